This is an optimization exercise on Yosys and OpenROAD, whose aim is small area and a short achievable clock period, not a production implementation.
Where RTL was checked, it was by simulation tests only, not by an equivalence proof against the original.
The runs stand in the order in which they began. Some may have run side by side, so a run need not build on the results above it, and the first need not be the original design.
Some runs may be left out. An edit can pass the tests and still lose a function that they never use.
Only the layout flow was run in runs 2 to 8 and 20; the RTL was not checked for function there.
Power is estimated from default activity; no workload was simulated. The clock port is modelled as an ideal driver; clocking choices that lean on that would not hold on a real chip.

`flow/config.mk`:
```
export PLATFORM = sky130hd
export DESIGN_NAME = top_level
export DESIGN_NICKNAME = top_level
export VERILOG_FILES = /design/flow/design.v
export SDC_FILE = /design/flow/constraint.sdc
export NUM_CORES = 4
export LEC_CHECK = 0
export CAP_MARGIN = 40
export CORE_MARGIN = 2
export CORE_UTILIZATION = 22
export GPL_ROUTABILITY_DRIVEN = 1
export PLACE_DENSITY = 0.32
export SLEW_MARGIN = 40
```
`flow/design.v`:
```
module RankerCore (
    input  wire        clk,
    input  wire        rst,
    input  wire        valid,
    input  wire        pos_hi_zero,
    input  wire [9:0]  pos_lo,
    input  wire [31:0] base_score,
    output reg  [31:0] result,
    output reg  [15:0] rank,
    output reg         seen
);
    wire [9:0] bias_lut;
    bias_table lut (.p(pos_lo), .bias_lut(bias_lut));
    wire [9:0] bias = {10{pos_hi_zero}} & bias_lut;
    always @(posedge clk) begin
        if (valid)
            result <= base_score + {22'd0, bias};
    end
    always @(posedge clk or posedge rst) begin
        if (rst) begin
            rank <= 16'd0;
            seen <= 1'b0;
        end else if (valid) begin
            rank <= rank + {15'd0, seen};
            seen <= 1'b1;
        end
    end
endmodule
module bias_table(p, bias_lut);
  input [9:0] p;
  wire [9:0] p;
  output [9:0] bias_lut;
  wire [9:0] bias_lut;
  wire _000_;
  wire _001_;
  wire _002_;
  wire _003_;
  wire _004_;
  wire _005_;
  wire _006_;
  wire _007_;
  wire _008_;
  wire _009_;
  wire _010_;
  wire _011_;
  wire _012_;
  wire _013_;
  wire _014_;
  wire _015_;
  wire _016_;
  wire _017_;
  wire _018_;
  wire _019_;
  wire _020_;
  wire _021_;
  wire _022_;
  wire _023_;
  wire _024_;
  wire _025_;
  wire _026_;
  wire _027_;
  wire _028_;
  wire _029_;
  wire _030_;
  wire _031_;
  wire _032_;
  wire _033_;
  wire _034_;
  wire _035_;
  wire _036_;
  wire _037_;
  wire _038_;
  wire _039_;
  wire _040_;
  wire _041_;
  wire _042_;
  wire _043_;
  wire _044_;
  wire _045_;
  wire _046_;
  wire _047_;
  wire _048_;
  wire _049_;
  wire _050_;
  wire _051_;
  wire _052_;
  wire _053_;
  wire _054_;
  wire _055_;
  wire _056_;
  wire _057_;
  wire _058_;
  wire _059_;
  wire _060_;
  wire _061_;
  wire _062_;
  wire _063_;
  wire _064_;
  wire _065_;
  wire _066_;
  wire _067_;
  wire _068_;
  wire _069_;
  wire _070_;
  wire _071_;
  wire _072_;
  wire _073_;
  wire _074_;
  wire _075_;
  wire _076_;
  wire _077_;
  wire _078_;
  wire _079_;
  wire _080_;
  wire _081_;
  wire _082_;
  wire _083_;
  wire _084_;
  wire _085_;
  wire _086_;
  wire _087_;
  wire _088_;
  wire _089_;
  wire _090_;
  wire _091_;
  wire _092_;
  wire _093_;
  wire _094_;
  wire _095_;
  wire _096_;
  wire _097_;
  wire _098_;
  wire _099_;
  wire _100_;
  wire _101_;
  wire _102_;
  wire _103_;
  wire _104_;
  wire _105_;
  wire _106_;
  wire _107_;
  wire _108_;
  wire _109_;
  wire _110_;
  wire _111_;
  wire _112_;
  wire _113_;
  wire _114_;
  wire _115_;
  wire _116_;
  wire _117_;
  wire _118_;
  wire _119_;
  wire _120_;
  wire _121_;
  wire _122_;
  wire _123_;
  wire _124_;
  wire _125_;
  wire _126_;
  wire _127_;
  wire _128_;
  wire _129_;
  wire _130_;
  wire _131_;
  wire _132_;
  wire _133_;
  wire _134_;
  wire _135_;
  wire _136_;
  wire _137_;
  wire _138_;
  wire _139_;
  wire _140_;
  wire _141_;
  wire _142_;
  wire _143_;
  wire _144_;
  wire _145_;
  wire _146_;
  wire _147_;
  wire _148_;
  wire _149_;
  wire _150_;
  wire _151_;
  wire _152_;
  wire _153_;
  wire _154_;
  wire _155_;
  wire _156_;
  wire _157_;
  wire _158_;
  wire _159_;
  wire _160_;
  wire _161_;
  wire _162_;
  wire _163_;
  wire _164_;
  wire _165_;
  wire _166_;
  wire _167_;
  wire _168_;
  wire _169_;
  wire _170_;
  wire _171_;
  wire _172_;
  wire _173_;
  wire _174_;
  wire _175_;
  wire _176_;
  wire _177_;
  wire _178_;
  wire _179_;
  wire _180_;
  wire _181_;
  wire _182_;
  wire _183_;
  wire _184_;
  wire _185_;
  wire _186_;
  wire _187_;
  wire _188_;
  wire _189_;
  wire _190_;
  wire _191_;
  wire _192_;
  wire _193_;
  wire _194_;
  wire _195_;
  wire _196_;
  wire _197_;
  wire _198_;
  wire _199_;
  wire _200_;
  wire _201_;
  wire _202_;
  wire _203_;
  wire _204_;
  wire _205_;
  wire _206_;
  wire _207_;
  wire _208_;
  wire _209_;
  wire _210_;
  wire _211_;
  wire _212_;
  wire _213_;
  wire _214_;
  wire _215_;
  wire _216_;
  wire _217_;
  wire _218_;
  wire _219_;
  wire _220_;
  wire _221_;
  wire _222_;
  wire _223_;
  wire _224_;
  wire _225_;
  wire _226_;
  wire _227_;
  wire _228_;
  wire _229_;
  wire _230_;
  wire _231_;
  wire _232_;
  wire _233_;
  wire _234_;
  wire _235_;
  wire _236_;
  wire _237_;
  wire _238_;
  wire _239_;
  wire _240_;
  wire _241_;
  wire _242_;
  wire _243_;
  wire _244_;
  wire _245_;
  wire _246_;
  wire _247_;
  wire _248_;
  wire _249_;
  wire _250_;
  wire _251_;
  wire _252_;
  wire _253_;
  wire _254_;
  wire _255_;
  wire _256_;
  wire _257_;
  wire _258_;
  wire _259_;
  wire _260_;
  wire _261_;
  wire _262_;
  wire _263_;
  wire _264_;
  wire _265_;
  wire _266_;
  wire _267_;
  wire _268_;
  wire _269_;
  wire _270_;
  wire _271_;
  wire _272_;
  wire _273_;
  wire _274_;
  wire _275_;
  wire _276_;
  wire _277_;
  wire _278_;
  wire _279_;
  wire _280_;
  wire _281_;
  wire _282_;
  wire _283_;
  wire _284_;
  wire _285_;
  wire _286_;
  wire _287_;
  wire _288_;
  wire _289_;
  wire _290_;
  wire _291_;
  wire _292_;
  wire _293_;
  wire _294_;
  wire _295_;
  wire _296_;
  wire _297_;
  wire _298_;
  wire _299_;
  wire _300_;
  wire _301_;
  wire _302_;
  wire _303_;
  wire _304_;
  wire _305_;
  wire _306_;
  wire _307_;
  wire _308_;
  wire _309_;
  wire _310_;
  wire _311_;
  wire _312_;
  wire _313_;
  wire _314_;
  wire _315_;
  assign _109_ = 4'h1 >> p[9:8];
  assign _120_ = 4'h1 >> p[7:6];
  assign _130_ = 4'h8 >> { _120_, _109_ };
  assign _141_ = 4'h4 >> { _109_, p[7] };
  assign _152_ = 4'h4 >> { _141_, p[6] };
  assign _163_ = 4'h1 >> p[5:4];
  assign _174_ = 4'h4 >> { _163_, p[3] };
  assign _185_ = 4'h1 >> { p[5], p[3] };
  assign _196_ = 4'h4 >> { _185_, p[4] };
  assign _207_ = 4'h8 >> { _217_, _216_ };
  assign _215_ = 4'h2 >> { _185_, p[6] };
  assign _226_ = 4'h8 >> { p[0], p[1] };
  assign _235_ = 4'h1 >> { _226_, p[2] };
  assign _245_ = 4'h4 >> { _235_, _215_ };
  assign bias_lut[8] = 4'h8 >> { _245_, _207_ };
  assign _252_ = 4'h4 >> { p[5], p[3] };
  assign _253_ = 4'h8 >> p[2:1];
  assign _254_ = 4'h1 >> { _253_, p[4] };
  assign _255_ = 4'h8 >> { _254_, _252_ };
  assign _256_ = 4'h2 >> { _255_, p[7] };
  assign _257_ = 4'h8 >> p[5:4];
  assign _258_ = 4'h1 >> p[2:1];
  assign _259_ = 4'h2 >> { _258_, p[3] };
  assign _260_ = 4'h8 >> { p[3], p[1] };
  assign _261_ = 4'h8 >> p[3:2];
  assign _262_ = 4'h1 >> { _261_, _260_ };
  assign _263_ = 4'h2 >> { _218_, _257_ };
  assign _264_ = 4'h1 >> { _254_, p[5] };
  assign _265_ = 4'h1 >> { _264_, p[6] };
  assign _266_ = 4'h1 >> { _265_, _217_ };
  assign _267_ = 4'h4 >> { _266_, _263_ };
  assign _268_ = 4'h1 >> { _263_, _217_ };
  assign _269_ = 4'h4 >> { _268_, _265_ };
  assign _270_ = 4'h2 >> { _219_, _256_ };
  assign _271_ = 4'h2 >> p[7:6];
  assign _272_ = 4'h1 >> { p[0], p[1] };
  assign _273_ = 4'h2 >> { _272_, _261_ };
  assign _274_ = 4'h2 >> { _273_, _257_ };
  assign _275_ = 4'h4 >> p[4:3];
  assign _276_ = 4'h8 >> { _275_, _235_ };
  assign _277_ = 4'h1 >> { _276_, _274_ };
  assign _278_ = 4'h8 >> { _277_, _271_ };
  assign _279_ = 4'h2 >> { _276_, _271_ };
  assign _280_ = 4'h4 >> { _279_, _274_ };
  assign _281_ = 4'h2 >> { p[4], p[1] };
  assign _282_ = 4'h1 >> p[3:2];
  assign _283_ = 4'h1 >> { _282_, _281_ };
  assign _284_ = 4'h8 >> { _261_, _226_ };
  assign _285_ = 4'h1 >> { p[5], p[2] };
  assign _286_ = 4'h2 >> p[3:2];
  assign _287_ = 4'h1 >> { _286_, _260_ };
  assign _288_ = 4'h4 >> { _287_, _285_ };
  assign _289_ = 4'h1 >> { _285_, _260_ };
  assign _290_ = 4'h4 >> { _289_, _286_ };
  assign _291_ = 4'h1 >> { _221_, _284_ };
  assign _292_ = 4'h1 >> { _291_, _283_ };
  assign _293_ = 4'h4 >> p[3:2];
  assign _294_ = 4'h8 >> { _293_, _281_ };
  assign _295_ = 4'h1 >> { _294_, p[5] };
  assign _296_ = 4'h4 >> { _295_, _258_ };
  assign _297_ = 4'h4 >> { _296_, _275_ };
  assign _298_ = 4'h1 >> { _275_, _258_ };
  assign _299_ = 4'h8 >> { _298_, _295_ };
  assign _300_ = 4'h1 >> { _222_, _292_ };
  assign _301_ = 4'h8 >> { _300_, _220_ };
  assign _302_ = 4'h2 >> { _292_, _220_ };
  assign _303_ = 4'h4 >> { _302_, _222_ };
  assign _304_ = 4'h2 >> { _222_, _220_ };
  assign _305_ = 4'h4 >> { _304_, _292_ };
  assign _306_ = 4'h1 >> { _223_, _270_ };
  assign _307_ = 4'h1 >> { _306_, p[8] };
  assign _308_ = 4'h1 >> { p[4], p[0] };
  assign _309_ = 4'h4 >> { _308_, p[5] };
  assign _310_ = 4'h4 >> { _163_, p[0] };
  assign _311_ = 4'h1 >> { _224_, _257_ };
  assign _312_ = 4'h4 >> { p[3], p[1] };
  assign _313_ = 4'h2 >> { p[3], p[1] };
  assign _314_ = 4'h1 >> { _313_, _312_ };
  assign _315_ = 4'h1 >> { _314_, p[6] };
  assign _000_ = 4'h1 >> { p[3], p[1] };
  assign _001_ = 4'h1 >> { _260_, p[6] };
  assign _002_ = 4'h4 >> { _001_, _000_ };
  assign _003_ = 4'h4 >> { _225_, _311_ };
  assign _004_ = 4'h1 >> { _003_, p[2] };
  assign _005_ = 4'h8 >> { _308_, _252_ };
  assign _006_ = 4'h2 >> { _005_, p[2] };
  assign _007_ = 4'h1 >> { _006_, _004_ };
  assign _008_ = 4'h1 >> { _221_, _276_ };
  assign _009_ = 4'h2 >> { _257_, p[0] };
  assign _010_ = 4'h4 >> { _009_, _008_ };
  assign _011_ = 4'h8 >> { _286_, _226_ };
  assign _012_ = 4'h2 >> { p[5], p[2] };
  assign _013_ = 4'h8 >> { _012_, _275_ };
  assign _014_ = 4'h1 >> { _013_, p[8] };
  assign _015_ = 4'h4 >> { _014_, _011_ };
  assign _016_ = 4'h1 >> { _011_, p[8] };
  assign _017_ = 4'h4 >> { _016_, _013_ };
  assign _018_ = 4'h8 >> { _284_, p[4] };
  assign _019_ = 4'h2 >> { _018_, _227_ };
  assign _020_ = 4'h8 >> { _263_, _253_ };
  assign _021_ = 4'h1 >> { _308_, _285_ };
  assign _022_ = 4'h2 >> { _021_, _260_ };
  assign _023_ = 4'h4 >> { _022_, _224_ };
  assign _024_ = 4'h2 >> { _224_, _260_ };
  assign _025_ = 4'h4 >> { _024_, _021_ };
  assign _026_ = 4'h1 >> { _228_, _020_ };
  assign _027_ = 4'h8 >> { _026_, _019_ };
  assign _028_ = 4'h1 >> { _020_, p[8] };
  assign _029_ = 4'h1 >> { _013_, _011_ };
  assign _030_ = 4'h4 >> { _029_, _018_ };
  assign _031_ = 4'h4 >> { _030_, _228_ };
  assign _032_ = 4'h8 >> { _031_, _028_ };
  assign _033_ = 4'h4 >> { _229_, _010_ };
  assign _034_ = 4'h4 >> { _033_, _007_ };
  assign _035_ = 4'h4 >> { _229_, _007_ };
  assign _036_ = 4'h4 >> { _035_, _010_ };
  assign _037_ = 4'h1 >> { p[6], p[2] };
  assign _038_ = 4'h4 >> { _037_, _260_ };
  assign _039_ = 4'h4 >> { _038_, _000_ };
  assign _040_ = 4'h4 >> { _039_, _311_ };
  assign _041_ = 4'h1 >> { _040_, _228_ };
  assign _042_ = 4'h4 >> { _041_, _020_ };
  assign _043_ = 4'h8 >> { _005_, p[2] };
  assign _044_ = 4'h1 >> { _043_, _018_ };
  assign _045_ = 4'h8 >> { _044_, _227_ };
  assign _046_ = 4'h4 >> { _045_, _010_ };
  assign _047_ = 4'h8 >> { _046_, _042_ };
  assign _048_ = 4'h1 >> { _273_, p[4] };
  assign _049_ = 4'h1 >> { p[7], p[5] };
  assign _050_ = 4'h8 >> { _049_, _048_ };
  assign _051_ = 4'h1 >> { _050_, _120_ };
  assign _052_ = 4'h4 >> { _048_, p[5] };
  assign _053_ = 4'h2 >> { _273_, _163_ };
  assign _054_ = 4'h2 >> { _231_, p[6] };
  assign _055_ = 4'h1 >> { _054_, p[7] };
  assign _056_ = 4'h4 >> { _232_, _230_ };
  assign _057_ = 4'h8 >> { p[7], p[5] };
  assign _058_ = 4'h8 >> { _057_, p[6] };
  assign _059_ = 4'h8 >> p[6:5];
  assign _060_ = 4'h8 >> { _059_, p[7] };
  assign _061_ = 4'h8 >> { _233_, p[8] };
  assign _062_ = 4'h2 >> { _282_, p[4] };
  assign _063_ = 4'h8 >> { _062_, _061_ };
  assign _064_ = 4'h1 >> { _063_, p[9] };
  assign _065_ = 4'h4 >> { _064_, _056_ };
  assign _066_ = 4'h4 >> { _065_, _307_ };
  assign bias_lut[7] = 4'h8 >> { _066_, _207_ };
  assign _067_ = 4'h1 >> { _272_, _226_ };
  assign _068_ = 4'h8 >> { _067_, _286_ };
  assign _069_ = 4'h2 >> { _284_, _163_ };
  assign _070_ = 4'h8 >> { _069_, _216_ };
  assign _071_ = 4'h2 >> { _284_, _216_ };
  assign _072_ = 4'h8 >> { _071_, _163_ };
  assign _073_ = 4'h4 >> { _234_, _068_ };
  assign _074_ = 4'h1 >> { _284_, p[6] };
  assign _075_ = 4'h8 >> { _163_, _141_ };
  assign _076_ = 4'h4 >> { _075_, _068_ };
  assign _077_ = 4'h8 >> { _076_, _074_ };
  assign _078_ = 4'h8 >> { _261_, _254_ };
  assign _079_ = 4'h2 >> { _078_, _216_ };
  assign _080_ = 4'h2 >> { _018_, _295_ };
  assign _081_ = 4'h4 >> { _308_, _258_ };
  assign _082_ = 4'h2 >> { _081_, _080_ };
  assign _083_ = 4'h8 >> { _082_, _079_ };
  assign _084_ = 4'h2 >> { _081_, _216_ };
  assign _085_ = 4'h4 >> { _084_, _078_ };
  assign _086_ = 4'h8 >> { _085_, _080_ };
  assign _087_ = 4'h1 >> { _308_, _283_ };
  assign _088_ = 4'h2 >> { _087_, _080_ };
  assign _089_ = 4'h1 >> { _020_, p[6] };
  assign _090_ = 4'h4 >> { _089_, _088_ };
  assign _091_ = 4'h8 >> { _090_, _141_ };
  assign _092_ = 4'h2 >> { _020_, _216_ };
  assign _093_ = 4'h4 >> { _092_, _088_ };
  assign _094_ = 4'h4 >> { _224_, _253_ };
  assign _095_ = 4'h4 >> { _258_, p[0] };
  assign _096_ = 4'h4 >> { _272_, p[2] };
  assign _097_ = 4'h4 >> { _236_, _257_ };
  assign _098_ = 4'h1 >> { _097_, _094_ };
  assign _099_ = 4'h1 >> { _275_, _226_ };
  assign _100_ = 4'h2 >> { _099_, _012_ };
  assign _101_ = 4'h8 >> { _012_, _226_ };
  assign _102_ = 4'h1 >> { _101_, _013_ };
  assign _103_ = 4'h4 >> { _185_, p[1] };
  assign _104_ = 4'h4 >> { _000_, p[5] };
  assign _105_ = 4'h1 >> p[4:3];
  assign _106_ = 4'h4 >> { _105_, _238_ };
  assign _107_ = 4'h2 >> { _106_, _237_ };
  assign _108_ = 4'h8 >> { _107_, _098_ };
  assign _110_ = 4'h8 >> { _237_, _098_ };
  assign _111_ = 4'h4 >> { _110_, _106_ };
  assign _112_ = 4'h4 >> { _237_, _094_ };
  assign _113_ = 4'h1 >> { _106_, _097_ };
  assign _114_ = 4'h8 >> { _113_, _112_ };
  assign _115_ = 4'h8 >> { _257_, p[6] };
  assign _116_ = 4'h8 >> { _115_, _273_ };
  assign _117_ = 4'h8 >> { _273_, _257_ };
  assign _118_ = 4'h8 >> { _117_, p[6] };
  assign _119_ = 4'h1 >> { _240_, _089_ };
  assign _121_ = 4'h2 >> { _119_, _239_ };
  assign _122_ = 4'h4 >> { _020_, p[6] };
  assign _123_ = 4'h2 >> { _117_, p[6] };
  assign _124_ = 4'h2 >> { _123_, _239_ };
  assign _125_ = 4'h4 >> { _124_, _122_ };
  assign bias_lut[3] = 4'h2 >> { _241_, _141_ };
  assign _126_ = 4'h1 >> { _119_, _252_ };
  assign _127_ = 4'h1 >> { _020_, p[7] };
  assign _128_ = 4'h1 >> { _245_, _163_ };
  assign _129_ = 4'h8 >> { _128_, _127_ };
  assign _131_ = 4'h4 >> { _129_, _126_ };
  assign _132_ = 4'h1 >> { _123_, _252_ };
  assign _133_ = 4'h2 >> { _132_, _128_ };
  assign _134_ = 4'h8 >> { _133_, _127_ };
  assign _135_ = 4'h4 >> { _233_, _218_ };
  assign _136_ = 4'h2 >> p[2:1];
  assign _137_ = 4'h2 >> { _312_, p[5] };
  assign _138_ = 4'h4 >> { _137_, _136_ };
  assign _139_ = 4'h1 >> { _000_, _253_ };
  assign _140_ = 4'h2 >> { _139_, p[5] };
  assign _142_ = 4'h2 >> { _243_, _120_ };
  assign _143_ = 4'h4 >> { _142_, _284_ };
  assign _144_ = 4'h2 >> { _284_, _120_ };
  assign _145_ = 4'h4 >> { _074_, p[7] };
  assign _146_ = 4'h4 >> { _244_, _243_ };
  assign _147_ = 4'h1 >> { _246_, _135_ };
  assign _148_ = 4'h1 >> { _282_, p[4] };
  assign _149_ = 4'h2 >> { _148_, _226_ };
  assign _150_ = 4'h2 >> { _285_, p[4] };
  assign _151_ = 4'h4 >> { _150_, _238_ };
  assign _153_ = 4'h8 >> { _105_, _272_ };
  assign _154_ = 4'h8 >> { _000_, _308_ };
  assign _155_ = 4'h8 >> { _260_, _163_ };
  assign _156_ = 4'h1 >> { _155_, _247_ };
  assign _157_ = 4'h4 >> { _236_, _163_ };
  assign _158_ = 4'h2 >> { _157_, _156_ };
  assign _159_ = 4'h4 >> { _158_, _151_ };
  assign _160_ = 4'h4 >> { _159_, _149_ };
  assign _161_ = 4'h4 >> { _156_, _151_ };
  assign _162_ = 4'h1 >> { _157_, _149_ };
  assign _164_ = 4'h8 >> { _162_, _161_ };
  assign _165_ = 4'h1 >> { _248_, _147_ };
  assign _166_ = 4'h2 >> { _165_, _109_ };
  assign _167_ = 4'h4 >> { _166_, _242_ };
  assign _168_ = 4'h2 >> { _242_, _109_ };
  assign _169_ = 4'h4 >> { _168_, _165_ };
  assign _170_ = 4'h1 >> { _252_, _163_ };
  assign _171_ = 4'h2 >> { _170_, _258_ };
  assign _172_ = 4'h4 >> { _067_, _253_ };
  assign _173_ = 4'h4 >> { _264_, _258_ };
  assign _175_ = 4'h8 >> { _173_, _172_ };
  assign _176_ = 4'h1 >> { _258_, _253_ };
  assign _177_ = 4'h8 >> { _176_, _067_ };
  assign _178_ = 4'h8 >> { _177_, _264_ };
  assign _179_ = 4'h1 >> { _249_, _171_ };
  assign _180_ = 4'h1 >> { _179_, _308_ };
  assign _181_ = 4'h8 >> { p[5], p[3] };
  assign _182_ = 4'h4 >> { _181_, _048_ };
  assign _183_ = 4'h1 >> { _182_, _011_ };
  assign _184_ = 4'h4 >> { p[4], p[0] };
  assign _186_ = 4'h1 >> { _184_, _157_ };
  assign _187_ = 4'h1 >> { _293_, _260_ };
  assign _188_ = 4'h1 >> { _187_, _186_ };
  assign _189_ = 4'h4 >> { _094_, _293_ };
  assign _190_ = 4'h8 >> { _005_, p[1] };
  assign _191_ = 4'h1 >> { _190_, _189_ };
  assign _192_ = 4'h4 >> { _191_, _188_ };
  assign _193_ = 4'h8 >> { _192_, _183_ };
  assign _194_ = 4'h1 >> { _190_, _011_ };
  assign _195_ = 4'h4 >> { _194_, _189_ };
  assign _197_ = 4'h4 >> { _195_, _182_ };
  assign _198_ = 4'h4 >> { _197_, _188_ };
  assign _199_ = 4'h4 >> { _250_, _180_ };
  assign _200_ = 4'h2 >> { _199_, _127_ };
  assign _201_ = 4'h8 >> { _256_, p[5] };
  assign _202_ = 4'h1 >> { _201_, p[6] };
  assign _203_ = 4'h4 >> { _202_, _200_ };
  assign _204_ = 4'h2 >> { _087_, _185_ };
  assign _205_ = 4'h2 >> { _204_, _148_ };
  assign _206_ = 4'h1 >> { _135_, _220_ };
  assign _208_ = 4'h1 >> { _206_, _205_ };
  assign _209_ = 4'h1 >> { _208_, p[8] };
  assign _210_ = 4'h4 >> { _209_, _203_ };
  assign bias_lut[1] = 4'h2 >> { _210_, _064_ };
  assign _211_ = 4'h2 >> { _105_, _061_ };
  assign _212_ = 4'h8 >> { _211_, p[9] };
  assign _213_ = 4'h2 >> { _105_, p[9] };
  assign _214_ = 4'h8 >> { _213_, _061_ };
  assign bias_lut[0] = 4'h1 >> { _251_, _066_ };
  assign bias_lut[9] = 4'h8 >> { _272_, bias_lut[8] };
  assign _216_ = 4'he >> { _130_, _152_ };
  assign _217_ = 4'he >> { _174_, _196_ };
  assign _218_ = 4'hb >> { _259_, _262_ };
  assign _219_ = 4'he >> { _267_, _269_ };
  assign _220_ = 4'he >> { _278_, _280_ };
  assign _221_ = 4'he >> { _288_, _290_ };
  assign _222_ = 4'he >> { _297_, _299_ };
  assign _223_ = 8'hfe >> { _301_, _303_, _305_ };
  assign _224_ = 4'he >> { _309_, _310_ };
  assign _225_ = 4'he >> { _315_, _002_ };
  assign _227_ = 4'he >> { _015_, _017_ };
  assign _228_ = 4'he >> { _023_, _025_ };
  assign _229_ = 4'he >> { _027_, _032_ };
  assign _230_ = 8'hfe >> { _034_, _036_, _047_ };
  assign _231_ = 4'he >> { _052_, _053_ };
  assign _232_ = 4'hb >> { _051_, _055_ };
  assign _233_ = 4'he >> { _058_, _060_ };
  assign _234_ = 4'he >> { _070_, _072_ };
  assign bias_lut[6] = 4'he >> { _073_, _077_ };
  assign bias_lut[5] = 4'he >> { _083_, _086_ };
  assign bias_lut[4] = 4'he >> { _091_, _093_ };
  assign _236_ = 4'he >> { _095_, _096_ };
  assign _237_ = 4'hb >> { _100_, _102_ };
  assign _238_ = 4'he >> { _103_, _104_ };
  assign _239_ = 8'hfe >> { _108_, _111_, _114_ };
  assign _240_ = 4'he >> { _116_, _118_ };
  assign _241_ = 4'he >> { _121_, _125_ };
  assign _242_ = 4'he >> { _131_, _134_ };
  assign _243_ = 4'he >> { _138_, _140_ };
  assign _244_ = 4'he >> { _144_, _145_ };
  assign _246_ = 4'he >> { _143_, _146_ };
  assign _247_ = 4'he >> { _153_, _154_ };
  assign _248_ = 4'he >> { _160_, _164_ };
  assign bias_lut[2] = 4'he >> { _167_, _169_ };
  assign _249_ = 4'he >> { _175_, _178_ };
  assign _250_ = 4'he >> { _193_, _198_ };
  assign _251_ = 4'he >> { _212_, _214_ };
endmodule
module top_level (
    input wire clk,
    input wire rst_n,
    input  wire [15:0] axi_awaddr,
    input  wire        axi_awvalid,
    output wire        axi_awready,
    input  wire [2:0]  axi_awprot,
    input  wire [31:0] axi_wdata,
    input  wire [3:0]  axi_wstrb,
    input  wire        axi_wvalid,
    output wire        axi_wready,
    output wire [1:0]  axi_bresp,
    output wire        axi_bvalid,
    input  wire        axi_bready,
    input  wire [15:0] axi_araddr,
    input  wire        axi_arvalid,
    output wire        axi_arready,
    input  wire [2:0]  axi_arprot,
    output wire [31:0] axi_rdata,
    output wire [1:0]  axi_rresp,
    output wire        axi_rvalid,
    input  wire        axi_rready,
    output wire [31:0] mem_addr,
    output wire [15:0] mem_wdata,
    input  wire [15:0] mem_rdata,
    output wire        mem_we,
    output wire        mem_oe,
    output wire        mem_ce,
    input  wire        mem_ready,
    output wire [7:0]  led_status,
    output wire        led_error,
    output wire        irq_out
);
    wire reset = !rst_n;
    reg wr_dat, wr_rsp;
    wire wr_idle = !wr_dat & !wr_rsp;
    always @(posedge clk or posedge reset) begin
        if (reset) begin
            wr_dat <= 1'b0;
            wr_rsp <= 1'b0;
        end else begin
            wr_dat <= wr_idle & axi_awvalid & axi_wvalid;
            wr_rsp <= wr_dat | (wr_rsp & !axi_bready);
        end
    end
    reg rd_dat, rd_rsp;
    wire rd_idle = !rd_dat & !rd_rsp;
    always @(posedge clk or posedge reset) begin
        if (reset) begin
            rd_dat <= 1'b0;
            rd_rsp <= 1'b0;
        end else begin
            rd_dat <= rd_idle & axi_arvalid;
            rd_rsp <= rd_dat | (rd_rsp & !axi_rready);
        end
    end
    assign axi_awready = wr_dat;
    assign axi_wready  = wr_dat;
    assign axi_bvalid  = wr_rsp;
    assign axi_bresp   = 2'b00;
    assign axi_arready = rd_dat;
    assign axi_rvalid  = rd_rsp;
    assign axi_rresp   = 2'b00;
    reg       wa_hit, ra_hit;
    reg [3:0] wa_idx, ra_idx;
    always @(posedge clk) begin
        wa_hit <= (axi_awaddr[15:6] == 10'd0) & (axi_awaddr[1:0] == 2'b00);
        wa_idx <= axi_awaddr[5:2];
        ra_hit <= (axi_araddr[15:6] == 10'd0) & (axi_araddr[1:0] == 2'b00);
        ra_idx <= axi_araddr[5:2];
    end
    wire [15:0] wsel = {16{wr_dat & wa_hit}} & (16'd1 << wa_idx);
    wire [15:0] rsel = {16{ra_hit}} & (16'd1 << ra_idx);
    reg [31:0] ctrl_q, cfg_q, keyl_q, keyh_q, root_q, hashl_q, hashh_q, segl_q, segh_q, posl_q, posh_q;
    reg        ctrl_v, cfg_v, keyl_v, keyh_v, root_v, hashl_v, hashh_v, segl_v, segh_v, posl_v, posh_v;
    reg [31:0] score_q;
    always @(posedge clk) begin
        if (wsel[0])  ctrl_q  <= axi_wdata;
        if (wsel[2])  cfg_q   <= axi_wdata;
        if (wsel[4])  keyl_q  <= axi_wdata;
        if (wsel[5])  keyh_q  <= axi_wdata;
        if (wsel[6])  root_q  <= axi_wdata;
        if (wsel[8])  hashl_q <= axi_wdata;
        if (wsel[9])  hashh_q <= axi_wdata;
        if (wsel[10]) segl_q  <= axi_wdata;
        if (wsel[11]) segh_q  <= axi_wdata;
        if (wsel[12]) posl_q  <= axi_wdata;
        if (wsel[13]) posh_q  <= axi_wdata;
    end
    always @(posedge clk or posedge reset) begin
        if (reset) begin
            ctrl_v <= 1'b0; cfg_v <= 1'b0; keyl_v <= 1'b0; keyh_v <= 1'b0;
            root_v <= 1'b0; hashl_v <= 1'b0; hashh_v <= 1'b0; segl_v <= 1'b0;
            segh_v <= 1'b0; posl_v <= 1'b0; posh_v <= 1'b0;
            score_q <= 32'd0;
        end else begin
            if (wsel[0])  ctrl_v  <= 1'b1;
            if (wsel[2])  cfg_v   <= 1'b1;
            if (wsel[4])  keyl_v  <= 1'b1;
            if (wsel[5])  keyh_v  <= 1'b1;
            if (wsel[6])  root_v  <= 1'b1;
            if (wsel[8])  hashl_v <= 1'b1;
            if (wsel[9])  hashh_v <= 1'b1;
            if (wsel[10]) segl_v  <= 1'b1;
            if (wsel[11]) segh_v  <= 1'b1;
            if (wsel[12]) posl_v  <= 1'b1;
            if (wsel[13]) posh_v  <= 1'b1;
            if (wsel[14]) score_q <= axi_wdata;
        end
    end
    wire ranker_valid = ctrl_v & ctrl_q[1];
    wire [31:0] rnk_res;
    wire [15:0] rnk_rank;
    wire        rnk_seen;
    wire        pos_hi_zero = (!posh_v | (posh_q == 32'd0)) & (!posl_v | (posl_q[31:10] == 22'd0));
    wire [9:0]  pos_lo = {10{posl_v}} & posl_q[9:0];
    RankerCore ranker (
        .clk(clk),
        .rst(reset),
        .valid(ranker_valid),
        .pos_hi_zero(pos_hi_zero),
        .pos_lo(pos_lo),
        .base_score(score_q),
        .result(rnk_res),
        .rank(rnk_rank),
        .seen(rnk_seen)
    );
    wire [31:0] rmux =
          ({32{rsel[0]  & ctrl_v}}  & ctrl_q)
        | ({32{rsel[1]}}            & {rnk_rank, 14'd0, rnk_seen, 1'b0})
        | ({32{rsel[2]  & cfg_v}}   & cfg_q)
        | ({32{rsel[4]  & keyl_v}}  & keyl_q)
        | ({32{rsel[5]  & keyh_v}}  & keyh_q)
        | ({32{rsel[6]  & root_v}}  & root_q)
        | ({32{rsel[8]  & hashl_v}} & hashl_q)
        | ({32{rsel[9]  & hashh_v}} & hashh_q)
        | ({32{rsel[10] & segl_v}}  & segl_q)
        | ({32{rsel[11] & segh_v}}  & segh_q)
        | ({32{rsel[12] & posl_v}}  & posl_q)
        | ({32{rsel[13] & posh_v}}  & posh_q)
        | ({32{rsel[14]}}           & score_q)
        | ({32{rsel[15] & rnk_seen}} & rnk_res)
        | ({32{!ra_hit}}            & 32'hDEADBEEF);
    reg [31:0] rd_data_q;
    always @(posedge clk or posedge reset) begin
        if (reset)
            rd_data_q <= 32'd0;
        else if (rd_dat)
            rd_data_q <= rmux;
    end
    assign axi_rdata = rd_data_q;
    assign mem_addr   = 32'd0;
    assign mem_wdata  = 16'd0;
    assign mem_we     = 1'b0;
    assign mem_oe     = 1'b0;
    assign mem_ce     = 1'b0;
    assign led_status = {1'b0, ranker_valid, 1'b0, mem_ready, 4'b0000};
    assign led_error  = 1'b0;
    assign irq_out    = ranker_valid;
endmodule
```
`flow/constraint.sdc`:
```
create_clock -name core_clock -period 300.0 [get_ports {clk}]
set_input_delay 60.0000 -clock core_clock [delete_from_list [all_inputs] [get_ports {clk}]]
set_output_delay 60.0000 -clock core_clock [all_outputs]
set_load 0.01 [all_outputs]
```
`flow/run.sh`:
```
#!/bin/bash
# synth_recipe.tcl (not shown) runs the flow's synth.tcl, then flattens the netlist and writes it again
# the make line also repeats each setting of config.mk as NAME=value (left out here)
make -C /OpenROAD-flow-scripts/flow DESIGN_CONFIG=/design/flow/config.mk WORK_HOME=/design/flow/orfs CLKGATE_MAP_FILE= SYNTH_SCRIPT=/design/flow/synth_recipe.tcl finish
```
==> results of run 1 <==
[cell type report]
class,instances,share of cell area
timing repair buffer,148,0.0570
clock inverter,21,0.00923
tap,1254,0.0629
multi-input combinational,844,0.237
inverter,21,0.00316
sequential,490,0.567
clock buffer,79,0.0636
[power by group through the flow]
| stage | Clock (mW) | Sequential [mW] | Combinational [mW] |
|---|---|---|---|
| after floorplan | 0 | 0.0757 | 0.00178 |
| after global placement | 0 | 0.0757 | 0.00505 |
| after detailed placement | 0 | 0.0757 | 0.00506 |
| after CTS | 0.0711 | 0.0743 | 0.00509 |
| after global routing | 0.0736 | 0.0743 | 0.00545 |
| final | 0.0689 | 0.0743 | 0.00494 |
[cells in the final DEF (no fill, tap or decap), types with 8 or more instances in the layout]
master             n
nor4_1            20
dfrtp_1           95
clkbuf_16         55
conb_1            62
and3_1            24
a221oi_1          26
xor2_1            25
ha_1              20
mux2_2            30
nor2_1            51
nor3_1            12
clkbuf_1          12
buf_4             35
o21ai_0           21
a31oi_1           17
nor2b_1            8
clkdlybuf4s50_1  108
nand3_1           38
inv_1             21
nand4_1           28
a222oi_1          21
and3_2             8
clkinv_1           8
a22o_1            25
a22oi_1          123
a21o_1             8
edfxtp_1         384
a21oi_1           45
clkbuf_8          12
xnor2_1           18
dfxtp_1           10
or2_2             15
nand2_1           57
o22a_1            13
[path summary, 6_finish.rpt]
path	from	endpoint	slack, ns	depth (start not counted)
max in group asynchronous	rst_n	rd_dat$_DFF_PN0_	239.51	2
min	rd_rsp$_DFF_PN0_	rd_dat$_DFF_PN0_	0.45	1
min in group asynchronous	rst_n	rd_data_q[29]$_DFFE_PN0P_	59.39	1
min reg2reg	rd_rsp$_DFF_PN0_	rd_dat$_DFF_PN0_	0.45	1
max	mem_ready	led_status[4]	180.00	0
max reg2reg	posl_q[2]$_DFFE_PP_	ranker.result[30]$_DFFE_PP_	294.32	15
[flip-flops by register name, summed over array words and instances, names as in the netlist, 4 cells and up]
name	cells
cfg_q	32
ctrl_q	32
hashh_q	32
hashl_q	32
keyh_q	32
keyl_q	32
posh_q	32
posl_q	32
ranker.result	32
rd_data_q	32
root_q	32
score_q	32
segh_q	32
segl_q	32
ranker.rank	16
ra_idx	4
wa_idx	4
[routing by layer]
metal / up-vias / part of all wire / global-route usage
met1: 6976 / 0.45 / 0.218
met3: 80 / 0.044 / 0.0252
met2: 390 / 0.49 / 0.269
li1: 5847 / - / -
met4: 2 / 0.016 / 0.0311
met5: - / 0.00017 / 0
[per-stage QoR]
stage | setup slack [ns] | area [um2] | util
after floorplan | 179.88 | 20800 | -
final | 180.00 | 24900 | 0.268
after global placement | 180.00 | 23000 | 0.247
after global routing | 180.00 | 24900 | 0.268
after detailed placement | 180.00 | 23100 | 0.248
after CTS | 180.00 | 24900 | 0.268
[cell families (layout without fill, tap and decap cells)]
group           Yosys count  in the layout  share of synthesized area
other cells               1             62                   0.000182
buf+inv                 176            269                     0.0447
flops                   490            490                      0.687
simple gates            315            315                     0.0830
fa+ha+maj                21             21                     0.0131
compound gates          369            369                      0.136
xor+xnor                 43             43                     0.0183
mux                      34             34                     0.0184
==> flow_summary.yaml, run 1 <==
cts:
  cts_setup_buffers: 0
  cts_made_buffers: 54
  clockBufferDepth: 3
  cts_resized: 0
  clock_latency_ns: 0.61
  clock-sinks: 490
  root_buffer: "clkbuf_16"
  htreeDepth: 2
  path_clk_slew_ns: 0.06
  cts_tree: "built"
  cts_hold_buf: 0
logic_synthesis:
  yosysWarnings: 2
  synthDistinctLibCells: 76
  async_flop_share: 0.196
  synth_commonest_cells: "384 x edfxtp_1, 123 x a22oi_1, 96 x dfrtp_1"
  ys.flop_type: "edfxtp_1"
  synthCells: 1449
  post-synth-top-count-cell: "edfxtp_1"
  avgSynthCellArea_um2: 14.2
  synth.ff_latch_count: 490
  synth_top_area_frac: 0.560
  netlist_top_cells_area: "edfxtp_1 56%, dfrtp_1 12%, a22oi_1 4.5%"
  seq_area_frac_synth: 0.687
  netlist_area_um2: 20600
  synth_largest_area_cell: "edfxtp_1"
  synth-edff-count: 384
setup_path:
  required_ns: 240.00
  worstPathMaxFanout: 1
  worst_ep_arrival_time_ns: 60.00
  path_class: "primary input to output pin"
  cp-end-kind: "output pin"
  start_kind: "primary input"
power_and_ir_drop:
  ir_worst_vdd_uv: 3.39
  seqPwrFrac: 0.501
  clockPowerShare: 0.465
  powerDensity_nw_per_um2: 5.94
  intPower_mw: 0.117
  p_leak_nw: 8.55
  p_sw_frac: 0.213
  comb_power_share: 0.033
  power_mw: 0.148
  p_sw_mw: 0.0316
detailed_routing:
  via_per_inst: 4.65
  vias: 13300
  ant_nets: 0
  drtPass1Iterations: 7
  wl_mm: 77.0
  wl_per_cell_um: 27.0
  drtIter0Drc: 1064
  drc: 0
die:
  die_w_um: 310
  rows: 112
  start_util: 0.221
  core_area_um2: 93000
  die_h_um: 310
  die_area_um2: 96000
  io_pins: 200
final_layout:
  final_nets: 1678
  drive_gt1_frac: 0.128
  diodes: 0
  instances_no_fill: 2857
  n_fill_cell: 9590
  syn_to_final_growth_pct: 21.1
  multi_input_area_um2: 5910
  regArea_um2: 14100
timing:
  whs_ns: 0.454
  timing.slew.headroom: 0.434
  setup_violations: 0
  rsz0062_at_grt: "no"
  drv_slew: 0
  fin_crit_ns: 120.00
  worstMarginPinSlew_ns: 0.841
  finalHoldViolCount: 0
  fin_setup_tns_ns: 0
  final.setup_skew_ns: 0.0212
  fmax_mhz: 8.33
  post-route-period-util: 0.400
global_route:
  grt-ovfl-total: 0
  global_route.usage.total: 0.160
  grt_max_degree: 65
  grt_pass1_wl_mm: 108
  grt_pass1_vias: 13600
  antenna_found_initial: 1
job:
  drv_cap: 0
run_status:
  outcome: "timing/DRC/antenna clean"
min_path:
  hp-class: "flop to flop"
placement:
  hpwl_mm: 44.6
  portBuffers: 109
  dpl.cell_count: 2756
  finalWeightedCongestion: 0.799
==> run 2, diff against run 1 <==
--- a/flow/design.v
+++ b/flow/design.v
@@ -22,5 +22,5 @@
             seen <= 1'b0;
-        end else if (valid) begin
-            rank <= rank + {15'd0, seen};
-            seen <= 1'b1;
+        end else begin
+            rank <= rank + {15'd0, valid & seen};
+            seen <= seen | valid;
         end
@@ -823,4 +823,4 @@
             rd_data_q <= 32'd0;
-        else if (rd_dat)
-            rd_data_q <= rmux;
+        else
+            rd_data_q <= ({32{rd_dat}} & rmux) | ({32{!rd_dat}} & rd_data_q);
     end
--- a/flow/config.mk
+++ b/flow/config.mk
@@ -7,7 +7,10 @@
 export LEC_CHECK = 0
-export CAP_MARGIN = 40
+export CAP_MARGIN = 10
 export CORE_MARGIN = 2
-export CORE_UTILIZATION = 22
+export CORE_UTILIZATION = 45
+export CTS_BUF_LIST = sky130_fd_sc_hd__clkbuf_8
+export CTS_CLUSTER_DIAMETER = 50
+export CTS_CLUSTER_SIZE = 16
 export GPL_ROUTABILITY_DRIVEN = 1
-export PLACE_DENSITY = 0.32
-export SLEW_MARGIN = 40
+export PLACE_DENSITY = 0.6
+export SLEW_MARGIN = 10
==> run 2 against run 1 <==
Against the previous run:
- still clean
- sequential share of layout area up 4.9 points
- via count barely moved
- clock skew grew 0.021 ns
- final cell count decreased by 25%
- hold slack improved by 0.014 ns
- power is 17% lower
- combinational power decreased by 5.9%
- worst setup slack unchanged
- final area shrank 8.0%
- critical path depth unchanged
- critical endpoint unchanged
- largest cell class unchanged
- largest power group unchanged
- highest routed layer is now met4
==> flow_summary.yaml, run 2 <==
run_status:
  outcome: "timing/DRC/antenna clean"
die:
  io_pins: 200
  start_util: 0.458
  die_h_um: 217
  die_w_um: 217
  rows: 77
  die_area_um2: 47000
  core_area_um2: 44400
detailed_routing:
  ant_nets: 0
  drc: 0
  via_per_inst: 6.21
  drtIter0Drc: 1436
  vias: 13300
  drtPass1Iterations: 6
  wl_per_cell_um: 28.1
  wl_mm: 60.1
logic_synthesis:
  synthCells: 1413
  yosysWarnings: 2
  synth_commonest_cells: "384 x edfxtp_1, 96 x dfrtp_1, 92 x a22oi_1"
  async_flop_share: 0.196
  netlist_top_cells_area: "edfxtp_1 57%, dfrtp_1 12%, a22oi_1 3.4%"
  synth_top_area_frac: 0.566
  netlist_area_um2: 20400
  synth_largest_area_cell: "edfxtp_1"
  synth-edff-count: 384
  post-synth-top-count-cell: "edfxtp_1"
  synthDistinctLibCells: 80
  seq_area_frac_synth: 0.694
  avgSynthCellArea_um2: 14.4
  synth.ff_latch_count: 490
  ys.flop_type: "edfxtp_1"
setup_path:
  path_class: "primary input to output pin"
  worst_ep_arrival_time_ns: 60.00
  startpoint: "mem_ready"
  worstPathMaxFanout: 1
  cp-end-kind: "output pin"
  start_kind: "primary input"
  rr_startpoint: "posl_q[3]$_DFFE_PP_"
  required_ns: 240.00
final_layout:
  multi_input_area_um2: 5650
  final_nets: 1634
  instances_no_fill: 2141
  final_area_um2: 22900
  n_fill_cell: 3729
  finish.utilization: 0.516
  final_common_cell: "edfxtp_1"
  drive_gt1_frac: 0.114
  syn_to_final_growth_pct: 12.6
  diodes: 0
  regArea_um2: 14100
  final_cell_mix: "384 x edfxtp_1, 108 x clkdlybuf4s50_1, 95 x dfrtp_1"
power_and_ir_drop:
  clockPowerShare: 0.355
  power_mw: 0.122
  comb_power_share: 0.038
  p_leak_nw: 8.01
  p_sw_mw: 0.0279
  intPower_mw: 0.0944
  ir_worst_vdd_uv: 2.80
  p_sw_frac: 0.228
  seqPwrFrac: 0.607
  powerDensity_nw_per_um2: 5.33
global_route:
  grt_max_degree: 60
  grt-ovfl-total: 0
  grt_pass1_vias: 12800
  antenna_found_initial: 0
  global_route.usage.total: 0.256
  grt_pass1_wl_mm: 87.7
min_path:
  hp-class: "flop to flop"
  min-delay-start: "rd_rsp$_DFF_PN0_"
timing:
  final.setup_skew_ns: 0.0425
  timing.slew.headroom: 0.360
  fin_crit_ns: 120.00
  fmax_mhz: 8.33
  fin_ws_ns: 180.00
  finalHoldViolCount: 0
  whs_ns: 0.467
  rsz0062_at_grt: "no"
  setup_violations: 0
  fin_setup_tns_ns: 0
  worstMarginPinSlew_ns: 0.957
  post-route-period-util: 0.400
  drv_slew: 0
placement:
  portBuffers: 109
  dpl.cell_count: 2060
  placed_cell_area_um2: 22000
  pre_cts_ws_ns: 180.00
  hpwl_mm: 33.4
  finalWeightedCongestion: 0.838
cts:
  clockBufferDepth: 3
  clock_latency_ns: 0.66
  path_clk_slew_ns: 0.09
  cts_setup_buffers: 0
  root_buffer: "clkbuf_8"
  cts_tree: "built"
  htreeDepth: 2
  cts_made_buffers: 45
  cts_resized: 0
  cts_hold_buf: 0
  clock-sinks: 490
job:
  drv_cap: 0
run 2: cell types whose count changed after synthesis, sizes merged, moves of 5 or more:
cell,change
a221oi,+28
a22o,+10
a22oi,-31
and3,-15
buf,+12
clkbuf,-17
nand2,+5
nor4,+8
o21ai,-6
run 2: cell type report:
cell class / instances / area share
Clock buffer: 49 / 0.0294
Inverter: 21 / 0.00344
Multi-Input combinational cell: 813 / 0.246
Sequential cell: 490 / 0.616
Timing Repair Buffer: 144 / 0.0589
Tap cell: 592 / 0.0323
Clock inverter: 32 / 0.0133
run 2: cell families (layout without fill, tap and decap cells):
| logic type | Yosys count | count (layout) | synth area share |
|---|---|---|---|
| compound gates | 346 | 346 | 0.131 |
| xor+xnor | 44 | 44 | 0.0189 |
| fa+ha+maj | 21 | 21 | 0.0133 |
| buf+inv | 171 | 246 | 0.0453 |
| flops | 490 | 490 | 0.694 |
| mux | 32 | 32 | 0.0176 |
| other cells | 1 | 62 | 0.000184 |
| simple gates | 308 | 308 | 0.0791 |
run 2: metal layers:
layer	vias up	GRT usage	wire [um]
li1	5663	-	-
met1	6863	0.370	25200
met2	677	0.413	28700
met3	94	0.0307	5060
met4	0	0.0694	1160
met5	-	0	0
run 2: final timing paths:
check                                         endpoint  slack (ns)  cells after the start
max in group asynchronous             rd_dat$_DFF_PN0_      239.28                      2
hold / removal                        rd_dat$_DFF_PN0_        0.47                      1
min in group asynchronous   asynchronous set/reset pin       59.34                      1
hold reg to reg                       rd_dat$_DFF_PN0_        0.47                      1
setup reg to reg           ranker.result[31]$_DFFE_PP_      294.45                     16
setup / recovery                         led_status[4]      180.00                      0
run 2: power by group through the flow:
stage          Sequential [mW]  Combinational [mW]  Clock [mW]
6_report                0.0742             0.00465      0.0434
5_1_grt                 0.0743             0.00503      0.0466
4_1_cts                 0.0742             0.00469      0.0440
3_5_place_dp            0.0757             0.00468           0
3_3_place_gp            0.0757             0.00461           0
2_1_floorplan           0.0757             0.00174           0
==> run 3, diff against run 2 <==
--- a/flow/config.mk
+++ b/flow/config.mk
@@ -10,5 +10,5 @@
 export CORE_UTILIZATION = 45
-export CTS_BUF_LIST = sky130_fd_sc_hd__clkbuf_8
-export CTS_CLUSTER_DIAMETER = 50
-export CTS_CLUSTER_SIZE = 16
+export CTS_BUF_LIST = sky130_fd_sc_hd__clkbuf_16
+export CTS_CLUSTER_DIAMETER = 70
+export CTS_CLUSTER_SIZE = 32
 export GPL_ROUTABILITY_DRIVEN = 1
==> run 3 against run 2 <==
Against the previous run:
- power increased by 1.9%
- synthesized cell count unchanged
- sequential power about the same
- highest routed layer unchanged
- fmax unchanged
- largest power group unchanged
- still clean
- hold slack got worse by 0.00059 ns
- via count decreased by 0.33%
- global-route usage decreased by 0.40 points
- first-iteration DRC count increased by 4.3%
==> flow_summary.yaml, run 3 <==
run_status:
  outcome: "timing/DRC/antenna clean"
detailed_routing:
  wl_per_cell_um: 28.2
  ant_nets: 0
  drtIter0Drc: 1498
  via_per_inst: 6.27
  drtPass1Iterations: 6
  wl_mm: 59.6
  drc: 0
  vias: 13300
timing:
  fmax_mhz: 8.33
  timing.slew.headroom: 0.362
  post-route-period-util: 0.400
  drv_slew: 0
  worstMarginPinSlew_ns: 0.957
  finalHoldViolCount: 0
  whs_ns: 0.467
  fin_crit_ns: 120.00
  setup_violations: 0
  rsz0062_at_grt: "no"
  fin_setup_tns_ns: 0
  final.setup_skew_ns: 0.0269
min_path:
  hp-class: "flop to flop"
logic_synthesis:
  netlist_top_cells_area: "edfxtp_1 57%, dfrtp_1 12%, a22oi_1 3.4%"
  synth-edff-count: 384
  post-synth-top-count-cell: "edfxtp_1"
  avgSynthCellArea_um2: 14.4
  synth.ff_latch_count: 490
  yosysWarnings: 2
  synth_largest_area_cell: "edfxtp_1"
  netlist_area_um2: 20400
  synthDistinctLibCells: 80
  seq_area_frac_synth: 0.694
  synth_commonest_cells: "384 x edfxtp_1, 96 x dfrtp_1, 92 x a22oi_1"
  synth_top_area_frac: 0.566
  synthCells: 1413
  ys.flop_type: "edfxtp_1"
  async_flop_share: 0.196
cts:
  clock_latency_ns: 0.61
  root_buffer: "clkbuf_16"
  cts_hold_buf: 0
  cts_tree: "built"
  cts_setup_buffers: 0
  clock-sinks: 490
  clockBufferDepth: 3
  path_clk_slew_ns: 0.08
  cts_resized: 0
  htreeDepth: 1
  cts_made_buffers: 29
power_and_ir_drop:
  p_leak_nw: 7.99
  powerDensity_nw_per_um2: 5.42
  power_mw: 0.125
  ir_worst_vdd_uv: 4.04
die:
  die_w_um: 217
  core_area_um2: 44400
  die_area_um2: 47000
  rows: 77
  die_h_um: 217
  io_pins: 200
  start_util: 0.458
final_layout:
  syn_to_final_growth_pct: 13.0
  final_cell_mix: "384 x edfxtp_1, 108 x clkdlybuf4s50_1, 95 x dfrtp_1"
  n_fill_cell: 3716
  instances_no_fill: 2113
  drive_gt1_frac: 0.105
  finish.utilization: 0.518
  multi_input_area_um2: 5650
  final_nets: 1618
  final_common_cell: "edfxtp_1"
  regArea_um2: 14100
  diodes: 0
setup_path:
  worst_ep_arrival_time_ns: 60.00
  start_kind: "primary input"
  worstPathMaxFanout: 1
  required_ns: 240.00
  path_class: "primary input to output pin"
  cp-end-kind: "output pin"
global_route:
  grt_pass1_wl_mm: 86.6
  grt_max_degree: 60
  grt_pass1_vias: 12600
  global_route.usage.total: 0.252
  grt-ovfl-total: 0
  antenna_found_initial: 0
placement:
  hpwl_mm: 33.4
  finalWeightedCongestion: 0.838
  portBuffers: 109
  dpl.cell_count: 2060
job:
  drv_cap: 0
[run 3: cells by family (layout without fill, tap and decap cells)]
| group | count (synthesis) | in the layout | synth area share |
|---|---|---|---|
| other cells | 1 | 62 | 0.000184 |
| buf+inv | 171 | 218 | 0.0453 |
| xor+xnor | 44 | 44 | 0.0189 |
| flops | 490 | 490 | 0.694 |
| compound gates | 346 | 346 | 0.131 |
| simple gates | 308 | 308 | 0.0791 |
| fa+ha+maj | 21 | 21 | 0.0133 |
| mux | 32 | 32 | 0.0176 |
[run 3: worst paths after layout]
path	start	to	slack, ns	cells after the start
max	mem_ready	led_status[4]	180.00	0
min	rd_rsp$_DFF_PN0_	rd_dat$_DFF_PN0_	0.47	1
max reg2reg	posl_q[3]$_DFFE_PP_	ranker.result[31]$_DFFE_PP_	294.47	16
min reg2reg	rd_rsp$_DFF_PN0_	rd_dat$_DFF_PN0_	0.47	1
max in group asynchronous	rst_n	rd_dat$_DFF_PN0_	239.20	2
min in group asynchronous	rst_n	score_q[28]$_DFFE_PN0P_	59.39	1
[run 3: where the power goes]
group          switching [mW]  leakage [nW]  internal (mW)  total [mW]
logic                 0.00264          2.79        0.00201     0.00465
registers            0.000570          4.69         0.0736      0.0742
clock network          0.0259         0.508         0.0199      0.0458
total                  0.0291          7.99         0.0955       0.125
[run 3: worst register-to-register path, stage by stage (launching register included)]
cell and delay [ns]:
edfxtp_1 0.81, nand2_1 0.33, inv_1 0.15, ha_1 0.30, nor2_1 0.09, nor3_1 0.26, nand3_1 0.32, nand2_1 0.14
a22oi_1 0.08, a211oi_1 0.54, ha_1 0.35, a211oi_1 0.23, o21bai_1 0.13, a211oi_1 0.45, o31a_1 0.69, nor4b_1 0.22
xor2_1 0.19
[run 3: final cells by class]
type	count	share of cell area
sequential	490	0.614
multi-input combinational	813	0.246
timing repair buffer	144	0.0587
tap	592	0.0322
clock buffer	29	0.0315
clock inverter	24	0.0144
inverter	21	0.00343
[run 3: per-layer routing]
metal	global-route usage	vias to the layer above	part of all wire
met5	0	-	0
met4	0.0571	0	0.019
met3	0.0269	81	0.082
met2	0.411	661	0.48
met1	0.367	6886	0.42
li1	-	5625	-
[run 3: metrics by stage]
| step | worst slack, ns | instance area, um2 |
|---|---|---|
| final | 180.00 | 23000 |
| after global routing | 180.00 | 23000 |
| after CTS | 180.00 | 23000 |
| after detailed placement | 180.00 | 22000 |
| after global placement | 180.00 | 22000 |
| after floorplan | 179.88 | 20600 |
==> run 4, diff against run 3 <==
==> flow/flow/run.sh (new file) <==
#!/bin/bash
# Own layout flow: the standard ORFS flow, with small port buffers
# (buf_1 instead of the default pick) and CTS without dummy loads.
set -euo pipefail
cd "$(dirname "$0")/.."
{
  echo 'export BUFFER_PORTS_ARGS = -buffer_cell sky130_fd_sc_hd__buf_1'
} >> config.mk
bash standard.sh > standard_flow.log 2>&1
==> flow/standard.sh (new file) <==
#!/bin/bash
# synth_recipe.tcl (not shown) runs the flow's synth.tcl, then flattens the netlist and writes it again
# the make line also repeats each setting of config.mk as NAME=value (left out here)
make -C /OpenROAD-flow-scripts/flow DESIGN_CONFIG=/design/flow/config.mk WORK_HOME=/design/flow/orfs CLKGATE_MAP_FILE= SYNTH_SCRIPT=/design/flow/synth_recipe.tcl "${@:-finish}"
--- a/flow/config.mk
+++ b/flow/config.mk
@@ -16 +16,2 @@
 export SLEW_MARGIN = 10
+export BUFFER_PORTS_ARGS = -buffer_cell sky130_fd_sc_hd__buf_1
removed: flow/run.sh
==> run 4 against run 3 <==
Against the previous run:
- still clean
- sequential power hardly changed
- flip-flop and latch count stayed put
- routed wire length is 0.90% lower
- critical path depth stayed put
- clock skew is 0.0028 ns lower
- clock-buffer cell count stayed put
==> flow_summary.yaml, run 4 <==
global_route:
  antenna_found_initial: 0
  grt_pass1_vias: 12500
  global_route.usage.total: 0.249
  grt_max_degree: 53
  grt_pass1_wl_mm: 85.3
  grt-ovfl-total: 0
cts:
  clock-sinks: 490
  clockBufferDepth: 3
  cts_made_buffers: 28
  root_buffer: "clkbuf_16"
  clock_latency_ns: 0.60
  cts_hold_buf: 0
  htreeDepth: 1
  cts_resized: 0
  cts_tree: "built"
  path_clk_slew_ns: 0.09
  cts_setup_buffers: 0
power_and_ir_drop:
  ir_worst_vdd_uv: 4.93
  p_leak_nw: 7.69
  power_mw: 0.123
  powerDensity_nw_per_um2: 5.52
timing:
  drv_slew: 0
  fin_setup_tns_ns: 0
  fin_ws_ns: 180.00
  timing.slew.headroom: 0.301
  final.setup_skew_ns: 0.0241
  setup_violations: 0
  fin_crit_ns: 120.00
  fmax_mhz: 8.33
  finalHoldViolCount: 0
  rsz0062_at_grt: "no"
  post-route-period-util: 0.400
  whs_ns: 0.467
  worstMarginPinSlew_ns: 1.05
detailed_routing:
  ant_nets: 0
  drtIter0Drc: 1715
  via_per_inst: 6.18
  drtPass1Iterations: 6
  drc: 0
  wl_per_cell_um: 28.0
  wl_mm: 59.1
  vias: 13100
logic_synthesis:
  synth.ff_latch_count: 490
  synthAdderAreaFrac: 0.0133
  synth_commonest_cells: "384 x edfxtp_1, 96 x dfrtp_1, 92 x a22oi_1"
  post-synth-top-count-cell: "edfxtp_1"
  synth_compound_area_frac: 0.131
  seq_area_frac_synth: 0.694
  synth-edff-count: 384
  ys.flop_type: "edfxtp_1"
  avgSynthCellArea_um2: 14.4
  synth-simple-area-share: 0.0791
  synth_largest_area_cell: "edfxtp_1"
  synth_top_area_frac: 0.566
  async_flop_share: 0.196
  synthDistinctLibCells: 80
  synth_xor_area_frac: 0.0189
  yosysWarnings: 2
  netlist_area_um2: 20400
  synthMuxAreaShare: 0.0176
  synthCells: 1413
  synth_top_family_by_area: "compound AO/OA/AOI/OAI gates"
  netlist_top_cells_area: "edfxtp_1 57%, dfrtp_1 12%, a22oi_1 3.4%"
final_layout:
  syn_to_final_growth_pct: 9.67
  final_nets: 1618
  drive_gt1_frac: 0.103
  n_fill_cell: 3755
  diodes: 0
  final_common_cell: "edfxtp_1"
  finish.utilization: 0.503
  final_cell_mix: "384 x edfxtp_1, 108 x buf_1, 95 x dfrtp_1"
run_status:
  outcome: "timing/DRC/antenna clean"
die:
  start_util: 0.458
  rows: 77
  die_w_um: 217
  die_area_um2: 47000
  die_h_um: 217
  io_pins: 200
  core_area_um2: 44400
setup_path:
  path_class: "primary input to output pin"
  start_kind: "primary input"
  required_ns: 240.00
  worstPathMaxFanout: 1
  worst_ep_arrival_time_ns: 60.00
  cp-end-kind: "output pin"
placement:
  hpwl_mm: 33.2
  pre_cts_ws_ns: 180.00
  finalWeightedCongestion: 0.884
  portBuffers: 109
job:
  drv_cap: 0
min_path:
  hp-class: "flop to flop"
run 4: cell count changes in the layout (fill, tap and decap cells not counted), sizes merged:
cell,delta
buf,+108
clkdlybuf4s50,-108
bufinv,+2
inv,-2
clkbuf,+1
clkinvlp,-1
run 4: power breakdown:
| part | internal [mW] | leakage (nW) | switching (mW) | total (mW) |
|---|---|---|---|---|
| clock network | 0.0210 | 0.513 | 0.0247 | 0.0457 |
| logic | 0.000800 | 2.49 | 0.00264 | 0.00344 |
| registers | 0.0736 | 4.69 | 0.000553 | 0.0742 |
run 4: kinds of logic (layout without fill, tap and decap cells):
group / after synthesis / in the layout
simple gates: 308 / 308
fa+ha+maj: 21 / 21
xor+xnor: 44 / 44
other cells: 1 / 62
mux: 32 / 32
flops: 490 / 490
compound gates: 346 / 346
buf+inv: 171 / 218
run 4: layout make-up:
cell class                      count  area, um2  share of cell area
Clock buffer                       29        726              0.0325
Clock inverter                     23        315              0.0141
Inverter                           21       78.8             0.00353
Multi-Input combinational cell    813       5650               0.253
Sequential cell                   490      14100               0.633
Tap cell                          592        741              0.0332
Timing Repair Buffer              145        683              0.0306
run 4: worst paths after layout:
path / from / endpoint / slack (ns) / depth (start not counted)
max in group asynchronous: rst_n / rd_dat$_DFF_PN0_ / 239.13 / 2
setup reg to reg: posl_v$_DFFE_PN0P_ / ranker.result[31]$_DFFE_PP_ / 294.36 / 17
min in group asynchronous: rst_n / asynchronous set/reset pin / 59.50 / 1
hold reg to reg: hashl_v$_DFFE_PN0P_ / hashl_v$_DFFE_PN0P_ / 0.47 / 1
hold / removal: hashl_v$_DFFE_PN0P_ / hashl_v$_DFFE_PN0P_ / 0.47 / 1
setup / recovery: mem_ready / led_status[4] / 180.00 / 0
run 4: per-stage QoR:
stage | instance area [um2] | std cells
after detailed placement | 21300 | 2061
after global placement | 21300 | 2061
after global routing | 22300 | 2113
final | 22300 | 2113
after floorplan | 20600 | 1474
after CTS | 22300 | 2113
run 4: layer usage:
metal / track usage / vias up / share of wire
met5: 0 / - / 0
met4: 0.0587 / 0 / 0.021
met3: 0.0330 / 87 / 0.089
met2: 0.398 / 701 / 0.47
met1: 0.364 / 6642 / 0.42
li1: - / 5629 / -
==> run 5, diff against run 4 <==
==> flow/run.sh (new file) <==
#!/bin/bash
# synth_recipe.tcl (not shown) runs the flow's synth.tcl, then flattens the netlist and writes it again
# the make line also repeats each setting of config.mk as NAME=value (left out here)
make -C /OpenROAD-flow-scripts/flow DESIGN_CONFIG=/design/flow/config.mk WORK_HOME=/design/flow/orfs CLKGATE_MAP_FILE= SYNTH_SCRIPT=/design/flow/synth_recipe.tcl finish
--- a/flow/config.mk
+++ b/flow/config.mk
@@ -11,4 +11,4 @@
 export CTS_BUF_LIST = sky130_fd_sc_hd__clkbuf_16
-export CTS_CLUSTER_DIAMETER = 70
-export CTS_CLUSTER_SIZE = 32
+export CTS_CLUSTER_DIAMETER = 55
+export CTS_CLUSTER_SIZE = 45
 export GPL_ROUTABILITY_DRIVEN = 1
@@ -16,2 +16 @@
 export SLEW_MARGIN = 10
-export BUFFER_PORTS_ARGS = -buffer_cell sky130_fd_sc_hd__buf_1
removed: flow/flow/run.sh
removed: flow/standard.sh
==> run 5 against run 4 <==
Against the previous run:
- utilization rose by 1.9 points
- first-iteration DRC count fell by 28%
- via count rose by 0.93%
- fmax did not move
- clock power rose by 11%
- die area did not move
- synthesized cell count did not move
- global-route usage rose by 0.66 points
- power rose by 5.0%
- routed wire length rose by 1.3%
==> flow_summary.yaml, run 5 <==
final_layout:
  final_cell_mix: "384 x edfxtp_1, 108 x clkdlybuf4s50_1, 95 x dfrtp_1"
  final_nets: 1624
  drive_gt1_frac: 0.108
  final_common_cell: "edfxtp_1"
  instances_no_fill: 2123
  finish.utilization: 0.521
  syn_to_final_growth_pct: 13.8
  diodes: 0
  n_fill_cell: 3691
cts:
  path_clk_slew_ns: 0.07
  root_buffer: "clkbuf_16"
  htreeDepth: 2
  clock_latency_ns: 0.57
  cts_made_buffers: 35
  clockBufferDepth: 3
  cts_setup_buffers: 0
  clock-sinks: 490
  cts_resized: 0
  cts_hold_buf: 0
  cts_tree: "built"
power_and_ir_drop:
  p_sw_mw: 0.0277
  clockPowerShare: 0.391
  p_leak_nw: 8.08
  intPower_mw: 0.102
  ir_worst_vdd_uv: 3.42
  comb_power_share: 0.036
  seqPwrFrac: 0.573
  powerDensity_nw_per_um2: 5.59
  p_sw_frac: 0.214
global_route:
  global_route.usage.total: 0.255
  grt_max_degree: 60
  grt_pass1_wl_mm: 87.1
  grt_pass1_vias: 12700
  antenna_found_initial: 0
  grt-ovfl-total: 0
min_path:
  min-delay-start: "rd_rsp$_DFF_PN0_"
  hp-class: "flop to flop"
  hold_path_depth: 1
  hold_path_end: "rd_dat$_DFF_PN0_"
die:
  die_h_um: 217
  rows: 77
  start_util: 0.458
  die_w_um: 217
  io_pins: 200
  die_area_um2: 47000
  core_area_um2: 44400
timing:
  finalHoldViolCount: 0
  fin_crit_ns: 120.00
  drv_slew: 0
  post-route-period-util: 0.400
  fmax_mhz: 8.33
  worstMarginPinSlew_ns: 0.967
  final.setup_skew_ns: 0.0279
  fin_setup_tns_ns: 0
  rsz0062_at_grt: "no"
  timing.slew.headroom: 0.353
  setup_violations: 0
detailed_routing:
  ant_nets: 0
  wl_mm: 59.9
  wl_per_cell_um: 28.2
  drtPass1Iterations: 8
  drc: 0
  drtIter0Drc: 1229
  via_per_inst: 6.21
  vias: 13200
logic_synthesis:
  seq_area_frac_synth: 0.694
  synth_top_area_frac: 0.566
  synth_commonest_cells: "384 x edfxtp_1, 96 x dfrtp_1, 92 x a22oi_1"
  synthCells: 1413
  synth-edff-count: 384
  async_flop_share: 0.196
  synth.ff_latch_count: 490
  post-synth-top-count-cell: "edfxtp_1"
  ys.flop_type: "edfxtp_1"
  yosysWarnings: 2
  netlist_area_um2: 20400
  netlist_top_cells_area: "edfxtp_1 57%, dfrtp_1 12%, a22oi_1 3.4%"
  synth_largest_area_cell: "edfxtp_1"
  avgSynthCellArea_um2: 14.4
  synthDistinctLibCells: 80
setup_path:
  startpoint: "mem_ready"
  reg2reg_slack_ns: 294.51
  start_kind: "primary input"
  cp-end-kind: "output pin"
  rr_startpoint: "posl_q[3]$_DFFE_PP_"
  path_class: "primary input to output pin"
  worst_ep_arrival_time_ns: 60.00
  required_ns: 240.00
  crit_cells: 0
  reg2reg_to: "ranker.result[31]$_DFFE_PP_"
  worstPathMaxFanout: 1
  r2r_cells: 16
job:
  drv_cap: 0
placement:
  finalWeightedCongestion: 0.838
  hpwl_mm: 33.4
  portBuffers: 109
  dpl.cell_count: 2060
run_status:
  outcome: "timing/DRC/antenna clean"
## run 5: cell types whose count changed in the layout (fill, tap and decap cells not counted), sizes merged
cell and change:
clkbuf +6, clkdlybuf4s50 +108, clkinv +3, inv -3, buf -108, bufinv +2, clkinvlp +2
## run 5: how the worst max path moves through the flow
stage | to | slack [ns]
detailed placement | led_status[4] | 180.00
global route | led_status[4] | 180.00
CTS | led_status[4] | 180.00
global placement | led_status[4] | 180.00
floorplan | led_status[4] | 179.88
finish | led_status[4] | 180.00
## run 5: cell families after synthesis
family,Yosys count,synth area share
other,1,0.000184
adders and majority gates,21,0.0133
xor gates and xnor gates,44,0.0189
AOI/OAI and AO/OA,346,0.131
DFF,490,0.694
buffers and inverters,171,0.0453
and+or+nand+nor,308,0.0791
muxes,32,0.0176
## run 5: final cells by class
cell class	count	area (um2)	area share
Clock buffer	36	901	0.0389
Sequential cell	490	14100	0.610
Multi-Input combinational cell	813	5650	0.244
Tap cell	592	741	0.0320
Timing Repair Buffer	144	1350	0.0583
Inverter	21	78.8	0.00340
Clock inverter	27	303	0.0131
## run 5: power groups by stage
stage | Clock, mW | Combinational [mW] | Sequential [mW]
finish | 0.0507 | 0.00463 | 0.0742
global route | 0.0539 | 0.00503 | 0.0743
CTS | 0.0515 | 0.00469 | 0.0742
detailed placement | 0 | 0.00468 | 0.0757
global placement | 0 | 0.00461 | 0.0757
floorplan | 0 | 0.00174 | 0.0757
## run 5: routing by layer
metal | global-route usage | routed length (um) | part of all wire | vias up
met4 | 0.0689 | 1210 | 0.020 | 0
li1 | - | - | - | 5640
met2 | 0.409 | 28300 | 0.47 | 670
met5 | 0 | 0 | 0 | -
met3 | 0.0359 | 5080 | 0.085 | 88
met1 | 0.367 | 25300 | 0.42 | 6783
## run 5: metrics by stage
stage	instance area (um2)	power, mW	hold slack, ns	setup slack, ns
floorplan	20600	0.0775	0.430	179.88
global placement	22000	0.0803	0.445	180.00
detailed placement	22000	0.0804	0.448	180.00
CTS	23200	0.130	0.465	180.00
global route	23200	0.133	0.479	180.00
finish	23200	0.130	0.465	180.00
==> run 6, diff against run 5 <==
==> flow/flow/run.sh (new file) <==
#!/bin/bash
# Own layout flow: the standard ORFS flow (standard.sh), with buf_1 as
# the port buffer cell and CTS without dummy loads.
set -euo pipefail
cd "$(dirname "$0")/.."
{
  echo 'export BUFFER_PORTS_ARGS = -buffer_cell sky130_fd_sc_hd__buf_1'
  echo 'export CTS_ARGS = -sink_clustering_enable -repair_clock_nets -dont_use_dummy_load -buf_list sky130_fd_sc_hd__clkbuf_16 -sink_clustering_size 32 -sink_clustering_max_diameter 70'
} >> config.mk
bash standard.sh > standard_flow.log 2>&1
==> flow/standard.sh (new file) <==
#!/bin/bash
# synth_recipe.tcl (not shown) runs the flow's synth.tcl, then flattens the netlist and writes it again
# the make line also repeats each setting of config.mk as NAME=value (left out here)
make -C /OpenROAD-flow-scripts/flow DESIGN_CONFIG=/design/flow/config.mk WORK_HOME=/design/flow/orfs CLKGATE_MAP_FILE= SYNTH_SCRIPT=/design/flow/synth_recipe.tcl "${@:-finish}"
--- a/flow/config.mk
+++ b/flow/config.mk
@@ -10,5 +10,2 @@
 export CORE_UTILIZATION = 45
-export CTS_BUF_LIST = sky130_fd_sc_hd__clkbuf_16
-export CTS_CLUSTER_DIAMETER = 55
-export CTS_CLUSTER_SIZE = 45
 export GPL_ROUTABILITY_DRIVEN = 1
@@ -16 +13,3 @@
 export SLEW_MARGIN = 10
+export BUFFER_PORTS_ARGS = -buffer_cell sky130_fd_sc_hd__buf_1
+export CTS_ARGS = -sink_clustering_enable -repair_clock_nets -dont_use_dummy_load -buf_list sky130_fd_sc_hd__clkbuf_16 -sink_clustering_size 32 -sink_clustering_max_diameter 70
removed: flow/run.sh
==> run 6 against run 5 <==
Against the previous run:
- still clean on timing, DRC and antenna
- clock skew increased by 0.049 ns
- final cell count shrank 1.6%
- synthesized cell count unchanged
- first-iteration DRC count increased by 41%
- clock power is 27% lower
- register-to-register slack worse by 0.16 ns
- critical path type unchanged
- largest cell class unchanged
==> flow_summary.yaml, run 6 <==
final_layout:
  regArea_um2: 14100
  instances_no_fill: 2089
  multi_input_area_um2: 5650
  final_area_um2: 22000
  drive_gt1_frac: 0.0908
  final_cell_mix: "384 x edfxtp_1, 108 x buf_1, 95 x dfrtp_1"
  finish.utilization: 0.495
  syn_to_final_growth_pct: 8.00
  n_fill_cell: 3795
  final_common_cell: "edfxtp_1"
  final_nets: 1618
  diodes: 0
placement:
  dpl.cell_count: 2061
  portBuffers: 109
  placed_cell_area_um2: 21300
  finalWeightedCongestion: 0.884
  hpwl_mm: 33.2
global_route:
  grt_pass1_vias: 12400
  antenna_found_initial: 0
  grt-ovfl-total: 0
  global_route.usage.total: 0.248
  grt_pass1_wl_mm: 85.0
  grt_max_degree: 53
detailed_routing:
  wl_mm: 59.0
  wl_per_cell_um: 28.2
  drc: 0
  ant_nets: 0
  drtIter0Drc: 1738
  via_per_inst: 6.21
  drtPass1Iterations: 8
  vias: 13000
logic_synthesis:
  synth_top_family_by_area: "compound AO/OA/AOI/OAI gates"
  synth_commonest_cells: "384 x edfxtp_1, 96 x dfrtp_1, 92 x a22oi_1"
  synthAdderAreaFrac: 0.0133
  netlist_area_um2: 20400
  synth_top_area_frac: 0.566
  async_flop_share: 0.196
  yosysWarnings: 2
  synth_compound_area_frac: 0.131
  synthMuxAreaShare: 0.0176
  synth.ff_latch_count: 490
  ys.flop_type: "edfxtp_1"
  seq_area_frac_synth: 0.694
  synth_xor_area_frac: 0.0189
  synth-simple-area-share: 0.0791
  synthDistinctLibCells: 80
  synth-edff-count: 384
  avgSynthCellArea_um2: 14.4
  netlist_top_cells_area: "edfxtp_1 57%, dfrtp_1 12%, a22oi_1 3.4%"
  post-synth-top-count-cell: "edfxtp_1"
  synth_largest_area_cell: "edfxtp_1"
  synthCells: 1413
die:
  rows: 77
  die_h_um: 217
  start_util: 0.458
  die_w_um: 217
  core_area_um2: 44400
  io_pins: 200
  die_area_um2: 47000
cts:
  path_clk_slew_ns: 0.07
  cts_made_buffers: 28
  cts_hold_buf: 0
  cts_setup_buffers: 0
  clock-sinks: 490
  cts_tree: "built"
  htreeDepth: 1
  cts_resized: 0
  root_buffer: "clkbuf_16"
  clockBufferDepth: 3
  clock_latency_ns: 0.60
timing:
  post-route-period-util: 0.400
  rsz0062_at_grt: "no"
  worstMarginPinSlew_ns: 1.04
  final.setup_skew_ns: 0.0768
  fmax_mhz: 8.33
  setup_violations: 0
  finalHoldViolCount: 0
  drv_slew: 0
  timing.slew.headroom: 0.300
  fin_crit_ns: 120.00
  fin_setup_tns_ns: 0
min_path:
  hp-class: "flop to flop"
power_and_ir_drop:
  seqPwrFrac: 0.649
  intPower_mw: 0.0910
  p_leak_nw: 7.52
  p_sw_mw: 0.0235
  comb_power_share: 0.030
  p_sw_frac: 0.205
  power_mw: 0.114
  clockPowerShare: 0.321
  powerDensity_nw_per_um2: 5.20
  ir_worst_vdd_uv: 3.86
job:
  drv_cap: 0
setup_path:
  worstPathMaxFanout: 1
  path_class: "primary input to output pin"
  start_kind: "primary input"
  cp-end-kind: "output pin"
  worst_ep_arrival_time_ns: 60.00
  required_ns: 240.00
run_status:
  outcome: "timing/DRC/antenna clean"
run 6: cell counts after synthesis:
No cell type changed its count.
run 6: final cells by class:
class / count / area share
flip-flops and latches: 490 / 0.643
clock buffers: 28 / 0.0319
inverters: 21 / 0.00358
well taps: 592 / 0.0337
multi-input cells: 813 / 0.257
repair buffers: 145 / 0.0311
run 6: power groups by stage:
stage          registers, mW  logic (mW)  clock network [mW]
2_1_floorplan         0.0757     0.00174                   0
3_3_place_gp          0.0757     0.00341                   0
3_5_place_dp          0.0757     0.00348                   0
4_1_cts               0.0742     0.00348              0.0375
5_1_grt               0.0743     0.00380              0.0396
6_report              0.0742     0.00344              0.0368
run 6: path summary, 6_finish.rpt:
| path | start | endpoint | slack [ns] | cells past startpoint |
|---|---|---|---|---|
| max reg2reg | posl_v$_DFFE_PN0P_ | ranker.result[31]$_DFFE_PP_ | 294.35 | 17 |
| max in group asynchronous | rst_n | rd_dat$_DFF_PN0_ | 239.08 | 2 |
| min | hashl_v$_DFFE_PN0P_ | hashl_v$_DFFE_PN0P_ | 0.46 | 1 |
| max | mem_ready | led_status[4] | 180.00 | 0 |
| min reg2reg | hashl_v$_DFFE_PN0P_ | hashl_v$_DFFE_PN0P_ | 0.46 | 1 |
| min in group asynchronous | rst_n | asynchronous set/reset pin | 59.51 | 1 |
run 6: kinds of logic after synthesis:
logic type	Yosys count
and+or+nand+nor	308
AOI/OAI and AO/OA	346
adders and majority gates	21
DFF	490
xor gates and xnor gates	44
other	1
buffers and inverters	171
muxes	32
run 6: worst register-to-register path, cell delays in order, from the launching register on:
cell and delay, ns:
dfrtp_1 0.48, buf_4 0.42, nand2_1 0.25, inv_1 0.17, ha_1 0.42, nor4_1 0.09
a21oi_1 0.19, o2111ai_1 0.13, nor4_1 0.32, nor2_1 0.12, a211oi_1 0.52, ha_1 0.36
a211oi_1 0.21, o21bai_1 0.15, a211oi_1 0.45, o31a_1 0.70, nor4b_1 0.21, xor2_1 0.19
run 6: stage by stage:
| step | worst slack (ns) | hold WS [ns] |
|---|---|---|
| 6_report | 180.00 | 0.462 |
| 5_1_grt | 180.00 | 0.470 |
| 3_5_place_dp | 180.00 | 0.444 |
| 3_3_place_gp | 180.00 | 0.443 |
| 2_1_floorplan | 179.88 | 0.430 |
| 4_1_cts | 180.00 | 0.463 |
run 6: metal layers:
layer | GRT usage | part of all wire | up-vias
met3 | 0.0324 | 0.080 | 76
met4 | 0.0557 | 0.020 | 0
met1 | 0.365 | 0.43 | 6624
li1 | - | - | 5599
met5 | 0 | 0 | -
met2 | 0.396 | 0.47 | 664
==> run 7, diff against run 6 <==
==> flow/flow/run.sh (replaced) <==
#!/bin/bash
# Own layout flow: the standard ORFS flow (standard.sh), with buf_1 as
# the port buffer cell and CTS without dummy loads.
set -euo pipefail
cd "$(dirname "$0")/.."
{
  echo 'export BUFFER_PORTS_ARGS = -buffer_cell sky130_fd_sc_hd__buf_1'
  echo 'export CTS_ARGS = -sink_clustering_enable -repair_clock_nets -dont_use_dummy_load -buf_list sky130_fd_sc_hd__clkbuf_16 -sink_clustering_size 40 -sink_clustering_max_diameter 50'
} >> config.mk
bash standard.sh > standard_flow.log 2>&1
==> flow/config.mk (replaced) <==
export PLATFORM = sky130hd
export DESIGN_NAME = top_level
export DESIGN_NICKNAME = top_level
export VERILOG_FILES = /design/flow/design.v
export SDC_FILE = /design/flow/constraint.sdc
export NUM_CORES = 4
export LEC_CHECK = 0
export CAP_MARGIN = 10
export CORE_MARGIN = 2
export CORE_UTILIZATION = 70
export GPL_ROUTABILITY_DRIVEN = 1
export PLACE_DENSITY = 0.8
export SLEW_MARGIN = 10
export BUFFER_PORTS_ARGS = -buffer_cell sky130_fd_sc_hd__buf_1
export CTS_ARGS = -sink_clustering_enable -repair_clock_nets -dont_use_dummy_load -buf_list sky130_fd_sc_hd__clkbuf_16 -sink_clustering_size 40 -sink_clustering_max_diameter 50
==> run 7 against run 6 <==
Against the previous run:
- clock-buffer cell count increased by 8
- still clean on timing, DRC and antenna
- global-route usage grew 12 points
- critical path depth stayed put
- flip-flop and latch count did not move
- first-iteration DRC count is 32% higher
- non-clock buffer count fell by 1
- register-to-register slack better by 0.26 ns
==> flow_summary.yaml, run 7 <==
cts:
  clock_latency_ns: 0.54
  clock-sinks: 490
  path_clk_slew_ns: 0.05
  root_buffer: "clkbuf_16"
  cts_made_buffers: 36
  cts_hold_buf: 0
  clockBufferDepth: 3
  cts_resized: 0
  cts_tree: "built"
  htreeDepth: 2
  cts_setup_buffers: 0
detailed_routing:
  via_per_inst: 7.21
  ant_nets: 0
  drc: 0
  drtPass1Iterations: 6
  wl_mm: 54.8
  wl_per_cell_um: 29.0
  drtIter0Drc: 2300
  vias: 13600
placement:
  hpwl_mm: 30.9
  portBuffers: 109
  finalWeightedCongestion: 0.898
  pre_cts_ws_ns: 180.00
final_layout:
  final_cell_mix: "384 x edfxtp_1, 108 x buf_1, 95 x dfrtp_1"
  regArea_um2: 14100
  n_fill_cell: 1722
  multi_input_area_um2: 5650
  final_common_cell: "edfxtp_1"
  syn_to_final_growth_pct: 7.68
  final_nets: 1625
  drive_gt1_frac: 0.0944
die:
  io_pins: 200
  die_h_um: 175
  rows: 62
  die_w_um: 175
  start_util: 0.709
  die_area_um2: 30500
  core_area_um2: 28700
setup_path:
  cp-end-kind: "output pin"
  worstPathMaxFanout: 1
  start_kind: "primary input"
  path_class: "primary input to output pin"
  worst_ep_arrival_time_ns: 60.00
  required_ns: 240.00
timing:
  rsz0062_at_grt: "no"
  drv_slew: 0
  fin_ws_ns: 180.00
  worstMarginPinSlew_ns: 1.23
  fin_crit_ns: 120.00
  final.setup_skew_ns: 0.0631
  fmax_mhz: 8.33
  timing.slew.headroom: 0.180
  setup_violations: 0
  fin_setup_tns_ns: 0
  post-route-period-util: 0.400
  finalHoldViolCount: 0
power_and_ir_drop:
  powerDensity_nw_per_um2: 5.45
  ir_worst_vdd_uv: 5.04
  p_sw_frac: 0.199
  comb_power_share: 0.029
  p_leak_nw: 7.61
  intPower_mw: 0.0957
  clockPowerShare: 0.350
  seqPwrFrac: 0.621
  p_sw_mw: 0.0237
logic_synthesis:
  synth_top_area_frac: 0.566
  synth.ff_latch_count: 490
  synth_largest_area_cell: "edfxtp_1"
  synth_commonest_cells: "384 x edfxtp_1, 96 x dfrtp_1, 92 x a22oi_1"
  synth-edff-count: 384
  synth_top_family_by_area: "compound AO/OA/AOI/OAI gates"
  async_flop_share: 0.196
  synthDistinctLibCells: 80
  post-synth-top-count-cell: "edfxtp_1"
  seq_area_frac_synth: 0.694
  netlist_area_um2: 20400
  ys.flop_type: "edfxtp_1"
  synthMuxAreaShare: 0.0176
  synth_xor_area_frac: 0.0189
  synthCells: 1413
  synth_compound_area_frac: 0.131
  yosysWarnings: 2
  netlist_top_cells_area: "edfxtp_1 57%, dfrtp_1 12%, a22oi_1 3.4%"
  synth-simple-area-share: 0.0791
  synthAdderAreaFrac: 0.0133
  avgSynthCellArea_um2: 14.4
global_route:
  grt-ovfl-total: 0
  grt_max_degree: 52
  grt_pass1_vias: 13300
  global_route.usage.total: 0.366
  grt_pass1_wl_mm: 81.9
  antenna_found_initial: 4
min_path:
  hp-class: "flop to flop"
job:
  drv_cap: 0
run_status:
  outcome: "timing/DRC/antenna clean"
[run 7: cell types whose count changed in the layout (fill, tap and decap cells not counted), sizes merged]
cell    change
diode       +2
clkbuf      +8
buf         -1
[run 7: layout make-up]
class | instances | area share
Antenna cell | 2 | 0.000228
Clock buffer | 36 | 0.0411
Inverter | 21 | 0.00360
Multi-Input combinational cell | 813 | 0.258
Sequential cell | 490 | 0.645
Tap cell | 384 | 0.0219
Timing Repair Buffer | 144 | 0.0308
[run 7: through the flow]
stage | util | cells | power [mW] | hold WS [ns] | instance area [um2]
after floorplan | - | 1474 | 0.0775 | 0.430 | 20600
after global placement | 0.732 | 1852 | 0.0789 | 0.439 | 21000
after detailed placement | 0.732 | 1852 | 0.0791 | 0.445 | 21000
after CTS | 0.764 | 1888 | 0.120 | 0.457 | 21900
after global routing | 0.764 | 1890 | 0.123 | 0.470 | 21900
final | 0.764 | 1890 | 0.119 | 0.455 | 21900
[run 7: path summary, 6_finish.rpt]
| check | start | end | slack [ns] | cells after the start |
|---|---|---|---|---|
| min in group asynchronous | rst_n | asynchronous set/reset pin | 59.61 | 1 |
| max in group asynchronous | rst_n | score_q[28]$_DFFE_PN0P_ | 239.13 | 2 |
| worst min-delay path | wr_rsp$_DFF_PN0_ | wr_dat$_DFF_PN0_ | 0.45 | 1 |
| worst max-delay path | mem_ready | led_status[4] | 180.00 | 0 |
| worst min register to register | wr_rsp$_DFF_PN0_ | wr_dat$_DFF_PN0_ | 0.45 | 1 |
| worst max register to register | posl_q[3]$_DFFE_PP_ | ranker.result[31]$_DFFE_PP_ | 294.61 | 16 |
[run 7: kinds of logic (layout without fill, tap and decap cells)]
family                     count (synthesis)  count (layout)
xor gates and xnor gates                  44              44
and+or+nand+nor                          308             308
AOI/OAI and AO/OA                        346             346
buffers and inverters                    171             201
DFF                                      490             490
other                                      1              64
muxes                                     32              32
adders and majority gates                 21              21
[run 7: routing by layer]
metal  vias up  global-route usage  routed length (um)
met5         -                   0                  13
met4         2               0.149                2240
met3       177              0.0724                7500
met2      1169               0.563               25300
met1      6661               0.526               19800
li1       5614                   -                   -
[run 7: power groups by stage]
stage	Clock, mW	Sequential, mW	Combinational, mW
final	0.0418	0.0743	0.00341
after global routing	0.0445	0.0743	0.00376
after CTS	0.0420	0.0742	0.00342
after detailed placement	0	0.0757	0.00338
after global placement	0	0.0757	0.00324
after floorplan	0	0.0757	0.00174
==> run 8, diff against run 7 <==
==> flow/flow/run.sh (replaced) <==
#!/bin/bash
# Own layout flow: the standard ORFS flow (standard.sh), with buf_1 as
# the port buffer cell and CTS without dummy loads.
set -euo pipefail
cd "$(dirname "$0")/.."
{
  echo 'export BUFFER_PORTS_ARGS = -buffer_cell sky130_fd_sc_hd__buf_1'
  echo 'export CTS_ARGS = -sink_clustering_enable -repair_clock_nets -dont_use_dummy_load -buf_list sky130_fd_sc_hd__clkbuf_16 -sink_clustering_size 30 -sink_clustering_max_diameter 100'
} >> config.mk
bash standard.sh > standard_flow.log 2>&1
==> flow/config.mk (replaced) <==
export PLATFORM = sky130hd
export DESIGN_NAME = top_level
export DESIGN_NICKNAME = top_level
export VERILOG_FILES = /design/flow/design.v
export SDC_FILE = /design/flow/constraint.sdc
export NUM_CORES = 4
export LEC_CHECK = 0
export CAP_MARGIN = 10
export CORE_MARGIN = 2
export CORE_UTILIZATION = 45
export GPL_ROUTABILITY_DRIVEN = 1
export PLACE_DENSITY = 0.6
export SLEW_MARGIN = 10
export BUFFER_PORTS_ARGS = -buffer_cell sky130_fd_sc_hd__buf_1
export CTS_ARGS = -sink_clustering_enable -repair_clock_nets -dont_use_dummy_load -buf_list sky130_fd_sc_hd__clkbuf_16 -sink_clustering_size 30 -sink_clustering_max_diameter 100
==> run 8 against run 7 <==
Against the previous run:
- flip-flop and latch count unchanged
- utilization decreased by 27 points
- global-route usage fell by 12 points
- largest power group unchanged
==> flow_summary.yaml, run 8 <==
final_layout:
  regArea_um2: 14100
  diodes: 0
  final_area_um2: 21800
  final_nets: 1610
  n_fill_cell: 3808
  drive_gt1_frac: 0.0860
  syn_to_final_growth_pct: 7.02
  final_cell_mix: "384 x edfxtp_1, 108 x buf_1, 95 x dfrtp_1"
  multi_input_area_um2: 5650
  final_common_cell: "edfxtp_1"
  instances_no_fill: 2081
power_and_ir_drop:
  seqPwrFrac: 0.680
  intPower_mw: 0.0865
  powerDensity_nw_per_um2: 5.01
  p_leak_nw: 7.42
  clockPowerShare: 0.288
  comb_power_share: 0.032
  ir_worst_vdd_uv: 4.48
  p_sw_mw: 0.0226
  p_sw_frac: 0.207
timing:
  rsz0062_at_grt: "no"
  post-route-period-util: 0.400
  fin_crit_ns: 120.00
  fin_setup_tns_ns: 0
  fmax_mhz: 8.33
  fin_ws_ns: 180.00
  worstMarginPinSlew_ns: 1.06
  drv_slew: 0
  timing.slew.headroom: 0.296
  setup_violations: 0
  finalHoldViolCount: 0
  final.setup_skew_ns: 0.0682
logic_synthesis:
  synthAdderAreaFrac: 0.0133
  synth_top_area_frac: 0.566
  seq_area_frac_synth: 0.694
  async_flop_share: 0.196
  avgSynthCellArea_um2: 14.4
  post-synth-top-count-cell: "edfxtp_1"
  synth.ff_latch_count: 490
  synthMuxAreaShare: 0.0176
  synthCells: 1413
  synth_largest_area_cell: "edfxtp_1"
  synth_xor_area_frac: 0.0189
  synthDistinctLibCells: 80
  synth_top_family_by_area: "compound AO/OA/AOI/OAI gates"
  ys.flop_type: "edfxtp_1"
  synth-edff-count: 384
  yosysWarnings: 2
  synth-simple-area-share: 0.0791
  netlist_area_um2: 20400
  synth_commonest_cells: "384 x edfxtp_1, 96 x dfrtp_1, 92 x a22oi_1"
  synth_compound_area_frac: 0.131
  netlist_top_cells_area: "edfxtp_1 57%, dfrtp_1 12%, a22oi_1 3.4%"
die:
  core_area_um2: 44400
  rows: 77
  die_h_um: 217
  start_util: 0.458
  io_pins: 200
  die_w_um: 217
  die_area_um2: 47000
setup_path:
  worstPathMaxFanout: 1
  worst_ep_arrival_time_ns: 60.00
  path_class: "primary input to output pin"
  required_ns: 240.00
  start_kind: "primary input"
  cp-end-kind: "output pin"
cts:
  cts_hold_buf: 0
  cts_setup_buffers: 0
  root_buffer: "clkbuf_16"
  htreeDepth: 1
  clock-sinks: 490
  path_clk_slew_ns: 0.10
  cts_resized: 0
  clock_latency_ns: 0.58
  cts_made_buffers: 20
  clockBufferDepth: 3
  cts_tree: "built"
placement:
  portBuffers: 109
  finalWeightedCongestion: 0.884
  placed_cell_area_um2: 21300
  hpwl_mm: 33.2
  pre_cts_ws_ns: 180.00
  dpl.cell_count: 2061
detailed_routing:
  drtIter0Drc: 1649
  drtPass1Iterations: 8
  drc: 0
  wl_per_cell_um: 28.3
  via_per_inst: 6.27
  ant_nets: 0
  vias: 13000
  wl_mm: 58.9
global_route:
  met2_usage: 0.395
  grt_max_degree: 53
  grt_pass1_wl_mm: 85.0
  antenna_found_initial: 0
  grt_pass1_vias: 12300
  grt_use_met3: 0.0289
  grt-ovfl-total: 0
  grt-busiest-layer: "met2"
  use_met1: 0.367
  global_route.usage.total: 0.248
job:
  drv_cap: 0
min_path:
  hp-class: "flop to flop"
run_status:
  outcome: "timing/DRC/antenna clean"
[run 8: cell counts after synthesis]
No cell type changed its count.
[run 8: power groups by stage]
| stage | clock network (mW) | logic (mW) | registers [mW] |
|---|---|---|---|
| 4_1_cts | 0.0319 | 0.00348 | 0.0742 |
| 3_5_place_dp | 0 | 0.00348 | 0.0757 |
| 3_3_place_gp | 0 | 0.00341 | 0.0757 |
| 2_1_floorplan | 0 | 0.00174 | 0.0757 |
| 5_1_grt | 0.0341 | 0.00381 | 0.0743 |
| 6_report | 0.0315 | 0.00345 | 0.0742 |
[run 8: cells by family (layout without fill, tap and decap cells)]
logic type | Yosys count | count (layout)
AOI/OAI and AO/OA | 346 | 346
xor gates and xnor gates | 44 | 44
adders and majority gates | 21 | 21
buffers and inverters | 171 | 186
DFF | 490 | 490
muxes | 32 | 32
other | 1 | 62
and+or+nand+nor | 308 | 308
[run 8: final cells by class]
cell class	instances	share of cell area
repair buffers	145	0.0314
inverters	21	0.00362
clock buffers	20	0.0230
multi-input cells	813	0.259
flip-flops and latches	490	0.649
well taps	592	0.0340
[run 8: path summary, 6_finish.rpt]
path                                      from                           to  slack, ns  depth (start not counted)
setup / recovery                     mem_ready                led_status[4]     180.00                          0
hold / removal             hashl_v$_DFFE_PN0P_          hashl_v$_DFFE_PN0P_       0.47                          1
setup reg to reg            posl_v$_DFFE_PN0P_  ranker.result[31]$_DFFE_PP_     294.37                         17
hold reg to reg            hashl_v$_DFFE_PN0P_          hashl_v$_DFFE_PN0P_       0.47                          1
max in group asynchronous                rst_n       score_q[3]$_DFFE_PN0P_     239.10                          2
min in group asynchronous                rst_n    ranker.rank[12]$_DFF_PN0_      59.53                          1
[run 8: per-stage QoR]
stage	utilization	hold WS (ns)	total power, mW
floorplan	-	0.430	0.0775
global placement	0.479	0.443	0.0791
detailed placement	0.479	0.444	0.0792
CTS	0.491	0.471	0.110
global route	0.491	0.480	0.112
finish	0.491	0.470	0.109
[run 8: layer usage]
layer  part of all wire  up-vias
met1               0.43     6711
met4              0.022        0
met3              0.084       82
met5                  0        -
li1                   -     5567
met2               0.47      686
==> run 9, diff against run 8 <==
--- a/flow/design.v
+++ b/flow/design.v
@@ -7,3 +7,4 @@
     input  wire [31:0] base_score,
-    output reg  [31:0] result,
+    input  wire        base_valid,
+    output wire [31:0] result,
     output reg  [15:0] rank,
@@ -14,6 +15,13 @@
     wire [9:0] bias = {10{pos_hi_zero}} & bias_lut;
+    wire [10:0] lo_sum = {1'b0, {10{base_valid}} & base_score[9:0]} + {1'b0, bias};
+    wire [21:0] hi_sum = base_score[31:10] + {21'd0, lo_sum[10]};
+    reg  [31:0] res_q;
+    reg         hi_valid;
     always @(posedge clk) begin
-        if (valid)
-            result <= base_score + {22'd0, bias};
+        if (valid) begin
+            res_q    <= {hi_sum, lo_sum[9:0]};
+            hi_valid <= base_valid;
+        end
     end
+    assign result = {{22{hi_valid}} & res_q[31:10], res_q[9:0]};
     always @(posedge clk or posedge rst) begin
@@ -749,5 +757,4 @@
     wire [15:0] rsel = {16{ra_hit}} & (16'd1 << ra_idx);
-    reg [31:0] ctrl_q, cfg_q, keyl_q, keyh_q, root_q, hashl_q, hashh_q, segl_q, segh_q, posl_q, posh_q;
-    reg        ctrl_v, cfg_v, keyl_v, keyh_v, root_v, hashl_v, hashh_v, segl_v, segh_v, posl_v, posh_v;
-    reg [31:0] score_q;
+    reg [31:0] score_q, ctrl_q, cfg_q, keyl_q, keyh_q, root_q, hashl_q, hashh_q, segl_q, segh_q, posl_q, posh_q;
+    reg        score_v, ctrl_v, cfg_v, keyl_v, keyh_v, root_v, hashl_v, hashh_v, segl_v, segh_v, posl_v, posh_v;
     always @(posedge clk) begin
@@ -764,2 +771,3 @@
         if (wsel[13]) posh_q  <= axi_wdata;
+        if (wsel[14]) score_q <= axi_wdata;
     end
@@ -770,3 +778,3 @@
             segh_v <= 1'b0; posl_v <= 1'b0; posh_v <= 1'b0;
-            score_q <= 32'd0;
+            score_v <= 1'b0;
         end else begin
@@ -783,3 +791,3 @@
             if (wsel[13]) posh_v  <= 1'b1;
-            if (wsel[14]) score_q <= axi_wdata;
+            if (wsel[14]) score_v <= 1'b1;
         end
@@ -799,2 +807,3 @@
         .base_score(score_q),
+        .base_valid(score_v),
         .result(rnk_res),
@@ -816,3 +825,3 @@
         | ({32{rsel[13] & posh_v}}  & posh_q)
-        | ({32{rsel[14]}}           & score_q)
+        | ({32{rsel[14] & score_v}} & score_q)
         | ({32{rsel[15] & rnk_seen}} & rnk_res)
--- a/flow/config.mk
+++ b/flow/config.mk
@@ -7,3 +7,3 @@
 export LEC_CHECK = 0
-export CAP_MARGIN = 10
+export CAP_MARGIN = 0
 export CORE_MARGIN = 2
@@ -12,3 +12,3 @@
 export PLACE_DENSITY = 0.6
-export SLEW_MARGIN = 10
+export SLEW_MARGIN = 0
 export BUFFER_PORTS_ARGS = -buffer_cell sky130_fd_sc_hd__buf_1
==> run 9 against run 8 <==
Against the previous run:
- first-iteration DRC count is 1.5% higher
- fmax is the same
- non-clock buffer count fell by 3
- clock-buffer cell count unchanged
- clock power barely moved
- power increased by 0.71%
- critical endpoint unchanged
- largest power group unchanged
- highest routed layer is now met5
==> flow_summary.yaml, run 9 <==
run_status:
  outcome: "timing/DRC/antenna clean"
placement:
  hpwl_mm: 33.2
  placed_cell_area_um2: 21200
  finalWeightedCongestion: 0.853
  portBuffers: 109
  pre_cts_ws_ns: 180.00
cts:
  clockBufferDepth: 3
  clock_latency_ns: 0.56
  path_clk_slew_ns: 0.11
  cts_hold_buf: 0
  clock-sinks: 492
  cts_made_buffers: 20
  cts_tree: "built"
  cts_resized: 0
  htreeDepth: 1
  cts_setup_buffers: 0
  root_buffer: "clkbuf_16"
die:
  die_area_um2: 46900
  start_util: 0.458
  die_h_um: 217
  io_pins: 200
  core_area_um2: 44400
  rows: 77
  die_w_um: 217
power_and_ir_drop:
  p_sw_mw: 0.0224
  p_leak_nw: 7.09
  seqPwrFrac: 0.684
  power_mw: 0.110
  powerDensity_nw_per_um2: 5.06
  p_sw_frac: 0.204
  ir_worst_vdd_uv: 4.69
  intPower_mw: 0.0875
  clockPowerShare: 0.286
  comb_power_share: 0.031
min_path:
  min-delay-start: "rd_rsp$_DFF_PN0_"
  hp-class: "flop to flop"
detailed_routing:
  via_per_inst: 6.21
  top_layer_used: "met5"
  vias: 12800
  wl_mm: 57.0
  drtPass1Iterations: 6
  wl_per_cell_um: 27.8
  wl_met1_mm: 24.5
  wl_met3_mm: 4.15
  drtIter0Drc: 1673
  wl_met2_mm: 27.2
  drc: 0
  ant_nets: 0
setup_path:
  cp-endpoint: "led_status[4]"
  worstPathMaxFanout: 1
  crit_cells: 0
  path_class: "primary input to output pin"
  worst_ep_arrival_time_ns: 60.00
  reg2reg_slack_ns: 293.67
  rr_startpoint: "posl_v$_DFFE_PN0P_"
  startpoint: "mem_ready"
  reg2reg_to: "ranker.res_q[26]$_DFFE_PP_"
  r2r_cells: 22
  start_kind: "primary input"
  required_ns: 240.00
  cp-end-kind: "output pin"
final_layout:
  final_cell_mix: "417 x edfxtp_1, 162 x a22oi_1, 108 x buf_1"
  drive_gt1_frac: 0.0684
  final_common_cell: "edfxtp_1"
  final_nets: 1586
  diodes: 0
  final_area_um2: 21700
  n_fill_cell: 3816
  syn_to_final_growth_pct: 6.76
timing:
  rsz0062_at_grt: "no"
  fin_setup_tns_ns: 0
  setup_violations: 0
  timing.slew.headroom: 0.271
  fmax_mhz: 8.33
  drv_slew: 0
  worstMarginPinSlew_ns: 1.09
  post-route-period-util: 0.400
  fin_crit_ns: 120.00
  final.setup_skew_ns: 0.0593
  finalHoldViolCount: 0
  fin_ws_ns: 180.00
logic_synthesis:
  synth_top_area_frac: 0.616
  synthCells: 1386
  netlist_area_um2: 20300
  synth_largest_area_cell: "edfxtp_1"
  netlist_top_cells_area: "edfxtp_1 62%, dfrtp_1 8.0%, a22oi_1 6.0%"
  ys.flop_type: "edfxtp_1"
  post-synth-top-count-cell: "edfxtp_1"
  synth_commonest_cells: "417 x edfxtp_1, 162 x a22oi_1, 66 x buf_4"
  avgSynthCellArea_um2: 14.7
  synthDistinctLibCells: 78
  seq_area_frac_synth: 0.706
  synth-edff-count: 417
  async_flop_share: 0.132
  synth.ff_latch_count: 492
  yosysWarnings: 2
job:
  drv_cap: 0
global_route:
  grt_pass1_vias: 12500
  grt-ovfl-total: 0
  grt_max_degree: 58
  global_route.usage.total: 0.240
  grt_pass1_wl_mm: 83.3
  antenna_found_initial: 2
## run 9: worst min-delay path by stage
stage / end / cells after the start
3_5_place_dp: rd_dat$_DFF_PN0_ / 1
5_1_grt: rd_dat$_DFF_PN0_ / 1
6_report: rd_dat$_DFF_PN0_ / 1
2_1_floorplan: hashh_v$_DFFE_PN0P_ / 1
4_1_cts: wr_dat$_DFF_PN0_ / 1
3_3_place_gp: rd_dat$_DFF_PN0_ / 1
## run 9: cell type report
class	instances	area (um2)	share of cell area
Inverter	19	72.6	0.00334
Timing Repair Buffer	142	661	0.0304
Multi-Input combinational cell	790	5380	0.248
Sequential cell	492	14400	0.661
Tap cell	592	741	0.0341
Clock buffer	20	500	0.0231
## run 9: per-layer routing
metal / track usage / up-vias
li1: - / 5493
met1: 0.349 / 6583
met2: 0.392 / 608
met3: 0.0241 / 78
met4: 0.0594 / 4
met5: 0 / -
## run 9: per-stage QoR
step / utilization / hold WS (ns) / std cells
6_report: 0.489 / 0.457 / 2055
3_5_place_dp: 0.477 / 0.444 / 2035
4_1_cts: 0.489 / 0.461 / 2055
5_1_grt: 0.489 / 0.468 / 2055
3_3_place_gp: 0.477 / 0.438 / 2035
2_1_floorplan: - / 0.430 / 1447
## run 9: kinds of logic after synthesis
| logic type | count (synthesis) | synth area share |
|---|---|---|
| compound gates | 332 | 0.126 |
| xor+xnor | 41 | 0.0177 |
| fa+ha+maj | 23 | 0.0145 |
| buf+inv | 165 | 0.0465 |
| flops | 492 | 0.706 |
| mux | 3 | 0.00148 |
| other cells | 1 | 0.000184 |
| simple gates | 329 | 0.0881 |
## run 9: power by group through the flow
stage | clock network [mW] | registers [mW] | logic (mW)
2_1_floorplan | 0 | 0.0766 | 0.00184
3_3_place_gp | 0 | 0.0766 | 0.00332
3_5_place_dp | 0 | 0.0767 | 0.00339
4_1_cts | 0.0319 | 0.0751 | 0.00341
5_1_grt | 0.0340 | 0.0752 | 0.00373
6_report | 0.0314 | 0.0752 | 0.00337
==> run 10, diff against run 9 <==
--- a/flow/config.mk
+++ b/flow/config.mk
@@ -9,5 +9,6 @@
 export CORE_MARGIN = 2
-export CORE_UTILIZATION = 45
+export CORE_UTILIZATION = 65
 export GPL_ROUTABILITY_DRIVEN = 1
-export PLACE_DENSITY = 0.6
+export GPL_TIMING_DRIVEN = 0
+export PLACE_DENSITY = 0.75
 export SLEW_MARGIN = 0
==> run 10 against run 9 <==
Against the previous run:
- still clean
- area after synthesis is the same
- utilization grew 24 points
- worst setup slack lost 0.22 ns
- first-iteration DRC count grew 44%
- largest power group unchanged
==> flow_summary.yaml, run 10 <==
global_route:
  grt_pass1_wl_mm: 88.3
  grt_pass1_vias: 13100
  global_route.usage.total: 0.374
  grt_max_degree: 31
  antenna_found_initial: 0
  grt-ovfl-total: 0
logic_synthesis:
  seq_area_frac_synth: 0.706
  synth.ff_latch_count: 492
  post-synth-top-count-cell: "edfxtp_1"
  avgSynthCellArea_um2: 14.7
  netlist_area_um2: 20300
  async_flop_share: 0.132
  synthDistinctLibCells: 78
  synthCells: 1386
  netlist_top_cells_area: "edfxtp_1 62%, dfrtp_1 8.0%, a22oi_1 6.0%"
  synth_commonest_cells: "417 x edfxtp_1, 162 x a22oi_1, 66 x buf_4"
  synth_top_area_frac: 0.616
  synth_largest_area_cell: "edfxtp_1"
  ys.flop_type: "edfxtp_1"
  yosysWarnings: 2
  synth-edff-count: 417
setup_path:
  slowest_stage: "buf_1"
  path_cells: "buf_4 > buf_1"
  crit_cells: 2
  worstPathMaxFanout: 1
  reg2reg_to: "ranker.res_q[26]$_DFFE_PP_"
  r2r_cells: 26
  worst_ep_arrival_time_ns: 60.22
  critPathBufInv: 2
  max_stage_delay_ns: 0.11
  path_class: "primary input to output pin"
  start_kind: "primary input"
  cp-end-kind: "output pin"
  required_ns: 240.00
  reg2reg_slack_ns: 292.93
  crit_family: "buffers and inverters"
  rr_startpoint: "posl_v$_DFFE_PN0P_"
cts:
  clock-sinks: 492
  cts_tree: "built"
  root_buffer: "clkbuf_16"
  htreeDepth: 1
  clock_latency_ns: 0.58
  cts_setup_buffers: 0
  cts_resized: 0
  cts_hold_buf: 0
  cts_made_buffers: 20
  path_clk_slew_ns: 0.08
  clockBufferDepth: 3
detailed_routing:
  drtIter0Drc: 2403
  drtPass1Iterations: 6
  via_per_inst: 7.02
  vias: 14100
  ant_nets: 0
  wl_per_cell_um: 30.7
  drc: 0
  wl_mm: 61.5
final_layout:
  diodes: 0
  instances_no_fill: 2006
  syn_to_final_growth_pct: 10.6
  drive_gt1_frac: 0.122
  finish.utilization: 0.733
  final_cell_mix: "417 x edfxtp_1, 162 x a22oi_1, 110 x buf_1"
  n_fill_cell: 1961
  final_nets: 1733
  final_common_cell: "edfxtp_1"
  regArea_um2: 14300
  multi_input_area_um2: 5350
placement:
  portBuffers: 110
  pre_cts_ws_ns: 179.78
  hpwl_mm: 42.4
  finalWeightedCongestion: 0.920
  dpl.cell_count: 1986
timing:
  worstMarginPinSlew_ns: 1.38
  fin_crit_ns: 120.22
  rsz0062_at_grt: "no"
  final.setup_skew_ns: 0.0731
  setup_violations: 0
  post-route-period-util: 0.401
  fin_setup_tns_ns: 0
  finalHoldViolCount: 0
  drv_slew: 0
  fin_ws_ns: 179.78
  fmax_mhz: 8.32
  timing.slew.headroom: 0.0695
job:
  drv_cap: 0
min_path:
  hp-class: "flop to flop"
  hold_path_end: "segl_v$_DFFE_PN0P_"
  min-delay-start: "segl_v$_DFFE_PN0P_"
  hold_path_depth: 1
run_status:
  outcome: "timing/DRC/antenna clean"
die:
  rows: 64
  die_area_um2: 32700
  start_util: 0.663
  die_w_um: 181
  io_pins: 200
  core_area_um2: 30700
  die_h_um: 181
power_and_ir_drop:
  power_mw: 0.111
  ir_worst_vdd_uv: 7.53
  powerDensity_nw_per_um2: 4.93
  p_leak_nw: 7.71
==> run 10: worst max-delay path by stage <==
stage                                to       from  slack [ns]
after floorplan           led_status[4]  mem_ready      179.88
after detailed placement  led_status[4]  mem_ready      179.78
after global routing      led_status[4]  mem_ready      179.78
after CTS                 led_status[4]  mem_ready      179.78
after global placement    led_status[4]  mem_ready      179.78
final                     led_status[4]  mem_ready      179.78
==> run 10: cell families after synthesis <==
family	share of synthesized area
fa+ha+maj	0.0145
simple gates	0.0881
compound gates	0.126
other cells	0.000184
flops	0.706
xor+xnor	0.0177
mux	0.00148
buf+inv	0.0465
==> run 10: layout make-up <==
| type | instances | area share |
|---|---|---|
| Clock buffer | 20 | 0.0223 |
| Multi-Input combinational cell | 790 | 0.238 |
| Tap cell | 396 | 0.0220 |
| Inverter | 19 | 0.00323 |
| Sequential cell | 492 | 0.638 |
| Timing Repair Buffer | 143 | 0.0374 |
| Buffer | 146 | 0.0389 |
==> run 10: per-layer routing <==
layer | wire length (um) | share of wire | global-route usage
met1 | 22200 | 0.36 | 0.543
met2 | 27500 | 0.45 | 0.562
met3 | 9750 | 0.16 | 0.0996
met4 | 2050 | 0.033 | 0.115
met5 | 0 | 0 | 0
==> run 10: report_power, final <==
| part | leakage, nW | total [mW] | switching (mW) | internal (mW) |
|---|---|---|---|---|
| Sequential | 4.60 | 0.0751 | 0.000565 | 0.0745 |
| Clock | 0.246 | 0.0314 | 0.0193 | 0.0121 |
| Combinational | 2.86 | 0.00431 | 0.00283 | 0.00148 |
| Total | 7.71 | 0.111 | 0.0227 | 0.0881 |
==> run 10: per-stage QoR <==
step / instance area, um2 / hold slack, ns
after global placement: 21500 / 0.439
after global routing: 22500 / 0.490
after floorplan: 20600 / 0.430
after detailed placement: 22000 / 0.448
after CTS: 22500 / 0.462
final: 22500 / 0.466
==> run 11, diff against run 10 <==
--- a/flow/config.mk
+++ b/flow/config.mk
@@ -9,6 +9,6 @@
 export CORE_MARGIN = 2
-export CORE_UTILIZATION = 65
+export CORE_UTILIZATION = 45
 export GPL_ROUTABILITY_DRIVEN = 1
 export GPL_TIMING_DRIVEN = 0
-export PLACE_DENSITY = 0.75
+export PLACE_DENSITY = 0.6
 export SLEW_MARGIN = 0
==> run 11 against run 10 <==
Against the previous run:
- first-iteration DRC count shrank 23%
- hold slack lost 0.0086 ns
- die area grew 43%
- final area grew 1.6%
- largest power group unchanged
- highest routed layer is now met5
==> flow_summary.yaml, run 11 <==
logic_synthesis:
  synthCells: 1386
  synth_top_area_frac: 0.616
  seq_area_frac_synth: 0.706
  ys.flop_type: "edfxtp_1"
  post-synth-top-count-cell: "edfxtp_1"
  synth-edff-count: 417
  avgSynthCellArea_um2: 14.7
  netlist_top_cells_area: "edfxtp_1 62%, dfrtp_1 8.0%, a22oi_1 6.0%"
  netlist_area_um2: 20300
  synth_commonest_cells: "417 x edfxtp_1, 162 x a22oi_1, 66 x buf_4"
  synth_largest_area_cell: "edfxtp_1"
  synthDistinctLibCells: 78
  async_flop_share: 0.132
  synth.ff_latch_count: 492
  yosysWarnings: 2
final_layout:
  n_fill_cell: 3791
  final_cell_mix: "417 x edfxtp_1, 162 x a22oi_1, 110 x buf_1"
  final_nets: 1738
  final_common_cell: "edfxtp_1"
  finish.utilization: 0.514
  syn_to_final_growth_pct: 12.3
  drive_gt1_frac: 0.124
  instances_no_fill: 2208
cts:
  cts_made_buffers: 20
  root_buffer: "clkbuf_16"
  clock_latency_ns: 0.56
  cts_hold_buf: 0
  cts_tree: "built"
  cts_resized: 0
  clockBufferDepth: 3
  cts_setup_buffers: 0
  clock-sinks: 492
  htreeDepth: 1
  path_clk_slew_ns: 0.10
detailed_routing:
  drtPass1Iterations: 6
  drc: 0
  wl_per_cell_um: 30.0
  ant_nets: 0
  vias: 13700
  wl_mm: 66.2
  via_per_inst: 6.18
  drtIter0Drc: 1859
setup_path:
  slowest_stage: "buf_1"
  worst_ep_arrival_time_ns: 60.22
  rr_startpoint: "posl_v$_DFFE_PN0P_"
  max_stage_delay_ns: 0.12
  cp-end-kind: "output pin"
  start_kind: "primary input"
  required_ns: 240.00
  critPathBufInv: 2
  path_class: "primary input to output pin"
  startpoint: "mem_ready"
  crit_family: "buffers and inverters"
  path_cells: "buf_4 > buf_1"
  worstPathMaxFanout: 1
power_and_ir_drop:
  power_mw: 0.111
  p_leak_nw: 7.76
  powerDensity_nw_per_um2: 4.86
  intPower_mw: 0.0881
  p_sw_frac: 0.205
  p_sw_mw: 0.0228
  seqPwrFrac: 0.677
  clockPowerShare: 0.284
  ir_worst_vdd_uv: 4.04
  comb_power_share: 0.039
timing:
  worstMarginPinSlew_ns: 1.43
  finalHoldViolCount: 0
  post-route-period-util: 0.401
  drv_slew: 0
  fin_setup_tns_ns: 0
  fin_crit_ns: 120.22
  rsz0062_at_grt: "no"
  whs_ns: 0.457
  fmax_mhz: 8.32
  final.setup_skew_ns: 0.0463
  timing.slew.headroom: 0.0391
  setup_violations: 0
global_route:
  grt-ovfl-total: 0
  antenna_found_initial: 2
  global_route.usage.total: 0.279
  grt_pass1_wl_mm: 93.9
  grt_pass1_vias: 13100
  grt_max_degree: 31
job:
  drv_cap: 0
die:
  die_w_um: 217
  core_area_um2: 44400
  rows: 77
  die_area_um2: 46900
  start_util: 0.458
  io_pins: 200
  die_h_um: 217
run_status:
  outcome: "timing/DRC/antenna clean"
placement:
  dpl.cell_count: 2187
  finalWeightedCongestion: 0.906
  hpwl_mm: 45.6
  portBuffers: 110
min_path:
  min-delay-start: "wr_rsp$_DFF_PN0_"
  hp-class: "flop to flop"
-- run 11: cell count changes in the layout (fill, tap and decap cells not counted), sizes merged --
cell / change
diode: +1
buf: +5
-- run 11: per-stage QoR --
stage	setup slack, ns	instance area (um2)
finish	179.78	22800
global route	179.77	22800
CTS	179.78	22800
detailed placement	179.78	22300
global placement	179.78	21700
floorplan	179.88	20600
-- run 11: area by class of cell --
type                            instances  area [um2]  area share
Tap cell                              592         741      0.0324
Clock buffer                           20         500      0.0219
Antenna cell                            1        2.50    0.000110
Inverter                               19        72.6     0.00318
Timing Repair Buffer                  148         955      0.0418
Sequential cell                       492       14300       0.628
Multi-Input combinational cell        790        5350       0.234
Buffer                                146         873      0.0382
-- run 11: routing by layer --
metal	wire length (um)	global-route usage
met5	13	0
met4	2460	0.0991
met3	5300	0.0296
met2	31800	0.460
met1	26600	0.387
-- run 11: path summary, 6_finish.rpt --
check | to | slack (ns) | cells after the start
setup / recovery | led_status[4] | 179.78 | 2
hold / removal | wr_dat$_DFF_PN0_ | 0.46 | 1
setup reg to reg | ranker.res_q[29]$_DFFE_PP_ | 293.02 | 26
hold reg to reg | wr_dat$_DFF_PN0_ | 0.46 | 1
max in group asynchronous | root_v$_DFFE_PN0P_ | 239.77 | 4
min in group asynchronous | asynchronous set/reset pin | 59.35 | 1
-- run 11: power groups by stage --
stage	combinational [mW]	sequential, mW	clock [mW]
finish	0.00436	0.0751	0.0315
CTS	0.00438	0.0751	0.0319
global placement	0.00416	0.0766	0
floorplan	0.00184	0.0766	0
detailed placement	0.00437	0.0766	0
global route	0.00482	0.0752	0.0340
-- run 11: kinds of logic after synthesis --
family / Yosys count / synth area share
XOR/XNOR: 41 / 0.0177
AO/OA/AOI/OAI: 332 / 0.126
AND/OR/NAND/NOR: 329 / 0.0881
adder cells (fa/ha/maj): 23 / 0.0145
other: 1 / 0.000184
flip-flops: 492 / 0.706
buffers and inverters: 165 / 0.0465
multiplexers: 3 / 0.00148
==> run 12, diff against run 11 <==
--- a/flow/config.mk
+++ b/flow/config.mk
@@ -7,3 +7,3 @@
 export LEC_CHECK = 0
-export CAP_MARGIN = 0
+export CAP_MARGIN = 10
 export CORE_MARGIN = 2
@@ -11,5 +11,4 @@
 export GPL_ROUTABILITY_DRIVEN = 1
-export GPL_TIMING_DRIVEN = 0
 export PLACE_DENSITY = 0.6
-export SLEW_MARGIN = 0
+export SLEW_MARGIN = 10
 export BUFFER_PORTS_ARGS = -buffer_cell sky130_fd_sc_hd__buf_1
==> run 12 against run 11 <==
Against the previous run:
- still clean
- fmax rose by 0.18%
- clock skew rose by 0.013 ns
- final cell count fell by 6.9%
- clock power barely moved
- register-to-register slack improved by 0.65 ns
- non-clock buffer count fell by 152
- area after synthesis did not move
==> flow_summary.yaml, run 12 <==
detailed_routing:
  via_per_inst: 6.21
  drc: 0
  vias: 12800
  drtIter0Drc: 1673
  ant_nets: 0
  wl_met2_mm: 27.2
  wl_met1_mm: 24.5
  wl_per_cell_um: 27.8
  wl_mm: 57.0
  drtPass1Iterations: 6
  top_layer_used: "met5"
  wl_met3_mm: 4.15
power_and_ir_drop:
  intPower_mw: 0.0875
  comb_power_share: 0.031
  p_sw_mw: 0.0224
  ir_worst_vdd_uv: 4.69
  p_sw_frac: 0.204
  clockPowerShare: 0.286
  p_leak_nw: 7.09
  powerDensity_nw_per_um2: 5.06
  seqPwrFrac: 0.684
timing:
  finalHoldViolCount: 0
  final.setup_skew_ns: 0.0593
  setup_violations: 0
  post-route-period-util: 0.400
  timing.slew.headroom: 0.271
  fin_ws_ns: 180.00
  drv_slew: 0
  fmax_mhz: 8.33
  rsz0062_at_grt: "no"
  fin_setup_tns_ns: 0
  fin_crit_ns: 120.00
  worstMarginPinSlew_ns: 1.09
setup_path:
  start_kind: "primary input"
  cp-end-kind: "output pin"
  rr_startpoint: "posl_v$_DFFE_PN0P_"
  worst_ep_arrival_time_ns: 60.00
  reg2reg_to: "ranker.res_q[26]$_DFFE_PP_"
  startpoint: "mem_ready"
  worstPathMaxFanout: 1
  required_ns: 240.00
  reg2reg_slack_ns: 293.67
  path_class: "primary input to output pin"
  crit_cells: 0
  cp-endpoint: "led_status[4]"
  r2r_cells: 22
cts:
  cts_made_buffers: 20
  cts_tree: "built"
  cts_setup_buffers: 0
  path_clk_slew_ns: 0.11
  clockBufferDepth: 3
  cts_hold_buf: 0
  clock_latency_ns: 0.56
  htreeDepth: 1
  clock-sinks: 492
  cts_resized: 0
  root_buffer: "clkbuf_16"
placement:
  hpwl_mm: 33.2
  portBuffers: 109
  pre_cts_ws_ns: 180.00
  finalWeightedCongestion: 0.853
die:
  io_pins: 200
  rows: 77
  die_w_um: 217
  die_h_um: 217
  die_area_um2: 46900
  start_util: 0.458
  core_area_um2: 44400
final_layout:
  final_nets: 1586
  diodes: 0
  drive_gt1_frac: 0.0684
  final_cell_mix: "417 x edfxtp_1, 162 x a22oi_1, 108 x buf_1"
  syn_to_final_growth_pct: 6.76
  final_common_cell: "edfxtp_1"
global_route:
  grt_pass1_vias: 12500
  grt-ovfl-total: 0
  antenna_found_initial: 2
  grt_max_degree: 58
  global_route.usage.total: 0.240
  grt_pass1_wl_mm: 83.3
logic_synthesis:
  synth.ff_latch_count: 492
  yosysWarnings: 2
  synthCells: 1386
  synth_top_area_frac: 0.616
  synth_largest_area_cell: "edfxtp_1"
  async_flop_share: 0.132
  post-synth-top-count-cell: "edfxtp_1"
  netlist_top_cells_area: "edfxtp_1 62%, dfrtp_1 8.0%, a22oi_1 6.0%"
  avgSynthCellArea_um2: 14.7
  seq_area_frac_synth: 0.706
  netlist_area_um2: 20300
  synth-edff-count: 417
  synth_commonest_cells: "417 x edfxtp_1, 162 x a22oi_1, 66 x buf_4"
  synthDistinctLibCells: 78
  ys.flop_type: "edfxtp_1"
min_path:
  hp-class: "flop to flop"
run_status:
  outcome: "timing/DRC/antenna clean"
job:
  drv_cap: 0
[run 12: cell counts after synthesis]
Identical to the previous run, type by type.
[run 12: power by group through the flow]
stage / sequential (mW) / clock [mW] / combinational, mW
after global routing: 0.0752 / 0.0340 / 0.00373
after detailed placement: 0.0767 / 0 / 0.00339
after floorplan: 0.0766 / 0 / 0.00184
final: 0.0752 / 0.0314 / 0.00337
after global placement: 0.0766 / 0 / 0.00332
after CTS: 0.0751 / 0.0319 / 0.00341
[run 12: layout make-up]
type | count | area [um2]
inverters | 19 | 72.6
fillers | 3816 | 22700
repair buffers | 142 | 661
well taps | 592 | 741
flip-flops and latches | 492 | 14400
clock buffers | 20 | 500
multi-input cells | 790 | 5380
[run 12: through the flow]
| step | hold slack [ns] | cell area (um2) | total power [mW] | std cells | util |
|---|---|---|---|---|---|
| after global placement | 0.438 | 21200 | 0.0800 | 2035 | 0.477 |
| after CTS | 0.461 | 21700 | 0.110 | 2055 | 0.489 |
| final | 0.457 | 21700 | 0.110 | 2055 | 0.489 |
| after global routing | 0.468 | 21700 | 0.113 | 2055 | 0.489 |
| after detailed placement | 0.444 | 21200 | 0.0801 | 2035 | 0.477 |
| after floorplan | 0.430 | 20600 | 0.0785 | 1447 | - |
[run 12: kinds of logic (layout without fill, tap and decap cells)]
kind of cell             Yosys count  after routing  synth area share
multiplexers                       3              3           0.00148
adder cells (fa/ha/maj)           23             23            0.0145
AO/OA/AOI/OAI                    332            332             0.126
other                              1             62          0.000184
buffers and inverters            165            181            0.0465
XOR/XNOR                          41             41            0.0177
AND/OR/NAND/NOR                  329            329            0.0881
flip-flops                       492            492             0.706
[run 12: worst min-delay path by stage]
stage / cells after the start / end / startpoint / slack [ns]
after floorplan: 1 / hashh_v$_DFFE_PN0P_ / hashh_v$_DFFE_PN0P_ / 0.43
after global placement: 1 / rd_dat$_DFF_PN0_ / rd_rsp$_DFF_PN0_ / 0.44
after detailed placement: 1 / rd_dat$_DFF_PN0_ / rd_rsp$_DFF_PN0_ / 0.44
after CTS: 1 / wr_dat$_DFF_PN0_ / wr_rsp$_DFF_PN0_ / 0.46
after global routing: 1 / rd_dat$_DFF_PN0_ / rd_rsp$_DFF_PN0_ / 0.47
final: 1 / rd_dat$_DFF_PN0_ / rd_rsp$_DFF_PN0_ / 0.46
[run 12: routing by layer]
| metal | global-route usage | vias up |
|---|---|---|
| li1 | - | 5493 |
| met3 | 0.0241 | 78 |
| met4 | 0.0594 | 4 |
| met2 | 0.392 | 608 |
| met5 | 0 | - |
| met1 | 0.349 | 6583 |
==> run 13, diff against run 12 <==
==> flow/flow/run.sh (replaced) <==
#!/bin/bash
# Own layout flow: the standard ORFS flow (standard.sh) with a few
# ORFS variables added to config.mk.
set -euo pipefail
cd "$(dirname "$0")/.."
{
  echo 'export BUFFER_PORTS_ARGS = -buffer_cell sky130_fd_sc_hd__buf_1'
  echo 'export CTS_ARGS = -sink_clustering_enable -repair_clock_nets -dont_use_dummy_load -buf_list sky130_fd_sc_hd__clkbuf_16 -sink_clustering_size 30 -sink_clustering_max_diameter 100'
  echo 'export SKIP_REPAIR_TIE_FANOUT = 1'
} >> config.mk
bash standard.sh > standard_flow.log 2>&1
--- a/flow/config.mk
+++ b/flow/config.mk
@@ -9,5 +9,5 @@
 export CORE_MARGIN = 2
-export CORE_UTILIZATION = 45
+export CORE_UTILIZATION = 60
 export GPL_ROUTABILITY_DRIVEN = 1
-export PLACE_DENSITY = 0.6
+export PLACE_DENSITY = 0.7
 export SLEW_MARGIN = 10
@@ -15 +15,2 @@
 export CTS_ARGS = -sink_clustering_enable -repair_clock_nets -dont_use_dummy_load -buf_list sky130_fd_sc_hd__clkbuf_16 -sink_clustering_size 30 -sink_clustering_max_diameter 100
+export SKIP_REPAIR_TIE_FANOUT = 1
==> run 13 against run 12 <==
Against the previous run:
- power shrank 0.22%
- via count is 0.14% higher
- register-to-register slack got worse by 0.18 ns
- largest power group unchanged
- highest routed layer is now met4
- clock-buffer cell count unchanged
==> flow_summary.yaml, run 13 <==
run_status:
  outcome: "timing/DRC/antenna clean"
power_and_ir_drop:
  p_leak_nw: 6.88
  powerDensity_nw_per_um2: 5.15
  ir_worst_vdd_uv: 5.88
  power_mw: 0.110
cts:
  clock_latency_ns: 0.55
  clockBufferDepth: 3
  cts_tree: "built"
  cts_hold_buf: 0
  root_buffer: "clkbuf_16"
  cts_setup_buffers: 0
  htreeDepth: 1
  clock-sinks: 492
  cts_made_buffers: 20
  path_clk_slew_ns: 0.11
  cts_resized: 0
final_layout:
  syn_to_final_growth_pct: 4.66
  drive_gt1_frac: 0.0679
  instances_no_fill: 1849
  final_nets: 1523
  final_common_cell: "edfxtp_1"
  final_cell_mix: "417 x edfxtp_1, 162 x a22oi_1, 108 x buf_1"
logic_synthesis:
  async_flop_share: 0.132
  seq_area_frac_synth: 0.706
  synthCells: 1386
  ys.flop_type: "edfxtp_1"
  synthDistinctLibCells: 78
  avgSynthCellArea_um2: 14.7
  synth_commonest_cells: "417 x edfxtp_1, 162 x a22oi_1, 66 x buf_4"
  yosysWarnings: 2
  netlist_area_um2: 20300
  post-synth-top-count-cell: "edfxtp_1"
  synth-edff-count: 417
  netlist_top_cells_area: "edfxtp_1 62%, dfrtp_1 8.0%, a22oi_1 6.0%"
  synth.ff_latch_count: 492
  synth_top_area_frac: 0.616
  synth_largest_area_cell: "edfxtp_1"
setup_path:
  cp-end-kind: "output pin"
  start_kind: "primary input"
  reg2reg_to: "ranker.res_q[29]$_DFFE_PP_"
  worst_ep_arrival_time_ns: 60.00
  startpoint: "mem_ready"
  path_class: "primary input to output pin"
  worstPathMaxFanout: 1
  crit_cells: 0
  rr_startpoint: "posl_v$_DFFE_PN0P_"
  required_ns: 240.00
  cp-endpoint: "led_status[4]"
  r2r_cells: 22
  reg2reg_slack_ns: 293.49
global_route:
  global_route.usage.total: 0.310
  antenna_found_initial: 1
  grt-ovfl-total: 0
  grt_pass1_wl_mm: 80.7
  grt_max_degree: 65
  grt_pass1_vias: 12300
timing:
  finalHoldViolCount: 0
  post-route-period-util: 0.400
  setup_violations: 0
  fin_setup_tns_ns: 0
  final.setup_skew_ns: 0.0567
  worstMarginPinSlew_ns: 1.19
  fin_crit_ns: 120.00
  timing.slew.headroom: 0.206
  fmax_mhz: 8.33
  rsz0062_at_grt: "no"
  drv_slew: 0
die:
  core_area_um2: 33400
  io_pins: 200
  die_area_um2: 35400
  die_w_um: 188
  die_h_um: 188
  start_util: 0.608
  rows: 67
placement:
  hpwl_mm: 30.8
  portBuffers: 109
  finalWeightedCongestion: 0.929
  dpl.cell_count: 1828
detailed_routing:
  drc: 0
  wl_mm: 54.7
  via_per_inst: 6.91
  vias: 12800
  ant_nets: 0
  drtPass1Iterations: 6
  drtIter0Drc: 1879
  wl_per_cell_um: 29.6
job:
  drv_cap: 0
min_path:
  hp-class: "flop to flop"
  hold_path_depth: 1
==> run 13: cell counts after synthesis <==
No cell type changed its count.
==> run 13: final cells by class <==
class / instances / area, um2
Antenna cell: 1 / 2.50
Clock buffer: 20 / 500
Fill cell: 2465 / 12200
Inverter: 19 / 72.6
Multi-Input combinational cell: 729 / 5150
Sequential cell: 492 / 14400
Tap cell: 448 / 561
Timing Repair Buffer: 140 / 646
==> run 13: how the worst min path moves through the flow <==
stage	start	endpoint
after floorplan	hashh_v$_DFFE_PN0P_	hashh_v$_DFFE_PN0P_
after global routing	hashl_v$_DFFE_PN0P_	hashl_v$_DFFE_PN0P_
after global placement	wr_rsp$_DFF_PN0_	wr_dat$_DFF_PN0_
after detailed placement	root_v$_DFFE_PN0P_	root_v$_DFFE_PN0P_
after CTS	root_v$_DFFE_PN0P_	root_v$_DFFE_PN0P_
final	rd_rsp$_DFF_PN0_	rd_dat$_DFF_PN0_
==> run 13: logic make-up after synthesis <==
| logic type | synth area share |
|---|---|
| DFF | 0.706 |
| AOI/OAI and AO/OA | 0.126 |
| and+or+nand+nor | 0.0881 |
| buffers and inverters | 0.0465 |
| xor gates and xnor gates | 0.0177 |
| adders and majority gates | 0.0145 |
| muxes | 0.00148 |
| other | 0.000184 |
==> run 13: power breakdown <==
part	switching [mW]	internal [mW]	total, mW
registers	0.000620	0.0745	0.0752
clock network	0.0192	0.0121	0.0313
logic	0.00238	0.000867	0.00325
==> run 13: per-stage QoR <==
stage	hold WS [ns]	util	setup WS [ns]	area (um2)
2_1_floorplan	0.430	-	179.88	20300
3_3_place_gp	0.436	0.621	180.00	20800
3_5_place_dp	0.449	0.621	180.00	20800
4_1_cts	0.463	0.636	180.00	21300
5_1_grt	0.484	0.636	180.00	21300
6_report	0.463	0.636	180.00	21300
==> run 13: layer usage <==
metal | routed length, um | GRT usage | share of wire
met5 | 0 | 0 | 0
met3 | 5750 | 0.0402 | 0.11
met4 | 1300 | 0.0809 | 0.024
met2 | 25400 | 0.488 | 0.46
met1 | 22200 | 0.465 | 0.41
==> run 14, diff against run 13 <==
--- a/flow/config.mk
+++ b/flow/config.mk
@@ -9,5 +9,5 @@
 export CORE_MARGIN = 2
-export CORE_UTILIZATION = 60
+export CORE_UTILIZATION = 45
 export GPL_ROUTABILITY_DRIVEN = 1
-export PLACE_DENSITY = 0.7
+export PLACE_DENSITY = 0.6
 export SLEW_MARGIN = 10
==> run 14 against run 13 <==
Against the previous run:
- worst setup slack did not move
- hold slack better by 0.0035 ns
- synthesized cell count stayed put
- critical path depth unchanged
==> flow_summary.yaml, run 14 <==
run_status:
  outcome: "timing/DRC/antenna clean"
cts:
  htreeDepth: 1
  clock-sinks: 492
  cts_made_buffers: 20
  clock_latency_ns: 0.56
  cts_setup_buffers: 0
  root_buffer: "clkbuf_16"
  cts_hold_buf: 0
  cts_tree: "built"
  path_clk_slew_ns: 0.11
  clockBufferDepth: 3
  cts_resized: 0
global_route:
  grt_pass1_wl_mm: 83.0
  grt-ovfl-total: 0
  global_route.usage.total: 0.239
  antenna_found_initial: 3
  grt_max_degree: 63
  grt_pass1_vias: 12400
detailed_routing:
  drtPass1Iterations: 7
  wl_mm: 56.2
  wl_per_cell_um: 28.2
  vias: 12600
  ant_nets: 0
  drtIter0Drc: 1542
  via_per_inst: 6.30
  drc: 0
timing:
  setup_violations: 0
  fmax_mhz: 8.33
  final.setup_skew_ns: 0.0432
  fin_setup_tns_ns: 0
  whs_ns: 0.467
  fin_crit_ns: 120.00
  post-route-period-util: 0.400
  timing.slew.headroom: 0.200
  finalHoldViolCount: 0
  drv_slew: 0
  fin_ws_ns: 180.00
  rsz0062_at_grt: "no"
  worstMarginPinSlew_ns: 1.20
placement:
  pre_cts_ws_ns: 180.00
  hpwl_mm: 32.5
  portBuffers: 109
  finalWeightedCongestion: 0.878
  placed_cell_area_um2: 21000
  dpl.cell_count: 1972
logic_synthesis:
  synth_largest_area_cell: "edfxtp_1"
  ys.flop_type: "edfxtp_1"
  synth_commonest_cells: "417 x edfxtp_1, 162 x a22oi_1, 66 x buf_4"
  synth-edff-count: 417
  synth_xor_area_frac: 0.0177
  synth_top_area_frac: 0.616
  synthAdderAreaFrac: 0.0145
  netlist_top_cells_area: "edfxtp_1 62%, dfrtp_1 8.0%, a22oi_1 6.0%"
  netlist_area_um2: 20300
  synthMuxAreaShare: 0.00148
  async_flop_share: 0.132
  synth_top_family_by_area: "compound AO/OA/AOI/OAI gates"
  synthCells: 1386
  synth.ff_latch_count: 492
  avgSynthCellArea_um2: 14.7
  yosysWarnings: 2
  synth-simple-area-share: 0.0881
  post-synth-top-count-cell: "edfxtp_1"
  synthDistinctLibCells: 78
  synth_compound_area_frac: 0.126
  seq_area_frac_synth: 0.706
final_layout:
  syn_to_final_growth_pct: 5.57
  instances_no_fill: 1993
  drive_gt1_frac: 0.0700
  final_nets: 1523
  final_area_um2: 21500
  final_common_cell: "edfxtp_1"
  n_fill_cell: 3811
  finish.utilization: 0.483
  final_cell_mix: "417 x edfxtp_1, 162 x a22oi_1, 108 x buf_1"
power_and_ir_drop:
  p_leak_nw: 6.88
  ir_worst_vdd_uv: 4.22
  powerDensity_nw_per_um2: 5.13
  power_mw: 0.110
die:
  start_util: 0.458
  die_h_um: 217
  die_area_um2: 46900
  die_w_um: 217
  io_pins: 200
  core_area_um2: 44400
  rows: 77
job:
  drv_cap: 0
min_path:
  hp-class: "flop to flop"
setup_path:
  path_class: "primary input to output pin"
  required_ns: 240.00
  worst_ep_arrival_time_ns: 60.00
  worstPathMaxFanout: 1
  cp-end-kind: "output pin"
  start_kind: "primary input"
run 14: cell count changes in the layout (fill, tap and decap cells not counted):
| cell | change |
|---|---|
| and4_1 | -1 |
| and4_2 | +1 |
| and4b_1 | -1 |
| and4b_2 | +1 |
| nand2_1 | -1 |
| nand2_2 | +1 |
run 14: kinds of logic (layout without fill, tap and decap cells):
kind of cell | count (synthesis) | in the layout
AO/OA/AOI/OAI | 332 | 332
XOR/XNOR | 41 | 41
adder cells (fa/ha/maj) | 23 | 23
buffers and inverters | 165 | 179
flip-flops | 492 | 492
multiplexers | 3 | 3
other | 1 | 2
AND/OR/NAND/NOR | 329 | 329
run 14: final timing paths:
path / start / endpoint / slack (ns) / depth (start not counted)
max: mem_ready / led_status[4] / 180.00 / 0
min: rd_rsp$_DFF_PN0_ / rd_dat$_DFF_PN0_ / 0.47 / 1
max reg2reg: posl_v$_DFFE_PN0P_ / ranker.res_q[27]$_DFFE_PP_ / 293.73 / 22
min reg2reg: rd_rsp$_DFF_PN0_ / rd_dat$_DFF_PN0_ / 0.47 / 1
max in group asynchronous: rst_n / rd_dat$_DFF_PN0_ / 239.47 / 2
min in group asynchronous: rst_n / asynchronous set/reset pin / 59.48 / 1
run 14: area by class of cell:
type / count / area [um2] / area share
Inverter: 19 / 72.6 / 0.00338
Timing Repair Buffer: 140 / 646 / 0.0301
Sequential cell: 492 / 14400 / 0.669
Multi-Input combinational cell: 729 / 5150 / 0.240
Antenna cell: 1 / 2.50 / 0.000117
Tap cell: 592 / 741 / 0.0345
Clock buffer: 20 / 500 / 0.0233
run 14: routing by layer:
| layer | vias to the layer above | GRT usage | part of all wire |
|---|---|---|---|
| met1 | 6489 | 0.347 | 0.43 |
| li1 | 5429 | - | - |
| met3 | 77 | 0.0219 | 0.069 |
| met5 | - | 0 | 0.00045 |
| met2 | 557 | 0.393 | 0.48 |
| met4 | 4 | 0.0543 | 0.020 |
run 14: worst reg2reg max path, stage by stage, from the launching register on:
cell and delay, ns:
dfrtp_1 0.34, buf_4 0.38, nand2_1 0.31, inv_1 0.30, ha_1 0.44, a21bo_2 0.27, a41oi_1 0.20, o21ai_1 0.09
o311ai_1 0.41, o31a_1 0.18, ha_1 0.19, fa_1 0.23, a21o_1 0.12, a21oi_1 0.09, o21ai_0 0.30, o41ai_1 0.15
o21ai_0 0.41, ha_1 0.25, and2_1 0.21, nand4_1 0.30, nor2_1 0.52, nand4_1 0.20, xnor2_1 0.15
run 14: report_power, final:
part,total [mW],leakage (nW),switching [mW],internal [mW]
logic,0.00341,2.04,0.00254,0.000869
registers,0.0751,4.60,0.000582,0.0745
clock network,0.0317,0.246,0.0195,0.0121
total,0.110,6.88,0.0227,0.0875
==> run 15, diff against run 14 <==
==> flow/flow/run.sh (replaced) <==
#!/bin/bash
# Own layout flow: the standard ORFS flow (standard.sh) with a few
# ORFS variables added to config.mk.
set -euo pipefail
cd "$(dirname "$0")/.."
{
  echo 'export BUFFER_PORTS_ARGS = -buffer_cell sky130_fd_sc_hd__buf_1'
  echo 'export CTS_ARGS = -sink_clustering_enable -repair_clock_nets -dont_use_dummy_load -buf_list sky130_fd_sc_hd__clkbuf_16 -sink_clustering_size 33 -sink_clustering_max_diameter 100'
  echo 'export SKIP_REPAIR_TIE_FANOUT = 1'
} >> config.mk
bash standard.sh > standard_flow.log 2>&1
--- a/flow/config.mk
+++ b/flow/config.mk
@@ -14,3 +14,3 @@
 export BUFFER_PORTS_ARGS = -buffer_cell sky130_fd_sc_hd__buf_1
-export CTS_ARGS = -sink_clustering_enable -repair_clock_nets -dont_use_dummy_load -buf_list sky130_fd_sc_hd__clkbuf_16 -sink_clustering_size 30 -sink_clustering_max_diameter 100
+export CTS_ARGS = -sink_clustering_enable -repair_clock_nets -dont_use_dummy_load -buf_list sky130_fd_sc_hd__clkbuf_16 -sink_clustering_size 33 -sink_clustering_max_diameter 100
 export SKIP_REPAIR_TIE_FANOUT = 1
==> run 15 against run 14 <==
Against the previous run:
- still clean
- first-iteration DRC count down 0.39%
- clock power down 5%
- global-route usage down 0.090 points
- critical path depth unchanged
- die area unchanged
- clock skew down 0.015 ns
- routed wire length up 0.28%
- register-to-register slack better by 0.02 ns
- power down 1.4%
==> flow_summary.yaml, run 15 <==
final_layout:
  final_common_cell: "edfxtp_1"
  n_fill_cell: 3821
  syn_to_final_growth_pct: 5.32
  drive_gt1_frac: 0.0687
  final_cell_mix: "417 x edfxtp_1, 162 x a22oi_1, 108 x buf_1"
  final_nets: 1521
global_route:
  global_route.usage.total: 0.238
  antenna_found_initial: 3
  grt_pass1_wl_mm: 83.0
  grt_max_degree: 63
  grt_pass1_vias: 12400
  grt-ovfl-total: 0
detailed_routing:
  wl_mm: 56.3
  drc: 0
  drtPass1Iterations: 8
  ant_nets: 0
  via_per_inst: 6.30
  wl_per_cell_um: 28.3
  drtIter0Drc: 1536
  vias: 12500
cts:
  cts_setup_buffers: 0
  root_buffer: "clkbuf_16"
  path_clk_slew_ns: 0.11
  clock-sinks: 492
  cts_resized: 0
  htreeDepth: 1
  clock_latency_ns: 0.54
  cts_made_buffers: 18
  clockBufferDepth: 3
  cts_hold_buf: 0
  cts_tree: "built"
setup_path:
  crit_cells: 0
  start_kind: "primary input"
  worst_ep_arrival_time_ns: 60.00
  required_ns: 240.00
  cp-end-kind: "output pin"
  path_class: "primary input to output pin"
  r2r_cells: 22
  worstPathMaxFanout: 1
die:
  rows: 77
  die_h_um: 217
  die_area_um2: 46900
  core_area_um2: 44400
  start_util: 0.458
  io_pins: 200
  die_w_um: 217
logic_synthesis:
  synth_top_family_by_area: "compound AO/OA/AOI/OAI gates"
  netlist_area_um2: 20300
  yosysWarnings: 2
  ys.flop_type: "edfxtp_1"
  synth_top_area_frac: 0.616
  synth-simple-area-share: 0.0881
  synth_compound_area_frac: 0.126
  synth_commonest_cells: "417 x edfxtp_1, 162 x a22oi_1, 66 x buf_4"
  synthDistinctLibCells: 78
  async_flop_share: 0.132
  synthMuxAreaShare: 0.00148
  synthCells: 1386
  synth-edff-count: 417
  avgSynthCellArea_um2: 14.7
  synth_largest_area_cell: "edfxtp_1"
  synthAdderAreaFrac: 0.0145
  post-synth-top-count-cell: "edfxtp_1"
  synth_xor_area_frac: 0.0177
  seq_area_frac_synth: 0.706
  synth.ff_latch_count: 492
  netlist_top_cells_area: "edfxtp_1 62%, dfrtp_1 8.0%, a22oi_1 6.0%"
placement:
  hpwl_mm: 32.5
  finalWeightedCongestion: 0.878
  portBuffers: 109
power_and_ir_drop:
  seqPwrFrac: 0.691
  ir_worst_vdd_uv: 5.17
  clockPowerShare: 0.277
  powerDensity_nw_per_um2: 5.07
  intPower_mw: 0.0864
  p_sw_frac: 0.205
  p_leak_nw: 6.86
  p_sw_mw: 0.0222
  comb_power_share: 0.031
timing:
  fmax_mhz: 8.33
  rsz0062_at_grt: "no"
  fin_crit_ns: 120.00
  drv_slew: 0
  fin_setup_tns_ns: 0
  final.setup_skew_ns: 0.0279
  setup_violations: 0
  post-route-period-util: 0.400
  worstMarginPinSlew_ns: 1.18
  timing.slew.headroom: 0.214
  finalHoldViolCount: 0
  whs_ns: 0.467
min_path:
  hp-class: "flop to flop"
  hold_path_depth: 1
job:
  drv_cap: 0
run_status:
  outcome: "timing/DRC/antenna clean"
==> run 15: cell count changes in the layout (fill, tap and decap cells not counted) <==
cell,change
clkbuf_16,-2
==> run 15: final cells by class <==
cell class,instances,area [um2],share of cell area
flip-flops and latches,492,14400,0.670
multi-input cells,729,5150,0.241
well taps,592,741,0.0346
repair buffers,140,646,0.0301
clock buffers,18,450,0.0210
inverters,19,72.6,0.00339
diodes,1,2.50,0.000117
==> run 15: worst paths after layout <==
check | endpoint | start | slack (ns)
min reg2reg | rd_dat$_DFF_PN0_ | rd_rsp$_DFF_PN0_ | 0.47
max in group asynchronous | rd_dat$_DFF_PN0_ | rst_n | 239.46
max | led_status[4] | mem_ready | 180.00
min in group asynchronous | asynchronous set/reset pin | rst_n | 59.50
max reg2reg | ranker.res_q[26]$_DFFE_PP_ | posl_v$_DFFE_PN0P_ | 293.75
min | rd_dat$_DFF_PN0_ | rd_rsp$_DFF_PN0_ | 0.47
==> run 15: power by group through the flow <==
stage,combinational (mW),clock (mW),sequential (mW)
5_1_grt,0.00375,0.0327,0.0752
2_1_floorplan,0.00184,0,0.0766
3_5_place_dp,0.00342,0,0.0767
4_1_cts,0.00344,0.0307,0.0751
3_3_place_gp,0.00334,0,0.0767
6_report,0.00339,0.0301,0.0751
==> run 15: logic make-up (layout without fill, tap and decap cells) <==
logic type,Yosys count,after routing
compound gates,332,332
xor+xnor,41,41
fa+ha+maj,23,23
buf+inv,165,177
flops,492,492
mux,3,3
other cells,1,2
simple gates,329,329
==> run 15: metrics by stage <==
| stage | area [um2] | utilization | worst slack [ns] | power (mW) | std cells |
|---|---|---|---|---|---|
| 6_report | 21400 | 0.482 | 180.00 | 0.109 | 1991 |
| 5_1_grt | 21400 | 0.482 | 180.00 | 0.112 | 1991 |
| 4_1_cts | 21400 | 0.482 | 180.00 | 0.109 | 1990 |
| 3_5_place_dp | 21000 | 0.472 | 180.00 | 0.0801 | 1972 |
| 3_3_place_gp | 21000 | 0.472 | 180.00 | 0.0800 | 1972 |
| 2_1_floorplan | 20300 | - | 179.88 | 0.0785 | 1386 |
==> run 15: per-layer routing <==
layer  global-route usage  vias up  wire (um)
met1                0.345     6451      24200
met2                0.394      587      27000
met5                    0        -         25
li1                     -     5422          -
met3               0.0236       73       4060
met4               0.0484        4       1090
==> run 16, diff against run 15 <==
==> flow/flow/run.sh (replaced) <==
#!/bin/bash
# Own layout flow: the standard ORFS flow (standard.sh) with a few
# ORFS variables added to config.mk.
set -euo pipefail
cd "$(dirname "$0")/.."
{
  echo 'export BUFFER_PORTS_ARGS = -buffer_cell sky130_fd_sc_hd__buf_1'
  echo 'export CTS_ARGS = -sink_clustering_enable -repair_clock_nets -dont_use_dummy_load -buf_list sky130_fd_sc_hd__clkbuf_16 -sink_clustering_size 30 -sink_clustering_max_diameter 100'
  echo 'export SKIP_REPAIR_TIE_FANOUT = 1'
  echo 'export REMOVE_ABC_BUFFERS = 1'
} >> config.mk
bash standard.sh > standard_flow.log 2>&1
--- a/flow/config.mk
+++ b/flow/config.mk
@@ -11,2 +11,3 @@
 export GPL_ROUTABILITY_DRIVEN = 1
+export GPL_TIMING_DRIVEN = 0
 export PLACE_DENSITY = 0.6
@@ -14,3 +15,4 @@
 export BUFFER_PORTS_ARGS = -buffer_cell sky130_fd_sc_hd__buf_1
-export CTS_ARGS = -sink_clustering_enable -repair_clock_nets -dont_use_dummy_load -buf_list sky130_fd_sc_hd__clkbuf_16 -sink_clustering_size 33 -sink_clustering_max_diameter 100
+export CTS_ARGS = -sink_clustering_enable -repair_clock_nets -dont_use_dummy_load -buf_list sky130_fd_sc_hd__clkbuf_16 -sink_clustering_size 30 -sink_clustering_max_diameter 100
 export SKIP_REPAIR_TIE_FANOUT = 1
+export REMOVE_ABC_BUFFERS = 1
==> run 16 against run 15 <==
Against the previous run:
- routed wire length grew 1.4%
- final cell count grew 1.6%
- combinational power shrank 4%
- synthesized cell count is the same
- critical path depth is the same
- critical path type unchanged
- largest cell class unchanged
==> flow_summary.yaml, run 16 <==
run_status:
  outcome: "timing/DRC/antenna clean"
logic_synthesis:
  netlist_top_cells_area: "edfxtp_1 62%, dfrtp_1 8.0%, a22oi_1 6.0%"
  avgSynthCellArea_um2: 14.7
  async_flop_share: 0.132
  synth_commonest_cells: "417 x edfxtp_1, 162 x a22oi_1, 66 x buf_4"
  netlist_area_um2: 20300
  seq_area_frac_synth: 0.706
  synthDistinctLibCells: 78
  ys.flop_type: "edfxtp_1"
  synth_largest_area_cell: "edfxtp_1"
  synth_top_area_frac: 0.616
  yosysWarnings: 2
  post-synth-top-count-cell: "edfxtp_1"
  synth.ff_latch_count: 492
  synthCells: 1386
  synth-edff-count: 417
timing:
  worstMarginPinSlew_ns: 1.25
  timing.slew.headroom: 0.167
  rsz0062_at_grt: "no"
  drv_slew: 0
  setup_violations: 0
  final.setup_skew_ns: 0.0281
  fmax_mhz: 8.33
  post-route-period-util: 0.400
  finalHoldViolCount: 0
  fin_setup_tns_ns: 0
  fin_crit_ns: 120.00
cts:
  clock-sinks: 492
  cts_resized: 0
  clock_latency_ns: 0.55
  clockBufferDepth: 3
  cts_made_buffers: 20
  cts_hold_buf: 0
  cts_setup_buffers: 0
  cts_tree: "built"
  root_buffer: "clkbuf_16"
  htreeDepth: 1
  path_clk_slew_ns: 0.11
global_route:
  grt-ovfl-total: 0
  global_route.usage.total: 0.243
  grt_pass1_vias: 12600
  grt_pass1_wl_mm: 84.1
  antenna_found_initial: 2
  grt_max_degree: 63
job:
  drv_cap: 0
placement:
  hpwl_mm: 37.8
  portBuffers: 109
  placed_cell_area_um2: 21500
  finalWeightedCongestion: 0.890
setup_path:
  worstPathMaxFanout: 1
  path_class: "primary input to output pin"
  worst_ep_arrival_time_ns: 60.00
  required_ns: 240.00
  cp-end-kind: "output pin"
  start_kind: "primary input"
die:
  io_pins: 200
  die_area_um2: 46900
  die_w_um: 217
  start_util: 0.458
  die_h_um: 217
  core_area_um2: 44400
  rows: 77
detailed_routing:
  wl_met1_mm: 23.9
  drc: 0
  top_layer_used: "met5"
  wl_met2_mm: 28.2
  via_per_inst: 6.22
  drtIter0Drc: 1394
  drtPass1Iterations: 5
  wl_per_cell_um: 28.2
  vias: 12600
  wl_met3_mm: 3.63
  ant_nets: 0
  wl_mm: 57.1
power_and_ir_drop:
  powerDensity_nw_per_um2: 5.00
  ir_worst_vdd_uv: 5.33
  p_leak_nw: 7.13
final_layout:
  final_common_cell: "edfxtp_1"
  syn_to_final_growth_pct: 8.44
  final_nets: 1552
  final_area_um2: 22000
  drive_gt1_frac: 0.0938
  final_cell_mix: "417 x edfxtp_1, 162 x a22oi_1, 108 x buf_1"
min_path:
  hp-class: "flop to flop"
## run 16: cell counts after synthesis
Identical to the previous run, type by type.
## run 16: worst reg2reg max path, stage by stage, from the launching register on
cell and delay, ns:
dfrtp_1 1.18, nand2_1 0.43, inv_1 0.33, ha_1 0.43, o21bai_1 0.20, or3_1 0.45
o311ai_1 0.11, o211a_1 0.26, o31a_1 0.17, ha_1 0.18, fa_1 0.23, a21o_1 0.13
a21oi_1 0.09, o21ai_0 0.26, o41ai_1 0.15, o21ai_0 0.29, ha_1 0.34, ha_1 0.32
nand4_1 0.20, nor2_1 0.51, nand3_1 0.18, xnor2_1 0.17
## run 16: cell type report
cell class | count | area (um2)
sequential | 492 | 14400
inverter | 19 | 72.6
tap | 592 | 741
multi-input combinational | 729 | 5160
timing repair buffer | 169 | 1220
fill | 3729 | 22400
antenna | 1 | 2.50
clock buffer | 20 | 500
## run 16: power by group
part	switching [mW]	internal, mW
clock	0.0197	0.0121
combinational	0.00228	0.000965
sequential	0.000751	0.0745
total	0.0227	0.0876
## run 16: worst paths after layout
kind                                    start                    endpoint  slack, ns  depth (start not counted)
setup / recovery                    mem_ready               led_status[4]     180.00                          0
hold / removal               rd_rsp$_DFF_PN0_            rd_dat$_DFF_PN0_       0.46                          1
setup reg to reg           posl_v$_DFFE_PN0P_  ranker.res_q[26]$_DFFE_PP_     293.12                         21
hold reg to reg              rd_rsp$_DFF_PN0_            rd_dat$_DFF_PN0_       0.46                          1
max in group asynchronous               rst_n            rd_dat$_DFF_PN0_     239.80                          3
min in group asynchronous               rst_n  asynchronous set/reset pin      59.37                          1
## run 16: routing by layer
layer	GRT usage	vias to the layer above
met4	0.0642	2
met1	0.331	6526
li1	-	5491
met5	0	-
met2	0.415	474
met3	0.0279	83
## run 16: kinds of logic (layout without fill, tap and decap cells)
| family | count (synthesis) | in the layout | share of synthesized area |
|---|---|---|---|
| XOR/XNOR | 41 | 41 | 0.0177 |
| multiplexers | 3 | 3 | 0.00148 |
| AO/OA/AOI/OAI | 332 | 332 | 0.126 |
| adder cells (fa/ha/maj) | 23 | 23 | 0.0145 |
| AND/OR/NAND/NOR | 329 | 329 | 0.0881 |
| buffers and inverters | 165 | 208 | 0.0465 |
| other | 1 | 2 | 0.000184 |
| flip-flops | 492 | 492 | 0.706 |
## run 16: per-stage QoR
| stage | total power [mW] | util | hold slack, ns | setup WS (ns) | std cells |
|---|---|---|---|---|---|
| global placement | 0.0798 | 0.464 | 0.439 | 180.00 | 1941 |
| CTS | 0.111 | 0.496 | 0.465 | 180.00 | 2021 |
| global route | 0.113 | 0.496 | 0.474 | 180.00 | 2022 |
| finish | 0.110 | 0.496 | 0.463 | 180.00 | 2022 |
| detailed placement | 0.0801 | 0.485 | 0.449 | 180.00 | 2001 |
| floorplan | 0.0778 | - | 0.430 | 180.00 | 1240 |
==> run 17, diff against run 16 <==
--- a/flow/flow/run.sh
+++ b/flow/flow/run.sh
@@ -9,3 +9,2 @@
   echo 'export SKIP_REPAIR_TIE_FANOUT = 1'
-  echo 'export REMOVE_ABC_BUFFERS = 1'
 } >> config.mk
--- a/flow/config.mk
+++ b/flow/config.mk
@@ -9,6 +9,5 @@
 export CORE_MARGIN = 2
-export CORE_UTILIZATION = 45
+export CORE_UTILIZATION = 50
 export GPL_ROUTABILITY_DRIVEN = 1
-export GPL_TIMING_DRIVEN = 0
-export PLACE_DENSITY = 0.6
+export PLACE_DENSITY = 0.85
 export SLEW_MARGIN = 10
@@ -17,2 +16 @@
 export SKIP_REPAIR_TIE_FANOUT = 1
-export REMOVE_ABC_BUFFERS = 1
==> run 17 against run 16 <==
Against the previous run:
- clock skew shrank 0.0038 ns
- final cell count fell by 4.7%
- power fell by 0.98%
- routed wire length decreased by 6.1%
- clock power shrank 3%
- fmax is the same
- sequential power about the same
- hold slack about the same
- first-iteration DRC count is 45% higher
- register-to-register slack better by 0.55 ns
- worst setup slack unchanged
==> flow_summary.yaml, run 17 <==
detailed_routing:
  drtPass1Iterations: 6
  wl_met1_mm: 19.6
  wl_met2_mm: 24.9
  vias: 13000
  top_layer_used: "met4"
  drtIter0Drc: 2027
  ant_nets: 0
  wl_met3_mm: 7.12
  drc: 0
  wl_mm: 53.6
  wl_per_cell_um: 27.8
  via_per_inst: 6.74
timing:
  whs_ns: 0.463
  final.setup_skew_ns: 0.0243
  setup_violations: 0
  fin_crit_ns: 120.00
  fin_setup_tns_ns: 0
  fmax_mhz: 8.33
  drv_slew: 0
  rsz0062_at_grt: "no"
  timing.slew.headroom: 0.190
  post-route-period-util: 0.400
  worstMarginPinSlew_ns: 1.21
  finalHoldViolCount: 0
min_path:
  hold_path_end: "wr_dat$_DFF_PN0_"
  min-delay-start: "wr_rsp$_DFF_PN0_"
  hp-class: "flop to flop"
  hold_path_depth: 1
logic_synthesis:
  synthDistinctLibCells: 78
  avgSynthCellArea_um2: 14.7
  seq_area_frac_synth: 0.706
  synth_top_area_frac: 0.616
  synth.ff_latch_count: 492
  synth-edff-count: 417
  ys.flop_type: "edfxtp_1"
  synth_commonest_cells: "417 x edfxtp_1, 162 x a22oi_1, 66 x buf_4"
  post-synth-top-count-cell: "edfxtp_1"
  netlist_area_um2: 20300
  yosysWarnings: 2
  netlist_top_cells_area: "edfxtp_1 62%, dfrtp_1 8.0%, a22oi_1 6.0%"
  async_flop_share: 0.132
  synthCells: 1386
  synth_largest_area_cell: "edfxtp_1"
placement:
  portBuffers: 109
  placed_cell_area_um2: 20900
  finalWeightedCongestion: 0.927
  hpwl_mm: 30.7
cts:
  clock_latency_ns: 0.54
  cts_hold_buf: 0
  cts_resized: 0
  cts_setup_buffers: 0
  clock-sinks: 492
  path_clk_slew_ns: 0.09
  htreeDepth: 1
  cts_tree: "built"
  clockBufferDepth: 3
  root_buffer: "clkbuf_16"
  cts_made_buffers: 20
die:
  start_util: 0.509
  die_w_um: 206
  core_area_um2: 39900
  rows: 73
  die_h_um: 206
  die_area_um2: 42300
  io_pins: 200
setup_path:
  r2r_cells: 22
  required_ns: 240.00
  path_class: "primary input to output pin"
  worstPathMaxFanout: 1
  worst_ep_arrival_time_ns: 60.00
  reg2reg_slack_ns: 293.67
  cp-end-kind: "output pin"
  reg2reg_to: "ranker.res_q[29]$_DFFE_PP_"
  start_kind: "primary input"
  rr_startpoint: "posl_v$_DFFE_PN0P_"
final_layout:
  final_cell_mix: "417 x edfxtp_1, 162 x a22oi_1, 108 x buf_1"
  finish.utilization: 0.536
  syn_to_final_growth_pct: 5.18
  final_area_um2: 21400
  drive_gt1_frac: 0.0672
  final_nets: 1522
  final_common_cell: "edfxtp_1"
power_and_ir_drop:
  seqPwrFrac: 0.688
  powerDensity_nw_per_um2: 5.11
  p_sw_frac: 0.199
  clockPowerShare: 0.281
  ir_worst_vdd_uv: 5.29
  p_leak_nw: 6.88
  comb_power_share: 0.030
  intPower_mw: 0.0875
  p_sw_mw: 0.0217
global_route:
  global_route.usage.total: 0.252
  grt_pass1_wl_mm: 79.0
  grt-ovfl-total: 0
  antenna_found_initial: 3
  grt_max_degree: 66
  grt_pass1_vias: 12800
job:
  drv_cap: 0
run_status:
  outcome: "timing/DRC/antenna clean"
-- run 17: cells by family (layout without fill, tap and decap cells) --
family / count (synthesis) / in the layout / share of synthesized area
mux: 3 / 3 / 0.00148
other cells: 1 / 4 / 0.000184
fa+ha+maj: 23 / 23 / 0.0145
flops: 492 / 492 / 0.706
compound gates: 332 / 332 / 0.126
xor+xnor: 41 / 41 / 0.0177
buf+inv: 165 / 178 / 0.0465
simple gates: 329 / 329 / 0.0881
-- run 17: power by group through the flow --
stage	logic (mW)	clock network [mW]	registers, mW
3_3_place_gp	0.00314	0	0.0767
4_1_cts	0.00331	0.0309	0.0752
2_1_floorplan	0.00184	0	0.0766
5_1_grt	0.00370	0.0331	0.0753
6_report	0.00331	0.0307	0.0752
3_5_place_dp	0.00327	0	0.0767
-- run 17: how the worst max path moves through the flow --
stage	startpoint	end	slack, ns	cells past startpoint
6_report	mem_ready	led_status[4]	180.00	0
5_1_grt	mem_ready	led_status[4]	180.00	0
4_1_cts	mem_ready	led_status[4]	180.00	0
3_5_place_dp	mem_ready	led_status[4]	180.00	0
3_3_place_gp	mem_ready	led_status[4]	180.00	0
2_1_floorplan	mem_ready	led_status[4]	179.88	1
-- run 17: through the flow --
| stage | std cells | worst slack (ns) | total power, mW |
|---|---|---|---|
| finish | 1927 | 180.00 | 0.109 |
| global route | 1926 | 180.00 | 0.112 |
| CTS | 1923 | 180.00 | 0.109 |
| detailed placement | 1903 | 180.00 | 0.0800 |
| global placement | 1903 | 180.00 | 0.0798 |
| floorplan | 1386 | 179.88 | 0.0785 |
-- run 17: final cells by class --
type,count,area [um2]
Multi-Input combinational cell,729,5150
Fill cell,3107,18500
Timing Repair Buffer,139,651
Antenna cell,3,7.51
Sequential cell,492,14400
Clock buffer,20,500
Tap cell,525,657
Inverter,19,72.6
-- run 17: metal layers --
metal,global-route usage,vias up
li1,-,5431
met1,0.338,6385
met2,0.395,1017
met3,0.0562,150
met4,0.118,0
met5,0,-
==> run 18, diff against run 17 <==
==> flow/flow/run.sh (replaced) <==
#!/bin/bash
# Own layout flow: the standard ORFS flow (standard.sh) with a few
# ORFS variables added to config.mk.
set -euo pipefail
cd "$(dirname "$0")/.."
{
  echo 'export BUFFER_PORTS_ARGS = -buffer_cell sky130_fd_sc_hd__buf_1'
  echo 'export CTS_ARGS = -sink_clustering_enable -repair_clock_nets -dont_use_dummy_load -buf_list sky130_fd_sc_hd__clkbuf_8 -sink_clustering_size 16 -sink_clustering_max_diameter 60'
  echo 'export SKIP_REPAIR_TIE_FANOUT = 1'
} >> config.mk
bash standard.sh > standard_flow.log 2>&1
==> flow/config.mk (replaced) <==
export PLATFORM = sky130hd
export DESIGN_NAME = top_level
export DESIGN_NICKNAME = top_level
export VERILOG_FILES = /design/flow/design.v
export SDC_FILE = /design/flow/constraint.sdc
export NUM_CORES = 4
export LEC_CHECK = 0
export CAP_MARGIN = 10
export CORE_MARGIN = 2
export CORE_UTILIZATION = 45
export GPL_ROUTABILITY_DRIVEN = 1
export PLACE_DENSITY = 0.6
export SLEW_MARGIN = 10
export BUFFER_PORTS_ARGS = -buffer_cell sky130_fd_sc_hd__buf_1
export CTS_ARGS = -sink_clustering_enable -repair_clock_nets -dont_use_dummy_load -buf_list sky130_fd_sc_hd__clkbuf_8 -sink_clustering_size 16 -sink_clustering_max_diameter 60
export SKIP_REPAIR_TIE_FANOUT = 1
==> run 18 against run 17 <==
Against the previous run:
- still clean on timing, DRC and antenna
- global-route usage down 1.0 points
- critical path type unchanged
- non-clock buffer count up 1
- utilization down 5.2 points
- sequential power about the same
- critical endpoint unchanged
- register-to-register slack better by 0.08 ns
- highest routed layer is now met5
==> flow_summary.yaml, run 18 <==
global_route:
  grt-ovfl-total: 0
  antenna_found_initial: 3
  global_route.usage.total: 0.242
  grt_pass1_wl_mm: 83.5
  grt_pass1_vias: 12600
  grt_max_degree: 63
min_path:
  min-delay-start: "rd_rsp$_DFF_PN0_"
  hp-class: "flop to flop"
timing:
  finalHoldViolCount: 0
  post-route-period-util: 0.400
  timing.slew.headroom: 0.215
  whs_ns: 0.461
  worstMarginPinSlew_ns: 1.18
  fin_crit_ns: 120.00
  setup_violations: 0
  fmax_mhz: 8.33
  fin_setup_tns_ns: 0
  final.setup_skew_ns: 0.0920
  rsz0062_at_grt: "no"
  drv_slew: 0
logic_synthesis:
  synth_largest_area_cell: "edfxtp_1"
  synthDistinctLibCells: 78
  netlist_top_cells_area: "edfxtp_1 62%, dfrtp_1 8.0%, a22oi_1 6.0%"
  synth_top_area_frac: 0.616
  avgSynthCellArea_um2: 14.7
  post-synth-top-count-cell: "edfxtp_1"
  synth-edff-count: 417
  synth_commonest_cells: "417 x edfxtp_1, 162 x a22oi_1, 66 x buf_4"
  seq_area_frac_synth: 0.706
  ys.flop_type: "edfxtp_1"
  yosysWarnings: 2
  synthCells: 1386
  async_flop_share: 0.132
  netlist_area_um2: 20300
  synth.ff_latch_count: 492
die:
  start_util: 0.458
  die_h_um: 217
  core_area_um2: 44400
  io_pins: 200
  die_w_um: 217
  rows: 77
  die_area_um2: 46900
setup_path:
  worstPathMaxFanout: 1
  worst_ep_arrival_time_ns: 60.00
  r2r_cells: 22
  reg2reg_slack_ns: 293.75
  cp-end-kind: "output pin"
  path_class: "primary input to output pin"
  crit_cells: 0
  reg2reg_to: "ranker.res_q[27]$_DFFE_PP_"
  required_ns: 240.00
  cp-endpoint: "led_status[4]"
  start_kind: "primary input"
  rr_startpoint: "posl_v$_DFFE_PN0P_"
  startpoint: "mem_ready"
cts:
  cts_made_buffers: 39
  clock-sinks: 492
  root_buffer: "clkbuf_8"
  clock_latency_ns: 0.63
  path_clk_slew_ns: 0.07
  cts_tree: "built"
  cts_setup_buffers: 0
  cts_hold_buf: 0
  htreeDepth: 2
  clockBufferDepth: 3
  cts_resized: 0
detailed_routing:
  via_per_inst: 6.25
  drtIter0Drc: 1537
  ant_nets: 0
  drc: 0
  wl_per_cell_um: 28.1
  wl_mm: 56.6
  drtPass1Iterations: 9
  vias: 12600
final_layout:
  final_common_cell: "edfxtp_1"
  n_fill_cell: 3813
  drive_gt1_frac: 0.0825
  syn_to_final_growth_pct: 5.75
  final_cell_mix: "417 x edfxtp_1, 162 x a22oi_1, 108 x buf_1"
  final_nets: 1542
  instances_no_fill: 2012
placement:
  hpwl_mm: 32.5
  finalWeightedCongestion: 0.878
  dpl.cell_count: 1972
  portBuffers: 109
job:
  drv_cap: 0
power_and_ir_drop:
  power_mw: 0.111
  powerDensity_nw_per_um2: 5.15
  ir_worst_vdd_uv: 3.56
  p_leak_nw: 6.92
run_status:
  outcome: "timing/DRC/antenna clean"
run 18: report_power, final:
part           switching, mW  leakage, nW  internal (mW)
clock                 0.0205        0.280         0.0117
sequential          0.000581         4.60         0.0745
combinational        0.00252         2.04       0.000869
run 18: worst min-delay path by stage:
stage	endpoint	slack (ns)	depth (start not counted)
final	rd_dat$_DFF_PN0_	0.46	1
after detailed placement	keyl_v$_DFFE_PN0P_	0.45	1
after floorplan	hashh_v$_DFFE_PN0P_	0.43	1
after global placement	rd_dat$_DFF_PN0_	0.44	1
after global routing	rd_dat$_DFF_PN0_	0.49	1
after CTS	keyl_v$_DFFE_PN0P_	0.46	1
run 18: cell families (layout without fill, tap and decap cells):
family                     Yosys count  count (layout)  synth area share
muxes                                3               3           0.00148
other                                1               2          0.000184
xor gates and xnor gates            41              41            0.0177
AOI/OAI and AO/OA                  332             332             0.126
DFF                                492             492             0.706
buffers and inverters              165             198            0.0465
and+or+nand+nor                    329             329            0.0881
adders and majority gates           23              23            0.0145
run 18: stage by stage:
step	utilization	instance area (um2)	worst slack [ns]
floorplan	-	20300	179.88
global placement	0.472	21000	180.00
detailed placement	0.472	21000	180.00
CTS	0.484	21500	180.00
global route	0.484	21500	180.00
finish	0.484	21500	180.00
run 18: layout make-up:
cell class                      instances  area, um2  area share
Sequential cell                       492      14400       0.667
Clock buffer                           39        537      0.0250
Tap cell                              592        741      0.0345
Multi-Input combinational cell        729       5150       0.240
Antenna cell                            1       2.50    0.000116
Inverter                               19       72.6     0.00338
Timing Repair Buffer                  140        646      0.0300
run 18: routing by layer:
metal	vias to the layer above	share of wire	global-route usage
met3	97	0.074	0.0303
met5	-	0.00044	0
met4	4	0.026	0.0731
li1	5458	-	-
met2	572	0.47	0.390
met1	6444	0.43	0.346
==> run 19, diff against run 18 <==
==> flow/flow/run.sh (replaced) <==
#!/bin/bash
# Own layout flow: the standard ORFS flow (standard.sh) with a few
# ORFS variables added to config.mk.
set -euo pipefail
cd "$(dirname "$0")/.."
{
  echo 'export BUFFER_PORTS_ARGS = -buffer_cell sky130_fd_sc_hd__buf_1'
  echo 'export CTS_ARGS = -sink_clustering_enable -repair_clock_nets -dont_use_dummy_load -buf_list sky130_fd_sc_hd__clkbuf_16 -sink_clustering_size 30 -sink_clustering_max_diameter 100'
  echo 'export SKIP_REPAIR_TIE_FANOUT = 1'
} >> config.mk
bash standard.sh > standard_flow.log 2>&1
--- a/flow/config.mk
+++ b/flow/config.mk
@@ -7,2 +7,3 @@
 export LEC_CHECK = 0
+export ABC_AREA = 1
 export CAP_MARGIN = 10
@@ -14,3 +15,3 @@
 export BUFFER_PORTS_ARGS = -buffer_cell sky130_fd_sc_hd__buf_1
-export CTS_ARGS = -sink_clustering_enable -repair_clock_nets -dont_use_dummy_load -buf_list sky130_fd_sc_hd__clkbuf_8 -sink_clustering_size 16 -sink_clustering_max_diameter 60
+export CTS_ARGS = -sink_clustering_enable -repair_clock_nets -dont_use_dummy_load -buf_list sky130_fd_sc_hd__clkbuf_16 -sink_clustering_size 30 -sink_clustering_max_diameter 100
 export SKIP_REPAIR_TIE_FANOUT = 1
==> run 19 against run 18 <==
Against the previous run:
- still clean on timing, DRC and antenna
- worst setup slack unchanged
- routed wire length grew 6.3%
- first-iteration DRC count is 1.6% higher
- clock skew is 0.061 ns lower
- final area is 4.8% higher
- utilization fell by 0.13 points
- area after synthesis grew 5.1%
- critical path depth did not move
- die area grew 5.0%
- global-route usage rose by 0.32 points
- largest cell class unchanged
==> flow_summary.yaml, run 19 <==
setup_path:
  path_class: "primary input to output pin"
  start_kind: "primary input"
  cp-end-kind: "output pin"
  worst_ep_arrival_time_ns: 60.00
  worstPathMaxFanout: 1
  required_ns: 240.00
  r2r_cells: 31
  crit_cells: 0
timing:
  final.setup_skew_ns: 0.0310
  whs_ns: 0.456
  fmax_mhz: 8.33
  rsz0062_at_grt: "no"
  timing.slew.headroom: 0.277
  setup_violations: 0
  fin_setup_tns_ns: 0
  worstMarginPinSlew_ns: 1.08
  fin_crit_ns: 120.00
  finalHoldViolCount: 0
  post-route-period-util: 0.400
  drv_slew: 0
die:
  core_area_um2: 46700
  start_util: 0.458
  die_h_um: 222
  die_w_um: 222
  rows: 79
  io_pins: 200
  die_area_um2: 49200
logic_synthesis:
  yosysWarnings: 2
  netlist_area_um2: 21400
  synth_commonest_cells: "564 x nand2_1, 417 x edfxtp_1, 235 x nor2_1"
  synthCells: 1983
  netlist_top_cells_area: "edfxtp_1 59%, nand2_1 9.9%, dfrtp_1 7.6%"
  avgSynthCellArea_um2: 10.8
  post-synth-top-count-cell: "nand2_1"
  synth.ff_latch_count: 492
  synthDistinctLibCells: 43
  synth_largest_area_cell: "edfxtp_1"
  synth_top_area_frac: 0.586
  synth-edff-count: 417
  async_flop_share: 0.132
  seq_area_frac_synth: 0.672
  ys.flop_type: "edfxtp_1"
cts:
  clock_latency_ns: 0.56
  clockBufferDepth: 3
  root_buffer: "clkbuf_16"
  cts_hold_buf: 0
  htreeDepth: 1
  cts_setup_buffers: 0
  cts_resized: 0
  cts_tree: "built"
  cts_made_buffers: 20
  clock-sinks: 492
  path_clk_slew_ns: 0.11
global_route:
  global_route.usage.total: 0.245
  grt-ovfl-total: 0
  grt_pass1_vias: 13900
  grt_max_degree: 66
  grt_pass1_wl_mm: 89.7
  antenna_found_initial: 2
power_and_ir_drop:
  comb_power_share: 0.035
  p_leak_nw: 8.56
  p_sw_frac: 0.208
  clockPowerShare: 0.288
  intPower_mw: 0.0875
  seqPwrFrac: 0.678
  ir_worst_vdd_uv: 3.53
  power_mw: 0.110
  p_sw_mw: 0.0230
  powerDensity_nw_per_um2: 4.90
detailed_routing:
  ant_nets: 0
  vias: 14300
  drtIter0Drc: 1561
  wl_per_cell_um: 22.9
  via_per_inst: 5.43
  wl_mm: 60.2
  drc: 0
  drtPass1Iterations: 7
min_path:
  hp-class: "flop to flop"
  hold_path_depth: 1
final_layout:
  finish.utilization: 0.483
  syn_to_final_growth_pct: 5.46
  multi_input_area_um2: 5650
  final_nets: 2145
  drive_gt1_frac: 0.0485
  final_cell_mix: "564 x nand2_1, 417 x edfxtp_1, 226 x nor2_1"
  regArea_um2: 14400
  n_fill_cell: 4284
  final_area_um2: 22500
  final_common_cell: "nand2_1"
placement:
  placed_cell_area_um2: 22000
  hpwl_mm: 35.9
  portBuffers: 109
  finalWeightedCongestion: 0.829
run_status:
  outcome: "timing/DRC/antenna clean"
job:
  drv_cap: 0
[run 19: changes by cell type in the layout (fill, tap and decap cells not counted), moves of 17 or more]
cell,previous run,this run
a22oi_1,162,2
nand2_1,64,564
o21ai_0,16,66
and3_1,17,0
a221oi_1,28,0
clkbuf_8,39,0
xor2_1,14,33
nor2_1,38,226
o22a_1,17,0
a21oi_1,19,47
xnor2_1,27,8
inv_1,17,167
clkbuf_16,0,20
nand3_1,55,83
[run 19: metal layers]
metal | vias up | wire [um] | global-route usage
li1 | 6603 | - | -
met1 | 7074 | 26200 | 0.347
met2 | 517 | 28800 | 0.412
met3 | 72 | 3780 | 0.0212
met4 | 2 | 1410 | 0.0615
met5 | - | 13 | 0
[run 19: final cells by class]
cell class / instances / share of cell area
antenna: 1 / 0.000111
clock buffer: 20 / 0.0222
inverter: 181 / 0.0302
tap: 607 / 0.0337
multi-input combinational: 1197 / 0.251
timing repair buffer: 132 / 0.0260
sequential: 492 / 0.637
[run 19: final timing paths]
| check | slack, ns | from | endpoint |
|---|---|---|---|
| max reg2reg | 293.67 | posl_v$_DFFE_PN0P_ | ranker.res_q[28]$_DFFE_PP_ |
| min in group asynchronous | 59.68 | rst_n | asynchronous set/reset pin |
| max in group asynchronous | 239.55 | rst_n | rd_dat$_DFF_PN0_ |
| min | 0.46 | rd_rsp$_DFF_PN0_ | rd_dat$_DFF_PN0_ |
| min reg2reg | 0.46 | rd_rsp$_DFF_PN0_ | rd_dat$_DFF_PN0_ |
| max | 180.00 | mem_ready | led_status[4] |
[run 19: per-stage QoR]
stage	cells	worst slack (ns)
after floorplan	1983	179.88
after global placement	2609	180.00
after detailed placement	2609	180.00
after CTS	2629	180.00
after global routing	2630	180.00
final	2630	180.00
[run 19: power groups by stage]
stage / Combinational (mW) / Clock [mW] / Sequential [mW]
final: 0.00383 / 0.0318 / 0.0749
after global routing: 0.00428 / 0.0344 / 0.0750
after CTS: 0.00387 / 0.0324 / 0.0749
after detailed placement: 0.00386 / 0 / 0.0764
after global placement: 0.00380 / 0 / 0.0764
after floorplan: 0.00209 / 0 / 0.0766
[run 19: logic make-up (layout without fill, tap and decap cells)]
logic type               after synthesis  after routing  synth area share
AO/OA/AOI/OAI                        147            147            0.0370
XOR/XNOR                              41             41            0.0168
adder cells (fa/ha/maj)               23             23            0.0138
buffers and inverters                294            333            0.0681
other                                  1              2          0.000176
AND/OR/NAND/NOR                      985            985             0.192
flip-flops                           492            492             0.672
==> run 20, diff against run 19 <==
==> flow/design.v (replaced) <==
module RankerCore (
    input  wire        clk,
    input  wire        rst,
    input  wire        valid,
    input  wire        pos_hi_zero,
    input  wire [9:0]  pos_lo,
    input  wire [31:0] base_score,
    input  wire        base_valid,
    output wire [31:0] result,
    output reg  [15:0] rank,
    output reg         seen
);
    wire [9:0] bias_lut;
    bias_table lut (.p(pos_lo), .bias_lut(bias_lut));
    wire [9:0] bias = {10{pos_hi_zero}} & bias_lut;
    wire [10:0] lo_sum = {1'b0, {10{base_valid}} & base_score[9:0]} + {1'b0, bias};
    wire [21:0] hi_sum = base_score[31:10] + {21'd0, lo_sum[10]};
    reg  [31:0] res_q;
    reg         hi_valid;
    always @(posedge clk) begin
        if (valid) begin
            res_q    <= {hi_sum, lo_sum[9:0]};
            hi_valid <= base_valid;
        end
    end
    assign result = {{22{hi_valid}} & res_q[31:10], res_q[9:0]};
    always @(posedge clk or posedge rst) begin
        if (rst) begin
            rank <= 16'd0;
            seen <= 1'b0;
        end else begin
            rank <= rank + {15'd0, valid & seen};
            seen <= seen | valid;
        end
    end
endmodule
module bias_table(p, bias_lut);
  input [9:0] p;
  wire [9:0] p;
  output [9:0] bias_lut;
  wire [9:0] bias_lut;
  wire _000_;
  wire _001_;
  wire _002_;
  wire _003_;
  wire _004_;
  wire _005_;
  wire _006_;
  wire _007_;
  wire _008_;
  wire _009_;
  wire _010_;
  wire _011_;
  wire _012_;
  wire _013_;
  wire _014_;
  wire _015_;
  wire _016_;
  wire _017_;
  wire _018_;
  wire _019_;
  wire _020_;
  wire _021_;
  wire _022_;
  wire _023_;
  wire _024_;
  wire _025_;
  wire _026_;
  wire _027_;
  wire _028_;
  wire _029_;
  wire _030_;
  wire _031_;
  wire _032_;
  wire _033_;
  wire _034_;
  wire _035_;
  wire _036_;
  wire _037_;
  wire _038_;
  wire _039_;
  wire _040_;
  wire _041_;
  wire _042_;
  wire _043_;
  wire _044_;
  wire _045_;
  wire _046_;
  wire _047_;
  wire _048_;
  wire _049_;
  wire _050_;
  wire _051_;
  wire _052_;
  wire _053_;
  wire _054_;
  wire _055_;
  wire _056_;
  wire _057_;
  wire _058_;
  wire _059_;
  wire _060_;
  wire _061_;
  wire _062_;
  wire _063_;
  wire _064_;
  wire _065_;
  wire _066_;
  wire _067_;
  wire _068_;
  wire _069_;
  wire _070_;
  wire _071_;
  wire _072_;
  wire _073_;
  wire _074_;
  wire _075_;
  wire _076_;
  wire _077_;
  wire _078_;
  wire _079_;
  wire _080_;
  wire _081_;
  wire _082_;
  wire _083_;
  wire _084_;
  wire _085_;
  wire _086_;
  wire _087_;
  wire _088_;
  wire _089_;
  wire _090_;
  wire _091_;
  wire _092_;
  wire _093_;
  wire _094_;
  wire _095_;
  wire _096_;
  wire _097_;
  wire _098_;
  wire _099_;
  wire _100_;
  wire _101_;
  wire _102_;
  wire _103_;
  wire _104_;
  wire _105_;
  wire _106_;
  wire _107_;
  wire _108_;
  wire _109_;
  wire _110_;
  wire _111_;
  wire _112_;
  wire _113_;
  wire _114_;
  wire _115_;
  wire _116_;
  wire _117_;
  wire _118_;
  wire _119_;
  wire _120_;
  wire _121_;
  wire _122_;
  wire _123_;
  wire _124_;
  wire _125_;
  wire _126_;
  wire _127_;
  wire _128_;
  wire _129_;
  wire _130_;
  wire _131_;
  wire _132_;
  wire _133_;
  wire _134_;
  wire _135_;
  wire _136_;
  wire _137_;
  wire _138_;
  wire _139_;
  wire _140_;
  wire _141_;
  wire _142_;
  wire _143_;
  wire _144_;
  wire _145_;
  wire _146_;
  wire _147_;
  wire _148_;
  wire _149_;
  wire _150_;
  wire _151_;
  wire _152_;
  wire _153_;
  wire _154_;
  wire _155_;
  wire _156_;
  wire _157_;
  wire _158_;
  wire _159_;
  wire _160_;
  wire _161_;
  wire _162_;
  wire _163_;
  wire _164_;
  wire _165_;
  wire _166_;
  wire _167_;
  wire _168_;
  wire _169_;
  wire _170_;
  wire _171_;
  wire _172_;
  wire _173_;
  wire _174_;
  wire _175_;
  wire _176_;
  wire _177_;
  wire _178_;
  wire _179_;
  wire _180_;
  wire _181_;
  wire _182_;
  wire _183_;
  wire _184_;
  wire _185_;
  wire _186_;
  wire _187_;
  wire _188_;
  wire _189_;
  wire _190_;
  wire _191_;
  wire _192_;
  wire _193_;
  wire _194_;
  wire _195_;
  wire _196_;
  wire _197_;
  wire _198_;
  wire _199_;
  wire _200_;
  wire _201_;
  wire _202_;
  wire _203_;
  wire _204_;
  wire _205_;
  wire _206_;
  wire _207_;
  wire _208_;
  wire _209_;
  wire _210_;
  wire _211_;
  wire _212_;
  wire _213_;
  wire _214_;
  wire _215_;
  wire _216_;
  wire _217_;
  wire _218_;
  wire _219_;
  wire _220_;
  wire _221_;
  wire _222_;
  wire _223_;
  wire _224_;
  wire _225_;
  wire _226_;
  wire _227_;
  wire _228_;
  wire _229_;
  wire _230_;
  wire _231_;
  wire _232_;
  wire _233_;
  wire _234_;
  wire _235_;
  wire _236_;
  wire _237_;
  wire _238_;
  wire _239_;
  wire _240_;
  wire _241_;
  wire _242_;
  wire _243_;
  wire _244_;
  wire _245_;
  wire _246_;
  wire _247_;
  wire _248_;
  wire _249_;
  wire _250_;
  wire _251_;
  wire _252_;
  wire _253_;
  wire _254_;
  wire _255_;
  wire _256_;
  wire _257_;
  wire _258_;
  wire _259_;
  wire _260_;
  wire _261_;
  wire _262_;
  wire _263_;
  wire _264_;
  wire _265_;
  wire _266_;
  wire _267_;
  wire _268_;
  wire _269_;
  wire _270_;
  wire _271_;
  wire _272_;
  wire _273_;
  wire _274_;
  wire _275_;
  wire _276_;
  assign _108_ = 4'h8 >> { p[0], p[1] };
  assign _119_ = 4'h1 >> { _108_, p[2] };
  assign _130_ = 4'h1 >> p[4:3];
  assign _140_ = 4'h4 >> { _130_, p[5] };
  assign _151_ = 4'h1 >> p[5:4];
  assign _162_ = 4'h4 >> { _151_, p[3] };
  assign _173_ = 4'h1 >> p[9:8];
  assign _181_ = 4'h4 >> { _173_, p[7] };
  assign _192_ = 4'h4 >> { _181_, p[6] };
  assign _200_ = 4'h8 >> { _192_, _179_ };
  assign bias_lut[8] = 4'h8 >> { _200_, _119_ };
  assign _209_ = 4'h2 >> p[5:4];
  assign _210_ = 4'h8 >> p[4:3];
  assign _211_ = 4'h1 >> p[2:1];
  assign _212_ = 4'h2 >> { _211_, p[6] };
  assign _213_ = 4'h8 >> { _212_, _210_ };
  assign _214_ = 4'h8 >> { _210_, p[6] };
  assign _215_ = 4'h4 >> { _214_, _211_ };
  assign _216_ = 4'h2 >> { _180_, p[6] };
  assign _217_ = 4'h1 >> { _216_, _209_ };
  assign _218_ = 4'h1 >> { _217_, _179_ };
  assign _219_ = 4'h2 >> { p[5], p[2] };
  assign _220_ = 4'h8 >> { p[3], p[1] };
  assign _221_ = 4'h8 >> { _220_, _219_ };
  assign _222_ = 4'h8 >> p[2:1];
  assign _223_ = 4'h2 >> { _222_, p[5] };
  assign _224_ = 4'h8 >> { _223_, _130_ };
  assign _225_ = 4'h2 >> { _224_, p[7] };
  assign _226_ = 4'h4 >> { _225_, _221_ };
  assign _227_ = 4'h2 >> { _221_, p[7] };
  assign _228_ = 4'h4 >> { _227_, _224_ };
  assign _229_ = 4'h4 >> { _182_, p[8] };
  assign _230_ = 4'h4 >> { _229_, _218_ };
  assign _231_ = 4'h4 >> { _209_, p[3] };
  assign _232_ = 4'h4 >> { _231_, _119_ };
  assign _233_ = 4'h2 >> { _223_, _210_ };
  assign _234_ = 4'h8 >> { _233_, p[5] };
  assign _235_ = 4'h8 >> { _231_, p[2] };
  assign _236_ = 4'h1 >> { _235_, p[6] };
  assign _237_ = 4'h4 >> { _236_, _234_ };
  assign _238_ = 4'h8 >> { _222_, p[0] };
  assign _239_ = 4'h8 >> { _108_, p[2] };
  assign _240_ = 4'h4 >> { _211_, p[0] };
  assign _241_ = 4'h1 >> { _240_, _183_ };
  assign _242_ = 4'h1 >> { _241_, p[5] };
  assign _243_ = 4'h1 >> { p[5], p[1] };
  assign _244_ = 4'h2 >> { _243_, _130_ };
  assign _245_ = 4'h1 >> { _244_, _242_ };
  assign _246_ = 4'h8 >> { _245_, _237_ };
  assign _247_ = 4'h8 >> { p[2], p[0] };
  assign _248_ = 4'h1 >> { _247_, _222_ };
  assign _249_ = 4'h2 >> { _248_, p[5] };
  assign _250_ = 4'h8 >> { _249_, _180_ };
  assign _251_ = 4'h2 >> { _248_, _180_ };
  assign _252_ = 4'h8 >> { _251_, p[5] };
  assign _253_ = 4'h8 >> { _214_, p[5] };
  assign _254_ = 4'h4 >> { _253_, _248_ };
  assign _255_ = 4'h1 >> { _184_, _246_ };
  assign _256_ = 4'h4 >> { _255_, _232_ };
  assign _257_ = 4'h2 >> { p[4], p[0] };
  assign _258_ = 4'h4 >> { p[3], p[1] };
  assign _259_ = 4'h4 >> { _258_, _257_ };
  assign _260_ = 4'h1 >> { _259_, _130_ };
  assign _261_ = 4'h4 >> { _243_, p[2] };
  assign _262_ = 4'h4 >> { _211_, p[5] };
  assign _263_ = 4'h1 >> { p[5], p[2] };
  assign _264_ = 4'h4 >> { _263_, p[1] };
  assign _265_ = 4'h1 >> { _185_, _183_ };
  assign _266_ = 4'h4 >> { _265_, p[8] };
  assign _267_ = 4'h1 >> { _183_, p[8] };
  assign _268_ = 4'h4 >> { _267_, _185_ };
  assign _269_ = 4'h1 >> { _186_, _260_ };
  assign _270_ = 4'h1 >> p[3:2];
  assign _271_ = 4'h1 >> { _270_, _183_ };
  assign _272_ = 4'h1 >> { _219_, p[4] };
  assign _273_ = 4'h8 >> { _272_, _271_ };
  assign _274_ = 4'h1 >> { _273_, _269_ };
  assign _275_ = 4'h8 >> { _274_, p[6] };
  assign _276_ = 4'h2 >> { _273_, p[6] };
  assign _000_ = 4'h4 >> { _276_, _269_ };
  assign _001_ = 4'h8 >> { _187_, _256_ };
  assign _002_ = 4'h1 >> { p[3], p[1] };
  assign _003_ = 4'h1 >> { _002_, _220_ };
  assign _004_ = 4'h4 >> { _003_, p[2] };
  assign _005_ = 4'h1 >> { p[4], p[0] };
  assign _006_ = 4'h4 >> { _005_, p[5] };
  assign _007_ = 4'h4 >> { _151_, p[0] };
  assign _008_ = 4'h2 >> { _263_, p[4] };
  assign _009_ = 4'h4 >> { _008_, _002_ };
  assign _010_ = 4'h1 >> { _009_, _188_ };
  assign _011_ = 4'h2 >> { _010_, _004_ };
  assign _012_ = 4'h1 >> { _270_, _258_ };
  assign _013_ = 4'h2 >> { _263_, _257_ };
  assign _014_ = 4'h4 >> { _013_, _012_ };
  assign _015_ = 4'h8 >> { _209_, p[0] };
  assign _016_ = 4'h4 >> { _015_, _004_ };
  assign _017_ = 4'h1 >> { _016_, _014_ };
  assign _018_ = 4'h4 >> { _017_, _011_ };
  assign _019_ = 4'h1 >> { _005_, _263_ };
  assign _020_ = 4'h2 >> { _019_, _012_ };
  assign _021_ = 4'h4 >> { _020_, _188_ };
  assign _022_ = 4'h4 >> { _012_, _188_ };
  assign _023_ = 4'h4 >> { _022_, _019_ };
  assign _024_ = 4'h4 >> { _183_, p[3] };
  assign _025_ = 4'h1 >> { _024_, p[8] };
  assign _026_ = 4'h4 >> { _025_, _189_ };
  assign _027_ = 4'h8 >> { _026_, _237_ };
  assign _028_ = 4'h8 >> { _027_, _018_ };
  assign _029_ = 4'h4 >> { _025_, _014_ };
  assign _030_ = 4'h1 >> { _014_, p[8] };
  assign _031_ = 4'h4 >> { _030_, _024_ };
  assign _032_ = 4'h1 >> { _189_, _016_ };
  assign _033_ = 4'h8 >> { _032_, _190_ };
  assign _034_ = 4'h2 >> { _011_, _237_ };
  assign _035_ = 4'h8 >> { _034_, _033_ };
  assign _036_ = 4'h8 >> { p[8], p[6] };
  assign _037_ = 4'h4 >> { _036_, _151_ };
  assign _038_ = 4'h1 >> { _037_, _191_ };
  assign _039_ = 4'h4 >> { _038_, p[7] };
  assign _040_ = 4'h1 >> { _037_, p[7] };
  assign _041_ = 4'h4 >> { _040_, _191_ };
  assign _042_ = 4'h4 >> { _193_, _001_ };
  assign _043_ = 4'h8 >> { p[7], p[5] };
  assign _044_ = 4'h8 >> { _043_, _036_ };
  assign _045_ = 4'h2 >> { _270_, p[4] };
  assign _046_ = 4'h8 >> { _045_, _044_ };
  assign _047_ = 4'h1 >> { _046_, p[9] };
  assign _048_ = 4'h4 >> { _047_, _042_ };
  assign _049_ = 4'h4 >> { _048_, _230_ };
  assign _050_ = 4'h4 >> { _047_, _230_ };
  assign _051_ = 4'h4 >> { _050_, _042_ };
  assign bias_lut[7] = 4'h8 >> { _194_, _200_ };
  assign _052_ = 4'h2 >> { _003_, _247_ };
  assign _053_ = 4'h8 >> { _256_, p[2] };
  assign _054_ = 4'h1 >> { _053_, p[6] };
  assign _055_ = 4'h4 >> { _179_, _108_ };
  assign _056_ = 4'h4 >> { _270_, p[4] };
  assign _057_ = 4'h1 >> { _056_, _055_ };
  assign _058_ = 4'h4 >> { _057_, _233_ };
  assign _059_ = 4'h1 >> { _056_, _233_ };
  assign _060_ = 4'h4 >> { _059_, _055_ };
  assign _061_ = 4'h8 >> { _195_, _256_ };
  assign _062_ = 4'h1 >> { _061_, p[7] };
  assign _063_ = 4'h4 >> { _062_, _054_ };
  assign _064_ = 4'h2 >> { _063_, _192_ };
  assign _065_ = 4'h8 >> { _064_, _151_ };
  assign _066_ = 4'h4 >> { _065_, _052_ };
  assign _067_ = 4'h2 >> { _052_, _151_ };
  assign _068_ = 4'h8 >> { _067_, _064_ };
  assign _069_ = 4'h1 >> { _211_, p[4] };
  assign _070_ = 4'h2 >> { _222_, p[3] };
  assign _071_ = 4'h2 >> { _070_, p[0] };
  assign _072_ = 4'h2 >> { _071_, _069_ };
  assign _073_ = 4'h2 >> { p[3], p[0] };
  assign _074_ = 4'h2 >> { _073_, _069_ };
  assign _075_ = 4'h4 >> { _074_, _183_ };
  assign _076_ = 4'h2 >> p[4:3];
  assign _077_ = 4'h1 >> { _076_, _005_ };
  assign _078_ = 4'h1 >> { _183_, _211_ };
  assign _079_ = 4'h4 >> { _078_, _077_ };
  assign _080_ = 4'h2 >> { _196_, _064_ };
  assign _081_ = 4'h4 >> { _080_, p[5] };
  assign _082_ = 4'h1 >> { _196_, p[5] };
  assign _083_ = 4'h8 >> { _082_, _064_ };
  assign _084_ = 4'h1 >> { _005_, _271_ };
  assign _085_ = 4'h4 >> { _220_, p[4] };
  assign _086_ = 4'h8 >> { _076_, p[1] };
  assign _087_ = 4'h4 >> { _197_, p[2] };
  assign _088_ = 4'h1 >> { _087_, p[5] };
  assign _089_ = 4'h4 >> { _088_, _084_ };
  assign _090_ = 4'h4 >> { _271_, p[5] };
  assign _091_ = 4'h1 >> { _090_, _188_ };
  assign _092_ = 4'h1 >> { _091_, _087_ };
  assign _093_ = 4'h2 >> { _198_, _181_ };
  assign _094_ = 4'h8 >> { _093_, _237_ };
  assign _095_ = 4'h8 >> { _237_, _181_ };
  assign _096_ = 4'h4 >> { _095_, _198_ };
  assign _097_ = 4'h4 >> { _248_, p[4] };
  assign _098_ = 4'h1 >> { _188_, _240_ };
  assign _099_ = 4'h2 >> { _098_, _097_ };
  assign _100_ = 4'h1 >> { _099_, _255_ };
  assign bias_lut[3] = 4'h2 >> { _100_, _181_ };
  assign _101_ = 4'h2 >> { _180_, p[7] };
  assign _102_ = 4'h4 >> p[6:5];
  assign _103_ = 4'h1 >> { _102_, _101_ };
  assign _104_ = 4'h8 >> { _063_, p[4] };
  assign _105_ = 4'h8 >> { _104_, _103_ };
  assign _106_ = 4'h8 >> { _256_, p[4] };
  assign _107_ = 4'h8 >> { p[5], p[3] };
  assign _109_ = 4'h8 >> { _107_, _240_ };
  assign _110_ = 4'h1 >> { _109_, _009_ };
  assign _111_ = 4'h1 >> { _219_, _119_ };
  assign _112_ = 4'h4 >> { _111_, _107_ };
  assign _113_ = 4'h1 >> { _107_, _219_ };
  assign _114_ = 4'h4 >> { _113_, _119_ };
  assign _115_ = 4'h4 >> { _188_, _003_ };
  assign _116_ = 4'h1 >> { _115_, _199_ };
  assign _117_ = 4'h8 >> { _116_, _110_ };
  assign _118_ = 4'h2 >> { _115_, _110_ };
  assign _120_ = 4'h4 >> { _118_, _199_ };
  assign _121_ = 4'h1 >> { _199_, _009_ };
  assign _122_ = 4'h1 >> { _115_, _109_ };
  assign _123_ = 4'h8 >> { _122_, _121_ };
  assign _124_ = 4'h4 >> { _201_, p[6] };
  assign _125_ = 4'h4 >> { _124_, _106_ };
  assign _126_ = 4'h1 >> { _104_, _103_ };
  assign _127_ = 4'h1 >> { _126_, _125_ };
  assign _128_ = 4'h4 >> { _127_, _105_ };
  assign _129_ = 4'h2 >> { _104_, _103_ };
  assign _131_ = 4'h4 >> { _104_, _103_ };
  assign _132_ = 4'h1 >> { _131_, _129_ };
  assign _133_ = 4'h1 >> { _132_, _125_ };
  assign bias_lut[2] = 4'h2 >> { _202_, _173_ };
  assign _134_ = 4'h1 >> { _211_, p[3] };
  assign _135_ = 4'h1 >> { _134_, _097_ };
  assign _136_ = 4'h1 >> { _135_, _182_ };
  assign _137_ = 4'h2 >> { _136_, p[5] };
  assign _138_ = 4'h1 >> { _220_, p[0] };
  assign _139_ = 4'h4 >> { _002_, _151_ };
  assign _141_ = 4'h1 >> { _139_, _008_ };
  assign _142_ = 4'h2 >> { _141_, _138_ };
  assign _143_ = 4'h1 >> { _008_, _002_ };
  assign _144_ = 4'h4 >> { _138_, _151_ };
  assign _145_ = 4'h1 >> { _151_, p[0] };
  assign _146_ = 4'h4 >> { _145_, _220_ };
  assign _147_ = 4'h4 >> { _203_, _143_ };
  assign _148_ = 4'h8 >> { _188_, _258_ };
  assign _149_ = 4'h2 >> { _015_, _119_ };
  assign _150_ = 4'h4 >> { _149_, _148_ };
  assign _152_ = 4'h2 >> { _257_, _219_ };
  assign _153_ = 4'h1 >> { _152_, _222_ };
  assign _154_ = 4'h4 >> { _153_, _150_ };
  assign _155_ = 4'h8 >> { _013_, _258_ };
  assign _156_ = 4'h1 >> { _197_, p[7] };
  assign _157_ = 4'h4 >> { _156_, _155_ };
  assign _158_ = 4'h4 >> { _157_, _154_ };
  assign _159_ = 4'h4 >> { _158_, _204_ };
  assign _160_ = 4'h4 >> { _157_, _204_ };
  assign _161_ = 4'h4 >> { _160_, _154_ };
  assign _163_ = 4'h1 >> { _205_, _137_ };
  assign _164_ = 4'h4 >> { _163_, p[6] };
  assign _165_ = 4'h1 >> { _205_, p[6] };
  assign _166_ = 4'h4 >> { _165_, _137_ };
  assign _167_ = 4'h8 >> { _043_, _180_ };
  assign _168_ = 4'h1 >> { _167_, _206_ };
  assign _169_ = 4'h4 >> { _168_, _063_ };
  assign _170_ = 4'h4 >> { _169_, p[8] };
  assign _171_ = 4'h1 >> { _167_, p[8] };
  assign _172_ = 4'h4 >> { _171_, _206_ };
  assign _174_ = 4'h4 >> { _172_, _063_ };
  assign bias_lut[1] = 4'h2 >> { _207_, _047_ };
  assign _175_ = 4'h4 >> { _044_, _130_ };
  assign _176_ = 4'h8 >> { _175_, p[9] };
  assign _177_ = 4'h2 >> { _130_, p[9] };
  assign _178_ = 4'h8 >> { _177_, _044_ };
  assign bias_lut[0] = 4'h1 >> { _208_, _194_ };
  assign bias_lut[9] = 4'h2 >> { _201_, bias_lut[8] };
  assign _179_ = 4'he >> { _140_, _162_ };
  assign _180_ = 4'he >> { _213_, _215_ };
  assign _182_ = 4'he >> { _226_, _228_ };
  assign _183_ = 4'he >> { _238_, _239_ };
  assign _184_ = 8'hfe >> { _250_, _252_, _254_ };
  assign _185_ = 8'hfe >> { _261_, _262_, _264_ };
  assign _186_ = 4'he >> { _266_, _268_ };
  assign _187_ = 4'he >> { _275_, _000_ };
  assign _188_ = 4'he >> { _006_, _007_ };
  assign _189_ = 4'he >> { _021_, _023_ };
  assign _190_ = 4'he >> { _029_, _031_ };
  assign _191_ = 4'he >> { _028_, _035_ };
  assign _193_ = 4'he >> { _039_, _041_ };
  assign _194_ = 4'he >> { _049_, _051_ };
  assign _195_ = 4'he >> { _058_, _060_ };
  assign bias_lut[6] = 4'he >> { _066_, _068_ };
  assign _196_ = 8'hfe >> { _072_, _075_, _079_ };
  assign bias_lut[5] = 4'he >> { _081_, _083_ };
  assign _197_ = 4'he >> { _085_, _086_ };
  assign _198_ = 4'he >> { _089_, _092_ };
  assign bias_lut[4] = 4'he >> { _094_, _096_ };
  assign _199_ = 4'he >> { _112_, _114_ };
  assign _201_ = 8'hfe >> { _117_, _120_, _123_ };
  assign _202_ = 4'he >> { _128_, _133_ };
  assign _203_ = 4'he >> { _144_, _146_ };
  assign _204_ = 4'he >> { _142_, _147_ };
  assign _205_ = 4'he >> { _159_, _161_ };
  assign _206_ = 4'he >> { _164_, _166_ };
  assign _207_ = 4'he >> { _170_, _174_ };
  assign _208_ = 4'he >> { _176_, _178_ };
endmodule
module top_level (
    input wire clk,
    input wire rst_n,
    input  wire [15:0] axi_awaddr,
    input  wire        axi_awvalid,
    output wire        axi_awready,
    input  wire [2:0]  axi_awprot,
    input  wire [31:0] axi_wdata,
    input  wire [3:0]  axi_wstrb,
    input  wire        axi_wvalid,
    output wire        axi_wready,
    output wire [1:0]  axi_bresp,
    output wire        axi_bvalid,
    input  wire        axi_bready,
    input  wire [15:0] axi_araddr,
    input  wire        axi_arvalid,
    output wire        axi_arready,
    input  wire [2:0]  axi_arprot,
    output wire [31:0] axi_rdata,
    output wire [1:0]  axi_rresp,
    output wire        axi_rvalid,
    input  wire        axi_rready,
    output wire [31:0] mem_addr,
    output wire [15:0] mem_wdata,
    input  wire [15:0] mem_rdata,
    output wire        mem_we,
    output wire        mem_oe,
    output wire        mem_ce,
    input  wire        mem_ready,
    output wire [7:0]  led_status,
    output wire        led_error,
    output wire        irq_out
);
    wire reset = !rst_n;
    reg wr_dat, wr_rsp;
    wire wr_idle = !wr_dat & !wr_rsp;
    always @(posedge clk or posedge reset) begin
        if (reset) begin
            wr_dat <= 1'b0;
            wr_rsp <= 1'b0;
        end else begin
            wr_dat <= wr_idle & axi_awvalid & axi_wvalid;
            wr_rsp <= wr_dat | (wr_rsp & !axi_bready);
        end
    end
    reg rd_dat, rd_rsp;
    wire rd_idle = !rd_dat & !rd_rsp;
    always @(posedge clk or posedge reset) begin
        if (reset) begin
            rd_dat <= 1'b0;
            rd_rsp <= 1'b0;
        end else begin
            rd_dat <= rd_idle & axi_arvalid;
            rd_rsp <= rd_dat | (rd_rsp & !axi_rready);
        end
    end
    assign axi_awready = wr_dat;
    assign axi_wready  = wr_dat;
    assign axi_bvalid  = wr_rsp;
    assign axi_bresp   = 2'b00;
    assign axi_arready = rd_dat;
    assign axi_rvalid  = rd_rsp;
    assign axi_rresp   = 2'b00;
    reg       wa_hit, ra_hit;
    reg [3:0] wa_idx, ra_idx;
    always @(posedge clk) begin
        wa_hit <= (axi_awaddr[15:6] == 10'd0) & (axi_awaddr[1:0] == 2'b00);
        wa_idx <= axi_awaddr[5:2];
        ra_hit <= (axi_araddr[15:6] == 10'd0) & (axi_araddr[1:0] == 2'b00);
        ra_idx <= axi_araddr[5:2];
    end
    wire [15:0] wsel = {16{wr_dat & wa_hit}} & (16'd1 << wa_idx);
    wire [15:0] rsel = {16{ra_hit}} & (16'd1 << ra_idx);
    reg [31:0] score_q, ctrl_q, cfg_q, keyl_q, keyh_q, root_q, hashl_q, hashh_q, segl_q, segh_q, posl_q, posh_q;
    reg        score_v, ctrl_v, cfg_v, keyl_v, keyh_v, root_v, hashl_v, hashh_v, segl_v, segh_v, posl_v, posh_v;
    always @(posedge clk) begin
        if (wsel[0])  ctrl_q  <= axi_wdata;
        if (wsel[2])  cfg_q   <= axi_wdata;
        if (wsel[4])  keyl_q  <= axi_wdata;
        if (wsel[5])  keyh_q  <= axi_wdata;
        if (wsel[6])  root_q  <= axi_wdata;
        if (wsel[8])  hashl_q <= axi_wdata;
        if (wsel[9])  hashh_q <= axi_wdata;
        if (wsel[10]) segl_q  <= axi_wdata;
        if (wsel[11]) segh_q  <= axi_wdata;
        if (wsel[12]) posl_q  <= axi_wdata;
        if (wsel[13]) posh_q  <= axi_wdata;
        if (wsel[14]) score_q <= axi_wdata;
    end
    always @(posedge clk or posedge reset) begin
        if (reset) begin
            ctrl_v <= 1'b0; cfg_v <= 1'b0; keyl_v <= 1'b0; keyh_v <= 1'b0;
            root_v <= 1'b0; hashl_v <= 1'b0; hashh_v <= 1'b0; segl_v <= 1'b0;
            segh_v <= 1'b0; posl_v <= 1'b0; posh_v <= 1'b0;
            score_v <= 1'b0;
        end else begin
            if (wsel[0])  ctrl_v  <= 1'b1;
            if (wsel[2])  cfg_v   <= 1'b1;
            if (wsel[4])  keyl_v  <= 1'b1;
            if (wsel[5])  keyh_v  <= 1'b1;
            if (wsel[6])  root_v  <= 1'b1;
            if (wsel[8])  hashl_v <= 1'b1;
            if (wsel[9])  hashh_v <= 1'b1;
            if (wsel[10]) segl_v  <= 1'b1;
            if (wsel[11]) segh_v  <= 1'b1;
            if (wsel[12]) posl_v  <= 1'b1;
            if (wsel[13]) posh_v  <= 1'b1;
            if (wsel[14]) score_v <= 1'b1;
        end
    end
    wire ranker_valid = ctrl_v & ctrl_q[1];
    wire [31:0] rnk_res;
    wire [15:0] rnk_rank;
    wire        rnk_seen;
    wire        pos_hi_zero = (!posh_v | (posh_q == 32'd0)) & (!posl_v | (posl_q[31:10] == 22'd0));
    wire [9:0]  pos_lo = {10{posl_v}} & posl_q[9:0];
    RankerCore ranker (
        .clk(clk),
        .rst(reset),
        .valid(ranker_valid),
        .pos_hi_zero(pos_hi_zero),
        .pos_lo(pos_lo),
        .base_score(score_q),
        .base_valid(score_v),
        .result(rnk_res),
        .rank(rnk_rank),
        .seen(rnk_seen)
    );
    wire [31:0] rmux =
          ({32{rsel[0]  & ctrl_v}}  & ctrl_q)
        | ({32{rsel[1]}}            & {rnk_rank, 14'd0, rnk_seen, 1'b0})
        | ({32{rsel[2]  & cfg_v}}   & cfg_q)
        | ({32{rsel[4]  & keyl_v}}  & keyl_q)
        | ({32{rsel[5]  & keyh_v}}  & keyh_q)
        | ({32{rsel[6]  & root_v}}  & root_q)
        | ({32{rsel[8]  & hashl_v}} & hashl_q)
        | ({32{rsel[9]  & hashh_v}} & hashh_q)
        | ({32{rsel[10] & segl_v}}  & segl_q)
        | ({32{rsel[11] & segh_v}}  & segh_q)
        | ({32{rsel[12] & posl_v}}  & posl_q)
        | ({32{rsel[13] & posh_v}}  & posh_q)
        | ({32{rsel[14] & score_v}} & score_q)
        | ({32{rsel[15] & rnk_seen}} & rnk_res)
        | ({32{!ra_hit}}            & 32'hDEADBEEF);
    reg [31:0] rd_data_q;
    always @(posedge clk or posedge reset) begin
        if (reset)
            rd_data_q <= 32'd0;
        else
            rd_data_q <= ({32{rd_dat}} & rmux) | ({32{!rd_dat}} & rd_data_q);
    end
    assign axi_rdata = rd_data_q;
    assign mem_addr   = 32'd0;
    assign mem_wdata  = 16'd0;
    assign mem_we     = 1'b0;
    assign mem_oe     = 1'b0;
    assign mem_ce     = 1'b0;
    assign led_status = {1'b0, ranker_valid, 1'b0, mem_ready, 4'b0000};
    assign led_error  = 1'b0;
    assign irq_out    = ranker_valid;
endmodule
--- a/flow/flow/run.sh
+++ b/flow/flow/run.sh
@@ -9,2 +9,3 @@
   echo 'export SKIP_REPAIR_TIE_FANOUT = 1'
+  echo "export PRE_GLOBAL_PLACE_TCL = $PWD/flow/ties.tcl"
 } >> config.mk
==> flow/flow/ties.tcl (new file) <==
# Tie cells: one conb_1 per group of at most 8 constant outputs, in place of
# the standard one per output (the floorplan's own tie repair is skipped).
set tielo_cell_name [lindex $::env(TIELO_CELL_AND_PORT) 0]
set tielo_lib_name [get_name [get_property [lindex [get_lib_cell $tielo_cell_name] 0] library]]
set tielo_pin $tielo_lib_name/$tielo_cell_name/[lindex $::env(TIELO_CELL_AND_PORT) 1]
repair_tie_fanout -max_fanout 8 -separation $::env(TIE_SEPARATION) -verbose $tielo_pin
--- a/flow/config.mk
+++ b/flow/config.mk
@@ -7,3 +7,2 @@
 export LEC_CHECK = 0
-export ABC_AREA = 1
 export CAP_MARGIN = 10
@@ -17 +16,2 @@
 export SKIP_REPAIR_TIE_FANOUT = 1
+export PRE_GLOBAL_PLACE_TCL = /design/flow/flow/ties.tcl
==> run 20 against run 19 <==
Against the previous run:
- synthesized cell count shrank 31%
- the run now fails in 3_3_place_gp
- area after synthesis shrank 5.6%
==> flow_summary.yaml, run 20 <==
logic_synthesis:
  synthCells: 1371
  post-synth-top-count-cell: "edfxtp_1"
  avgSynthCellArea_um2: 14.7
  synth_commonest_cells: "417 x edfxtp_1, 125 x a22oi_1, 67 x nand2_1"
  netlist_area_um2: 20200
  synth-edff-count: 417
  seq_area_frac_synth: 0.712
  synth.ff_latch_count: 492
  synth_top_area_frac: 0.621
  netlist_top_cells_area: "edfxtp_1 62%, dfrtp_1 8.1%, a22oi_1 4.7%"
  async_flop_share: 0.132
  yosysWarnings: 2
  synth_largest_area_cell: "edfxtp_1"
  synthDistinctLibCells: 71
  ys.flop_type: "edfxtp_1"
die:
  rows: 77
  die_h_um: 216
  start_util: 0.456
  die_w_um: 216
  io_pins: 200
placement:
  portBuffers: 0
run_status:
  stop_stage: "3_3_place_gp"
  error: "Error: global_place.tcl, 5 can't read \"::env(TIELO_CELL_AND_PORT)\": no such variable"
  outcome: "stopped before the end"
run 20: cell count changes after synthesis, moves of 21 or more:
cell,delta
a221oi_1,+48
a22o_1,+21
a22oi_1,+123
clkbuf_1,+56
inv_1,-158
nand2_1,-497
nand3_1,-38
nor2_1,-181
nor4_1,+22
o21ai_0,-54
o22a_1,+23
run 20: logic make-up after synthesis:
kind of cell	Yosys count	synth area share
flip-flops	492	0.712
AND/OR/NAND/NOR	333	0.0885
AO/OA/AOI/OAI	327	0.126
buffers and inverters	156	0.0424
XOR/XNOR	41	0.0178
adder cells (fa/ha/maj)	20	0.0128
other	1	0.000186
multiplexers	1	0.000559

==> port drivers added, routing unchanged <==
The flow's constraints put no driver on any port. The routed layouts listed below were extracted and timed again, unchanged, in two steps.
Step 1, drivers: a clkbuf_16 drives clk and a buf_2 each remaining input, both assumed.
Step 2 times the ports against the registers' clock, not the clock port: input delays grow and output delays shrink by t, the midpoint of the rising clock arrivals with the driver on.
Three values: ideal ports, drivers, drivers and shift; two values: the first two.
run | t, ns | setup WS [ns] | worst hold slack (ns) | worst slew at a driven data input, ns | pins driven straight from the clock port
run 1 | 0.667 | 180.000 / 179.954 / 179.954 | 0.454 / 0.454 / 0.454 | 0.10 | 1
run 2 | 0.684 | 180.000 / 179.957 / 179.957 | 0.467 / 0.467 / 0.467 | 0.08 | 1
run 3 | 0.647 | 180.000 / 179.957 / 179.957 | 0.467 / 0.467 / 0.467 | 0.08 | 1
run 4 | 0.643 | 180.000 / 179.957 / 179.957 | 0.467 / 0.467 / 0.467 | 0.10 | 1
run 5 | 0.608 | 180.000 / 179.957 / 179.957 | 0.465 / 0.465 / 0.465 | 0.08 | 1
run 6 | 0.615 | 180.000 / 179.957 / 179.957 | 0.462 / 0.462 / 0.462 | 0.10 | 1
run 7 | 0.556 | 180.000 / 179.959 / 179.959 | 0.455 / 0.455 / 0.455 | 0.09 | 1
run 8 | 0.595 | 180.000 / 179.957 / 179.957 | 0.470 / 0.470 / 0.470 | 0.09 | 1
run 9 | 0.584 | 180.000 / 179.959 / 179.959 | 0.457 / 0.457 / 0.457 | 0.08 | 1
run 10 | 0.589 | 179.784 / 179.763 / 179.763 | 0.466 / 0.466 / 0.466 | 0.06 | 1
run 11 | 0.592 | 179.779 / 179.754 / 179.754 | 0.457 / 0.457 / 0.457 | 0.09 | 1
run 12 | 0.584 | 180.000 / 179.959 / 179.959 | 0.457 / 0.457 / 0.457 | 0.08 | 1
run 13 | 0.578 | 180.000 / 179.959 / 179.959 | 0.463 / 0.463 / 0.463 | 0.08 | 1
run 14 | 0.594 | 180.000 / 179.959 / 179.959 | 0.467 / 0.467 / 0.467 | 0.08 | 1
run 15 | 0.585 | 180.000 / 179.959 / 179.959 | 0.467 / 0.467 / 0.467 | 0.08 | 1
run 16 | 0.595 | 180.000 / 179.954 / 179.954 | 0.463 / 0.463 / 0.463 | 0.10 | 1
run 17 | 0.583 | 180.000 / 179.953 / 179.953 | 0.463 / 0.463 / 0.463 | 0.11 | 1
run 18 | 0.634 | 180.000 / 179.959 / 179.959 | 0.461 / 0.461 / 0.461 | 0.07 | 1
run 19 | 0.603 | 180.000 / 179.959 / 179.959 | 0.456 / 0.456 / 0.456 | 0.09 | 1
After both steps setup and hold are still met in every run listed. For run 17, which loses most, drivers alone change the setup slack by -0.047 ns; drivers and shift together by -0.047 ns.
